Context: an optimization exercise on an open-source flow, tuned for small area. The choices shown serve that exercise and are no tape-out recipe. RTL that was checked went through simulation tests only; none was proved equivalent to the original. Runs are listed by start time; runs that overlapped did not see each other's results, and the first one shown may already differ from the original design. The series may have gaps, and a smaller design here may also do less where the tests do not look. The RTL of run 4 was laid out without a check of its function. Power and IR drop assume default switching activity.

--- flow/config.mk ---
export PLATFORM = sky130hd
export DESIGN_NAME = dac_and_adc_top
export DESIGN_NICKNAME = dac_and_adc_top
export VERILOG_FILES = /design/flow/design.v
export SDC_FILE = /design/flow/constraint.sdc
export NUM_CORES = 4
export LEC_CHECK = 0
export CAP_MARGIN = 20
export CORE_MARGIN = 2
export CORE_UTILIZATION = 40
export SLEW_MARGIN = 20
--- flow/constraint.sdc ---
create_clock -name core_clock -period 20.0 [get_ports {clk}]
set_input_delay 4.0000 -clock core_clock [delete_from_list [all_inputs] [get_ports {clk}]]
set_output_delay 4.0000 -clock core_clock [all_outputs]
set_load 0.01 [all_outputs]
--- flow/design.v ---
module fifo #(
    parameter integer Width = 12,
    parameter integer Depth = 32,
    parameter integer AddrBits = 5,
    parameter integer AlmostEmptyValue = 2,
    parameter integer AlmostFullValue = 30
) (
    input clock,
    input rst_n,
    input [Width-1:0] data,
    input rdreq,
    input wrreq,
    output almost_empty,
    output almost_full,
    output empty,
    output full,
    output [Width-1:0] q,
    output [AddrBits-1:0] usedw
);
  reg [Width-1:0] mem[0:Depth-1];
  reg [AddrBits-1:0] rd_ptr;
  reg [AddrBits-1:0] wr_ptr;
  reg [AddrBits:0] count;
  wire do_rd = rdreq && (count != 0);
  wire do_wr = wrreq && (count != Depth);
  always @(posedge clock) begin
    if (do_wr) mem[wr_ptr] <= data;
  end
  always @(posedge clock, negedge rst_n) begin
    if (!rst_n) begin
      rd_ptr <= 0;
      wr_ptr <= 0;
      count  <= 0;
    end else begin
      if (do_rd) rd_ptr <= rd_ptr + 1'b1;
      if (do_wr) wr_ptr <= wr_ptr + 1'b1;
      if (do_wr && !do_rd) count <= count + 1'b1;
      else if (do_rd && !do_wr) count <= count - 1'b1;
    end
  end
  assign q = mem[rd_ptr];
  assign empty = (count == 0);
  assign full = (count == Depth);
  assign usedw = count[AddrBits-1:0];
  assign almost_empty = (count < AlmostEmptyValue);
  assign almost_full = (count >= AlmostFullValue);
endmodule
module rom_data (
    input [7:0] address,
    input clock,
    output reg [15:0] q
);
  reg [15:0] rom[0:255];
  reg [7:0] address_q;
  initial $readmemh("rom_data_sine.hex", rom);
  always @(posedge clock) begin
    address_q <= address;
    q <= rom[address_q];
  end
endmodule
module key_detect (
    input key_n,
    input clk,
    input rst_n,
    output reg press_down,
    output reg press_up
);
  localparam unsigned Idle = 2'b00, WaitDown = 2'b01, Down = 2'b10, WaitUp = 2'b11;
  reg [ 1:0] state;
  reg [19:0] cnt;
  reg en_cnt, cnt_full;
  reg key_nq1;
  reg key_nq2;
  reg key_nq3;
  reg key_nq4;
  always @(posedge clk) key_nq1 <= key_n;
  always @(posedge clk) key_nq2 <= key_nq1;
  always @(posedge clk) key_nq3 <= key_nq2;
  always @(posedge clk) key_nq4 <= key_nq3;
  wire p_edge, n_edge;
  assign p_edge = !key_nq4 && key_nq3;
  assign n_edge = key_nq4 && !key_nq3;
  always @(posedge clk, negedge rst_n) begin
    if (!rst_n) begin
      state <= Idle;
      en_cnt <= 1'b0;
      press_down <= 1'b0;
      press_up <= 1'b0;
    end else begin
      press_up   <= 1'b0;
      press_down <= 1'b0;
      case (state)
        Idle: begin
          if (n_edge) begin
            state  <= WaitDown;
            en_cnt <= 1'b1;
          end
        end
        WaitDown: begin
          if (p_edge) begin
            state  <= Idle;
            en_cnt <= 1'b0;
          end else if (cnt_full) begin
            state <= Down;
            en_cnt <= 1'b0;
            press_down <= 1'b1;
          end
        end
        Down: begin
          if (p_edge) begin
            state  <= WaitUp;
            en_cnt <= 1'b1;
          end
        end
        WaitUp: begin
          if (n_edge) begin
            state  <= Down;
            en_cnt <= 1'b0;
          end else if (cnt_full) begin
            state <= Idle;
            en_cnt <= 1'b0;
            press_up <= 1'b1;
          end
        end
        default: begin
          state <= Idle;
          en_cnt <= 1'b0;
          press_down <= 1'b0;
          press_up <= 1'b0;
        end
      endcase
    end
  end
  always @(posedge clk, negedge rst_n) begin
    if (!rst_n) begin
      cnt <= 1'b0;
      cnt_full <= 1'b0;
    end else if (en_cnt) begin
      cnt <= cnt + 20'd1;
      if (cnt == 20'd100_000 - 20'd2) cnt_full <= 1'b1;
    end else begin
      cnt <= 1'b0;
      cnt_full <= 1'b0;
    end
  end
endmodule
module dac_tlv5618 #(
    parameter unsigned DivCntMax = 2   
) (
    input clk,
    input rst_n,
    input sending_start,
    output reg sending_done,
    input [15:0] data,
    output reg dac_cs_n,
    output reg dac_din,
    output reg dac_sclk
);
  reg en;
  reg [1:0] div_cnt;
  reg [5:0] sending_seq_cnt;   
  reg [15:0] data_q;   
  always @(posedge clk, negedge rst_n) begin
    if (!rst_n) data_q <= 1'b0;
    else if (sending_start) data_q <= data;
  end
  always @(posedge clk, negedge rst_n) begin
    if (!rst_n) en <= 1'b0;
    else if (sending_start) en <= 1'b1;
    else if (sending_done) en <= 1'b0;
  end
  always @(posedge clk, negedge rst_n) begin
    if (!rst_n) div_cnt <= 1'b0;
    else if (en)
      if (div_cnt == DivCntMax - 1) div_cnt <= 1'b0;
      else div_cnt <= div_cnt + 1'b1;
    else div_cnt <= 1'b0;
  end
  always @(posedge clk, negedge rst_n) begin
    if (!rst_n) sending_seq_cnt <= 1'b0;
    else if (en)
      if (div_cnt == DivCntMax - 1)
        if (sending_seq_cnt == 33) sending_seq_cnt <= 1'b0;
        else sending_seq_cnt <= sending_seq_cnt + 1'b1;
      else sending_seq_cnt <= sending_seq_cnt;
    else sending_seq_cnt <= 1'b0;
  end
  always @(posedge clk, negedge rst_n) begin
    if (!rst_n) begin
      dac_cs_n <= 1'b1;
      dac_din  <= 1'b0;
      dac_sclk <= 1'b0;
    end else if (en && div_cnt == DivCntMax - 1) begin
      case (sending_seq_cnt)
        0: begin
          dac_cs_n <= 1'b0;
          dac_din  <= data_q[15];
          dac_sclk <= 1'b1;
        end
        1, 3, 5, 7, 9, 11, 13, 15, 17, 19, 21, 23, 25, 27, 29, 31: begin
          dac_sclk <= 1'b0;
        end
        2: begin
          dac_din  <= data_q[14];
          dac_sclk <= 1'b1;
        end
        4: begin
          dac_din  <= data_q[13];
          dac_sclk <= 1'b1;
        end
        6: begin
          dac_din  <= data_q[12];
          dac_sclk <= 1'b1;
        end
        8: begin
          dac_din  <= data_q[11];
          dac_sclk <= 1'b1;
        end
        10: begin
          dac_din  <= data_q[10];
          dac_sclk <= 1'b1;
        end
        12: begin
          dac_din  <= data_q[9];
          dac_sclk <= 1'b1;
        end
        14: begin
          dac_din  <= data_q[8];
          dac_sclk <= 1'b1;
        end
        16: begin
          dac_din  <= data_q[7];
          dac_sclk <= 1'b1;
        end
        18: begin
          dac_din  <= data_q[6];
          dac_sclk <= 1'b1;
        end
        20: begin
          dac_din  <= data_q[5];
          dac_sclk <= 1'b1;
        end
        22: begin
          dac_din  <= data_q[4];
          dac_sclk <= 1'b1;
        end
        24: begin
          dac_din  <= data_q[3];
          dac_sclk <= 1'b1;
        end
        26: begin
          dac_din  <= data_q[2];
          dac_sclk <= 1'b1;
        end
        28: begin
          dac_din  <= data_q[1];
          dac_sclk <= 1'b1;
        end
        30: begin
          dac_din  <= data_q[0];
          dac_sclk <= 1'b1;
        end
        32: begin
          dac_sclk <= 1'b1;
        end
        33: begin
          dac_cs_n <= 1'b1;
        end
        default: ;
      endcase
    end
  end
  always @(posedge clk, negedge rst_n) begin
    if (!rst_n) sending_done <= 1'b0;
    else if (div_cnt == DivCntMax - 1 && sending_seq_cnt == 33) sending_done <= 1'b1;
    else sending_done <= 1'b0;
  end
endmodule
module test_dac_tlv5618 (
    input clk,
    input rst_n,
    input key_n,
    output dac_cs_n,
    output dac_din,
    output dac_sclk
);
  localparam unsigned DivCntMax = 2;
  reg [7:0] address;
  reg sending_start;
  wire sending_done;
  wire press_down, press_up;
  wire [15:0] data;
  rom_data rom_data_dut (
      .address(address),
      .clock(clk),
      .q(data)
  );
  key_detect key_detect_dut (
      .key_n(key_n),
      .clk(clk),
      .rst_n(rst_n),
      .press_down(press_down),
      .press_up(press_up)
  );
  dac_tlv5618 #(
      .DivCntMax(DivCntMax)
  ) dac_tlv5618_dut (
      .clk(clk),
      .rst_n(rst_n),
      .sending_start(sending_start),
      .sending_done(sending_done),
      .data(data),
      .dac_cs_n(dac_cs_n),
      .dac_din(dac_din),
      .dac_sclk(dac_sclk)
  );
  always @(posedge clk, negedge rst_n) begin
    if (!rst_n) begin
      address <= 8'b0;
      sending_start <= 1'b0;
    end else begin
      if (press_up || sending_done) sending_start <= 1'b1;
      else sending_start <= 1'b0;
      if (sending_done) begin
        if (address == 8'd255) address <= 8'd0;
        else address <= address + 1'b1;
      end
    end
  end
endmodule
module uart_byte_tx (
    input [7:0] data_byte,
    input rst_n,
    input en_send,
    input clk,
    input [2:0] set_baud,
    output reg tx,
    output reg tx_done
);
  reg [19:0] cnt_max;   
  reg [19:0] cnt;
  reg [3:0] cnt_bit;   
  always @(*) begin
    case (set_baud)
      0: cnt_max = 20'd5208 - 20'd1;
      1: cnt_max = 20'd2604 - 20'd1;
      2: cnt_max = 20'd1302 - 20'd1;
      3: cnt_max = 20'd868 - 20'd1;
      4: cnt_max = 20'd434 - 20'd1;
      default: cnt_max = 20'd5208 - 20'd1;
    endcase
  end
  always @(posedge clk, negedge rst_n) begin
    if (!rst_n) cnt <= 1'b0;
    else if (en_send)
      if (cnt == cnt_max) cnt <= 1'b0;
      else cnt <= cnt + 20'd1;
    else cnt <= 1'b0;
  end
  always @(posedge clk, negedge rst_n) begin
    if (!rst_n) begin
      cnt_bit <= 1'b0;
      tx_done <= 1'b0;
    end else if (en_send) begin
      if (cnt == cnt_max) begin
        if (cnt_bit == 9) begin
          cnt_bit <= 1'b0;
          tx_done <= 1'b1;
        end else begin
          cnt_bit <= cnt_bit + 4'd1;
          tx_done <= 1'b0;
        end
      end else begin
        cnt_bit <= cnt_bit;
        tx_done <= 1'b0;
      end
    end else begin
      cnt_bit <= 1'b0;
      tx_done <= 1'b0;
    end
  end
  always @(posedge clk, negedge rst_n) begin
    if (!rst_n) begin
      tx <= 1'b1;
    end else if (en_send) begin
      case (cnt_bit)
        0: tx <= 1'b0;
        1: tx <= data_byte[0];
        2: tx <= data_byte[1];
        3: tx <= data_byte[2];
        4: tx <= data_byte[3];
        5: tx <= data_byte[4];
        6: tx <= data_byte[5];
        7: tx <= data_byte[6];
        8: tx <= data_byte[7];
        9: tx <= 1'b1;
        default: tx <= tx;
      endcase
    end else begin
      tx <= 1'b1;
    end
  end
endmodule
module adc_adc128s022 #(
    parameter unsigned DivCntMax = 8
) (
    input clk,
    input rst_n,
    input receiving_start,
    output reg receiving_done,
    output reg [11:0] data,
    input [2:0] addr,   
    output reg adc_cs_n,
    output reg adc_sclk,
    output reg adc_din,
    input adc_dout
);
  reg en;
  reg [2:0] div_cnt;
  reg [5:0] receiving_seq_cnt;
  reg [2:0] addr_q;
  always @(posedge clk, negedge rst_n) begin
    if (!rst_n) addr_q <= 3'b0;
    else if (receiving_start) addr_q <= addr;
  end
  always @(posedge clk, negedge rst_n) begin
    if (!rst_n) begin
      en <= 1'b0;
      adc_cs_n <= 1'b1;
    end else if (receiving_start) begin
      en <= 1'b1;
      adc_cs_n <= 1'b0;
    end else if (receiving_done) begin
      en <= 1'b0;
      adc_cs_n <= 1'b1;
    end
  end
  always @(posedge clk, negedge rst_n) begin
    if (!rst_n) div_cnt <= 1'b0;
    else if (en)
      if (div_cnt == DivCntMax - 1) div_cnt <= 2'b0;
      else div_cnt <= div_cnt + 1'b1;
    else div_cnt <= 2'b0;
  end
  always @(posedge clk, negedge rst_n) begin
    if (!rst_n) receiving_seq_cnt <= 1'b0;
    else if (en)
      if (div_cnt == DivCntMax - 1)
        if (receiving_seq_cnt == 31) receiving_seq_cnt <= 1'b0;
        else receiving_seq_cnt <= receiving_seq_cnt + 1'b1;
      else receiving_seq_cnt <= receiving_seq_cnt;
    else receiving_seq_cnt <= 1'b0;
  end
  always @(posedge clk, negedge rst_n) begin
    if (!rst_n) begin
      adc_din <= 1'b0;
      adc_sclk <= 1'b1;   
      data <= 12'b0;
      receiving_done <= 1'b0;
    end else if (en && div_cnt == DivCntMax - 1) begin
      case (receiving_seq_cnt)
        0: adc_sclk <= 1'b0;
        2, 10, 12, 14, 16, 18, 20, 22, 24, 26, 28, 30: adc_sclk <= 1'b0;
        4: begin
          adc_sclk <= 1'b0;
          adc_din  <= addr_q[2];
        end
        6: begin
          adc_sclk <= 1'b0;
          adc_din  <= addr_q[1];
        end
        8: begin
          adc_sclk <= 1'b0;
          adc_din  <= addr_q[0];
        end
        1, 3, 5, 7: adc_sclk <= 1'b1;
        9: begin
          adc_sclk <= 1'b1;
          data[11] <= adc_dout;
        end
        11: begin
          adc_sclk <= 1'b1;
          data[10] <= adc_dout;
        end
        13: begin
          adc_sclk <= 1'b1;
          data[9]  <= adc_dout;
        end
        15: begin
          adc_sclk <= 1'b1;
          data[8]  <= adc_dout;
        end
        17: begin
          adc_sclk <= 1'b1;
          data[7]  <= adc_dout;
        end
        19: begin
          adc_sclk <= 1'b1;
          data[6]  <= adc_dout;
        end
        21: begin
          adc_sclk <= 1'b1;
          data[5]  <= adc_dout;
        end
        23: begin
          adc_sclk <= 1'b1;
          data[4]  <= adc_dout;
        end
        25: begin
          adc_sclk <= 1'b1;
          data[3]  <= adc_dout;
        end
        27: begin
          adc_sclk <= 1'b1;
          data[2]  <= adc_dout;
        end
        29: begin
          adc_sclk <= 1'b1;
          data[1]  <= adc_dout;
        end
        31: begin
          adc_sclk <= 1'b1;
          data[0] <= adc_dout;
          receiving_done <= 1'b1;
        end
        default: ;
      endcase
    end else begin
      receiving_done <= 1'b0;
    end
  end
endmodule
module ctrl_fifo2uart (
    input clk,
    input rst_n,
    input start_all,
    output reg fifo_rdreq,   
    input [11:0] fifo_data,
    input fifo_almost_full,
    input fifo_almost_empty,
    output reg uart_en_send,
    output reg [7:0] uart_data,
    input uart_tx_done,
    input adc_receiving_done,
    output reg adc_receiving_start
);
  localparam unsigned Idle = 2'b00, Receiving = 2'b01, Sending = 2'b11;
  reg [1:0] state;
  reg sel_fifo_data;
  reg start;
  always @(posedge clk, negedge rst_n) begin
    if (!rst_n) sel_fifo_data <= 1'b0;
    else if (uart_tx_done) sel_fifo_data <= ~sel_fifo_data;   
  end
  always @(*) begin
    if (sel_fifo_data == 1'b0) begin
      uart_data <= fifo_data[7:0];
    end else begin
      uart_data <= {{4{1'b0}}, fifo_data[11:8]};
    end
  end
  always @(posedge clk, negedge rst_n) begin
    if (!rst_n) begin
      fifo_rdreq <= 1'b0;
    end else if (uart_tx_done && sel_fifo_data == 1) begin
      fifo_rdreq <= 1'b1;
    end else begin
      fifo_rdreq <= 1'b0;
    end
  end
  always @(posedge clk, negedge rst_n) begin
    if (!rst_n) begin
      uart_en_send <= 1'b0;
    end else if (state == Sending) begin
      uart_en_send <= 1'b1;
    end else begin
      uart_en_send <= 1'b0;
    end
  end
  always @(posedge clk, negedge rst_n) begin
    if (!rst_n) begin
      adc_receiving_start <= 1'b0;
    end else if (start_all || start) begin
      adc_receiving_start <= 1'b1;
    end else if (state == Receiving && adc_receiving_done == 1'b1) begin
      adc_receiving_start <= 1'b1;
    end else begin
      adc_receiving_start <= 1'b0;
    end
  end
  always @(posedge clk, negedge rst_n) begin
    if (!rst_n) begin
      state <= Idle;
      start <= 1'b0;
    end else begin
      case (state)
        Idle: begin
          if (start_all) state <= Receiving;
        end
        Receiving: begin
          start <= 1'b0;
          if (adc_receiving_done && fifo_almost_full) state <= Sending;
        end
        Sending: begin
          if (uart_tx_done && fifo_almost_empty) begin
            start <= 1'b1;
            state <= Receiving;
          end
        end
        default: begin
          start <= 1'b0;
          state <= Idle;
        end
      endcase
    end
  end
endmodule
module dac_and_adc_top (
    input clk,
    input rst_n,
    output tx,   
    output adc_cs_n,
    output adc_sclk,
    output adc_din,
    input adc_dout,
    input key_n,   
    output dac_cs_n,
    output dac_din,
    output dac_sclk
);
  wire tx_done;
  wire fifo_rdreq;
  wire [11:0] q;
  wire [7:0] uart_data;
  wire [11:0] adc_data;
  wire almost_empty, almost_full;
  wire uart_en_send;
  wire adc_receiving_start;
  wire adc_receiving_done;
  wire [2:0] adc_addr = 3'b0;
  wire start_all;
  ctrl_fifo2uart ctrl_fifo2uart_dut (
      .clk(clk),
      .rst_n(rst_n),
      .start_all(start_all),
      .fifo_rdreq(fifo_rdreq),
      .fifo_data(q),
      .fifo_almost_full(almost_full),
      .fifo_almost_empty(almost_empty),
      .uart_en_send(uart_en_send),
      .uart_data(uart_data),
      .uart_tx_done(tx_done),
      .adc_receiving_start(adc_receiving_start),
      .adc_receiving_done(adc_receiving_done)
  );
  uart_byte_tx uart_byte_tx_dut (
      .data_byte(uart_data),
      .rst_n(rst_n),
      .en_send(uart_en_send),
      .clk(clk),
      .set_baud(3'd4),
      .tx(tx),
      .tx_done(tx_done)
  );
  fifo fifo_dut (
      .clock(clk),
      .rst_n(rst_n),
      .data(adc_data),
      .rdreq(fifo_rdreq),
      .wrreq(adc_receiving_done),
      .almost_empty(almost_empty),
      .almost_full(almost_full),
      .empty(),
      .full(),
      .q(q),
      .usedw()
  );
  adc_adc128s022 adc_adc128s022_dut (
      .clk(clk),
      .rst_n(rst_n),
      .receiving_start(adc_receiving_start),
      .receiving_done(adc_receiving_done),
      .data(adc_data),
      .addr(adc_addr),
      .adc_cs_n(adc_cs_n),
      .adc_sclk(adc_sclk),
      .adc_din(adc_din),
      .adc_dout(adc_dout)
  );
  test_dac_tlv5618 test_dac_tlv5618_dut (
      .clk(clk),
      .rst_n(rst_n),
      .key_n(key_n),
      .dac_cs_n(dac_cs_n),
      .dac_din(dac_din),
      .dac_sclk(dac_sclk)
  );
  key_detect key_detect_dut (
      .key_n(key_n),
      .clk(clk),
      .rst_n(rst_n),
      .press_down(),
      .press_up(start_all)
  );
endmodule
--- flow/rom_data_sine.hex ---
0080
0083
0087
008b
008f
0093
0097
009b
009f
00a3
00a6
00aa
00ae
00b1
00b5
00b9
00bc
00c0
00c3
00c6
00c9
00cd
00d0
00d3
00d6
00d9
00db
00de
00e1
00e3
00e6
00e8
00ea
00ec
00ee
00f0
00f2
00f4
00f5
00f7
00f8
00f9
00fb
00fc
00fd
00fd
00fe
00ff
00ff
00ff
00ff
0100
00ff
00ff
00ff
00ff
00fe
00fd
00fd
00fc
00fb
00f9
00f8
00f7
00f5
00f4
00f2
00f0
00ee
00ec
00ea
00e8
00e6
00e3
00e1
00de
00db
00d9
00d6
00d3
00d0
00cd
00c9
00c6
00c3
00c0
00bc
00b9
00b5
00b1
00ae
00aa
00a6
00a3
009f
009b
0097
0093
008f
008b
0087
0083
0080
007c
0078
0074
0070
006c
0068
0064
0060
005c
0059
0055
0051
004e
004a
0046
0043
003f
003c
0039
0036
0032
002f
002c
0029
0026
0024
0021
001e
001c
0019
0017
0015
0013
0011
000f
000d
000b
000a
0008
0007
0006
0004
0003
0002
0002
0001
0000
0000
0000
0000
0000
0000
0000
0000
0000
0001
0002
0002
0003
0004
0006
0007
0008
000a
000b
000d
000f
0011
0013
0015
0017
0019
001c
001e
0021
0024
0026
0029
002c
002f
0032
0036
0039
003c
003f
0043
0046
004a
004e
0051
0055
0059
005c
0060
0064
0068
006c
0070
0074
0078
007c
007f
0083
0087
008b
008f
0093
0097
009b
009f
00a3
00a6
00aa
00ae
00b1
00b5
00b9
00bc
00bf
00c3
00c6
00c9
00cd
00d0
00d3
00d6
00d9
00db
00de
00e1
00e3
00e6
00e8
00ea
00ec
00ee
00f0
00f2
00f4
00f5
00f7
00f8
00f9
00fb
00fc
00fd
00fd
00fe
00ff
00ff
00ff
00ff
0100
--- flow/run.sh ---
#!/bin/bash
# synth_recipe.tcl (not shown) runs the flow's synth.tcl, then flattens the netlist and writes it again
# the make line also repeats each setting of config.mk as NAME=value (left out here)
make -C /OpenROAD-flow-scripts/flow DESIGN_CONFIG=/design/flow/config.mk WORK_HOME=/design/flow/orfs CLKGATE_MAP_FILE= SYNTH_SCRIPT=/design/flow/synth_recipe.tcl finish
==> flow_metrics.env, run 1 <==
export IMPL_async_flop_share_pct=27.7
export IMPL_die_x_um=254
export IMPL_drv_slew=0
export IMPL_holdWs_ns=0.326
export IMPL_gp_congestion=0.894
export IMPL_ys_types=74
export IMPL_crit_buf_inv=1
export IMPL_p_int_w=0.00192
export IMPL_cp_end_kind="output port"
export IMPL_critPathLaunchType="flop"
export IMPL_maxCapViolCount=0
export IMPL_rows=91
export IMPL_post_cts_resized=0
export IMPL_dp_hpwl_mm=35.0
export IMPL_slowest_delay_ns=0.56
export IMPL_synthTopCellsByArea="edfxtp_1 (46%), dfrtp_1 (15%), mux4_2 (7.4%)"
export IMPL_remaining_drc_errors=0
export IMPL_synth_top_area_share_pct=46.0
export IMPL_grt_pass1_wl_mm=90.4
export IMPL_area_growth_pct=12.1
export IMPL_fin_crit_ns=5.70
export IMPL_cp_arrival_ns=1.70
export IMPL_p_seq_share_pct=52.3
export IMPL_ys_seq_elements=560
export IMPL_wl_per_cell_um=21.0
export IMPL_grt_overflow=0
export IMPL_slew_headroom_pct=30.7
export IMPL_pin_count=11
export IMPL_drt_iter0_markers=1518
export IMPL_groute_usage_overall_pct=18.0
export IMPL_clk_pin_slew_ns=0.06
export IMPL_setup_violations_final=0
export IMPL_critical_path_class="reg -> out"
export IMPL_p_sw_share_pct=20.3
export IMPL_drive_gt1_share_pct=14.9
export IMPL_clockBufferDepth=3
export IMPL_start_util_pct=40.6
export IMPL_avgViaCountPerCell=5.63
export IMPL_cts_tree="built"
export IMPL_final_setup_tns_ns=0
export IMPL_cts_sinks=560
export IMPL_htreeDepth=2
export IMPL_die_y_um=254
export IMPL_fin_skew_ns=0.0644
export IMPL_worst_pin_slew_ns=1.04
export IMPL_required_ns=16.00
export IMPL_final_area_sq_um=28100
export IMPL_design_die_area_sq_um=64700
export IMPL_cts_buffers=57
export IMPL_grt_antenna_before_repair=0
export IMPL_timing_fmax_ghz=0.175
export IMPL_status="complete, no violations"
export IMPL_routed_wl_mm=57.3
export IMPL_grt_pass1_vias=15500
export IMPL_powerDensity_nw_per_um2=85.7
export IMPL_portBuffers=9
export IMPL_first_pass_iters=6
export IMPL_synth_seq_area_share_pct=63.2
export IMPL_synth_top_area_cell="edfxtp_1"
export IMPL_synth_edf_count=384
export IMPL_hp_class="reg -> reg"
export IMPL_slowest_stage="dfstp_2"
export IMPL_fill_cells=5455
export IMPL_syn_nets=1893
export IMPL_synth_cells=1849
export IMPL_pwr_share_comb_pct=1.2
export IMPL_postCtsSetupBuffers=0
export IMPL_rsz0062_at_grt="no"
export IMPL_insertion_delay_ns=0.65
export IMPL_cp_max_fo=2
export IMPL_p_switching_w=0.000488
export IMPL_ctsHoldBuffers=0
export IMPL_grt_max_degree=104
export IMPL_ant_nets=0
export IMPL_crit_chain="clkdlybuf4s50_1"
export IMPL_place_area_sq_um=26100
export IMPL_synth_ff_type="edfxtp_1"
export IMPL_synthesis_area_sq_um=25100
export IMPL_vias=15300
export IMPL_hold_viol=0
export IMPL_vdd_ir_drop_max_uv=69.4
export IMPL_cts_root_buf="clkbuf_16"
export IMPL_crit_family="flip-flops"
export IMPL_core_sq_um=61800
export IMPL_power_leakage_nw=9.12
export IMPL_fin_crit_sh_pct=28.5
export IMPL_synth_warnings=8
export IMPL_final_net_count=1885
export IMPL_clockPowerShare_pct=46.5
export IMPL_synth_area_per_cell_sq_um=13.6
[power by group through the flow]
stage / Sequential [W] / Clock (W) / Combinational (W)
6_report: 0.00126 / 0.00112 / 0.0000299
5_1_grt: 0.00126 / 0.00119 / 0.0000346
4_1_cts: 0.00126 / 0.00114 / 0.0000304
3_5_place_dp: 0.00128 / 0 / 0.0000303
3_3_place_gp: 0.00128 / 0 / 0.0000292
2_1_floorplan: 0.00127 / 0 / 0.0000220
[worst reg2reg max path, stage by stage (launching register included)]
cell,delay (ns)
dfrtp_4,0.75
buf_4,0.62
buf_4,0.72
mux4_2,0.61
mux4_2,0.53
mux2_2,0.29
nand4_1,0.09
nand4_1,0.09
nor4_1,0.22
nand2_1,0.13
[flip-flops by register name, summed over array words and instances, names as in the netlist, 9 cells and up]
| name | flops |
|---|---|
| test_dac_tlv5618_dut.key_detect_dut.cnt | 20 |
| key_detect_dut.cnt | 20 |
| test_dac_tlv5618_dut.rom_data_dut.q | 9 |
| uart_byte_tx_dut.cnt | 20 |
| fifo_dut.mem | 384 |
| test_dac_tlv5618_dut.dac_tlv5618_dut.data_q | 9 |
| adc_adc128s022_dut.data | 12 |
[layer usage]
layer	track usage [%]	vias to the layer above	part of all wire [%]	wire length, um
met3	2.86	85	5.7	3250
met5	0	-	0	0
met1	25.6	7862	45	25800
met4	4.29	0	1.8	1020
met2	29.2	420	48	27300
li1	-	6980	-	-
[placed cells by master (no fill, tap or decap), drive strengths merged, types with 8 or more instances in the layout]
cell,count
a211oi,22
a21boi,12
a21oi,67
a22o,9
a22oi,21
a31oi,17
and2,46
and3,15
buf,40
bufinv,10
clkbuf,73
clkdlybuf4s50,8
clkinv,20
dfrtp,151
dfxtp,21
edfxtp,384
ha,39
inv,37
mux2,31
mux2i,42
mux4,82
nand2,118
nand2b,12
nand3,58
nand3b,10
nand4,22
nor2,141
nor2b,33
nor3,17
nor3b,12
nor4,8
o21ai,94
o221ai,14
o22ai,11
o31ai,8
or3,15
xnor2,49
xor2,23
[area by class of cell]
| type | count | area [sq um] | area share (%) |
|---|---|---|---|
| multi-input combinational | 1137 | 8660 | 30.8 |
| clock inverter | 35 | 492 | 1.75 |
| tap | 837 | 1050 | 3.73 |
| sequential | 560 | 15900 | 56.4 |
| timing repair buffer | 48 | 404 | 1.44 |
| antenna | 1 | 2.50 | 0.00890 |
| clock buffer | 73 | 1510 | 5.36 |
| inverter | 37 | 139 | 0.494 |
[cell families after synthesis]
group / count (synthesis) / synth area share (%)
AO/OA/AOI/OAI: 338 / 8.79
XOR/XNOR: 72 / 2.51
adder cells (fa/ha/maj): 40 / 2.03
buffers and inverters: 152 / 2.47
flip-flops: 560 / 63.2
multiplexers: 155 / 10.4
other: 1 / 0.0150
AND/OR/NAND/NOR: 531 / 10.6
[stage by stage]
step | worst slack, ns | utilization [%] | std cells | power, W
6_report | 14.30 | 45.5 | 2728 | 0.00241
5_1_grt | 14.24 | 45.5 | 2727 | 0.00249
4_1_cts | 14.26 | 45.4 | 2726 | 0.00243
3_5_place_dp | 14.34 | 42.2 | 2618 | 0.00131
3_3_place_gp | 14.40 | 42.1 | 2618 | 0.00131
2_1_floorplan | 15.46 | - | 1849 | 0.00130
[worst paths after layout]
kind | from | to | slack, ns | cells after the start
worst min register to register | test_dac_tlv5618_dut.key_detect_dut.key_nq2 | key_detect_dut.key_nq3 | 0.33 | 0
worst max-delay path | uart_byte_tx_dut.tx | tx | 14.30 | 1
worst max register to register | fifo_dut.rd_ptr[0] | uart_byte_tx_dut.tx | 15.85 | 9
max in group asynchronous | rst_n | fifo_dut.rd_ptr[1] | 15.20 | 3
worst min-delay path | test_dac_tlv5618_dut.key_detect_dut.key_nq2 | key_detect_dut.key_nq3 | 0.33 | 0
min in group asynchronous | rst_n | test_dac_tlv5618_dut.dac_tlv5618_dut.data_q[4] | 3.30 | 1
[cells in the mapped netlist (14+ instances only)]
cell / instances
dfrtp_1: 151
mux2_2: 31
xor2_1: 23
mux4_2: 82
xnor2_1: 49
clkbuf_1: 84
a21oi_1: 67
a31oi_1: 17
edfxtp_1: 384
ha_1: 39
nor2b_1: 33
a211oi_1: 22
and3_1: 15
nand3_1: 58
inv_1: 36
mux2i_1: 42
nor3_1: 17
nand2_1: 118
o221ai_1: 14
nor2_1: 141
o21ai_0: 92
or3_1: 15
nand4_1: 22
dfxtp_1: 21
a22oi_1: 21
buf_2: 14
and2_1: 45
==> inputs of run 2 (changes only) <==
==> flow/design.v (replaced) <==
module fifo (
    input clock,
    input rst_n,
    input [11:0] data,
    input rdreq,
    input wrreq,
    output almost_empty,
    output almost_full,
    output reg [11:0] q
);
  reg [11:0] ring[0:31];
  reg [5:0] count;
  reg [4:0] rd_ptr;   
  reg [4:0] wp;   
  reg [4:0] ph;   
  reg pend;   
  wire do_rd = rdreq && (count != 6'd0);
  wire do_wr = wrreq && (count != 6'd32);
  wire put = pend && (ph == wp);
  integer i;
  always @(posedge clock) begin
    ring[0] <= put ? data : ring[31];
    for (i = 1; i < 32; i = i + 1) ring[i] <= ring[i-1];
    if (ph == rd_ptr) q <= ring[31];
  end
  always @(posedge clock, negedge rst_n) begin
    if (!rst_n) begin
      rd_ptr <= 5'd0;
      wp <= 5'd0;
      ph <= 5'd0;
      pend <= 1'b0;
      count <= 6'd0;
    end else begin
      ph <= ph + 5'd1;
      if (do_rd) rd_ptr <= rd_ptr + 5'd1;
      if (put) wp <= wp + 5'd1;
      if (do_wr) pend <= 1'b1;
      else if (put) pend <= 1'b0;
      if (do_wr && !do_rd) count <= count + 6'd1;
      else if (do_rd && !do_wr) count <= count - 6'd1;
    end
  end
  assign almost_empty = (count < 6'd2);
  assign almost_full = (count >= 6'd30);
endmodule
module rom_data (
    input [7:0] address,
    output [8:0] q
);
  reg [15:0] rom[0:255];
  initial $readmemh("rom_data_sine.hex", rom);
  wire [15:0] word = rom[address];
  assign q = word[8:0];
endmodule
module key_detect (
    input key_n,
    input clk,
    input rst_n,
    output reg press_up
);
  localparam unsigned Idle = 2'b00, WaitDown = 2'b01, Down = 2'b10, WaitUp = 2'b11;
  localparam [16:0] FullCnt = 100_000 - 1;
  reg [1:0] state;
  reg [16:0] cnt;
  reg key_nq1, key_nq2, key_nq3, key_nq4;
  always @(posedge clk) begin
    key_nq1 <= key_n;
    key_nq2 <= key_nq1;
    key_nq3 <= key_nq2;
    key_nq4 <= key_nq3;
  end
  wire p_edge = !key_nq4 && key_nq3;
  wire n_edge = key_nq4 && !key_nq3;
  wire en_cnt = state[0];
  wire cnt_full = ((cnt & FullCnt) == FullCnt);
  always @(posedge clk, negedge rst_n) begin
    if (!rst_n) begin
      state <= Idle;
      press_up <= 1'b0;
    end else begin
      press_up <= 1'b0;
      case (state)
        Idle: if (n_edge) state <= WaitDown;
        WaitDown:
        if (p_edge) state <= Idle;
        else if (cnt_full) state <= Down;
        Down: if (p_edge) state <= WaitUp;
        WaitUp:
        if (n_edge) state <= Down;
        else if (cnt_full) begin
          state <= Idle;
          press_up <= 1'b1;
        end
      endcase
    end
  end
  always @(posedge clk, negedge rst_n) begin
    if (!rst_n) cnt <= 17'd0;
    else if (en_cnt) cnt <= cnt + 17'd1;
    else cnt <= 17'd0;
  end
endmodule
module dac_tlv5618 (
    input clk,
    input rst_n,
    input sending_start,
    output reg sending_done,
    input [8:0] data,
    output dac_cs_n,
    output reg dac_din,
    output reg dac_sclk
);
  reg en;
  reg div;
  reg [5:0] seq;
  reg [8:0] data_q;
  wire tick = en && div;
  wire last = seq[5] && seq[0];   
  assign dac_cs_n = (seq == 6'd0);
  always @(posedge clk) begin
    if (sending_start) data_q <= data;
  end
  always @(posedge clk, negedge rst_n) begin
    if (!rst_n) en <= 1'b0;
    else if (sending_start) en <= 1'b1;
    else if (sending_done) en <= 1'b0;
  end
  always @(posedge clk, negedge rst_n) begin
    if (!rst_n) begin
      div <= 1'b0;
      seq <= 6'd0;
      sending_done <= 1'b0;
      dac_din <= 1'b0;
      dac_sclk <= 1'b0;
    end else begin
      div <= en && !div;
      if (!en) seq <= 6'd0;
      else if (div) seq <= last ? 6'd0 : seq + 6'd1;
      sending_done <= div && last;
      if (tick) begin
        dac_sclk <= ~seq[0] | seq[5];
        if (!seq[0] && !seq[5]) begin
          if (seq[4:1] < 4'd7) dac_din <= 1'b0;
          else dac_din <= data_q[4'd15-seq[4:1]];
        end
      end
    end
  end
endmodule
module test_dac_tlv5618 (
    input clk,
    input rst_n,
    input press_up,
    output dac_cs_n,
    output dac_din,
    output dac_sclk
);
  reg [7:0] rd_addr;
  reg sending_start;
  reg done_q1, done_q2;
  wire sending_done;
  wire [8:0] data;
  rom_data rom_data_dut (
      .address(rd_addr),
      .q(data)
  );
  dac_tlv5618 dac_tlv5618_dut (
      .clk(clk),
      .rst_n(rst_n),
      .sending_start(sending_start),
      .sending_done(sending_done),
      .data(data),
      .dac_cs_n(dac_cs_n),
      .dac_din(dac_din),
      .dac_sclk(dac_sclk)
  );
  always @(posedge clk, negedge rst_n) begin
    if (!rst_n) begin
      rd_addr <= 8'd0;
      sending_start <= 1'b0;
      done_q1 <= 1'b0;
      done_q2 <= 1'b0;
    end else begin
      sending_start <= press_up || sending_done;
      done_q1 <= sending_done;
      done_q2 <= done_q1;
      if (done_q2) rd_addr <= rd_addr + 8'd1;
    end
  end
endmodule
module uart_byte_tx (
    input [7:0] data_byte,
    input rst_n,
    input en_send,
    input clk,
    output reg tx,
    output reg tx_done
);
  localparam [8:0] CntMax = 9'd433;
  reg [8:0] cnt;   
  reg [3:0] cnt_bit;   
  wire cnt_end = ((cnt & CntMax) == CntMax);
  wire last_bit = cnt_bit[3] & cnt_bit[0];
  always @(posedge clk, negedge rst_n) begin
    if (!rst_n) cnt <= 9'd0;
    else if (en_send && !cnt_end) cnt <= cnt + 9'd1;
    else cnt <= 9'd0;
  end
  always @(posedge clk, negedge rst_n) begin
    if (!rst_n) begin
      cnt_bit <= 4'd0;
      tx_done <= 1'b0;
    end else begin
      tx_done <= en_send && cnt_end && last_bit;
      if (!en_send) cnt_bit <= 4'd0;
      else if (cnt_end) cnt_bit <= last_bit ? 4'd0 : cnt_bit + 4'd1;
    end
  end
  always @(posedge clk, negedge rst_n) begin
    if (!rst_n) tx <= 1'b1;
    else if (!en_send) tx <= 1'b1;
    else if (cnt_bit == 4'd0) tx <= 1'b0;
    else if (cnt_bit[3] && cnt_bit[0]) tx <= 1'b1;
    else tx <= data_byte[cnt_bit[2:0]-3'd1];
  end
endmodule
module adc_adc128s022 (
    input clk,
    input rst_n,
    input receiving_start,
    output reg receiving_done,
    output reg [11:0] data,
    output adc_cs_n,
    output adc_sclk,
    output adc_din,
    input adc_dout
);
  reg en;
  reg [7:0] cnt;   
  wire [4:0] seq = cnt[7:3];
  wire tick = en && (cnt[2:0] == 3'd7);
  assign adc_cs_n = ~en;
  assign adc_sclk = ~cnt[3];
  assign adc_din = 1'b0;
  always @(posedge clk, negedge rst_n) begin
    if (!rst_n) en <= 1'b0;
    else if (receiving_start) en <= 1'b1;
    else if (receiving_done) en <= 1'b0;
  end
  always @(posedge clk, negedge rst_n) begin
    if (!rst_n) begin
      cnt <= 8'd0;
      receiving_done <= 1'b0;
    end else begin
      cnt <= en ? cnt + 8'd1 : 8'd0;
      receiving_done <= en && (cnt == 8'hff);
    end
  end
  always @(posedge clk) begin
    if (tick && seq[0] && (seq >= 5'd9)) data <= {data[10:0], adc_dout};
  end
endmodule
module ctrl_fifo2uart (
    input clk,
    input rst_n,
    input start_all,
    output reg fifo_rdreq,
    input [11:0] fifo_data,
    input fifo_almost_full,
    input fifo_almost_empty,
    output reg uart_en_send,
    output [7:0] uart_data,
    input uart_tx_done,
    input adc_receiving_done,
    output reg adc_receiving_start
);
  localparam unsigned Idle = 2'b00, Receiving = 2'b01, Sending = 2'b11;
  reg [1:0] state;
  reg sel_fifo_data;
  reg start;
  always @(posedge clk, negedge rst_n) begin
    if (!rst_n) sel_fifo_data <= 1'b0;
    else if (uart_tx_done) sel_fifo_data <= ~sel_fifo_data;
  end
  assign uart_data = sel_fifo_data ? {4'b0, fifo_data[11:8]} : fifo_data[7:0];
  always @(posedge clk, negedge rst_n) begin
    if (!rst_n) begin
      fifo_rdreq <= 1'b0;
      uart_en_send <= 1'b0;
      adc_receiving_start <= 1'b0;
    end else begin
      fifo_rdreq <= uart_tx_done && sel_fifo_data;
      uart_en_send <= (state == Sending);
      adc_receiving_start <= start_all || start || (state == Receiving && adc_receiving_done);
    end
  end
  always @(posedge clk, negedge rst_n) begin
    if (!rst_n) begin
      state <= Idle;
      start <= 1'b0;
    end else begin
      case (state)
        Idle: if (start_all) state <= Receiving;
        Receiving: begin
          start <= 1'b0;
          if (adc_receiving_done && fifo_almost_full) state <= Sending;
        end
        Sending:
        if (uart_tx_done && fifo_almost_empty) begin
          start <= 1'b1;
          state <= Receiving;
        end
        default: begin
          start <= 1'b0;
          state <= Idle;
        end
      endcase
    end
  end
endmodule
module dac_and_adc_top (
    input clk,
    input rst_n,
    output tx,   
    output adc_cs_n,
    output adc_sclk,
    output adc_din,
    input adc_dout,
    input key_n,   
    output dac_cs_n,
    output dac_din,
    output dac_sclk
);
  wire tx_done;
  wire fifo_rdreq;
  wire [11:0] q;
  wire [7:0] uart_data;
  wire [11:0] adc_data;
  wire almost_empty, almost_full;
  wire uart_en_send;
  wire adc_receiving_start;
  wire adc_receiving_done;
  wire start_all;
  ctrl_fifo2uart ctrl_fifo2uart_dut (
      .clk(clk),
      .rst_n(rst_n),
      .start_all(start_all),
      .fifo_rdreq(fifo_rdreq),
      .fifo_data(q),
      .fifo_almost_full(almost_full),
      .fifo_almost_empty(almost_empty),
      .uart_en_send(uart_en_send),
      .uart_data(uart_data),
      .uart_tx_done(tx_done),
      .adc_receiving_start(adc_receiving_start),
      .adc_receiving_done(adc_receiving_done)
  );
  uart_byte_tx uart_byte_tx_dut (
      .data_byte(uart_data),
      .rst_n(rst_n),
      .en_send(uart_en_send),
      .clk(clk),
      .tx(tx),
      .tx_done(tx_done)
  );
  fifo fifo_dut (
      .clock(clk),
      .rst_n(rst_n),
      .data(adc_data),
      .rdreq(fifo_rdreq),
      .wrreq(adc_receiving_done),
      .almost_empty(almost_empty),
      .almost_full(almost_full),
      .q(q)
  );
  adc_adc128s022 adc_adc128s022_dut (
      .clk(clk),
      .rst_n(rst_n),
      .receiving_start(adc_receiving_start),
      .receiving_done(adc_receiving_done),
      .data(adc_data),
      .adc_cs_n(adc_cs_n),
      .adc_sclk(adc_sclk),
      .adc_din(adc_din),
      .adc_dout(adc_dout)
  );
  key_detect key_detect_dut (
      .key_n(key_n),
      .clk(clk),
      .rst_n(rst_n),
      .press_up(start_all)
  );
  test_dac_tlv5618 test_dac_tlv5618_dut (
      .clk(clk),
      .rst_n(rst_n),
      .press_up(start_all),
      .dac_cs_n(dac_cs_n),
      .dac_din(dac_din),
      .dac_sclk(dac_sclk)
  );
endmodule
==> flow_metrics.env, run 2 <==
export IMPL_status="complete, no violations"
export IMPL_drive_gt1_share_pct=8.61
export IMPL_synth_area_per_cell_sq_um=12.7
export IMPL_grt_antenna_before_repair=0
export IMPL_synth_most_common_cell="dfxtp_1"
export IMPL_slew_headroom_pct=45.9
export IMPL_timing_fmax_ghz=0.168
export IMPL_cts_buffers=45
export IMPL_dp_cells=1725
export IMPL_drv_slew=0
export IMPL_hp_class="reg -> reg"
export IMPL_vias=8785
export IMPL_htreeDepth=2
export IMPL_portBuffers=9
export IMPL_start_util_pct=40.7
export IMPL_slowest_delay_ns=0.53
export IMPL_avgViaCountPerCell=4.86
export IMPL_final_cell_mix="dfxtp_1 (388), dfrtp_1 (93), nand2_1 (72)"
export IMPL_synthTopCellsByCount="dfxtp_1 (388), dfrtp_1 (95), nand2_1 (72)"
export IMPL_ant_nets=0
export IMPL_fin_cells=1807
export IMPL_insertion_delay_ns=0.55
export IMPL_rows=72
export IMPL_grt_pass1_wl_mm=44.4
export IMPL_post_cts_resized=0
export IMPL_routed_wl_mm=26.4
export IMPL_maxCapViolCount=0
export IMPL_fin_crit_sh_pct=29.8
export IMPL_top_register="fifo_dut.ring"
export IMPL_startpoint="test_dac_tlv5618_dut.dac_tlv5618_dut.seq[2]"
export IMPL_async_flop_share_pct=18.6
export IMPL_synthTopCellsByArea="dfxtp_1 (49%), dfrtp_1 (15%), edfxtp_1 (6.3%)"
export IMPL_critical_path_class="reg -> out"
export IMPL_final_net_count=1291
export IMPL_cts_root_buf="clkbuf_16"
export IMPL_clockBufferDepth=3
export IMPL_grt_max_degree=75
export IMPL_cts_sinks=517
export IMPL_drt_iter0_markers=603
export IMPL_core_sq_um=38900
export IMPL_crit_chain="nor4_1, and2_1, clkdlybuf4s50_1"
export IMPL_final_common_cell="dfxtp_1"
export IMPL_synth_top_area_share_pct=49.0
export IMPL_dp_hpwl_mm=15.6
export IMPL_required_ns=16.00
export IMPL_diodes=0
export IMPL_design_die_area_sq_um=41200
export IMPL_crit_family="buffers and inverters"
export IMPL_final_core_util_pct=45.9
export IMPL_syn_nets=1285
export IMPL_die_y_um=203
export IMPL_pin_count=11
export IMPL_synthesis_area_sq_um=15800
export IMPL_groute_usage_overall_pct=13.1
export IMPL_postCtsSetupBuffers=0
export IMPL_die_x_um=203
export IMPL_synth_warnings=9
export IMPL_ctsHoldBuffers=0
export IMPL_cp_end_kind="output port"
export IMPL_ys_seq_elements=517
export IMPL_place_area_sq_um=16400
export IMPL_wl_per_cell_um=14.6
export IMPL_grt_pass1_vias=8565
export IMPL_synth_top_area_cell="dfxtp_1"
export IMPL_synth_ff_type="dfxtp_1"
export IMPL_reg_top3="fifo_dut.ring x384, key_detect_dut.cnt x17"
export IMPL_worst_pin_slew_ns=0.808
export IMPL_ys_types=88
export IMPL_synth_edf_count=33
export IMPL_final_setup_tns_ns=0
export IMPL_clk_pin_slew_ns=0.07
export IMPL_min_from="fifo_dut.ring[18][8]"
export IMPL_hold_viol=0
export IMPL_critPathLaunchType="flop"
export IMPL_first_pass_iters=5
export IMPL_setup_violations_final=0
export IMPL_slowest_stage="clkdlybuf4s50_1"
export IMPL_cts_tree="built"
export IMPL_synth_cells=1248
export IMPL_grt_overflow=0
export IMPL_cp_arrival_ns=1.97
export IMPL_largest_reg_flops=384
export IMPL_area_growth_pct=12.8
export IMPL_crit_buf_inv=1
export IMPL_fin_skew_ns=0.0215
export IMPL_rsz0062_at_grt="no"
export IMPL_r2r_start="test_dac_tlv5618_dut.rd_addr[1]"
export IMPL_remaining_drc_errors=0
export IMPL_gp_congestion=0.878
export IMPL_synth_seq_area_share_pct=70.4
export IMPL_fin_crit_ns=5.97
export IMPL_cp_max_fo=10
export IMPL_final_area_sq_um=17900
## run 2: cell count changes after synthesis, moves of 46 or more
cell,previous run,this run
dfrtp_1,151,95
edfxtp_1,384,33
mux4_2,82,5
nor2_1,141,68
dfxtp_1,21,388
nand2_1,118,72
o21ai_0,92,45
clkbuf_1,84,19
## run 2: layer usage
metal | vias up | wire [um] | track usage (%)
met5 | - | 0 | 0
met4 | 0 | 696 | 5.03
met3 | 62 | 1460 | 2.79
met2 | 244 | 11100 | 19.3
met1 | 4163 | 13100 | 18.8
li1 | 4316 | - | -
## run 2: layout make-up
cell class / count / area (sq um)
clock buffer: 65 / 1290
clock inverter: 17 / 228
fill: 3458 / 21000
inverter: 27 / 101
multi-input combinational: 646 / 4290
sequential: 517 / 11200
tap: 518 / 648
timing repair buffer: 17 / 148
## run 2: cells by family after synthesis
| kind of cell | Yosys count | share of synthesized area (%) |
|---|---|---|
| fa+ha+maj | 34 | 2.72 |
| mux | 27 | 2.23 |
| simple gates | 313 | 10.0 |
| other cells | 1 | 0.0237 |
| compound gates | 208 | 8.64 |
| flops | 517 | 70.4 |
| buf+inv | 85 | 2.48 |
| xor+xnor | 63 | 3.48 |
## run 2: stage by stage
stage | hold WS, ns | worst slack (ns)
after floorplan | 0.310 | 14.99
after global placement | 0.311 | 14.54
after detailed placement | 0.312 | 14.57
after CTS | 0.312 | 13.99
after global routing | 0.313 | 13.93
final | 0.314 | 14.03
## run 2: worst register-to-register path: stages, from the launching register on
cell and delay, ns:
dfrtp_1 0.82, inv_1 0.52, ha_1 0.70, or2_2 0.44, a31oi_1 0.17, nor2_1 0.05, o311ai_1 0.29, o21ai_1 0.11
o211ai_1 0.32
## run 2: final timing paths
path	end	slack, ns	depth (start not counted)
worst min register to register	fifo_dut.ring[19][8]	0.31	0
min in group asynchronous	key_detect_dut.cnt[5]	3.41	1
max in group asynchronous	test_dac_tlv5618_dut.rd_addr[3]	15.39	2
worst max-delay path	dac_cs_n	14.03	3
worst min-delay path	fifo_dut.ring[19][8]	0.31	0
worst max register to register	test_dac_tlv5618_dut.dac_tlv5618_dut.data_q[2]	16.35	8
Power of run 2 is not shown: the default activity estimate is doubtful for this run.
==> inputs of run 3 (changes only) <==
--- a/flow/design.v
+++ b/flow/design.v
@@ -6,7 +6,8 @@
     input wrreq,
     output almost_empty,
     output almost_full,
-    output reg [11:0] q
+    output [11:0] tap,
+    output tap_head
 );
   reg [11:0] ring[0:31];
   reg [5:0] count;
@@ -21,7 +22,6 @@
   always @(posedge clock) begin
     ring[0] <= put ? data : ring[31];
     for (i = 1; i < 32; i = i + 1) ring[i] <= ring[i-1];
-    if (ph == rd_ptr) q <= ring[31];
   end
   always @(posedge clock, negedge rst_n) begin
     if (!rst_n) begin
@@ -40,17 +40,77 @@
       else if (do_rd && !do_wr) count <= count - 6'd1;
     end
   end
+  assign tap = ring[31];
+  assign tap_head = (ph == rd_ptr);
   assign almost_empty = (count < 6'd2);
   assign almost_full = (count >= 6'd30);
 endmodule
 module rom_data (
-    input [7:0] address,
-    output [8:0] q
+    input [2:0] h,
+    input [5:0] k,
+    output [8:0] data
 );
-  reg [15:0] rom[0:255];
-  initial $readmemh("rom_data_sine.hex", rom);
-  wire [15:0] word = rom[address];
-  assign q = word[8:0];
+  reg [8:0] q;
+  always @(*) begin
+    case (k)
+      6'd0: q = 9'd128;
+      6'd1: q = 9'd131;
+      6'd2: q = 9'd135;
+      6'd3: q = 9'd139;
+      6'd4: q = 9'd143;
+      6'd5: q = 9'd147;
+      6'd6: q = 9'd151;
+      6'd7: q = 9'd155;
+      6'd8: q = 9'd159;
+      6'd9: q = 9'd163;
+      6'd10: q = 9'd166;
+      6'd11: q = 9'd170;
+      6'd12: q = 9'd174;
+      6'd13: q = 9'd177;
+      6'd14: q = 9'd181;
+      6'd15: q = 9'd185;
+      6'd16: q = 9'd188;
+      6'd17: q = 9'd192;
+      6'd18: q = 9'd195;
+      6'd19: q = 9'd198;
+      6'd20: q = 9'd201;
+      6'd21: q = 9'd205;
+      6'd22: q = 9'd208;
+      6'd23: q = 9'd211;
+      6'd24: q = 9'd214;
+      6'd25: q = 9'd217;
+      6'd26: q = 9'd219;
+      6'd27: q = 9'd222;
+      6'd28: q = 9'd225;
+      6'd29: q = 9'd227;
+      6'd30: q = 9'd230;
+      6'd31: q = 9'd232;
+      6'd32: q = 9'd234;
+      6'd33: q = 9'd236;
+      6'd34: q = 9'd238;
+      6'd35: q = 9'd240;
+      6'd36: q = 9'd242;
+      6'd37: q = 9'd244;
+      6'd38: q = 9'd245;
+      6'd39: q = 9'd247;
+      6'd40: q = 9'd248;
+      6'd41: q = 9'd249;
+      6'd42: q = 9'd251;
+      6'd43: q = 9'd252;
+      6'd44: q = 9'd253;
+      6'd45: q = 9'd253;
+      6'd46: q = 9'd254;
+      6'd47: q = 9'd255;
+      6'd48: q = 9'd255;
+      6'd49: q = 9'd255;
+      6'd50: q = 9'd255;
+      6'd51: q = 9'd256;
+      default: q = 9'd0;
+    endcase
+  end
+  wire inv = h[1];
+  wire [8:0] v = inv ? (q[8] ? 9'd0 : {1'b0, ~q[7:0]}) : q;
+  assign data = (h[2] && k == 6'd17) ? 9'd191 : v;
 endmodule
 module key_detect (
     input key_n,
@@ -59,7 +119,7 @@
     output reg press_up
 );
   localparam unsigned Idle = 2'b00, WaitDown = 2'b01, Down = 2'b10, WaitUp = 2'b11;
-  localparam [16:0] FullCnt = 100_000 - 1;
+  localparam [16:0] FullState = 17'd21611;
   reg [1:0] state;
   reg [16:0] cnt;
   reg key_nq1, key_nq2, key_nq3, key_nq4;
@@ -72,7 +132,7 @@
   wire p_edge = !key_nq4 && key_nq3;
   wire n_edge = key_nq4 && !key_nq3;
   wire en_cnt = state[0];
-  wire cnt_full = ((cnt & FullCnt) == FullCnt);
+  wire cnt_full = (cnt == FullState);
   always @(posedge clk, negedge rst_n) begin
     if (!rst_n) begin
       state <= Idle;
@@ -96,7 +156,7 @@
   end
   always @(posedge clk, negedge rst_n) begin
     if (!rst_n) cnt <= 17'd0;
-    else if (en_cnt) cnt <= cnt + 17'd1;
+    else if (en_cnt) cnt <= {cnt[15:0], ~(cnt[16] ^ cnt[13])};
     else cnt <= 17'd0;
   end
 endmodule
@@ -155,14 +215,16 @@
     output dac_din,
     output dac_sclk
 );
-  reg [7:0] rd_addr;
+  reg [2:0] h;
+  reg [5:0] k;
   reg sending_start;
   reg done_q1, done_q2;
   wire sending_done;
   wire [8:0] data;
   rom_data rom_data_dut (
-      .address(rd_addr),
-      .q(data)
+      .h(h),
+      .k(k),
+      .data(data)
   );
   dac_tlv5618 dac_tlv5618_dut (
       .clk(clk),
@@ -174,9 +236,12 @@
       .dac_din(dac_din),
       .dac_sclk(dac_sclk)
   );
+  wire k_top = k[5] & k[4] & k[1] & k[0];   
+  wire k_bot = (k == 6'd0);
   always @(posedge clk, negedge rst_n) begin
     if (!rst_n) begin
-      rd_addr <= 8'd0;
+      h <= 3'd0;
+      k <= 6'd0;
       sending_start <= 1'b0;
       done_q1 <= 1'b0;
       done_q2 <= 1'b0;
@@ -184,26 +249,47 @@
       sending_start <= press_up || sending_done;
       done_q1 <= sending_done;
       done_q2 <= done_q1;
-      if (done_q2) rd_addr <= rd_addr + 8'd1;
+      if (done_q2) begin
+        if (!h[0]) begin
+          if (!k_top) k <= k + 6'd1;
+          else if (h[2]) begin
+            h <= 3'd0;
+            k <= 6'd0;
+          end else begin
+            h <= h + 3'd1;
+            k <= 6'd50;
+          end
+        end else begin
+          if (!k_bot) k <= k - 6'd1;
+          else begin
+            h <= h + 3'd1;
+            k <= 6'd1;
+          end
+        end
+      end
     end
   end
 endmodule
 module uart_byte_tx (
-    input [7:0] data_byte,
+    input [11:0] tap,
+    input tap_head,
+    input sel_high,
     input rst_n,
     input en_send,
     input clk,
     output reg tx,
     output reg tx_done
 );
-  localparam [8:0] CntMax = 9'd433;
-  reg [8:0] cnt;   
+  localparam [8:0] EndState = 9'd182;
+  reg [8:0] cnt;
   reg [3:0] cnt_bit;   
-  wire cnt_end = ((cnt & CntMax) == CntMax);
+  reg next_bit;
+  wire cnt_end = (cnt == EndState);
   wire last_bit = cnt_bit[3] & cnt_bit[0];
+  wire [7:0] tap_byte = sel_high ? {4'b0, tap[11:8]} : tap[7:0];
   always @(posedge clk, negedge rst_n) begin
     if (!rst_n) cnt <= 9'd0;
-    else if (en_send && !cnt_end) cnt <= cnt + 9'd1;
+    else if (en_send && !cnt_end) cnt <= {cnt[7:0], ~(cnt[8] ^ cnt[4])};
     else cnt <= 9'd0;
   end
   always @(posedge clk, negedge rst_n) begin
@@ -216,12 +302,15 @@
       else if (cnt_end) cnt_bit <= last_bit ? 4'd0 : cnt_bit + 4'd1;
     end
   end
+  always @(posedge clk) begin
+    if (tap_head) next_bit <= tap_byte[cnt_bit[2:0]];
+  end
   always @(posedge clk, negedge rst_n) begin
     if (!rst_n) tx <= 1'b1;
     else if (!en_send) tx <= 1'b1;
     else if (cnt_bit == 4'd0) tx <= 1'b0;
-    else if (cnt_bit[3] && cnt_bit[0]) tx <= 1'b1;
-    else tx <= data_byte[cnt_bit[2:0]-3'd1];
+    else if (last_bit) tx <= 1'b1;
+    else if (cnt == 9'd0) tx <= next_bit;
   end
 endmodule
 module adc_adc128s022 (
@@ -265,24 +354,21 @@
     input rst_n,
     input start_all,
     output reg fifo_rdreq,
-    input [11:0] fifo_data,
     input fifo_almost_full,
     input fifo_almost_empty,
     output reg uart_en_send,
-    output [7:0] uart_data,
+    output reg sel_fifo_data,
     input uart_tx_done,
     input adc_receiving_done,
     output reg adc_receiving_start
 );
   localparam unsigned Idle = 2'b00, Receiving = 2'b01, Sending = 2'b11;
   reg [1:0] state;
-  reg sel_fifo_data;
   reg start;
   always @(posedge clk, negedge rst_n) begin
     if (!rst_n) sel_fifo_data <= 1'b0;
     else if (uart_tx_done) sel_fifo_data <= ~sel_fifo_data;
   end
-  assign uart_data = sel_fifo_data ? {4'b0, fifo_data[11:8]} : fifo_data[7:0];
   always @(posedge clk, negedge rst_n) begin
     if (!rst_n) begin
       fifo_rdreq <= 1'b0;
@@ -333,8 +419,9 @@
 );
   wire tx_done;
   wire fifo_rdreq;
-  wire [11:0] q;
-  wire [7:0] uart_data;
+  wire [11:0] tap;
+  wire tap_head;
+  wire sel_high;
   wire [11:0] adc_data;
   wire almost_empty, almost_full;
   wire uart_en_send;
@@ -346,17 +433,18 @@
       .rst_n(rst_n),
       .start_all(start_all),
       .fifo_rdreq(fifo_rdreq),
-      .fifo_data(q),
       .fifo_almost_full(almost_full),
       .fifo_almost_empty(almost_empty),
       .uart_en_send(uart_en_send),
-      .uart_data(uart_data),
+      .sel_fifo_data(sel_high),
       .uart_tx_done(tx_done),
       .adc_receiving_start(adc_receiving_start),
       .adc_receiving_done(adc_receiving_done)
   );
   uart_byte_tx uart_byte_tx_dut (
-      .data_byte(uart_data),
+      .tap(tap),
+      .tap_head(tap_head),
+      .sel_high(sel_high),
       .rst_n(rst_n),
       .en_send(uart_en_send),
       .clk(clk),
@@ -371,7 +459,8 @@
       .wrreq(adc_receiving_done),
       .almost_empty(almost_empty),
       .almost_full(almost_full),
-      .q(q)
+      .tap(tap),
+      .tap_head(tap_head)
   );
   adc_adc128s022 adc_adc128s022_dut (
       .clk(clk),
removed: flow/rom_data_sine.hex
==> flow_metrics.env, run 3 <==
export IMPL_status="complete, no violations"
export IMPL_synth_top_area_cell="dfxtp_1"
export IMPL_ant_nets=0
export IMPL_synthesis_area_sq_um=14000
export IMPL_timing_fmax_ghz=0.167
export IMPL_htreeDepth=2
export IMPL_cts_sinks=507
export IMPL_cp_arrival_ns=1.97
export IMPL_synth_warnings=9
export IMPL_rsz0062_at_grt="no"
export IMPL_largest_reg_flops=384
export IMPL_final_common_cell="dfxtp_1"
export IMPL_cp_end_kind="output port"
export IMPL_synth_area_per_cell_sq_um=14.4
export IMPL_wl_per_cell_um=12.5
export IMPL_synth_fa_ha_area_share_pct=2.65
export IMPL_crit_cells=3
export IMPL_ys_types=70
export IMPL_die_x_um=191
export IMPL_synth_seq_area_share_pct=77.6
export IMPL_ys_seq_elements=507
export IMPL_regArea_sq_um=10900
export IMPL_syn_nets=1003
export IMPL_fin_crit_ns=5.97
export IMPL_ff2ff_setup_slack_ns=16.99
export IMPL_grt_pass1_wl_mm=32.0
export IMPL_synthTopCellsByArea="dfxtp_1 (55%), dfrtp_1 (17%), edfxtp_1 (4.7%)"
export IMPL_avgViaCountPerCell=4.47
export IMPL_postCtsSetupBuffers=0
export IMPL_routed_wl_mm=18.7
export IMPL_die_y_um=191
export IMPL_rows=68
export IMPL_grt_max_degree=80
export IMPL_portBuffers=9
export IMPL_grt_pass1_vias=6355
export IMPL_grt_overflow=0
export IMPL_crit_chain="nor4_1, and2_1, clkdlybuf4s50_1"
export IMPL_ctsHoldBuffers=0
export IMPL_min_path_cells=0
export IMPL_start_util_pct=40.5
export IMPL_synth_ff_type="dfxtp_1"
export IMPL_dp_slack_ns=14.57
export IMPL_first_pass_iters=4
export IMPL_crit_buf_inv=1
export IMPL_remaining_drc_errors=0
export IMPL_critPathLaunchType="flop"
export IMPL_required_ns=16.00
export IMPL_insertion_delay_ns=0.55
export IMPL_core_sq_um=34500
export IMPL_top_register="fifo_dut.ring"
export IMPL_synth_compound_area_share_pct=5.47
export IMPL_clk_pin_slew_ns=0.06
export IMPL_slew_headroom_pct=40.9
export IMPL_cp_max_fo=11
export IMPL_fill_cells=3096
export IMPL_crit_family="buffers and inverters"
export IMPL_multi_input_area_sq_um=2940
export IMPL_synth_top_family_by_area="simple AND/OR/NAND/NOR gates"
export IMPL_worst_pin_slew_ns=0.887
export IMPL_clockBufferDepth=3
export IMPL_vias=6681
export IMPL_drv_slew=0
export IMPL_setup_violations_final=0
export IMPL_cts_buffers=46
export IMPL_synth_edf_count=22
export IMPL_fin_crit_sh_pct=29.9
export IMPL_drt_iter0_markers=408
export IMPL_design_die_area_sq_um=36500
export IMPL_hold_viol=0
export IMPL_drive_gt1_share_pct=11.0
export IMPL_grt_antenna_before_repair=0
export IMPL_maxCapViolCount=0
export IMPL_hp_class="reg -> reg"
export IMPL_muxShareOfSynthArea_pct=3.04
export IMPL_yosys_area_share_simple_pct=7.57
export IMPL_diodes=0
export IMPL_synth_cells=970
export IMPL_async_flop_share_pct=19.1
export IMPL_dp_hpwl_mm=10.8
export IMPL_final_cell_mix="dfxtp_1 (388), dfrtp_1 (96), clkbuf_16 (48)"
export IMPL_synth_xor_area_share_pct=2.25
export IMPL_cts_tree="built"
export IMPL_final_setup_tns_ns=0
export IMPL_reg2reg_depth=12
export IMPL_fin_skew_ns=0.0293
export IMPL_pin_count=11
export IMPL_synthTopCellsByCount="dfxtp_1 (388), dfrtp_1 (96), nand2_1 (43)"
export IMPL_gp_congestion=0.790
export IMPL_final_net_count=1037
export IMPL_synth_most_common_cell="dfxtp_1"
export IMPL_groute_usage_overall_pct=10.7
export IMPL_post_cts_resized=0
export IMPL_fin_ws_ns=14.03
export IMPL_area_growth_pct=15.4
export IMPL_slowest_delay_ns=0.52
export IMPL_reg_top3="fifo_dut.ring x384, key_detect_dut.cnt x17, adc_adc128s022_dut.data x12"
export IMPL_slowest_stage="clkdlybuf4s50_1"
export IMPL_synth_top_area_share_pct=55.5
export IMPL_cts_root_buf="clkbuf_16"
export IMPL_critical_path_class="reg -> out"
==> run 3: changes by cell type after synthesis, moves of 13 or more <==
cell / delta
xnor2_1: -19
nand2_1: -29
a21oi_1: -27
nor2b_1: -13
nor2_1: -41
nand3_1: -22
buf_2: -20
==> run 3: per-layer routing <==
layer	vias to the layer above	track usage (%)	part of all wire, %
met2	108	14.5	40
met4	0	4.26	2.7
met1	3184	16.4	53
met5	-	0	0
met3	38	2.50	4.0
li1	3351	-	-
==> run 3: stage by stage <==
step / hold WS [ns] / instance area (sq um) / util (%) / std cells
floorplan: 0.310 / 14000 / - / 970
global placement: 0.310 / 14600 / 42.1 / 1410
detailed placement: 0.312 / 14600 / 42.1 / 1410
CTS: 0.305 / 16100 / 46.7 / 1494
global route: 0.305 / 16200 / 46.8 / 1495
finish: 0.307 / 16200 / 46.8 / 1495
==> run 3: worst paths after layout <==
check	startpoint	end
max	test_dac_tlv5618_dut.dac_tlv5618_dut.seq[2]	dac_cs_n
min	fifo_dut.ring[11][4]	fifo_dut.ring[12][4]
max reg2reg	fifo_dut.count[2]	fifo_dut.count[5]
min reg2reg	fifo_dut.ring[11][4]	fifo_dut.ring[12][4]
max in group asynchronous	rst_n	uart_byte_tx_dut.tx
min in group asynchronous	rst_n	adc_adc128s022_dut.cnt[1]
==> run 3: kinds of logic (layout without fill, tap and decap cells) <==
logic type	count (synthesis)	count (layout)
xor+xnor	36	36
fa+ha+maj	29	29
compound gates	118	118
other cells	1	1
buf+inv	50	120
mux	34	34
simple gates	195	195
flops	507	507
==> run 3: worst register-to-register path, stage by stage, from the launching register on <==
cell	delay [ns]
dfrtp_1	0.43
nor3_1	0.26
nand2_1	0.14
o31a_1	0.32
inv_1	0.13
ha_1	0.24
inv_1	0.13
ha_1	0.34
a211oi_1	0.22
a21oi_1	0.11
or3_1	0.31
a21oi_1	0.19
xnor2_1	0.13
==> run 3: cell type report <==
type | instances | share of cell area (%)
clock buffer | 67 | 8.44
clock inverter | 17 | 1.28
inverter | 25 | 0.581
multi-input combinational | 413 | 18.2
sequential | 507 | 67.2
tap | 455 | 3.52
timing repair buffer | 11 | 0.759
Power of run 3 is not shown: the default activity estimate is doubtful for this run.
==> inputs of run 4 (changes only) <==
--- a/flow/design.v
+++ b/flow/design.v
@@ -154,9 +154,8 @@
       endcase
     end
   end
-  always @(posedge clk, negedge rst_n) begin
-    if (!rst_n) cnt <= 17'd0;
-    else if (en_cnt) cnt <= {cnt[15:0], ~(cnt[16] ^ cnt[13])};
+  always @(posedge clk) begin
+    if (en_cnt) cnt <= {cnt[15:0], ~(cnt[16] ^ cnt[13])};
     else cnt <= 17'd0;
   end
 endmodule
@@ -179,6 +178,7 @@
   assign dac_cs_n = (seq == 6'd0);
   always @(posedge clk) begin
     if (sending_start) data_q <= data;
+    div <= en && !div;
   end
   always @(posedge clk, negedge rst_n) begin
     if (!rst_n) en <= 1'b0;
@@ -187,13 +187,11 @@
   end
   always @(posedge clk, negedge rst_n) begin
     if (!rst_n) begin
-      div <= 1'b0;
       seq <= 6'd0;
       sending_done <= 1'b0;
       dac_din <= 1'b0;
       dac_sclk <= 1'b0;
     end else begin
-      div <= en && !div;
       if (!en) seq <= 6'd0;
       else if (div) seq <= last ? 6'd0 : seq + 6'd1;
       sending_done <= div && last;
@@ -216,7 +214,9 @@
     output dac_sclk
 );
   reg [2:0] h;
-  reg [5:0] k;
+  reg [5:0] c;
+  wire down = h[0];
+  wire [5:0] k = c ^ {6{down}};
   reg sending_start;
   reg done_q1, done_q2;
   wire sending_done;
@@ -236,12 +236,11 @@
       .dac_din(dac_din),
       .dac_sclk(dac_sclk)
   );
-  wire k_top = k[5] & k[4] & k[1] & k[0];   
-  wire k_bot = (k == 6'd0);
+  wire c_end = c[5] & c[4] & c[1] & c[0] & (!down | (c[3] & c[2]));
   always @(posedge clk, negedge rst_n) begin
     if (!rst_n) begin
       h <= 3'd0;
-      k <= 6'd0;
+      c <= 6'd0;
       sending_start <= 1'b0;
       done_q1 <= 1'b0;
       done_q2 <= 1'b0;
@@ -250,21 +249,13 @@
       done_q1 <= sending_done;
       done_q2 <= done_q1;
       if (done_q2) begin
-        if (!h[0]) begin
-          if (!k_top) k <= k + 6'd1;
-          else if (h[2]) begin
-            h <= 3'd0;
-            k <= 6'd0;
-          end else begin
-            h <= h + 3'd1;
-            k <= 6'd50;
-          end
+        if (!c_end) c <= c + 6'd1;
+        else if (h[2]) begin
+          h <= 3'd0;
+          c <= 6'd0;
         end else begin
-          if (!k_bot) k <= k - 6'd1;
-          else begin
-            h <= h + 3'd1;
-            k <= 6'd1;
-          end
+          h <= h + 3'd1;
+          c <= down ? 6'd1 : 6'd13;
         end
       end
     end
@@ -287,20 +278,15 @@
   wire cnt_end = (cnt == EndState);
   wire last_bit = cnt_bit[3] & cnt_bit[0];
   wire [7:0] tap_byte = sel_high ? {4'b0, tap[11:8]} : tap[7:0];
-  always @(posedge clk, negedge rst_n) begin
-    if (!rst_n) cnt <= 9'd0;
-    else if (en_send && !cnt_end) cnt <= {cnt[7:0], ~(cnt[8] ^ cnt[4])};
+  always @(posedge clk) begin
+    if (en_send && !cnt_end) cnt <= {cnt[7:0], ~(cnt[8] ^ cnt[4])};
     else cnt <= 9'd0;
+    if (!en_send) cnt_bit <= 4'd0;
+    else if (cnt_end) cnt_bit <= last_bit ? 4'd0 : cnt_bit + 4'd1;
   end
   always @(posedge clk, negedge rst_n) begin
-    if (!rst_n) begin
-      cnt_bit <= 4'd0;
-      tx_done <= 1'b0;
-    end else begin
-      tx_done <= en_send && cnt_end && last_bit;
-      if (!en_send) cnt_bit <= 4'd0;
-      else if (cnt_end) cnt_bit <= last_bit ? 4'd0 : cnt_bit + 4'd1;
-    end
+    if (!rst_n) tx_done <= 1'b0;
+    else tx_done <= en_send && cnt_end && last_bit;
   end
   always @(posedge clk) begin
     if (tap_head) next_bit <= tap_byte[cnt_bit[2:0]];
@@ -325,7 +311,10 @@
     input adc_dout
 );
   reg en;
-  reg [7:0] cnt;   
+  reg [3:0] seq_hi;
+  reg seq_lo;
+  reg [2:0] div;
+  wire [7:0] cnt = {seq_hi, seq_lo, div};
   wire [4:0] seq = cnt[7:3];
   wire tick = en && (cnt[2:0] == 3'd7);
   assign adc_cs_n = ~en;
@@ -336,16 +325,21 @@
     else if (receiving_start) en <= 1'b1;
     else if (receiving_done) en <= 1'b0;
   end
+  wire [7:0] cnt_next = en ? cnt + 8'd1 : 8'd0;
   always @(posedge clk, negedge rst_n) begin
     if (!rst_n) begin
-      cnt <= 8'd0;
+      seq_lo <= 1'b0;
       receiving_done <= 1'b0;
     end else begin
-      cnt <= en ? cnt + 8'd1 : 8'd0;
+      seq_lo <= cnt_next[3];
       receiving_done <= en && (cnt == 8'hff);
     end
   end
   always @(posedge clk) begin
+    seq_hi <= cnt_next[7:4];
+    div <= cnt_next[2:0];
+  end
+  always @(posedge clk) begin
     if (tick && seq[0] && (seq >= 5'd9)) data <= {data[10:0], adc_dout};
   end
 endmodule
==> flow/flow/run.sh (new file) <==
#!/bin/bash
# The standard layout (standard.sh: standard synthesis, floorplan,
# placement, routing), with a smaller clock tree: clkbuf_8 buffers only,
# sink clusters of up to 20 flip-flops within 50 um, and no dummy loads.
set -euo pipefail
export CTS_ARGS="-sink_clustering_enable -repair_clock_nets -dont_use_dummy_load -buf_list {sky130_fd_sc_hd__clkbuf_8} -sink_clustering_size 20 -sink_clustering_max_diameter 50"
bash standard.sh > standard.log 2>&1
==> flow/standard.sh (new file) <==
#!/bin/bash
# synth_recipe.tcl (not shown) runs the flow's synth.tcl, then flattens the netlist and writes it again
# the make line also repeats each setting of config.mk as NAME=value (left out here)
make -C /OpenROAD-flow-scripts/flow DESIGN_CONFIG=/design/flow/config.mk WORK_HOME=/design/flow/orfs CLKGATE_MAP_FILE= SYNTH_SCRIPT=/design/flow/synth_recipe.tcl "${@:-finish}"
--- a/flow/config.mk
+++ b/flow/config.mk
@@ -7,5 +7,6 @@
 export LEC_CHECK = 0
 export CAP_MARGIN = 20
 export CORE_MARGIN = 2
-export CORE_UTILIZATION = 40
+export CORE_UTILIZATION = 70
+export PLACE_DENSITY = 0.75
 export SLEW_MARGIN = 20
removed: flow/run.sh
==> flow_metrics.env, run 4 <==
export IMPL_dp_hpwl_mm=12.9
export IMPL_ctsHoldBuffers=0
export IMPL_clockBufferDepth=3
export IMPL_synth_top_area_share_pct=59.8
export IMPL_synth_seq_area_share_pct=74.8
export IMPL_groute_usage_overall_pct=19.7
export IMPL_slowest_stage="dfrtp_1"
export IMPL_synth_cells=1041
export IMPL_ys_seq_elements=507
export IMPL_hp_class="reg -> reg"
export IMPL_cp_max_fo=10
export IMPL_r2r_start="test_dac_tlv5618_dut.h[0]"
export IMPL_reg2reg_depth=9
export IMPL_status="complete, no violations"
export IMPL_crit_chain="inv_1, ha_1, and2_1, clkdlybuf4s50_1"
export IMPL_top_register="fifo_dut.ring"
export IMPL_synthTopCellsByCount="dfxtp_1 (426), dfrtp_1 (58), nand2_1 (45)"
export IMPL_fill_cells=1240
export IMPL_htreeDepth=1
export IMPL_postCtsSetupBuffers=0
export IMPL_grt_overflow=0
export IMPL_final_net_count=1075
export IMPL_slowest_delay_ns=0.52
export IMPL_fin_crit_ns=5.98
export IMPL_core_sq_um=20100
export IMPL_worst_pin_slew_ns=0.819
export IMPL_async_flop_share_pct=11.6
export IMPL_insertion_delay_ns=0.58
export IMPL_die_y_um=147
export IMPL_post_cts_resized=0
export IMPL_ff2ff_setup_slack_ns=16.70
export IMPL_cts_sinks=507
export IMPL_synth_most_common_cell="dfxtp_1"
export IMPL_diodes=0
export IMPL_ys_types=80
export IMPL_synth_area_per_cell_sq_um=13.7
export IMPL_wl_per_cell_um=15.5
export IMPL_pin_count=11
export IMPL_vias=7025
export IMPL_synth_edf_count=22
export IMPL_cp_arrival_ns=1.98
export IMPL_critPathLaunchType="flop"
export IMPL_drt_iter0_markers=348
export IMPL_fin_skew_ns=0.0434
export IMPL_first_pass_iters=5
export IMPL_cp_end_kind="output port"
export IMPL_final_common_cell="dfxtp_1"
export IMPL_crit_buf_inv=2
export IMPL_cts_tree="built"
export IMPL_crit_cells=4
export IMPL_avgViaCountPerCell=5.34
export IMPL_timing_fmax_ghz=0.167
export IMPL_drive_gt1_share_pct=7.07
export IMPL_synthTopCellsByArea="dfxtp_1 (60%), dfrtp_1 (10%), edfxtp_1 (4.6%)"
export IMPL_maxCapViolCount=0
export IMPL_min_path_cells=0
export IMPL_min_from="fifo_dut.ring[17][11]"
export IMPL_grt_max_degree=60
export IMPL_synth_ff_type="dfxtp_1"
export IMPL_slew_headroom_pct=45.4
export IMPL_cts_buffers=31
export IMPL_min_to="fifo_dut.ring[18][11]"
export IMPL_routed_wl_mm=20.4
export IMPL_portBuffers=9
export IMPL_fin_crit_sh_pct=29.9
export IMPL_final_setup_tns_ns=0
export IMPL_synthesis_area_sq_um=14300
export IMPL_area_growth_pct=4.50
export IMPL_hold_viol=0
export IMPL_setup_violations_final=0
export IMPL_crit_family="buffers and inverters"
export IMPL_largest_reg_flops=384
export IMPL_required_ns=16.00
export IMPL_cts_root_buf="clkbuf_8"
export IMPL_critical_path_class="reg -> out"
export IMPL_clk_pin_slew_ns=0.10
export IMPL_rsz0062_at_grt="no"
export IMPL_reg_top3="fifo_dut.ring x384, key_detect_dut.cnt x17, adc_adc128s022_dut.data x12"
export IMPL_design_die_area_sq_um=21500
export IMPL_gp_congestion=0.908
export IMPL_grt_antenna_before_repair=0
export IMPL_syn_nets=1068
export IMPL_die_x_um=147
export IMPL_remaining_drc_errors=0
export IMPL_r2r_end="test_dac_tlv5618_dut.dac_tlv5618_dut.data_q[3]"
export IMPL_synth_warnings=9
export IMPL_final_cell_mix="dfxtp_1 (426), dfrtp_1 (58), nand2_1 (45)"
export IMPL_grt_pass1_vias=6981
export IMPL_rows=52
export IMPL_start_util_pct=70.9
export IMPL_synth_top_area_cell="dfxtp_1"
export IMPL_ant_nets=0
export IMPL_drv_slew=0
export IMPL_grt_pass1_wl_mm=34.7
==> run 4: cell count changes after synthesis, moves of 8 or more <==
cell and change:
buf_6 +8, dfxtp_1 +38, nor2_1 +8, dfrtp_1 -38
==> run 4: logic make-up after synthesis <==
kind of cell / Yosys count / synth area share, %
flip-flops: 507 / 74.8
AND/OR/NAND/NOR: 221 / 8.37
AO/OA/AOI/OAI: 152 / 7.08
buffers and inverters: 68 / 2.43
XOR/XNOR: 37 / 2.27
multiplexers: 32 / 2.92
adder cells (fa/ha/maj): 23 / 2.07
other: 1 / 0.0263
==> run 4: layout make-up <==
cell class	count	area, sq um	area share [%]
multi-input combinational	466	3240	21.8
timing repair buffer	13	115	0.773
sequential	507	10700	71.6
inverter	29	109	0.731
clock buffer	31	427	2.86
tap	270	338	2.27
==> run 4: worst max path at each step <==
stage / start / endpoint / slack, ns
floorplan: test_dac_tlv5618_dut.dac_tlv5618_dut.seq[0] / dac_cs_n / 14.99
global placement: test_dac_tlv5618_dut.dac_tlv5618_dut.seq[2] / dac_cs_n / 14.58
detailed placement: test_dac_tlv5618_dut.dac_tlv5618_dut.seq[0] / dac_cs_n / 14.60
CTS: test_dac_tlv5618_dut.dac_tlv5618_dut.seq[0] / dac_cs_n / 13.96
global route: test_dac_tlv5618_dut.dac_tlv5618_dut.seq[0] / dac_cs_n / 13.89
finish: test_dac_tlv5618_dut.dac_tlv5618_dut.seq[0] / dac_cs_n / 14.02
==> run 4: routing by layer <==
layer,track usage (%),share of wire (%),routed length (um),up-vias
met5,0,0,0,-
met1,29.1,49,10000,3354
met2,31.3,45,9110,138
met3,2.89,4.5,919,29
met4,5.10,1.8,360,0
li1,-,-,-,3504
==> run 4: worst register-to-register path: stages, from the launching register on <==
cell and delay (ns):
dfrtp_1 0.69, xnor2_1 0.54, inv_1 0.12, ha_1 0.36
inv_1 0.32, a211o_1 0.17, o21ai_0 0.08, a222oi_1 0.40
o221ai_1 0.23, mux2i_1 0.15
==> run 4: metrics by stage <==
| step | setup WS (ns) | util [%] | area [sq um] | hold slack [ns] | std cells |
|---|---|---|---|---|---|
| 3_3_place_gp | 14.58 | 72.0 | 14500 | 0.310 | 1285 |
| 4_1_cts | 13.96 | 74.1 | 14900 | 0.304 | 1316 |
| 6_report | 14.02 | 74.1 | 14900 | 0.297 | 1316 |
| 5_1_grt | 13.89 | 74.1 | 14900 | 0.309 | 1316 |
| 2_1_floorplan | 14.99 | - | 14300 | 0.310 | 1041 |
| 3_5_place_dp | 14.60 | 72.0 | 14500 | 0.312 | 1285 |
Power of run 4 is not shown: the default activity estimate is doubtful for this run.
==> inputs of run 5 (changes only) <==
--- a/flow/design.v
+++ b/flow/design.v
@@ -172,12 +172,10 @@
   reg en;
   reg div;
   reg [5:0] seq;
-  reg [8:0] data_q;
   wire tick = en && div;
   wire last = seq[5] && seq[0];   
   assign dac_cs_n = (seq == 6'd0);
   always @(posedge clk) begin
-    if (sending_start) data_q <= data;
     div <= en && !div;
   end
   always @(posedge clk, negedge rst_n) begin
@@ -199,7 +197,7 @@
         dac_sclk <= ~seq[0] | seq[5];
         if (!seq[0] && !seq[5]) begin
           if (seq[4:1] < 4'd7) dac_din <= 1'b0;
-          else dac_din <= data_q[4'd15-seq[4:1]];
+          else dac_din <= data[4'd15-seq[4:1]];
         end
       end
     end
@@ -215,12 +213,13 @@
 );
   reg [2:0] h;
   reg [5:0] c;
-  wire down = h[0];
-  wire [5:0] k = c ^ {6{down}};
+  reg ahead;
   reg sending_start;
   reg done_q1, done_q2;
   wire sending_done;
   wire [8:0] data;
+  wire down = h[0];
+  wire [5:0] k = c ^ {6{down}};
   rom_data rom_data_dut (
       .h(h),
       .k(k),
@@ -241,14 +240,16 @@
     if (!rst_n) begin
       h <= 3'd0;
       c <= 6'd0;
+      ahead <= 1'b0;
       sending_start <= 1'b0;
       done_q1 <= 1'b0;
       done_q2 <= 1'b0;
     end else begin
       sending_start <= press_up || sending_done;
       done_q1 <= sending_done;
-      done_q2 <= done_q1;
-      if (done_q2) begin
+      done_q2 <= done_q1;   
+      ahead <= done_q2 || (ahead && !sending_start);
+      if (sending_start && ahead) begin
         if (!c_end) c <= c + 6'd1;
         else if (h[2]) begin
           h <= 3'd0;
--- a/flow/config.mk
+++ b/flow/config.mk
@@ -5,6 +5,7 @@
 export SDC_FILE = /design/flow/constraint.sdc
 export NUM_CORES = 4
 export LEC_CHECK = 0
+export ABC_AREA = 1
 export CAP_MARGIN = 20
 export CORE_MARGIN = 2
 export CORE_UTILIZATION = 70
==> flow_metrics.env, run 5 <==
export IMPL_clk_pin_slew_ns=0.11
export IMPL_wl_per_cell_um=13.0
export IMPL_synth_compound_area_share_pct=3.57
export IMPL_drt_iter0_markers=434
export IMPL_clockBufferDepth=3
export IMPL_holdWs_ns=0.279
export IMPL_setup_violations_final=0
export IMPL_ys_seq_elements=499
export IMPL_synth_area_per_cell_sq_um=12.0
export IMPL_ant_nets=0
export IMPL_ff2ff_setup_slack_ns=17.02
export IMPL_synth_xor_area_share_pct=1.48
export IMPL_postCtsSetupBuffers=0
export IMPL_htreeDepth=2
export IMPL_design_die_area_sq_um=20600
export IMPL_critical_path_class="reg -> out"
export IMPL_grt_pass1_wl_mm=32.3
export IMPL_first_pass_iters=5
export IMPL_synth_warnings=9
export IMPL_synth_ff_type="dfxtp_1"
export IMPL_synthTopCellsByArea="dfxtp_1 (63%), dfrtp_1 (11%), nand2_1 (4.9%)"
export IMPL_cts_root_buf="clkbuf_8"
export IMPL_fin_skew_ns=0.0611
export IMPL_groute_usage_overall_pct=19.5
export IMPL_cp_max_fo=7
export IMPL_grt_max_degree=61
export IMPL_power_leakage_nw=6.38
export IMPL_dp_cells=1401
export IMPL_portBuffers=9
export IMPL_min_path_cells=0
export IMPL_crit_family="buffers and inverters"
export IMPL_rows=51
export IMPL_post_cts_resized=0
export IMPL_startpoint="test_dac_tlv5618_dut.dac_tlv5618_dut.seq[1]"
export IMPL_dp_slack_ns=14.44
export IMPL_async_flop_share_pct=12.0
export IMPL_dp_hpwl_mm=12.0
export IMPL_slowest_stage="clkdlybuf4s50_1"
export IMPL_drive_gt1_share_pct=5.89
export IMPL_diodes=0
export IMPL_reg2reg_depth=17
export IMPL_gp_congestion=0.836
export IMPL_core_sq_um=19300
export IMPL_final_area_sq_um=14400
export IMPL_cts_tree="built"
export IMPL_vias=7068
export IMPL_routed_wl_mm=18.7
export IMPL_final_cell_mix="dfxtp_1 (426), nand2_1 (177), inv_1 (113)"
export IMPL_crit_buf_inv=2
export IMPL_r2r_start="fifo_dut.count[2]"
export IMPL_synth_cells=1140
export IMPL_fin_crit_sh_pct=30.4
export IMPL_final_common_cell="dfxtp_1"
export IMPL_top_register="fifo_dut.ring"
export IMPL_avgViaCountPerCell=4.92
export IMPL_synth_top_area_share_pct=62.6
export IMPL_cp_arrival_ns=2.07
export IMPL_final_setup_tns_ns=0
export IMPL_cts_sinks=499
export IMPL_synthesis_area_sq_um=13600
export IMPL_synth_most_common_cell="dfxtp_1"
export IMPL_die_y_um=144
export IMPL_start_util_pct=70.7
export IMPL_synth_top_area_cell="dfxtp_1"
export IMPL_insertion_delay_ns=0.55
export IMPL_crit_chain="inv_1, ha_1, nand3_1, nor3_1, clkdlybuf4s50_1"
export IMPL_pin_count=11
export IMPL_synth_seq_area_share_pct=76.5
export IMPL_largest_reg_flops=384
export IMPL_slowest_delay_ns=0.56
export IMPL_remaining_drc_errors=0
export IMPL_status="complete, no violations"
export IMPL_yosys_area_share_simple_pct=12.1
export IMPL_cts_buffers=35
export IMPL_critPathLaunchType="flop"
export IMPL_grt_pass1_vias=6928
export IMPL_synth_top_family_by_area="simple AND/OR/NAND/NOR gates"
export IMPL_place_area_sq_um=14000
export IMPL_grt_antenna_before_repair=0
export IMPL_min_to="fifo_dut.ring[28][9]"
export IMPL_required_ns=16.00
export IMPL_ctsHoldBuffers=0
export IMPL_fin_cells=1436
export IMPL_fin_crit_ns=6.07
export IMPL_powerDensity_nw_per_um2=101
export IMPL_synth_fa_ha_area_share_pct=2.26
export IMPL_min_from="fifo_dut.ring[27][9]"
export IMPL_synth_edf_count=13
export IMPL_reg_top3="fifo_dut.ring x384, key_detect_dut.cnt x17, adc_adc128s022_dut.data x12"
export IMPL_slew_headroom_pct=47.3
export IMPL_hold_viol=0
export IMPL_cp_end_kind="output port"
export IMPL_muxShareOfSynthArea_pct=0
export IMPL_rsz0062_at_grt="no"
export IMPL_die_x_um=144
export IMPL_area_growth_pct=6.00
export IMPL_hp_class="reg -> reg"
export IMPL_worst_pin_slew_ns=0.791
export IMPL_syn_nets=1168
export IMPL_grt_overflow=0
export IMPL_timing_fmax_ghz=0.165
export IMPL_fin_ws_ns=13.93
export IMPL_ys_types=43
export IMPL_synthTopCellsByCount="dfxtp_1 (426), nand2_1 (177), inv_1 (113)"
export IMPL_r2r_end="fifo_dut.count[5]"
export IMPL_final_net_count=1201
export IMPL_fill_cells=1284
export IMPL_drv_slew=0
export IMPL_vdd_ir_drop_max_uv=90.5
export IMPL_maxCapViolCount=0
==> run 5: layer usage <==
layer | share of wire (%) | routed length, um | track usage (%)
met1 | 50 | 9300 | 28.5
met2 | 45 | 8330 | 30.1
met3 | 3.2 | 607 | 3.40
met4 | 2.4 | 444 | 6.04
met5 | 0 | 0 | 0
==> run 5: worst max-delay path by stage <==
stage                    end  slack (ns)  cells past startpoint
CTS                 dac_cs_n       13.91                      5
global placement    dac_cs_n       14.44                      5
global route        dac_cs_n       13.78                      5
floorplan           dac_cs_n       14.95                      4
detailed placement  dac_cs_n       14.44                      5
finish              dac_cs_n       13.93                      5
==> run 5: logic make-up after synthesis <==
| kind of cell | after synthesis |
|---|---|
| AND/OR/NAND/NOR | 367 |
| flip-flops | 499 |
| XOR/XNOR | 23 |
| other | 1 |
| AO/OA/AOI/OAI | 90 |
| adder cells (fa/ha/maj) | 24 |
| buffers and inverters | 136 |
==> run 5: layout make-up <==
cell class | count | area (sq um) | area share (%)
flip-flops and latches | 499 | 10400 | 72.2
inverters | 121 | 459 | 3.18
multi-input cells | 505 | 2650 | 18.3
repair buffers | 11 | 100 | 0.693
well taps | 265 | 332 | 2.30
clock buffers | 35 | 482 | 3.34
==> run 5: where the power goes <==
group          internal [W]  switching [W]
Clock              0.000158       0.000266
Combinational    0.00000654      0.0000106
Sequential          0.00101     0.00000904
==> run 5: worst register-to-register path: stages, from the launching register on <==
cell and delay [ns]:
dfrtp_1 0.40, nor2_1 0.17, inv_1 0.06, nor3_1 0.19, nand2_1 0.08, nand2_1 0.18
ha_1 0.26, inv_1 0.13, ha_1 0.34, a21oi_1 0.14, inv_1 0.05, a31oi_1 0.21
nor2_1 0.08, nor2_1 0.09, nor2_1 0.06, o21ai_0 0.16, nand3_1 0.11, xnor2_1 0.13
==> run 5: metrics by stage <==
stage	util [%]	power (W)
2_1_floorplan	-	0.00105
3_3_place_gp	72.4	0.00105
3_5_place_dp	72.4	0.00105
4_1_cts	74.9	0.00147
5_1_grt	74.9	0.00151
6_report	74.9	0.00146
==> inputs of run 6 (changes only) <==
--- a/flow/design.v
+++ b/flow/design.v
@@ -18,6 +18,10 @@
   wire do_rd = rdreq && (count != 6'd0);
   wire do_wr = wrreq && (count != 6'd32);
   wire put = pend && (ph == wp);
+  function [4:0] next;
+    input [4:0] s;
+    next = {s[3:0], s[4] ^ s[2] ^ (s[3:0] == 4'd0)};
+  endfunction
   integer i;
   always @(posedge clock) begin
     ring[0] <= put ? data : ring[31];
@@ -31,9 +35,9 @@
       pend <= 1'b0;
       count <= 6'd0;
     end else begin
-      ph <= ph + 5'd1;
-      if (do_rd) rd_ptr <= rd_ptr + 5'd1;
-      if (put) wp <= wp + 5'd1;
+      ph <= next(ph);
+      if (do_rd) rd_ptr <= next(rd_ptr);
+      if (put) wp <= next(wp);
       if (do_wr) pend <= 1'b1;
       else if (put) pend <= 1'b0;
       if (do_wr && !do_rd) count <= count + 6'd1;
@@ -48,9 +52,10 @@
 module rom_data (
     input [2:0] h,
     input [5:0] k,
-    output [8:0] data
+    output reg [8:0] q,
+    output inv,
+    output exc
 );
-  reg [8:0] q;
   always @(*) begin
     case (k)
       6'd0: q = 9'd128;
@@ -108,9 +113,8 @@
       default: q = 9'd0;
     endcase
   end
-  wire inv = h[1];
-  wire [8:0] v = inv ? (q[8] ? 9'd0 : {1'b0, ~q[7:0]}) : q;
-  assign data = (h[2] && k == 6'd17) ? 9'd191 : v;
+  assign inv = h[1];
+  assign exc = h[2] && k == 6'd17;
 endmodule
 module key_detect (
     input key_n,
@@ -119,7 +123,7 @@
     output reg press_up
 );
   localparam unsigned Idle = 2'b00, WaitDown = 2'b01, Down = 2'b10, WaitUp = 2'b11;
-  localparam [16:0] FullState = 17'd21611;
+  localparam [16:0] FullState = 17'd104525;
   reg [1:0] state;
   reg [16:0] cnt;
   reg key_nq1, key_nq2, key_nq3, key_nq4;
@@ -155,7 +159,7 @@
     end
   end
   always @(posedge clk) begin
-    if (en_cnt) cnt <= {cnt[15:0], ~(cnt[16] ^ cnt[13])};
+    if (en_cnt) cnt <= {~cnt[15:0], cnt[16] ^ cnt[13]};
     else cnt <= 17'd0;
   end
 endmodule
@@ -164,7 +168,9 @@
     input rst_n,
     input sending_start,
     output reg sending_done,
-    input [8:0] data,
+    input [8:0] q,
+    input inv,
+    input exc,
     output dac_cs_n,
     output reg dac_din,
     output reg dac_sclk
@@ -175,6 +181,11 @@
   wire tick = en && div;
   wire last = seq[5] && seq[0];   
   assign dac_cs_n = (seq == 6'd0);
+  wire [3:0] j = 4'd15 - seq[4:1];
+  wire [15:0] q16 = {7'd0, q};
+  wire [15:0] c191 = 16'd191;
+  wire q_bit = q16[j];
+  wire word_bit = exc ? c191[j] : inv ? ~(q_bit | q[8] | j[3]) : q_bit;
   always @(posedge clk) begin
     div <= en && !div;
   end
@@ -197,7 +208,7 @@
         dac_sclk <= ~seq[0] | seq[5];
         if (!seq[0] && !seq[5]) begin
           if (seq[4:1] < 4'd7) dac_din <= 1'b0;
-          else dac_din <= data[4'd15-seq[4:1]];
+          else dac_din <= word_bit;
         end
       end
     end
@@ -217,20 +228,25 @@
   reg sending_start;
   reg done_q1, done_q2;
   wire sending_done;
-  wire [8:0] data;
+  wire [8:0] q;
+  wire inv, exc;
   wire down = h[0];
   wire [5:0] k = c ^ {6{down}};
   rom_data rom_data_dut (
       .h(h),
       .k(k),
-      .data(data)
+      .q(q),
+      .inv(inv),
+      .exc(exc)
   );
   dac_tlv5618 dac_tlv5618_dut (
       .clk(clk),
       .rst_n(rst_n),
       .sending_start(sending_start),
       .sending_done(sending_done),
-      .data(data),
+      .q(q),
+      .inv(inv),
+      .exc(exc),
       .dac_cs_n(dac_cs_n),
       .dac_din(dac_din),
       .dac_sclk(dac_sclk)
@@ -272,7 +288,7 @@
     output reg tx,
     output reg tx_done
 );
-  localparam [8:0] EndState = 9'd182;
+  localparam [8:0] EndState = 9'd292;
   reg [8:0] cnt;
   reg [3:0] cnt_bit;   
   reg next_bit;
@@ -280,7 +296,7 @@
   wire last_bit = cnt_bit[3] & cnt_bit[0];
   wire [7:0] tap_byte = sel_high ? {4'b0, tap[11:8]} : tap[7:0];
   always @(posedge clk) begin
-    if (en_send && !cnt_end) cnt <= {cnt[7:0], ~(cnt[8] ^ cnt[4])};
+    if (en_send && !cnt_end) cnt <= {~cnt[7:0], cnt[8] ^ cnt[4]};
     else cnt <= 9'd0;
     if (!en_send) cnt_bit <= 4'd0;
     else if (cnt_end) cnt_bit <= last_bit ? 4'd0 : cnt_bit + 4'd1;
==> flow/flow/run.sh (replaced) <==
#!/bin/bash
# The standard layout (standard.sh: standard synthesis, floorplan,
# placement, routing) with two changes:
#  * a smaller clock tree: clkbuf_8 buffers only, sink clusters of up to 20
#    flip-flops within 50 um, and no dummy loads;
#  * the input and output ports are buffered with buf_1.
set -euo pipefail
export CTS_ARGS="-sink_clustering_enable -repair_clock_nets -dont_use_dummy_load -buf_list {sky130_fd_sc_hd__clkbuf_8} -sink_clustering_size 20 -sink_clustering_max_diameter 50"
export BUFFER_PORTS_ARGS="-buffer_cell sky130_fd_sc_hd__buf_1"
bash standard.sh > standard.log 2>&1
==> flow_metrics.env, run 6 <==
export IMPL_htreeDepth=1
export IMPL_r2r_start="fifo_dut.count[1]"
export IMPL_ff2ff_setup_slack_ns=16.87
export IMPL_pin_count=11
export IMPL_die_x_um=142
export IMPL_power_leakage_nw=6.04
export IMPL_vias=6692
export IMPL_post_cts_resized=0
export IMPL_portBuffers=9
export IMPL_synth_ff_type="dfxtp_1"
export IMPL_wl_per_cell_um=13.5
export IMPL_start_util_pct=71.1
export IMPL_timing_fmax_ghz=0.174
export IMPL_reg_top3="fifo_dut.ring x384, key_detect_dut.cnt x17, adc_adc128s022_dut.data x12"
export IMPL_fin_cells=1342
export IMPL_cts_sinks=499
export IMPL_fin_crit_ns=5.76
export IMPL_gp_congestion=0.837
export IMPL_synthTopCellsByArea="dfxtp_1 (64%), dfrtp_1 (11%), nand2_1 (4.6%)"
export IMPL_synth_warnings=9
export IMPL_slew_headroom_pct=49.6
export IMPL_clk_pin_slew_ns=0.11
export IMPL_maxCapViolCount=0
export IMPL_synth_edf_count=13
export IMPL_r2r_end="fifo_dut.count[5]"
export IMPL_synthTopCellsByCount="dfxtp_1 (426), nand2_1 (163), inv_1 (91)"
export IMPL_p_int_w=0.00117
export IMPL_setup_violations_final=0
export IMPL_clockPowerShare_pct=27.4
export IMPL_min_from="fifo_dut.ring[9][9]"
export IMPL_cp_arrival_ns=1.76
export IMPL_rsz0062_at_grt="no"
export IMPL_cp_end_kind="output port"
export IMPL_design_die_area_sq_um=20100
export IMPL_grt_antenna_before_repair=0
export IMPL_fin_skew_ns=0.0537
export IMPL_holdWs_ns=0.304
export IMPL_critPathLaunchType="flop"
export IMPL_syn_nets=1104
export IMPL_core_sq_um=18600
export IMPL_ys_types=42
export IMPL_avgViaCountPerCell=4.99
export IMPL_grt_max_degree=61
export IMPL_grt_overflow=0
export IMPL_ctsHoldBuffers=0
export IMPL_pwr_share_comb_pct=2.1
export IMPL_fin_crit_sh_pct=28.8
export IMPL_groute_usage_overall_pct=18.5
export IMPL_diodes=0
export IMPL_rows=50
export IMPL_first_pass_iters=4
export IMPL_top_register="fifo_dut.ring"
export IMPL_synth_cells=1079
export IMPL_drt_iter0_markers=361
export IMPL_p_seq_share_pct=70.5
export IMPL_ys_seq_elements=499
export IMPL_final_common_cell="dfxtp_1"
export IMPL_final_net_count=1135
export IMPL_hold_viol=0
export IMPL_powerDensity_nw_per_um2=105
export IMPL_drv_slew=0
export IMPL_cp_max_fo=7
export IMPL_cts_tree="built"
export IMPL_dp_cells=1311
export IMPL_largest_reg_flops=384
export IMPL_clockBufferDepth=3
export IMPL_grt_pass1_vias=6425
export IMPL_cts_buffers=31
export IMPL_synthesis_area_sq_um=13300
export IMPL_dp_hpwl_mm=11.8
export IMPL_worst_pin_slew_ns=0.755
export IMPL_hp_class="reg -> reg"
export IMPL_grt_pass1_wl_mm=30.4
export IMPL_async_flop_share_pct=12.0
export IMPL_remaining_drc_errors=0
export IMPL_routed_wl_mm=18.1
export IMPL_reg2reg_depth=15
export IMPL_synth_top_area_share_pct=64.3
export IMPL_die_y_um=142
export IMPL_postCtsSetupBuffers=0
export IMPL_area_growth_pct=5.15
export IMPL_required_ns=16.00
export IMPL_synth_seq_area_share_pct=78.6
export IMPL_synth_most_common_cell="dfxtp_1"
export IMPL_ant_nets=0
export IMPL_p_switching_w=0.000290
export IMPL_synth_top_area_cell="dfxtp_1"
export IMPL_final_cell_mix="dfxtp_1 (426), nand2_1 (163), inv_1 (91)"
export IMPL_p_sw_share_pct=19.9
export IMPL_final_setup_tns_ns=0
export IMPL_insertion_delay_ns=0.56
export IMPL_synth_area_per_cell_sq_um=12.3
export IMPL_min_path_cells=0
export IMPL_drive_gt1_share_pct=4.69
export IMPL_min_to="fifo_dut.ring[10][9]"
export IMPL_cts_root_buf="clkbuf_8"
export IMPL_critical_path_class="reg -> out"
export IMPL_vdd_ir_drop_max_uv=85.7
export IMPL_status="complete, no violations"
==> run 6: changes by cell type in the layout (fill, tap and decap cells not counted), moves of 4 or more <==
cell	before	now
inv_1	113	91
nand2_1	177	163
nand4_1	12	6
clkbuf_8	35	31
nor2_1	55	70
nand3_2	5	0
xor2_1	15	9
buf_1	0	8
nand3_1	77	52
clkdlybuf4s50_1	8	0
o21ai_0	39	50
==> run 6: logic make-up (layout without fill, tap and decap cells) <==
| kind of cell | count (synthesis) | in the layout | synth area share, % |
|---|---|---|---|
| xor+xnor | 16 | 16 | 1.06 |
| fa+ha+maj | 21 | 21 | 2.04 |
| other cells | 1 | 1 | 0.0283 |
| compound gates | 105 | 105 | 4.30 |
| simple gates | 328 | 328 | 10.6 |
| flops | 499 | 499 | 78.6 |
| buf+inv | 109 | 138 | 3.41 |
==> run 6: how the worst max path moves through the flow <==
stage | end | from | slack, ns
floorplan | dac_cs_n | test_dac_tlv5618_dut.dac_tlv5618_dut.seq[1] | 15.05
global placement | dac_cs_n | test_dac_tlv5618_dut.dac_tlv5618_dut.seq[1] | 14.85
detailed placement | dac_cs_n | test_dac_tlv5618_dut.dac_tlv5618_dut.seq[1] | 14.83
CTS | dac_cs_n | test_dac_tlv5618_dut.dac_tlv5618_dut.seq[1] | 14.20
global route | dac_cs_n | test_dac_tlv5618_dut.dac_tlv5618_dut.seq[1] | 14.07
finish | dac_cs_n | test_dac_tlv5618_dut.dac_tlv5618_dut.seq[1] | 14.24
==> run 6: final cells by class <==
type | count | area (sq um)
clock buffer | 31 | 427
fill | 1251 | 4700
inverter | 96 | 365
multi-input combinational | 471 | 2390
sequential | 499 | 10400
tap | 234 | 293
timing repair buffer | 11 | 50.0
==> run 6: critical path, cell delays in order (launching register included) <==
cell and delay (ns):
dfrtp_1 0.47, inv_1 0.21, ha_1 0.18, nand3_1 0.07, nor2_1 0.10, buf_1 0.16
==> run 6: through the flow <==
stage	util (%)	worst slack, ns	total power [W]	area, sq um
6_report	74.8	14.24	0.00146	13900
5_1_grt	74.8	14.07	0.00152	13900
4_1_cts	74.8	14.20	0.00147	13900
3_5_place_dp	72.5	14.83	0.00108	13500
3_3_place_gp	72.5	14.85	0.00108	13500
2_1_floorplan	-	15.05	0.00107	13300
==> run 6: layer usage <==
| layer | global-route usage [%] | share of wire [%] | vias to the layer above |
|---|---|---|---|
| li1 | - | - | 3470 |
| met1 | 27.9 | 52 | 3096 |
| met2 | 28.4 | 43 | 92 |
| met3 | 2.87 | 3.3 | 34 |
| met4 | 5.26 | 2.5 | 0 |
| met5 | 0 | 0 | - |
==> run 6: power groups by stage <==
stage | logic (W) | clock network (W) | registers (W)
after floorplan | 0.0000245 | 0 | 0.00105
after global placement | 0.0000298 | 0 | 0.00105
after detailed placement | 0.0000314 | 0 | 0.00105
after CTS | 0.0000310 | 0.000414 | 0.00103
after global routing | 0.0000356 | 0.000448 | 0.00103
final | 0.0000307 | 0.000399 | 0.00103
==> inputs of run 7 (changes only) <==
--- a/flow/design.v
+++ b/flow/design.v
@@ -11,16 +11,15 @@
 );
   reg [11:0] ring[0:31];
   reg [5:0] count;
-  reg [4:0] rd_ptr;   
-  reg [4:0] wp;   
-  reg [4:0] ph;   
+  reg [4:0] d_rd;
+  reg [4:0] d_wr;
   reg pend;   
   wire do_rd = rdreq && (count != 6'd0);
   wire do_wr = wrreq && (count != 6'd32);
-  wire put = pend && (ph == wp);
-  function [4:0] next;
+  wire put = pend && (d_wr == 5'd0);
+  function [4:0] step;
     input [4:0] s;
-    next = {s[3:0], s[4] ^ s[2] ^ (s[3:0] == 4'd0)};
+    step = {s[3:0], s[4] ^ s[2] ^ (s[3:0] == 4'd0)};
   endfunction
   integer i;
   always @(posedge clock) begin
@@ -29,15 +28,13 @@
   end
   always @(posedge clock, negedge rst_n) begin
     if (!rst_n) begin
-      rd_ptr <= 5'd0;
-      wp <= 5'd0;
-      ph <= 5'd0;
+      d_rd <= 5'd0;
+      d_wr <= 5'd0;
       pend <= 1'b0;
       count <= 6'd0;
     end else begin
-      ph <= next(ph);
-      if (do_rd) rd_ptr <= next(rd_ptr);
-      if (put) wp <= next(wp);
+      if (!do_rd) d_rd <= step(d_rd);
+      if (!put) d_wr <= step(d_wr);
       if (do_wr) pend <= 1'b1;
       else if (put) pend <= 1'b0;
       if (do_wr && !do_rd) count <= count + 6'd1;
@@ -45,7 +42,7 @@
     end
   end
   assign tap = ring[31];
-  assign tap_head = (ph == rd_ptr);
+  assign tap_head = (d_rd == 5'd0);
   assign almost_empty = (count < 6'd2);
   assign almost_full = (count >= 6'd30);
 endmodule
==> flow/flow/run.sh (replaced) <==
#!/bin/bash
# The standard layout (standard.sh) with these changes:
#  * synthesis: the standard flow's synthesis script, with Yosys's abc (the mapping of
#    the logic between registers) run with flow/abc_area.script, a stronger
#    area-oriented ABC script; everything else, registers included, is as in
#    the standard synthesis;
#  * a smaller clock tree: clkbuf_8 buffers only, sink clusters of up to 20
#    flip-flops within 50 um, and no dummy loads;
#  * the input and output ports are buffered with buf_1.
# The make output goes to standard.log; ORFS keeps each step's log under
# orfs/logs.
set -euo pipefail
here=$(pwd)
export FLOW_ABC_SCRIPT="$here/flow/abc_area.script"
export CTS_ARGS="-sink_clustering_enable -repair_clock_nets -dont_use_dummy_load -buf_list {sky130_fd_sc_hd__clkbuf_8} -sink_clustering_size 20 -sink_clustering_max_diameter 50"
export BUFFER_PORTS_ARGS="-buffer_cell sky130_fd_sc_hd__buf_1"
{ head -n 1 synth_recipe.tcl; cat flow/abc_override.tcl; tail -n +2 synth_recipe.tcl; } > my_synth.tcl
sed "s|SYNTH_SCRIPT=[^ ]*|SYNTH_SCRIPT=$here/my_synth.tcl|" standard.sh > my_standard.sh
grep -q "SYNTH_SCRIPT=$here/my_synth.tcl" my_standard.sh
bash my_standard.sh > standard.log 2>&1
==> flow/flow/abc_area.script (new file) <==
strash
balance -l
resub -K 6 -l
rewrite -l
resub -K 6 -N 2 -l
refactor -l
resub -K 8 -l
balance -l
resub -K 8 -N 2 -l
rewrite -l
resub -K 10 -l
rewrite -z -l
resub -K 10 -N 2 -l
balance -l
resub -K 12 -l
refactor -z -l
resub -K 12 -N 2 -l
rewrite -z -l
balance -l
dc2
&get -n
&dch -f
&nf -p
&put
topo
dnsize -c
==> flow/flow/abc_override.tcl (new file) <==
# Run Yosys's abc with flow/abc_area.script in place of the script ORFS
# picks; every other argument (liberty, dont_use, -D, -constr) is kept.
proc abc {args} {
  set i [lsearch -exact $args -script]
  if { $i >= 0 } { set args [lreplace $args $i [expr {$i + 1}] -script $::env(FLOW_ABC_SCRIPT)] }
  yosys abc {*}$args
}
==> flow_metrics.env, run 7 <==
export IMPL_final_net_count=931
export IMPL_synth_top_area_cell="dfxtp_1"
export IMPL_clockBufferDepth=3
export IMPL_post_cts_resized=0
export IMPL_powerDensity_nw_per_um2=106
export IMPL_synth_seq_area_share_pct=81.4
export IMPL_htreeDepth=1
export IMPL_largest_reg_flops=384
export IMPL_reg_top3="fifo_dut.ring x384, key_detect_dut.cnt x17, adc_adc128s022_dut.data x12"
export IMPL_final_cell_mix="dfxtp_1 (426), dfrtp_1 (54), nor2_1 (46)"
export IMPL_syn_nets=890
export IMPL_slew_headroom_pct=33.7
export IMPL_power_leakage_nw=5.55
export IMPL_hp_class="reg -> reg"
export IMPL_drive_gt1_share_pct=4.54
export IMPL_synthesis_area_sq_um=12600
export IMPL_top_register="fifo_dut.ring"
export IMPL_grt_overflow=0
export IMPL_cp_end_kind="output port"
export IMPL_grt_pass1_vias=6265
export IMPL_grt_antenna_before_repair=0
export IMPL_synth_most_common_cell="dfxtp_1"
export IMPL_cp_max_fo=11
export IMPL_hold_viol=0
export IMPL_synthTopCellsByCount="dfxtp_1 (426), dfrtp_1 (54), nor2_1 (46)"
export IMPL_status="complete, no violations"
export IMPL_cts_buffers=31
export IMPL_required_ns=16.00
export IMPL_remaining_drc_errors=0
export IMPL_grt_pass1_wl_mm=32.0
export IMPL_first_pass_iters=6
export IMPL_setup_violations_final=0
export IMPL_dp_hpwl_mm=12.5
export IMPL_core_sq_um=17800
export IMPL_cts_root_buf="clkbuf_8"
export IMPL_ctsHoldBuffers=0
export IMPL_start_util_pct=70.9
export IMPL_ys_types=54
export IMPL_die_y_um=138
export IMPL_synthTopCellsByArea="dfxtp_1 (67%), dfrtp_1 (11%), edfxtp_1 (3.1%)"
export IMPL_synth_cells=865
export IMPL_gp_congestion=0.848
export IMPL_drt_iter0_markers=354
export IMPL_final_common_cell="dfxtp_1"
export IMPL_wl_per_cell_um=17.0
export IMPL_cts_sinks=494
export IMPL_rows=49
export IMPL_grt_max_degree=56
export IMPL_cp_arrival_ns=1.69
export IMPL_design_die_area_sq_um=19200
export IMPL_async_flop_share_pct=11.1
export IMPL_final_setup_tns_ns=0
export IMPL_pin_count=11
export IMPL_area_growth_pct=6.06
export IMPL_vias=6033
export IMPL_synth_warnings=9
export IMPL_synth_area_per_cell_sq_um=14.6
export IMPL_groute_usage_overall_pct=20.8
export IMPL_holdWs_ns=0.252
export IMPL_ant_nets=0
export IMPL_die_x_um=138
export IMPL_drv_slew=0
export IMPL_vdd_ir_drop_max_uv=97.4
export IMPL_synth_top_area_share_pct=67.4
export IMPL_maxCapViolCount=0
export IMPL_portBuffers=9
export IMPL_synth_edf_count=13
export IMPL_ys_seq_elements=494
export IMPL_fin_crit_ns=5.69
export IMPL_worst_pin_slew_ns=0.986
export IMPL_synth_ff_type="dfxtp_1"
export IMPL_rsz0062_at_grt="no"
export IMPL_cts_tree="built"
export IMPL_fin_crit_sh_pct=28.4
export IMPL_avgViaCountPerCell=5.32
export IMPL_critical_path_class="reg -> out"
export IMPL_fin_skew_ns=0.0743
export IMPL_insertion_delay_ns=0.61
export IMPL_diodes=0
export IMPL_critPathLaunchType="flop"
export IMPL_postCtsSetupBuffers=0
export IMPL_routed_wl_mm=19.3
export IMPL_clk_pin_slew_ns=0.10
export IMPL_timing_fmax_ghz=0.176
==> run 7: cell types whose count changed after synthesis, moves of 17 or more <==
cell      delta
nor2_1      -24
nand2_1    -119
nor2b_1     +19
nand3_1     -42
o21ai_0     -18
clkinv_1    +17
mux2_1      +18
inv_1       -91
==> run 7: final timing paths <==
kind                                                        startpoint                                           end  slack (ns)  cells after the start
max reg2reg                                  test_dac_tlv5618_dut.h[0]  test_dac_tlv5618_dut.dac_tlv5618_dut.dac_din       16.19                     12
max                        test_dac_tlv5618_dut.dac_tlv5618_dut.seq[0]                                      dac_cs_n       14.31                      4
min in group asynchronous                                        rst_n                         adc_adc128s022_dut.en        3.49                      2
max in group asynchronous                                        rst_n   test_dac_tlv5618_dut.dac_tlv5618_dut.seq[2]       15.93                      2
min reg2reg                                        fifo_dut.ring[4][1]                           fifo_dut.ring[5][1]        0.25                      0
min                                                fifo_dut.ring[4][1]                           fifo_dut.ring[5][1]        0.25                      0
==> run 7: layout make-up <==
cell class	count	area, sq um
sequential	494	10300
clock buffer	31	427
inverter	18	67.6
multi-input combinational	348	2270
timing repair buffer	13	65.1
tap	229	287
fill	973	4430
==> run 7: where the power goes <==
| part | total [W] | leakage, nW | internal, W | switching (W) |
|---|---|---|---|---|
| logic | 0.0000110 | 1.03 | 0.00000523 | 0.00000580 |
| clock network | 0.000400 | 0.223 | 0.000139 | 0.000261 |
| registers | 0.00101 | 4.30 | 0.000998 | 0.00000776 |
| total | 0.00142 | 5.55 | 0.00114 | 0.000275 |
==> run 7: per-layer routing <==
layer / share of wire, % / GRT usage (%) / vias to the layer above
li1: - / - / 2946
met1: 46 / 29.5 / 2895
met5: 0 / 0 / -
met3: 4.5 / 3.01 / 40
met4: 2.7 / 6.98 / 0
met2: 47 / 33.6 / 152
==> run 7: stage by stage <==
stage | std cells | worst slack, ns | cell area [sq um] | power (W) | util, %
after floorplan | 865 | 15.09 | 12600 | 0.00103 | -
after global placement | 1102 | 14.96 | 13000 | 0.00104 | 72.8
after detailed placement | 1102 | 14.91 | 13000 | 0.00104 | 72.8
after CTS | 1133 | 14.30 | 13400 | 0.00142 | 75.2
after global routing | 1133 | 14.24 | 13400 | 0.00146 | 75.2
final | 1133 | 14.31 | 13400 | 0.00142 | 75.2
==> run 7: cells by family after synthesis <==
logic type               count (synthesis)  synth area share [%]
flip-flops                             494                  81.4
AND/OR/NAND/NOR                        180                  7.04
AO/OA/AOI/OAI                          104                  5.06
multiplexers                            23                  2.30
buffers and inverters                   23                 0.712
adder cells (fa/ha/maj)                 21                  2.14
XOR/XNOR                                19                  1.32
other                                    1                0.0297
==> run 7: worst max-delay path, cell delays in order (launching register included) <==
cell and delay (ns):
dfrtp_1 0.54, clkinv_1 0.12, ha_1 0.22, and3_1 0.14, buf_1 0.12
==> inputs of run 8 (changes only) <==
--- a/flow/flow/run.sh
+++ b/flow/flow/run.sh
@@ -12,7 +12,7 @@
 set -euo pipefail
 here=$(pwd)
 export FLOW_ABC_SCRIPT="$here/flow/abc_area.script"
-export CTS_ARGS="-sink_clustering_enable -repair_clock_nets -dont_use_dummy_load -buf_list {sky130_fd_sc_hd__clkbuf_8} -sink_clustering_size 20 -sink_clustering_max_diameter 50"
+export CTS_ARGS="-sink_clustering_enable -repair_clock_nets -dont_use_dummy_load -buf_list {sky130_fd_sc_hd__clkbuf_8} -sink_clustering_size 18 -sink_clustering_max_diameter 45"
 export BUFFER_PORTS_ARGS="-buffer_cell sky130_fd_sc_hd__buf_1"
 { head -n 1 synth_recipe.tcl; cat flow/abc_override.tcl; tail -n +2 synth_recipe.tcl; } > my_synth.tcl
 sed "s|SYNTH_SCRIPT=[^ ]*|SYNTH_SCRIPT=$here/my_synth.tcl|" standard.sh > my_standard.sh
==> flow_metrics.env, run 8 <==
export IMPL_status="complete, no violations"
export IMPL_top_register="fifo_dut.ring"
export IMPL_grt_max_degree=56
export IMPL_synth_area_per_cell_sq_um=14.6
export IMPL_clockBufferDepth=3
export IMPL_final_area_sq_um=13500
export IMPL_power_w=0.00145
export IMPL_synth_cells=865
export IMPL_pin_count=11
export IMPL_die_y_um=138
export IMPL_synth_seq_area_share_pct=81.4
export IMPL_diodes=0
export IMPL_avgViaCountPerCell=5.41
export IMPL_cp_arrival_ns=1.59
export IMPL_wl_met3_um=916
export IMPL_fin_skew_ns=0.0713
export IMPL_top_layer_used="met4"
export IMPL_drive_gt1_share_pct=4.96
export IMPL_hp_class="reg -> reg"
export IMPL_routed_wl_mm=20.8
export IMPL_setup_violations_final=0
export IMPL_die_x_um=138
export IMPL_grt_overflow=0
export IMPL_synth_most_common_cell="dfxtp_1"
export IMPL_grt_pass1_wl_mm=34.0
export IMPL_slowest_delay_ns=0.53
export IMPL_required_ns=16.00
export IMPL_htreeDepth=2
export IMPL_cts_buffers=35
export IMPL_async_flop_share_pct=11.1
export IMPL_synthesis_area_sq_um=12600
export IMPL_maxCapViolCount=0
export IMPL_crit_chain="clkinv_1, ha_1, and3_1, buf_1"
export IMPL_post_cts_resized=0
export IMPL_slew_headroom_pct=34.3
export IMPL_cts_sinks=494
export IMPL_synthTopCellsByArea="dfxtp_1 (67%), dfrtp_1 (11%), edfxtp_1 (3.1%)"
export IMPL_postCtsSetupBuffers=0
export IMPL_final_setup_tns_ns=0
export IMPL_synth_edf_count=13
export IMPL_synth_top_area_cell="dfxtp_1"
export IMPL_critPathLaunchType="flop"
export IMPL_slowest_stage="dfrtp_1"
export IMPL_dp_hpwl_mm=12.5
export IMPL_rsz0062_at_grt="no"
export IMPL_ys_types=54
export IMPL_power_leakage_nw=5.58
export IMPL_synth_ff_type="dfxtp_1"
export IMPL_insertion_delay_ns=0.54
export IMPL_ctsHoldBuffers=0
export IMPL_final_core_util_pct=75.5
export IMPL_gp_congestion=0.848
export IMPL_ant_nets=0
export IMPL_design_die_area_sq_um=19200
export IMPL_final_net_count=935
export IMPL_m1WireLength_mm=9.21
export IMPL_grt_antenna_before_repair=0
export IMPL_powerDensity_nw_per_um2=107
export IMPL_reg_top3="fifo_dut.ring x384, key_detect_dut.cnt x17, adc_adc128s022_dut.data x12"
export IMPL_vdd_ir_drop_max_uv=84.8
export IMPL_grt_pass1_vias=6525
export IMPL_synthTopCellsByCount="dfxtp_1 (426), dfrtp_1 (54), nor2_1 (46)"
export IMPL_wl_per_cell_um=18.3
export IMPL_rows=49
export IMPL_cp_max_fo=11
export IMPL_syn_nets=890
export IMPL_worst_pin_slew_ns=0.978
export IMPL_hold_viol=0
export IMPL_vias=6151
export IMPL_timing_fmax_ghz=0.179
export IMPL_area_growth_pct=6.50
export IMPL_groute_usage_overall_pct=22.5
export IMPL_cts_tree="built"
export IMPL_fill_cells=951
export IMPL_cts_root_buf="clkbuf_8"
export IMPL_clk_pin_slew_ns=0.10
export IMPL_drt_iter0_markers=427
export IMPL_cp_end_kind="output port"
export IMPL_fin_crit_sh_pct=28.0
export IMPL_final_common_cell="dfxtp_1"
export IMPL_first_pass_iters=6
export IMPL_synth_top_area_share_pct=67.4
export IMPL_place_area_sq_um=13000
export IMPL_final_cell_mix="dfxtp_1 (426), dfrtp_1 (54), nor2_1 (46)"
export IMPL_core_sq_um=17800
export IMPL_largest_reg_flops=384
export IMPL_drv_slew=0
export IMPL_fin_crit_ns=5.59
export IMPL_wl_met2_mm=10.1
export IMPL_ys_seq_elements=494
export IMPL_synth_warnings=9
export IMPL_start_util_pct=70.9
export IMPL_portBuffers=9
export IMPL_remaining_drc_errors=0
export IMPL_critical_path_class="reg -> out"
-- run 8: cell counts after synthesis --
No cell type changed its count.
-- run 8: layout make-up --
type | instances | area [sq um] | share of cell area [%]
Tap cell | 229 | 287 | 2.13
Multi-Input combinational cell | 348 | 2270 | 16.9
Timing Repair Buffer | 13 | 65.1 | 0.483
Sequential cell | 494 | 10300 | 76.4
Clock buffer | 35 | 482 | 3.58
Inverter | 18 | 67.6 | 0.502
-- run 8: power by group --
part	leakage, nW	internal [W]	switching (W)
registers	4.30	0.000998	0.00000798
clock network	0.252	0.000158	0.000272
logic	1.03	0.00000523	0.00000581
total	5.58	0.00116	0.000286
-- run 8: worst max-delay path, delay by kind of cell, from the launching register on --
family / cells / cell delay (ns)
flip-flops: 1 / 0.53
adder cells (fa/ha/maj): 1 / 0.22
buffers and inverters: 2 / 0.24
AND/OR/NAND/NOR: 1 / 0.14
-- run 8: cells by family (layout without fill, tap and decap cells) --
kind of cell | count (synthesis) | after routing | share of synthesized area (%)
adders and majority gates | 21 | 21 | 2.14
buffers and inverters | 23 | 66 | 0.712
other | 1 | 1 | 0.0297
xor gates and xnor gates | 19 | 19 | 1.32
DFF | 494 | 494 | 81.4
AOI/OAI and AO/OA | 104 | 104 | 5.06
muxes | 23 | 23 | 2.30
and+or+nand+nor | 180 | 180 | 7.04
-- run 8: final timing paths --
check	slack (ns)	to	cells after the start	from
max in group asynchronous	15.88	test_dac_tlv5618_dut.dac_tlv5618_dut.seq[3]	2	rst_n
max	14.41	dac_cs_n	4	test_dac_tlv5618_dut.dac_tlv5618_dut.seq[0]
max reg2reg	16.18	test_dac_tlv5618_dut.dac_tlv5618_dut.dac_din	12	test_dac_tlv5618_dut.h[0]
min in group asynchronous	3.58	adc_adc128s022_dut.en	2	rst_n
min	0.31	fifo_dut.ring[21][0]	0	fifo_dut.ring[20][0]
min reg2reg	0.31	fifo_dut.ring[21][0]	0	fifo_dut.ring[20][0]
-- run 8: stage by stage --
stage,worst slack [ns],std cells,hold slack [ns]
CTS,14.39,1137,0.312
finish,14.41,1137,0.309
detailed placement,14.91,1102,0.312
floorplan,15.09,865,0.310
global placement,14.96,1102,0.310
global route,14.33,1137,0.318
-- run 8: layer usage --
layer / global-route usage [%] / vias to the layer above
li1: - / 2960
met1: 30.3 / 2995
met2: 37.5 / 146
met3: 4.43 / 50
met4: 7.41 / 0
met5: 0 / -
==> inputs of run 9 (changes only) <==
--- a/flow/design.v
+++ b/flow/design.v
@@ -177,7 +177,7 @@
   reg [5:0] seq;
   wire tick = en && div;
   wire last = seq[5] && seq[0];   
-  assign dac_cs_n = (seq == 6'd0);
+  assign dac_cs_n = !en || (seq == 6'd0);
   wire [3:0] j = 4'd15 - seq[4:1];
   wire [15:0] q16 = {7'd0, q};
   wire [15:0] c191 = 16'd191;
@@ -185,6 +185,8 @@
   wire word_bit = exc ? c191[j] : inv ? ~(q_bit | q[8] | j[3]) : q_bit;
   always @(posedge clk) begin
     div <= en && !div;
+    if (!en) seq <= 6'd0;
+    else if (div) seq <= last ? 6'd0 : seq + 6'd1;
   end
   always @(posedge clk, negedge rst_n) begin
     if (!rst_n) en <= 1'b0;
@@ -193,14 +195,11 @@
   end
   always @(posedge clk, negedge rst_n) begin
     if (!rst_n) begin
-      seq <= 6'd0;
       sending_done <= 1'b0;
       dac_din <= 1'b0;
       dac_sclk <= 1'b0;
     end else begin
-      if (!en) seq <= 6'd0;
-      else if (div) seq <= last ? 6'd0 : seq + 6'd1;
-      sending_done <= div && last;
+      sending_done <= en && div && last;
       if (tick) begin
         dac_sclk <= ~seq[0] | seq[5];
         if (!seq[0] && !seq[5]) begin
@@ -332,7 +331,7 @@
   wire [4:0] seq = cnt[7:3];
   wire tick = en && (cnt[2:0] == 3'd7);
   assign adc_cs_n = ~en;
-  assign adc_sclk = ~cnt[3];
+  assign adc_sclk = ~(en & cnt[3]);
   assign adc_din = 1'b0;
   always @(posedge clk, negedge rst_n) begin
     if (!rst_n) en <= 1'b0;
@@ -342,15 +341,14 @@
   wire [7:0] cnt_next = en ? cnt + 8'd1 : 8'd0;
   always @(posedge clk, negedge rst_n) begin
     if (!rst_n) begin
-      seq_lo <= 1'b0;
       receiving_done <= 1'b0;
     end else begin
-      seq_lo <= cnt_next[3];
       receiving_done <= en && (cnt == 8'hff);
     end
   end
   always @(posedge clk) begin
     seq_hi <= cnt_next[7:4];
+    seq_lo <= cnt_next[3];
     div <= cnt_next[2:0];
   end
   always @(posedge clk) begin
@@ -377,13 +375,12 @@
     if (!rst_n) sel_fifo_data <= 1'b0;
     else if (uart_tx_done) sel_fifo_data <= ~sel_fifo_data;
   end
+  always @(posedge clk) fifo_rdreq <= uart_tx_done && sel_fifo_data;
   always @(posedge clk, negedge rst_n) begin
     if (!rst_n) begin
-      fifo_rdreq <= 1'b0;
       uart_en_send <= 1'b0;
       adc_receiving_start <= 1'b0;
     end else begin
-      fifo_rdreq <= uart_tx_done && sel_fifo_data;
       uart_en_send <= (state == Sending);
       adc_receiving_start <= start_all || start || (state == Receiving && adc_receiving_done);
     end
--- a/flow/flow/run.sh
+++ b/flow/flow/run.sh
@@ -4,8 +4,8 @@
 #    the logic between registers) run with flow/abc_area.script, a stronger
 #    area-oriented ABC script; everything else, registers included, is as in
 #    the standard synthesis;
-#  * a smaller clock tree: clkbuf_8 buffers only, sink clusters of up to 20
-#    flip-flops within 50 um, and no dummy loads;
+#  * a smaller clock tree: clkbuf_8 buffers only, sink clusters of up to 18
+#    flip-flops within 45 um, and no dummy loads;
 #  * the input and output ports are buffered with buf_1.
 # The make output goes to standard.log; ORFS keeps each step's log under
 # orfs/logs.
--- a/flow/flow/abc_area.script
+++ b/flow/flow/abc_area.script
@@ -22,5 +22,10 @@
 &dch -f
 &nf -p
 &put
+strash
+&get -n
+&dch -f
+&nf -p
+&put
 topo
 dnsize -c
==> flow_metrics.env, run 9 <==
export IMPL_dp_slack_ns=14.60
export IMPL_syn_nets=880
export IMPL_rows=49
export IMPL_design_die_area_sq_um=19100
export IMPL_synthesis_area_sq_um=12600
export IMPL_post_cts_resized=0
export IMPL_power_w=0.00145
export IMPL_required_ns=16.00
export IMPL_synthTopCellsByArea="dfxtp_1 (69%), dfrtp_1 (9.1%), edfxtp_1 (3.1%)"
export IMPL_first_pass_iters=5
export IMPL_crit_chain="clkinv_1, ha_1, or4b_1, o21ai_0, buf_1"
export IMPL_drt_iter0_markers=345
export IMPL_synth_top_area_share_pct=68.9
export IMPL_final_net_count=923
export IMPL_synth_cells=855
export IMPL_synth_warnings=9
export IMPL_status="complete, no violations"
export IMPL_fin_ws_ns=14.07
export IMPL_maxCapViolCount=0
export IMPL_routed_wl_mm=18.6
export IMPL_final_common_cell="dfxtp_1"
export IMPL_final_cell_mix="dfxtp_1 (434), dfrtp_1 (46), nor2_1 (45)"
export IMPL_htreeDepth=2
export IMPL_cts_buffers=37
export IMPL_portBuffers=9
export IMPL_hp_class="reg -> reg"
export IMPL_drv_slew=0
export IMPL_reg_top3="fifo_dut.ring x384, key_detect_dut.cnt x17, adc_adc128s022_dut.data x12"
export IMPL_worst_pin_slew_ns=1.00
export IMPL_pin_count=11
export IMPL_min_to="key_detect_dut.key_nq3"
export IMPL_multi_input_area_sq_um=2290
export IMPL_cp_end_kind="output port"
export IMPL_die_x_um=138
export IMPL_rsz0062_at_grt="no"
export IMPL_hold_viol=0
export IMPL_synth_edf_count=13
export IMPL_postCtsSetupBuffers=0
export IMPL_core_sq_um=17800
export IMPL_grt_pass1_vias=6123
export IMPL_ff2ff_setup_slack_ns=16.23
export IMPL_timing_fmax_ghz=0.169
export IMPL_groute_usage_overall_pct=20.3
export IMPL_cp_max_fo=13
export IMPL_cts_sinks=494
export IMPL_avgViaCountPerCell=5.26
export IMPL_diodes=0
export IMPL_wl_met2_mm=8.78
export IMPL_fin_skew_ns=0.0737
export IMPL_grt_pass1_wl_mm=31.2
export IMPL_r2r_end="test_dac_tlv5618_dut.dac_tlv5618_dut.dac_din"
export IMPL_reg2reg_depth=12
export IMPL_synth_seq_area_share_pct=81.3
export IMPL_cts_root_buf="clkbuf_8"
export IMPL_area_growth_pct=6.50
export IMPL_largest_reg_flops=384
export IMPL_critical_path_class="reg -> out"
export IMPL_async_flop_share_pct=9.51
export IMPL_r2r_start="test_dac_tlv5618_dut.h[0]"
export IMPL_critPathLaunchType="flop"
export IMPL_vias=5922
export IMPL_die_y_um=138
export IMPL_vdd_ir_drop_max_uv=88.1
export IMPL_min_from="key_detect_dut.key_nq2"
export IMPL_cp_arrival_ns=1.93
export IMPL_regArea_sq_um=10300
export IMPL_clockBufferDepth=3
export IMPL_drive_gt1_share_pct=4.91
export IMPL_ys_seq_elements=494
export IMPL_ctsHoldBuffers=0
export IMPL_top_register="fifo_dut.ring"
export IMPL_grt_antenna_before_repair=0
export IMPL_ys_types=58
export IMPL_grt_max_degree=48
export IMPL_wl_met3_um=705
export IMPL_synth_ff_type="dfxtp_1"
export IMPL_ant_nets=0
export IMPL_grt_overflow=0
export IMPL_start_util_pct=70.7
export IMPL_final_setup_tns_ns=0
export IMPL_m1WireLength_mm=8.74
export IMPL_synth_most_common_cell="dfxtp_1"
export IMPL_fin_crit_ns=5.93
export IMPL_top_layer_used="met4"
export IMPL_power_leakage_nw=5.49
export IMPL_powerDensity_nw_per_um2=108
export IMPL_synth_area_per_cell_sq_um=14.7
export IMPL_slowest_delay_ns=0.44
export IMPL_slew_headroom_pct=32.6
export IMPL_wl_per_cell_um=16.6
export IMPL_dp_hpwl_mm=11.6
export IMPL_gp_congestion=0.837
export IMPL_insertion_delay_ns=0.54
export IMPL_synth_top_area_cell="dfxtp_1"
export IMPL_remaining_drc_errors=0
export IMPL_setup_violations_final=0
export IMPL_fin_crit_sh_pct=29.6
export IMPL_slowest_stage="dfxtp_1"
export IMPL_clk_pin_slew_ns=0.07
export IMPL_fill_cells=972
export IMPL_synthTopCellsByCount="dfxtp_1 (434), dfrtp_1 (46), nor2_1 (46)"
export IMPL_min_path_cells=0
export IMPL_cts_tree="built"
## run 9: cell count changes after synthesis, moves of 3 or more
cell,previous run,this run
nor4_1,6,3
clkinv_1,18,14
dfxtp_1,426,434
nand2b_1,8,5
nand2_1,44,41
and2_0,8,5
a41oi_1,0,3
dfrtp_1,54,46
a31oi_1,10,7
## run 9: critical path, delay by kind of cell, from the launching register on
kind / cells / cell delay [ns]
adder cells (fa/ha/maj): 1 / 0.13
flip-flops: 1 / 0.44
AND/OR/NAND/NOR: 1 / 0.41
AO/OA/AOI/OAI: 1 / 0.17
buffers and inverters: 2 / 0.29
## run 9: per-layer routing
layer | global-route usage (%) | vias up
met1 | 28.6 | 2835
met5 | 0 | -
met3 | 3.88 | 39
met2 | 32.3 | 117
li1 | - | 2931
met4 | 6.66 | 0
## run 9: area by class of cell
class                           instances  share of cell area, %
Multi-Input combinational cell        342                   17.0
Inverter                               14                  0.391
Timing Repair Buffer                    9                  0.280
Clock buffer                           37                   3.79
Sequential cell                       494                   76.4
Tap cell                              229                   2.13
## run 9: cells by family after synthesis
| logic type | synth area share (%) |
|---|---|
| adder cells (fa/ha/maj) | 2.14 |
| multiplexers | 2.22 |
| other | 0.0297 |
| XOR/XNOR | 1.60 |
| flip-flops | 81.3 |
| AO/OA/AOI/OAI | 5.23 |
| buffers and inverters | 0.595 |
| AND/OR/NAND/NOR | 6.85 |
## run 9: through the flow
step	hold WS [ns]	instances	instance area, sq um	utilization [%]
3_5_place_dp	0.312	1088	12900	72.4
3_3_place_gp	0.311	1088	12900	72.4
5_1_grt	0.313	1125	13400	75.3
4_1_cts	0.305	1125	13400	75.2
6_report	0.300	1125	13400	75.3
2_1_floorplan	0.310	855	12600	-
## run 9: report_power, final
| part | switching (W) | internal, W |
|---|---|---|
| logic | 0.00000488 | 0.00000533 |
| clock network | 0.000271 | 0.000167 |
| registers | 0.00000699 | 0.000997 |
| total | 0.000283 | 0.00117 |
## run 9: worst max-delay path by stage
stage | startpoint | end | cells after the start
after detailed placement | test_dac_tlv5618_dut.dac_tlv5618_dut.seq[1] | dac_cs_n | 5
after CTS | test_dac_tlv5618_dut.dac_tlv5618_dut.seq[1] | dac_cs_n | 5
final | test_dac_tlv5618_dut.dac_tlv5618_dut.seq[1] | dac_cs_n | 5
after global routing | test_dac_tlv5618_dut.dac_tlv5618_dut.seq[1] | dac_cs_n | 5
after global placement | test_dac_tlv5618_dut.dac_tlv5618_dut.seq[1] | dac_cs_n | 5
after floorplan | test_dac_tlv5618_dut.dac_tlv5618_dut.seq[1] | dac_cs_n | 4
==> inputs of run 10 (changes only) <==
--- a/flow/design.v
+++ b/flow/design.v
@@ -370,7 +370,7 @@
 );
   localparam unsigned Idle = 2'b00, Receiving = 2'b01, Sending = 2'b11;
   reg [1:0] state;
-  reg start;
+  wire start = (state == Receiving) && uart_en_send;
   always @(posedge clk, negedge rst_n) begin
     if (!rst_n) sel_fifo_data <= 1'b0;
     else if (uart_tx_done) sel_fifo_data <= ~sel_fifo_data;
@@ -386,25 +386,13 @@
     end
   end
   always @(posedge clk, negedge rst_n) begin
-    if (!rst_n) begin
-      state <= Idle;
-      start <= 1'b0;
-    end else begin
+    if (!rst_n) state <= Idle;
+    else begin
       case (state)
         Idle: if (start_all) state <= Receiving;
-        Receiving: begin
-          start <= 1'b0;
-          if (adc_receiving_done && fifo_almost_full) state <= Sending;
-        end
-        Sending:
-        if (uart_tx_done && fifo_almost_empty) begin
-          start <= 1'b1;
-          state <= Receiving;
-        end
-        default: begin
-          start <= 1'b0;
-          state <= Idle;
-        end
+        Receiving: if (adc_receiving_done && fifo_almost_full) state <= Sending;
+        Sending: if (uart_tx_done && fifo_almost_empty) state <= Receiving;
+        default: state <= Idle;
       endcase
     end
   end
==> flow_metrics.env, run 10 <==
export IMPL_cp_end_kind="output port"
export IMPL_core_sq_um=17800
export IMPL_syn_nets=887
export IMPL_clockBufferDepth=3
export IMPL_synth_top_family_by_area="simple AND/OR/NAND/NOR gates"
export IMPL_critical_path_class="reg -> out"
export IMPL_ys_seq_elements=493
export IMPL_drv_slew=0
export IMPL_p_switching_w=0.000289
export IMPL_design_die_area_sq_um=19000
export IMPL_synth_fa_ha_area_share_pct=2.15
export IMPL_clk_pin_slew_ns=0.10
export IMPL_power_leakage_nw=5.48
export IMPL_synth_area_per_cell_sq_um=14.6
export IMPL_die_y_um=138
export IMPL_postCtsSetupBuffers=0
export IMPL_pwr_share_comb_pct=0.8
export IMPL_p_int_w=0.00116
export IMPL_synth_cells=862
export IMPL_grt_pass1_wl_mm=35.1
export IMPL_synthTopCellsByCount="dfxtp_1 (434), nor2_1 (47), dfrtp_1 (45)"
export IMPL_routed_wl_mm=21.7
export IMPL_top_register="fifo_dut.ring"
export IMPL_power_w=0.00145
export IMPL_final_net_count=932
export IMPL_dp_hpwl_mm=12.7
export IMPL_cts_root_buf="clkbuf_8"
export IMPL_avgViaCountPerCell=5.43
export IMPL_die_x_um=138
export IMPL_first_pass_iters=5
export IMPL_post_cts_resized=0
export IMPL_ctsHoldBuffers=0
export IMPL_wl_met3_um=961
export IMPL_fin_crit_sh_pct=28.4
export IMPL_reg_top3="fifo_dut.ring x384, key_detect_dut.cnt x17, adc_adc128s022_dut.data x12"
export IMPL_synth_edf_count=13
export IMPL_p_sw_share_pct=19.9
export IMPL_drt_iter0_markers=457
export IMPL_required_ns=16.00
export IMPL_cts_sinks=493
export IMPL_startpoint="test_dac_tlv5618_dut.dac_tlv5618_dut.seq[1]"
export IMPL_synth_seq_area_share_pct=81.4
export IMPL_m1WireLength_mm=9.22
export IMPL_groute_usage_overall_pct=23.5
export IMPL_synth_xor_area_share_pct=1.46
export IMPL_cp_max_fo=11
export IMPL_synth_compound_area_share_pct=4.94
export IMPL_final_setup_tns_ns=0
export IMPL_grt_pass1_vias=6416
export IMPL_yosys_area_share_simple_pct=6.83
export IMPL_clockPowerShare_pct=30.2
export IMPL_start_util_pct=70.7
export IMPL_powerDensity_nw_per_um2=108
export IMPL_status="complete, no violations"
export IMPL_rows=49
export IMPL_wl_met2_mm=11.0
export IMPL_hp_class="reg -> reg"
export IMPL_fin_crit_ns=5.68
export IMPL_maxCapViolCount=0
export IMPL_setup_violations_final=0
export IMPL_fin_ws_ns=14.32
export IMPL_fin_skew_ns=0.0824
export IMPL_synth_top_area_cell="dfxtp_1"
export IMPL_synth_most_common_cell="dfxtp_1"
export IMPL_muxShareOfSynthArea_pct=2.41
export IMPL_slew_headroom_pct=38.8
export IMPL_pin_count=11
export IMPL_vdd_ir_drop_max_uv=89.5
export IMPL_synth_warnings=9
export IMPL_drive_gt1_share_pct=4.97
export IMPL_worst_pin_slew_ns=0.914
export IMPL_diodes=0
export IMPL_cp_arrival_ns=1.68
export IMPL_portBuffers=9
export IMPL_top_layer_used="met4"
export IMPL_timing_fmax_ghz=0.176
export IMPL_grt_overflow=0
export IMPL_cts_tree="built"
export IMPL_final_common_cell="dfxtp_1"
export IMPL_async_flop_share_pct=9.33
export IMPL_grt_antenna_before_repair=0
export IMPL_rsz0062_at_grt="no"
export IMPL_synthesis_area_sq_um=12600
export IMPL_dp_slack_ns=14.83
export IMPL_synth_ff_type="dfxtp_1"
export IMPL_ys_types=56
export IMPL_critPathLaunchType="flop"
export IMPL_r2r_start="test_dac_tlv5618_dut.h[0]"
export IMPL_htreeDepth=2
export IMPL_hold_viol=0
export IMPL_p_seq_share_pct=69.1
export IMPL_grt_max_degree=47
export IMPL_insertion_delay_ns=0.56
export IMPL_cts_buffers=36
export IMPL_min_from="fifo_dut.ring[19][6]"
export IMPL_wl_per_cell_um=19.2
export IMPL_ff2ff_setup_slack_ns=16.00
export IMPL_final_cell_mix="dfxtp_1 (434), nor2_1 (47), dfrtp_1 (45)"
export IMPL_ant_nets=0
export IMPL_vias=6159
export IMPL_synth_top_area_share_pct=69.1
export IMPL_area_growth_pct=6.52
export IMPL_synthTopCellsByArea="dfxtp_1 (69%), dfrtp_1 (9.0%), edfxtp_1 (3.1%)"
export IMPL_remaining_drc_errors=0
export IMPL_gp_congestion=0.808
export IMPL_largest_reg_flops=384
## run 10: through the flow
step | hold slack (ns) | util (%) | std cells | cell area, sq um
detailed placement | 0.312 | 72.5 | 1098 | 12900
global placement | 0.310 | 72.5 | 1097 | 12900
CTS | 0.304 | 75.3 | 1134 | 13400
global route | 0.313 | 75.3 | 1134 | 13400
floorplan | 0.310 | - | 862 | 12600
finish | 0.304 | 75.3 | 1134 | 13400
## run 10: area by class of cell
class,instances,area [sq um]
fill,949,4390
multi-input combinational,343,2240
clock buffer,36,495
inverter,21,78.8
timing repair buffer,12,60.1
sequential,493,10200
tap,229,287
## run 10: per-layer routing
layer  global-route usage [%]  up-vias
met2                     40.6      164
li1                         -     2945
met3                     3.81       44
met4                     6.87        0
met1                     31.2     3006
met5                        0        -
## run 10: worst max-delay path: stages (launching register included)
cell and delay, ns:
dfxtp_1 0.54, clkinv_1 0.18, ha_1 0.22, nand2_1 0.05
o21ai_0 0.07, buf_1 0.14
## run 10: worst paths after layout
path                                                           endpoint  cells past startpoint
max in group asynchronous  test_dac_tlv5618_dut.dac_tlv5618_dut.dac_din                      1
hold reg to reg                                    fifo_dut.ring[20][6]                      0
min in group asynchronous                              fifo_dut.d_rd[2]                      1
hold / removal                                     fifo_dut.ring[20][6]                      0
setup / recovery                                               dac_cs_n                      5
setup reg to reg           test_dac_tlv5618_dut.dac_tlv5618_dut.dac_din                     11
## run 10: cell families after synthesis
group	after synthesis
flip-flops	493
other	1
XOR/XNOR	21
adder cells (fa/ha/maj)	21
buffers and inverters	26
AND/OR/NAND/NOR	178
multiplexers	23
AO/OA/AOI/OAI	99
## run 10: power groups by stage
stage	combinational, W	clock (W)	sequential [W]
final	0.0000114	0.000438	0.00100
after global routing	0.0000129	0.000479	0.00100
after CTS	0.0000116	0.000446	0.00100
after detailed placement	0.0000115	0	0.00103
after global placement	0.00000998	0	0.00102
after floorplan	0.00000748	0	0.00102
==> inputs of run 11 (changes only) <==
--- a/flow/config.mk
+++ b/flow/config.mk
@@ -8,6 +8,6 @@
 export ABC_AREA = 1
 export CAP_MARGIN = 20
 export CORE_MARGIN = 2
-export CORE_UTILIZATION = 70
-export PLACE_DENSITY = 0.75
+export CORE_UTILIZATION = 80
+export PLACE_DENSITY = 0.85
 export SLEW_MARGIN = 20
==> flow_metrics.env, run 11 <==
export IMPL_dp_slack_ns=14.84
export IMPL_crit_end="dac_cs_n"
export IMPL_r2r_end="test_dac_tlv5618_dut.dac_tlv5618_dut.dac_din"
export IMPL_synth_area_per_cell_sq_um=14.6
export IMPL_crit_cells=5
export IMPL_fin_cells=1113
export IMPL_ctsHoldBuffers=0
export IMPL_final_net_count=928
export IMPL_final_core_util_pct=87.4
export IMPL_dp_cells=1077
export IMPL_final_common_cell="dfxtp_1"
export IMPL_drive_gt1_share_pct=4.77
export IMPL_cp_max_fo=11
export IMPL_reg_top3="fifo_dut.ring x384, key_detect_dut.cnt x17, adc_adc128s022_dut.data x12"
export IMPL_wl_per_cell_um=25.8
export IMPL_final_setup_tns_ns=0
export IMPL_pin_count=11
export IMPL_slew_headroom_pct=28.2
export IMPL_rsz0062_at_grt="no"
export IMPL_startpoint="test_dac_tlv5618_dut.dac_tlv5618_dut.seq[1]"
export IMPL_status="complete, no violations"
export IMPL_gp_congestion=0.879
export IMPL_fin_crit_ns=5.79
export IMPL_ant_nets=0
export IMPL_dp_hpwl_mm=17.3
export IMPL_worst_pin_slew_ns=1.07
export IMPL_required_ns=16.00
export IMPL_fin_ws_ns=14.21
export IMPL_fin_skew_ns=0.0719
export IMPL_hold_viol=0
export IMPL_synth_top_area_share_pct=69.1
export IMPL_grt_pass1_wl_mm=43.4
export IMPL_postCtsSetupBuffers=0
export IMPL_synth_most_common_cell="dfxtp_1"
export IMPL_rows=45
export IMPL_avgViaCountPerCell=6.23
export IMPL_first_pass_iters=8
export IMPL_die_y_um=129
export IMPL_cts_sinks=493
export IMPL_min_path_cells=0
export IMPL_cts_root_buf="clkbuf_8"
export IMPL_syn_nets=887
export IMPL_crit_chain="clkinv_1, ha_1, nand2_1, o21ai_0, buf_1"
export IMPL_ys_seq_elements=493
export IMPL_cts_buffers=34
export IMPL_top_register="fifo_dut.ring"
export IMPL_synthTopCellsByCount="dfxtp_1 (434), nor2_1 (47), dfrtp_1 (45)"
export IMPL_insertion_delay_ns=0.56
export IMPL_cp_arrival_ns=1.79
export IMPL_ys_types=56
export IMPL_synthesis_area_sq_um=12600
export IMPL_grt_pass1_vias=7262
export IMPL_core_sq_um=15300
export IMPL_drt_iter0_markers=896
export IMPL_synth_seq_area_share_pct=81.4
export IMPL_synthTopCellsByArea="dfxtp_1 (69%), dfrtp_1 (9.0%), edfxtp_1 (3.1%)"
export IMPL_ff2ff_setup_slack_ns=15.72
export IMPL_vias=6939
export IMPL_post_cts_resized=0
export IMPL_maxCapViolCount=0
export IMPL_setup_violations_final=0
export IMPL_power_w=0.00145
export IMPL_grt_overflow=0
export IMPL_drv_slew=0
export IMPL_grt_antenna_before_repair=5
export IMPL_hp_class="reg -> reg"
export IMPL_timing_fmax_ghz=0.173
export IMPL_clk_pin_slew_ns=0.11
export IMPL_htreeDepth=2
export IMPL_synth_top_area_cell="dfxtp_1"
export IMPL_critical_path_class="reg -> out"
export IMPL_fin_crit_sh_pct=28.9
export IMPL_powerDensity_nw_per_um2=109
export IMPL_cp_end_kind="output port"
export IMPL_design_die_area_sq_um=16700
export IMPL_area_growth_pct=6.13
export IMPL_crit_family="flip-flops"
export IMPL_start_util_pct=82.4
export IMPL_r2r_start="test_dac_tlv5618_dut.h[0]"
export IMPL_synth_edf_count=13
export IMPL_die_x_um=129
export IMPL_crit_buf_inv=2
export IMPL_synth_warnings=9
export IMPL_grt_max_degree=47
export IMPL_final_cell_mix="dfxtp_1 (434), nor2_1 (46), dfrtp_1 (45)"
export IMPL_slowest_delay_ns=0.61
export IMPL_fill_cells=505
export IMPL_critPathLaunchType="flop"
export IMPL_slowest_stage="dfxtp_1"
export IMPL_power_leakage_nw=5.45
export IMPL_groute_usage_overall_pct=36.1
export IMPL_cts_tree="built"
export IMPL_async_flop_share_pct=9.33
export IMPL_largest_reg_flops=384
export IMPL_clockBufferDepth=3
export IMPL_portBuffers=9
export IMPL_reg2reg_depth=12
export IMPL_remaining_drc_errors=0
export IMPL_synth_ff_type="dfxtp_1"
export IMPL_synth_cells=862
export IMPL_vdd_ir_drop_max_uv=106
export IMPL_routed_wl_mm=28.7
-- run 11: cell counts after synthesis --
No cell type changed its count.
-- run 11: worst min path at each step --
stage                                startpoint                     to  slack [ns]
final                      fifo_dut.ring[21][7]   fifo_dut.ring[22][7]        0.32
after detailed placement   fifo_dut.ring[17][8]   fifo_dut.ring[18][8]        0.31
after global placement     fifo_dut.ring[28][0]   fifo_dut.ring[29][0]        0.31
after global routing      fifo_dut.ring[27][10]  fifo_dut.ring[28][10]        0.31
after floorplan             fifo_dut.ring[9][0]   fifo_dut.ring[10][0]        0.31
after CTS                 fifo_dut.ring[27][10]  fifo_dut.ring[28][10]        0.31
-- run 11: final cells by class --
type | instances | area [sq um] | area share [%]
Antenna cell | 1 | 2.50 | 0.0188
Clock buffer | 34 | 468 | 3.51
Inverter | 21 | 78.8 | 0.591
Multi-Input combinational cell | 343 | 2250 | 16.9
Sequential cell | 493 | 10200 | 76.7
Tap cell | 211 | 264 | 1.98
Timing Repair Buffer | 10 | 48.8 | 0.366
-- run 11: cells by family (layout without fill, tap and decap cells) --
| group | count (synthesis) | count (layout) | share of synthesized area (%) |
|---|---|---|---|
| XOR/XNOR | 21 | 21 | 1.46 |
| AO/OA/AOI/OAI | 99 | 99 | 4.94 |
| buffers and inverters | 26 | 65 | 0.806 |
| other | 1 | 2 | 0.0298 |
| AND/OR/NAND/NOR | 178 | 178 | 6.83 |
| adder cells (fa/ha/maj) | 21 | 21 | 2.15 |
| multiplexers | 23 | 23 | 2.41 |
| flip-flops | 493 | 493 | 81.4 |
-- run 11: metal layers --
| layer | track usage, % | up-vias | wire (um) |
|---|---|---|---|
| li1 | - | 2935 | - |
| met1 | 41.5 | 3252 | 10100 |
| met2 | 57.8 | 521 | 13500 |
| met4 | 25.3 | 6 | 2460 |
| met5 | 0 | - | 41 |
| met3 | 11.3 | 225 | 2650 |
-- run 11: metrics by stage --
| step | hold slack, ns | cell area [sq um] |
|---|---|---|
| 2_1_floorplan | 0.310 | 12600 |
| 3_3_place_gp | 0.311 | 12800 |
| 3_5_place_dp | 0.312 | 12800 |
| 4_1_cts | 0.313 | 13300 |
| 5_1_grt | 0.310 | 13300 |
| 6_report | 0.320 | 13300 |
-- run 11: power breakdown --
| group | internal, W | switching (W) | leakage (nW) |
|---|---|---|---|
| sequential | 0.000995 | 0.00000908 | 4.23 |
| combinational | 0.00000558 | 0.00000742 | 0.974 |
| clock | 0.000154 | 0.000279 | 0.244 |
| total | 0.00116 | 0.000296 | 5.45 |
-- run 11: worst register-to-register path, stage by stage (launching register included) --
cell      delay, ns
dfrtp_1        0.63
xnor2_1        0.76
clkinv_1       0.29
ha_1           0.32
nor3_1         0.47
o21ai_0        0.31
a211oi_1       0.30
o21ai_0        0.13
o22ai_1        0.16
o311ai_0       0.18
a21boi_0       0.23
o22ai_1        0.11
a32o_1         0.24

==> re-timing with driven ports <==
Ports are ideal in the flow. The routed layouts listed here were re-timed in OpenROAD.
Step 1 assumes that a clkbuf_16 drives the clock port and a buf_2 every other input.
Step 2 adds t to the input delays and takes it off the output delays; t is the mean of the earliest and latest rising clock arrival at the registers after step 1. Input paths then give back, and output paths get back, about the clock's delay inside the block.
a / b / c = no drivers / after step 1 / after step 2; a / b = the first two.
run | t (ns) | setup WS [ns] | worst setup path after step 2 | cell pins on the clock port's net
run 1 | 0.676 | 14.297 / 14.236 / 14.552 | input, reset recovery | 1
run 2 | 0.590 | 14.032 / 13.983 / 14.573 | register to output | 1
run 3 | 0.580 | 14.027 / 13.982 / 14.562 | register to output | 1
run 4 | 0.606 | 14.021 / 13.975 / 14.581 | register to output | 1
run 5 | 0.544 | 13.928 / 13.888 / 14.433 | register to output | 1
run 6 | 0.590 | 14.243 / 14.203 / 14.793 | register to output | 1
run 7 | 0.598 | 14.314 / 14.277 / 14.875 | register to output | 1
run 8 | 0.548 | 14.405 / 14.365 / 14.913 | register to output | 1
run 9 | 0.555 | 14.071 / 14.031 / 14.586 | register to output | 1
run 10 | 0.552 | 14.321 / 14.280 / 14.832 | register to output | 1
run 11 | 0.563 | 14.212 / 14.175 / 14.738 | register to output | 1
After both steps every run listed still meets setup and hold. Setup slack includes reset recovery checks.
